Background: an optimization exercise with open tools, aiming at small area, a short achievable clock period and few clock cycles. Do not read the settings as production practice.
RTL that was checked went through simulation tests only; none was proved equivalent to the original.
Order is by start time. A run may have started before the one above it ended, and the first run may already hold edits.
The series may have gaps, and a smaller design here may also do less where the tests do not look.
Only the layout flow was run in runs 4, 8, 9, 11, 13, 14, 20, 23, 25 and 29; the RTL was not checked for function there.

===== flow/design.v =====
module SW #(parameter WIDTH_SCORE = 8, parameter WIDTH_POS_REF = 7, parameter WIDTH_POS_QUERY = 6)
       (
           input           clk,
           input           reset,
           input           valid,
           input [1:0]     data_ref,
           input [1:0]     data_query,
           output          finish,
           output [WIDTH_SCORE - 1:0]   max,
           output [WIDTH_POS_REF - 1:0]   pos_ref,
           output [WIDTH_POS_QUERY - 1:0]   pos_query
       );
parameter IDLE = 3'd0;
parameter CAL1 = 3'd1;                   
parameter CAL2 = 3'd2;
parameter CAL3 = 3'd3;
parameter OUT = 3'd4;
parameter signed [7:0] gopen = 8'shFE;  
parameter signed [7:0] gextend = 8'shFF; 
parameter signed [7:0] match = 8'sh02;
parameter signed [7:0] mismatch = 8'shFF;
parameter signed [7:0] zero = 8'sh00;
parameter num_q = 7'd47;
parameter num_h0 = 7'd48;
parameter num_r = 7'd63;
parameter num_s = 7'd15;    
parameter num_2s = 7'd31;
integer i;
reg [2:0] state, state_n;
reg [6:0] count, count_n;
reg [1:0] row, row_n;
reg [WIDTH_SCORE-1:0] maxi, maxi_n;
reg [WIDTH_POS_REF-1:0] refi, refi_n;
reg [WIDTH_POS_QUERY-1:0] queryi, queryi_n;
reg [1:0] ref_mem [0:num_r];
reg [1:0] ref_n [0:num_r];
reg [1:0] query [0:num_q];
reg [1:0] query_n [0:num_q];
reg signed [7:0] S [0:num_s];
reg signed [7:0] S_n [0:num_s];
reg [1:0] S_ref [0:num_s];
reg [1:0] S_query [0:num_s];
reg [1:0] S_query_n [0:num_s];
reg signed [WIDTH_SCORE-1:0] I [0:num_s];
reg signed [WIDTH_SCORE-1:0] I_n [0:num_s];
reg signed [WIDTH_SCORE-1:0] I0 [0:num_q];
reg signed [WIDTH_SCORE-1:0] D [0:num_s];
reg signed [WIDTH_SCORE-1:0] D_n [0:num_s];
reg signed [WIDTH_SCORE-1:0] H0 [0:num_h0];
reg signed [WIDTH_SCORE-1:0] H [0:num_2s];
reg signed [WIDTH_SCORE-1:0] H_n [0:num_2s];
reg signed [WIDTH_SCORE-1:0] max_h;
reg [WIDTH_POS_QUERY-1:0] max_i;
assign max = maxi;
assign pos_query = queryi;
assign pos_ref = refi;
assign finish = (state==OUT)? 1'd1 : 1'd0;
always @(*)
begin
    case(state)
        IDLE:
        begin
            state_n = (valid==1)? CAL1 : IDLE;
            count_n = 7'd0;
            row_n = 2'd0;
        end
        CAL1:
        begin
            state_n = (count < num_r-1)? CAL1 : CAL2;     
            count_n = (count < num_r-1)? count+1 : 7'd0;
            row_n = (count < num_r-1)? row : row+1;
        end
        CAL2:
        begin
            state_n = (row < 2'd2 | count < num_r)? CAL2 : CAL3;
            count_n = (count < num_r)? count+1 : 7'd0;
            row_n = (count < num_r)? row : row+1;
        end
        CAL3:
        begin
            state_n = (count < num_s+1)? CAL3 : OUT;   
            count_n = count + 1;
            row_n = row;
        end
        default:
        begin
            state_n = IDLE;
            count_n = 7'd0;
            row_n = 2'd0;
        end
    endcase
end
always @(*)
begin
    case(state)
        IDLE:
        begin
            S_query_n[0] = (valid==1)? data_query :2'd1;
            for(i=1;i<=num_s;i=i+1)
            begin
                S_query_n[i] = S_query[i];
            end
        end
        CAL1:
        begin
            S_query_n[0] = S_query[0];
            for(i=1;i<=num_s;i=i+1)
            begin
                S_query_n[i] = (count==i-1)? data_query : S_query[i];
            end
        end
        CAL2:
        begin
            for(i=0;i<=num_s;i=i+1)
            begin
                S_query_n[i] = (count==i)? query[i+(num_s+1)*row] : S_query[i];
            end
        end
        CAL3:
        begin
            for(i=0;i<=num_s;i=i+1)
            begin
                S_query_n[i] = (count==i)? 2'd1 : S_query[i];
            end
        end
        default:
        begin
            for(i=0;i<=num_s;i=i+1)
            begin
                S_query_n[i] = S_query[i];
            end
        end
    endcase
end
always @(*)
begin
    case(state)
        IDLE:
        begin
            for(i=1;i<=num_s;i=i+1)
            begin
                S_n[i] = S[i];
            end
            if(valid==1)
            begin
                S_n[0] = (data_query==data_ref)? match : mismatch;   
            end
            else
            begin
                S_n[0] = S[0];
            end
        end
        CAL1:
        begin
            S_n[0] = (data_ref==S_query[0])? match : mismatch;
            for(i=1;i<=num_s;i=i+1)
            begin
                S_n[i] = (i-1==count)? ((data_query==S_ref[i-1])? match : mismatch) :
                    (S_ref[i-1]==S_query[i])? match : mismatch;
            end
        end
        CAL2:
        begin
            S_n[0] = (S_query_n[0]==ref_mem[count])? match : mismatch;
            for(i=1;i<=num_s;i=i+1)
            begin
                S_n[i] = (S_query_n[i]==S_ref[i-1])? match : mismatch;
            end
        end
        CAL3:
        begin
            S_n[0] = mismatch;
            for(i=1;i<=num_s;i=i+1)
            begin
                S_n[i] = (S_query_n[i]==S_ref[i-1])? match : mismatch;
            end
        end
        default:
        begin
            for(i=0;i<=num_s;i=i+1)
            begin
                S_n[i] = S[i];
            end
        end
    endcase
end
always @(*)
begin
    for(i=0;i<=num_q;i=i+1)
    begin
        query_n[i] = query[i];
    end
    for(i=0;i<=num_r;i=i+1)
    begin
        ref_n[i] = ref_mem[i];
    end
    if(state==IDLE)
    begin
        ref_n[0] = (valid==1)? data_ref : ref_mem[0];
        query_n[0] = (valid==1)? data_query : query[0];
    end
    else if(state==CAL1)
    begin
        if(count<num_q)
        begin
            query_n[count+1] = data_query;
        end
        ref_n[count+1] = data_ref;
    end
end
always @(*)
begin
    case(state)
        IDLE:
        begin
            for(i=0;i<=num_2s;i=i+1)
            begin
                H_n[i] = H[i];
            end
        end
        CAL1:
        begin
            H_n[0] = (D[0][7] == 0)? {(D[0] > S[0])? D[0] : S[0]} : {(S[0] > zero)? S[0] : zero};    
            for(i=1;i<=num_s;i=i+1)
            begin
                if(I[i]>D[i])
                begin
                    if(H[i+num_s]+S[i]>zero)
                    begin
                        H_n[i] = (I[i]>H[i+num_s]+S[i])? I[i] : H[i+num_s]+S[i];
                    end
                    else
                    begin
                        H_n[i] = (I[i]>zero)? I[i] : zero;
                    end
                end
                else
                begin
                    if(H[i+num_s]+S[i]>zero)
                    begin
                        H_n[i] = (D[i]>H[i+num_s]+S[i])? D[i] : H[i+num_s]+S[i];
                    end
                    else
                    begin
                        H_n[i] = (D[i]>zero)? D[i] : zero;
                    end
                end
            end
            for(i=num_s+1;i<=num_2s;i=i+1)
            begin
                H_n[i] = H[i-num_s-1];
            end
        end
        CAL2, CAL3:
        begin
            if(I[0]>D[0])
            begin
                if(H0[num_h0]+S[0]>zero)
                begin
                    H_n[0] = (I[0]>H0[num_h0]+S[0])? I[0] : H0[num_h0]+S[0];
                end
                else
                begin
                    H_n[0] = (I[0]>zero)? I[0] : zero;
                end
            end
            else
            begin
                if(H0[num_h0]+S[0]>zero)
                begin
                    H_n[0] = (D[0]>H0[num_h0]+S[0])? D[0] : H0[num_h0]+S[0];
                end
                else
                begin
                    H_n[0] = (D[0]>zero)? D[0] : zero;
                end
            end
            for(i=1;i<=num_s;i=i+1)
            begin
                if(I[i]>D[i])
                begin
                    if(H[i+num_s]+S[i]>zero)
                    begin
                        H_n[i] = (I[i]>H[i+num_s]+S[i])? I[i] : H[i+num_s]+S[i];
                    end
                    else
                    begin
                        H_n[i] = (I[i]>zero)? I[i] : zero;
                    end
                end
                else
                begin
                    if(H[i+num_s]+S[i]>zero)
                    begin
                        H_n[i] = (D[i]>H[i+num_s]+S[i])? D[i] : H[i+num_s]+S[i];
                    end
                    else
                    begin
                        H_n[i] = (D[i]>zero)? D[i] : zero;
                    end
                end
            end
            for(i=num_s+1;i<=num_2s;i=i+1)
            begin
                H_n[i] = (i-(num_s+1)==count-1)? 8'd0 : H[i-num_s-1];
            end
        end
        default:
        begin
            for(i=0;i<=num_2s;i=i+1)
            begin
                H_n[i] = H[i];
            end
        end
    endcase
end
always @(*)
begin
    case(state)
        IDLE:
        begin
            for(i=0;i<=num_s;i=i+1)
            begin
                I_n[i] = I[i];
            end
        end
        CAL1:
        begin
            I_n[0] = I[0];
            for(i=1;i<=num_s;i=i+1)
            begin
                I_n[i] = (count>=i-1)? {(H_n[i-1]+gopen > I[i-1]+gextend)? H_n[i-1]+gopen : I[i-1]+gextend} : I[i];
            end
        end
        CAL2, CAL3:
        begin
            I_n[0] = (H0[num_q-1]+gopen > I0[num_q]+gextend)? H0[num_q-1]+gopen : I0[num_q]+gextend;
            for(i=1;i<=num_s;i=i+1)
            begin
                I_n[i] = (H_n[i-1]+gopen > I[i-1]+gextend)? H_n[i-1]+gopen : I[i-1]+gextend;
            end
        end
        default:
        begin
            for(i=0;i<=num_s;i=i+1)
            begin
                I_n[i] = I[i];
            end
        end
    endcase
end
always @(*)
begin
    case(state)
        IDLE:
        begin
            for(i=0;i<=num_s;i=i+1)
            begin
                D_n[i] = D[i];
            end
        end
        CAL1:
        begin
            for(i=0;i<=num_s;i=i+1)
            begin
                D_n[i] = (count>=i-1)? {(H_n[i]+gopen > D[i]+gextend)? H_n[i]+gopen : D[i]+gextend} : D[i];
            end
        end
        CAL2, CAL3:
        begin
            for(i=0;i<=num_s;i=i+1)
            begin
                D_n[i] = (i==count)? gopen :
                    (H_n[i]+gopen > D[i]+gextend)? H_n[i]+gopen : D[i]+gextend;
            end
        end
        default:
        begin
            for(i=0;i<=num_s;i=i+1)
            begin
                D_n[i] = D[i];
            end
        end
    endcase
end
always @(*)
begin
    case(state)
        IDLE:
        begin
            maxi_n = 8'd0;
            queryi_n = 6'd0;
            refi_n = 7'd0;
            max_h = 8'd0;
            max_i = 6'd0;
        end
        CAL1:
        begin
            max_i = num_s;
            max_h = H[num_s];
            for(i=0;i<num_s;i=i+1)
            begin  
                if(H[i] > max_h)
                begin
                    max_h = H[i];
                    max_i = i;
                end
            end
            if(max_h > $signed(maxi))
            begin
                maxi_n = max_h;
                refi_n = count-max_i;
                queryi_n = max_i+1;
            end
            else
            begin
                maxi_n = maxi;
                queryi_n = queryi;
                refi_n = refi;
            end
        end
        CAL2:
        begin
            max_i = num_s;
            max_h = H[num_s];
            for(i=0;i<num_s;i=i+1)
            begin
                if(H[i] > max_h)
                begin
                    max_h = H[i];
                    max_i = i;
                end
            end
            if(max_h > $signed(maxi))
            begin
                maxi_n = max_h;
                refi_n = ((count-max_i+num_r) > num_r+1)? count-max_i-1 : count-max_i+num_r;
                queryi_n = (count > max_i+1)? max_i+1+(1+num_s)*row :  max_i+1+(1+num_s)*(row-1);
            end
            else
            begin
                maxi_n = maxi;
                queryi_n = queryi;
                refi_n = refi;
            end
        end
        CAL3:
        begin                 
            max_i = num_s;
            max_h = H[num_s];
            for(i=0;i<num_s;i=i+1)
            begin
                if(H[i] > max_h)
                begin
                    max_h = H[i];
                    max_i = i;
                end
            end
            if(max_h > $signed(maxi))
            begin
                maxi_n = max_h;
                refi_n = ((count-max_i+num_r) > num_r+1)? count-max_i-1 : count-max_i+num_r;
                queryi_n = (count > max_i+1)? max_i+1+(1+num_s)*row :  max_i+1+(1+num_s)*(row-1);
            end
            else
            begin
                maxi_n = maxi;
                queryi_n = queryi;
                refi_n = refi;
            end
        end
        default:
        begin
            max_h = 8'd0;
            max_i = 6'd0;
            maxi_n = maxi;
            queryi_n = queryi;
            refi_n = refi;
        end
    endcase
end
always@(posedge clk or posedge reset)
begin
    if(reset)
    begin
        state <= IDLE;
        count <= 7'd0;
        row <= 2'd0;
        for(i=0;i<=num_q;i=i+1)
        begin
            query[i] <= 2'd1;       
        end
        for(i=0;i<=num_r;i=i+1)
        begin
            ref_mem[i] <= 2'd0;         
        end
        for(i=0;i<=num_s;i=i+1)
        begin
            S_query[i] <= 2'd1;
        end
        for(i=0;i<=num_s;i=i+1)
        begin
            S_ref[i] <= 2'd0;
        end
        for(i=0;i<=num_s;i=i+1)
        begin
            S[i] <= mismatch;
        end
        for(i=0;i<=num_q;i=i+1)
        begin
            I0[i] <= gopen;
        end
        for(i=0;i<=num_s;i=i+1)
        begin
            I[i] <= gopen;
        end
        for(i=0;i<=num_s;i=i+1)
        begin
            D[i] <= gopen;
        end
        for(i=0;i<=num_2s;i=i+1)
        begin
            H[i] <= zero;
        end
        for(i=0;i<=num_h0;i=i+1)
        begin
            H0[i] <= zero;
        end
        maxi <= 8'd0;
        queryi <= 6'd0;
        refi <= 7'd0;
    end
    else
    begin
        case(state)
            IDLE:
            begin
                S_ref[0] <= (valid==1)? data_ref : 2'd0;  
                for(i=1;i<=num_s;i=i+1)
                begin
                    S_ref[i] <= S_ref[i-1];
                end
                for(i=1;i<=num_h0;i=i+1)
                begin
                    H0[i] <= H0[i-1];
                end
                for(i=0;i<=num_q;i=i+1)
                begin
                    I0[i] <= I0[i];
                end
            end
            CAL1:
            begin
                S_ref[0] <= data_ref;  
                for(i=1;i<=num_s;i=i+1)
                begin
                    S_ref[i] <= S_ref[i-1];
                end
                H0[0] <= (count[6:4] > 3'd0)? H[15] : 8'd0;     
                for(i=1;i<=num_h0;i=i+1)
                begin
                    H0[i] <= H0[i-1];
                end
                I0[0] <= (count>=num_s)? I[num_s] : gopen;
                for(i=1;i<=num_q;i=i+1)
                begin
                    I0[i] <= I0[i-1];
                end
            end
            CAL2:
            begin
                S_ref[0] <= ref_mem[count];  
                for(i=1;i<=num_s;i=i+1)
                begin
                    S_ref[i] <= S_ref[i-1];
                end
                H0[0] <= (count == 7'd16)?  8'd0 : H[15];   
                for(i=1;i<=num_h0;i=i+1)
                begin
                    H0[i] <= H0[i-1];
                end
                I0[0] <= I[num_s];
                for(i=1;i<=num_q;i=i+1)
                begin
                    I0[i] <= I0[i-1];
                end
            end
            CAL3:
            begin
                S_ref[0] <= 2'd0;  
                for(i=1;i<=num_s;i=i+1)
                begin
                    S_ref[i] <= S_ref[i-1];
                end
                H0[0] <= (count == 7'd16)?  8'd0 : H[15];   
                for(i=1;i<=num_h0;i=i+1)
                begin
                    H0[i] <= H0[i-1];
                end
                I0[0] <= I[num_s];
                for(i=1;i<=num_q;i=i+1)
                begin
                    I0[i] <= I0[i-1];
                end
            end
            default:
            begin  
                for(i=1;i<=num_s;i=i+1)
                begin
                    S_ref[i] <= S_ref[i-1];
                end
                for(i=1;i<=num_h0;i=i+1)
                begin
                    H0[i] <= H0[i-1];
                end
                for(i=0;i<=num_q;i=i+1)
                begin
                    I0[i] <= I0[i];
                end
            end
        endcase
        state <= state_n;
        count <= count_n;
        row <= row_n;
        for(i=0;i<=num_q;i=i+1)
        begin
            query[i] <= query_n[i];
        end
        for(i=0;i<=num_r;i=i+1)
        begin
            ref_mem[i] <= ref_n[i];
        end
        for(i=0;i<=num_s;i=i+1)
        begin
            S_query[i] <= S_query_n[i];
        end
        for(i=0;i<=num_s;i=i+1)
        begin
            S[i] <= S_n[i];
        end
        for(i=0;i<=num_s;i=i+1)
        begin
            I[i] <= I_n[i];
        end
        for(i=0;i<=num_s;i=i+1)
        begin
            D[i] <= D_n[i];
        end
        for(i=0;i<=num_2s;i=i+1)
        begin
            H[i] <= H_n[i];
        end
        maxi <= maxi_n;
        queryi <= queryi_n;
        refi <= refi_n;
    end
end
endmodule

===== flow/run.sh =====
#!/bin/bash
# synth_recipe.tcl (not shown) runs the flow's synth.tcl, then flattens the netlist and writes it again
# the make line also repeats each setting of config.mk as NAME=value (left out here)
make -C /OpenROAD-flow-scripts/flow DESIGN_CONFIG=/design/flow/config.mk WORK_HOME=/design/flow/orfs CLKGATE_MAP_FILE= SYNTH_SCRIPT=/design/flow/synth_recipe.tcl finish

===== flow/config.mk =====
export PLATFORM = sky130hd
export DESIGN_NAME = SW
export DESIGN_NICKNAME = SW
export VERILOG_FILES = /design/flow/design.v
export SDC_FILE = /design/flow/constraint.sdc
export NUM_CORES = 4
export LEC_CHECK = 0
export CAP_MARGIN = 20
export CORE_MARGIN = 2
export CORE_UTILIZATION = 40
export SLEW_MARGIN = 20

===== flow/constraint.sdc =====
create_clock -name core_clock -period 33.0 [get_ports {clk}]
set_input_delay 6.6000 -clock core_clock [delete_from_list [all_inputs] [get_ports {clk}]]
set_output_delay 6.6000 -clock core_clock [all_outputs]
set_load 0.01 [all_outputs]

==> results of run 1 <==
## metal layers
metal / track usage / vias up / part of all wire
li1: - / 38000 / -
met1: 0.331 / 40200 / 0.46
met2: 0.365 / 2353 / 0.45
met3: 0.0297 / 541 / 0.055
met4: 0.0765 / 2 / 0.032
met5: 0 / - / 0.000040
## worst paths after layout
kind                                from         to  slack [ns]  cells past startpoint
worst max-delay path            H[15][1]    refi[6]        1.66                    167
worst min-delay path            H0[4][7]   H0[5][7]        0.34                      0
worst max register to register  H[15][1]    refi[6]        1.66                    167
worst min register to register  H0[4][7]   H0[5][7]        0.34                      0
max in group asynchronous          reset   H[15][2]       22.78                      7
min in group asynchronous          reset  I0[19][0]        6.35                      3
## through the flow
step	area, um^2	utilization	setup slack, ns	instances
after global placement	103000	0.419	-0.595	13900
after floorplan	99200	-	1.78	10900
final	111000	0.449	1.66	14300
after CTS	110000	0.446	0.0219	14300
after global routing	111000	0.449	-0.124	14300
after detailed placement	103000	0.419	-0.966	13900
## worst max-delay path: cells and delay by family (launching register included)
| family | cells | cell delay [ns] |
|---|---|---|
| adders and majority gates | 18 | 5.09 |
| xor gates and xnor gates | 1 | 0.13 |
| buffers and inverters | 20 | 2.49 |
| DFF | 1 | 0.39 |
| and+or+nand+nor | 41 | 5.15 |
| AOI/OAI and AO/OA | 80 | 15.69 |
| muxes | 7 | 2.24 |
## cells in the final DEF, fill, tap and decap left out, types with 67 or more instances in the layout
cell type	Yosys	routed
a21oi_1	765	756
a22o_1	129	129
a22oi_1	148	148
and3_1	67	67
buf_4	1	139
clkbuf_16	0	189
dfrtp_1	975	970
dfstp_2	640	640
ha_1	946	942
inv_1	561	560
mux2_2	266	266
mux2i_1	267	249
nand2_1	1816	1814
nand2b_1	151	150
nand3_1	215	212
nand4_1	120	120
nor2_1	871	856
nor2b_1	224	223
nor3_1	190	186
o21a_1	129	128
o21ai_0	657	645
xnor2_1	284	281
xor2_1	188	188
## kinds of logic after synthesis
group / count (synthesis)
buffers and inverters: 977
adder cells (fa/ha/maj): 950
AO/OA/AOI/OAI: 2472
AND/OR/NAND/NOR: 3839
multiplexers: 539
XOR/XNOR: 472
flip-flops: 1615
## cell type report
cell class                 count  area, um^2  area share
multi-input combinational   8275       55000       0.497
sequential                  1615       41200       0.373
clock buffer                 257        5350      0.0483
tap                         3312        4140      0.0375
inverter                     565        2120      0.0192
timing repair buffer         182        1540      0.0139
clock inverter                92        1220      0.0110
antenna                        2        5.00   0.0000453
## timing repair
| item | CTS | global route |
|---|---|---|
| gates resized for setup | 12 | 108 |
| endpoints found under the setup margin | 13 | 21 |
| buffers inserted | 2 | 22 |
| pin swaps | 1 | 20 |
| endpoints found under the hold margin | 0 | 0 |
| cloned | 0 | 4 |
## registers in the layout (all words and copies together) (netlist names), 3 cells and up
name and flops:
D 128, H 248, H0 392, I 128, I0 384, S 16, S_query 32, S_ref 30
count 7, maxi 8, query 96, queryi 6, ref_mem 128, refi 7, state 3
==> run_results.csv, run 1 <==
group,metric,value,unit
drt,drc,0,
logic_synthesis,yosysTopAreaCell,"dfrtp_1",
clocking,path_clk_slew,0.06,ns
logic_synthesis,yosysTopAreaCellShare,0.246,
logic_synthesis,synth_most_common_cell,"nand2_1",
cells_and_area,fin_nets,11800,
timing,holdWs,0.335,ns
drt,viasPerCell,5.67,
timing,slew_viol_final,0,
timing,fin_crit,31.34,ns
drt,num_vias,81000,
floorplan,core,246000,um^2
floorplan,num_rows,182,
worst_setup_path,required,33.75,ns
worst_setup_path,timing.critical_path.fanout_max,29,
clocking,cts_sinks,1615,
worst_setup_path,cp_slowest_cell,"o32a_1",
drt,drt-total-wl,298000,um
clocking,cts_hold_buffers,0,
drt,firstDrtPassIters,8,
placed_design,place_congestion,0.941,
grt,grt_pass1_vias,80300,
timing,final-setup-viol-count,0,
cells_and_area,n_fill_cell,23700,
floorplan,die_area,252000,um^2
logic_synthesis,yosysWarnings,18,
floorplan,fp.dieW,502,um
timing,finalHoldViolations,0,
logic_synthesis,seq_area_frac_synth,0.415,
clocking,numCtsBuffers,186,
cells_and_area,layout-drive-gt1-share,0.141,
cells_and_area,syn2layout_area_growth,11.5,%
worst_setup_path,end_kind,"flop",
drt,first_iter_violations,7242,
clocking,cts_root_buffer,"clkbuf_16",
floorplan,io_pins,29,
logic_synthesis,synth_edf_count,0,
hold_path,min_path_type,"flop to flop",
logic_synthesis,synthCells,10900,
logic_synthesis,avgSynthCellArea,9.13,um^2
clocking,cts_tree,"built",
worst_setup_path,slowest_delay,0.41,ns
logic_synthesis,synth_compound_area_frac,0.157,
logic_synthesis,synth-xor-area-share,0.0417,
run,drv_cap,0,
timing,tns,0,ns
timing,fin_worst_skew,0.0709,ns
run_status,status,"complete, no violations",
worst_setup_path,critPathKind,"flop to flop",
logic_synthesis,synth_mux_area_frac,0.0581,
timing,worst_slew_margin_rel,0.165,
logic_synthesis,ys_types,107,
logic_synthesis,synth-simple-area-share,0.171,
grt,grt_use_total,0.232,
floorplan,dieHeight,502,um
drt,wl_per_cell,20.9,um
logic_synthesis,synth.area.top_cells,"dfrtp_1 (25%), dfstp_2 (17%), ha_1 (12%)",
worst_setup_path,critPathArrivalTime,32.09,ns
grt,grt_pass1_wl,468000,um
grt,antenna_found_initial,6,
logic_synthesis,synthesis.area,99200,um^2
drt,ant_nets,0,
logic_synthesis,synth_seq_cells,1615,
timing,period_share,0.950,
clocking,cts_buffer_depth,3,
clocking,insertion_delay,0.86,ns
grt,grt_max_degree,222,
logic_synthesis,async_flop_share,1.00,
placed_design,dpl.hpwl,214000,um
timing,fmax,0.0319,GHz
worst_setup_path,worstSetupStartpointType,"flop",
placed_design,io_buffers,28,
logic_synthesis,synthFlopType,"dfrtp_1",
floorplan,initial_core_util,0.403,
logic_synthesis,ys_top_cells_by_count,"nand2_1 (1816), dfrtp_1 (975), ha_1 (946)",
logic_synthesis,synth_top_family_by_area,"simple AND/OR/NAND/NOR gates",
logic_synthesis,synth_adder_area_share,0.120,
timing,worst_slew_pin_slew,1.24,ns
grt,grt_overflow_total,0,
clocking,htreeDepth,4,
Testbench counts, summed over its fixed seeds: cycles 40,504.
Power of run 1 is left out: the tool's default activity adds up to more than one toggle a clock period on the data nets, which glitch-free logic cannot reach.
==> inputs of run 2 (changes only) <==
==> flow/design.v (replaced) <==
module SW #(parameter WIDTH_SCORE = 8, parameter WIDTH_POS_REF = 7, parameter WIDTH_POS_QUERY = 6)
       (
           input           clk,
           input           reset,
           input           valid,
           input [1:0]     data_ref,
           input [1:0]     data_query,
           output          finish,
           output [WIDTH_SCORE - 1:0]   max,
           output [WIDTH_POS_REF - 1:0]   pos_ref,
           output [WIDTH_POS_QUERY - 1:0]   pos_query
       );
localparam NQ = 48;
localparam K  = 4;                  
localparam P  = NQ / K;             
localparam D0 = 50 - P;             
localparam DL = D0 + P - 1;         
localparam FIN = DL + 65;           
function integer hw;                
    input integer v;
    integer b;
    begin
        b = 0;
        while ((1 << b) <= v) b = b + 1;
        hw = b;
    end
endfunction
reg [6:0] cnt;                      
reg       run;
reg       fin;
wire      go = valid | run;
always @(posedge clk or posedge reset)
begin
    if (reset) begin
        cnt <= 7'd0;
        run <= 1'b0;
        fin <= 1'b0;
    end
    else begin
        run <= go;
        if (go && cnt != FIN)
            cnt <= cnt + 7'd1;
        fin <= (cnt == FIN - 1);
    end
end
assign finish = fin;
reg [1:0] q_in;
reg [2*D0-1:0] rline;               
always @(posedge clk)
begin
    q_in  <= data_query;
    rline <= {rline[2*D0-3:0], data_ref};
end
reg  [7*NQ-1:0] Hr;                 
reg  [NQ-1:0]   eIr;
reg  [2*NQ-1:0] Qr;
wire [8*NQ-1:0] Xw, Dw;
wire [NQ-1:0]   gew;
reg  [7*P-1:0]  Hdiag;              
reg  [P-1:0]    eDr;                
reg  [2*P-1:0]  Rr;                 
wire [2*P-1:0]  Rin;                
reg  [7*P-1:0]  Mr;                 
reg  [6*P-1:0]  Jr;                 
reg  [6:0] best;
reg  [6:0] best_r;
reg  [5:0] best_q;
genvar p, c;
generate
for (p = 0; p < P; p = p + 1) begin : pe
    wire clr = (cnt == D0 + p - 1);
    wire ld  = (cnt >= p*K + 1) && (cnt <= p*K + K);
    if (p == 0) begin : r0
        assign Rin[1:0] = rline[2*D0-1:2*D0-2];
    end
    else begin : rn
        assign Rin[2*p+:2] = Rr[2*(p-1)+:2];
    end
    always @(posedge clk) begin
        Rr[2*p+:2] <= Rin[2*p+:2];
        eDr[p] <= gew[p*K+K-1];
    end
    if (p > 0) begin : hd
        always @(posedge clk)
            Hdiag[7*p+:7] <= Hr[7*(p*K-1)+:7];
    end
    for (c = 0; c < K; c = c + 1) begin : col
        localparam j = p*K + c;
        localparam W = hw(2*(j+1));
        wire [7:0] hup  = {1'b0, Hr[7*j+:7]};
        wire [7:0] diag;
        wire [7:0] dp;
        if (c == 0) begin : c0
            if (p == 0) begin : p0
                assign diag = 8'd0;
                assign dp   = 8'd0;
            end
            else begin : pn
                wire [7:0] hl = {1'b0, Hr[7*(j-1)+:7]} + eDr[p-1];
                assign diag = {1'b0, Hdiag[7*p+:7]};
                assign dp   = (hl >= 8'd2) ? hl - 8'd2 : 8'd0;
            end
        end
        else begin : cn
            wire [7:0] dprev = Dw[8*(j-1)+:8];
            wire [7:0] xprev = Xw[8*(j-1)+:8];
            assign diag = {1'b0, Hr[7*(j-1)+:7]};
            assign dp   = gew[j-1] ? ((dprev != 8'd0) ? dprev - 8'd1 : 8'd0)
                                   : ((xprev >= 8'd2) ? xprev - 8'd2 : 8'd0);
        end
        wire [7:0] a  = (Rin[2*p+:2] == Qr[2*j+:2]) ? diag + 8'd2
                      : ((diag != 8'd0) ? diag - 8'd1 : 8'd0);
        wire [7:0] t  = hup + eIr[j];
        wire [7:0] ip = (t >= 8'd2) ? t - 8'd2 : 8'd0;
        wire       cia = (ip >= a);
        wire [7:0] x  = cia ? ip : a;
        wire       ge = (dp >= x);
        wire [7:0] h  = ge ? dp : x;
        assign Xw[8*j+:8] = x;
        assign Dw[8*j+:8] = dp;
        assign gew[j] = ge;
        always @(posedge clk) begin
            Hr[7*j+:7] <= clr ? 7'd0 : {{(7-W){1'b0}}, h[W-1:0]};
            eIr[j]     <= clr ? 1'b0 : (cia & (x >= dp));
            if (ld)
                Qr[2*j+:2] <= (c == K-1) ? q_in : Qr[2*(j+1)+:2];
        end
    end
    wire [7*(K+1)-1:0] mv;
    wire [6*(K+1)-1:0] jv;
    if (p == 0) begin : m0
        assign mv[6:0] = 7'd0;
        assign jv[5:0] = 6'd0;
    end
    else begin : mn
        assign mv[6:0] = Mr[7*(p-1)+:7];
        assign jv[5:0] = Jr[6*(p-1)+:6];
    end
    for (c = 0; c < K; c = c + 1) begin : mc
        wire [6:0] hc = Hr[7*(p*K+c)+:7];
        wire       gt = (hc > mv[7*c+:7]);
        assign mv[7*(c+1)+:7] = gt ? hc : mv[7*c+:7];
        assign jv[6*(c+1)+:6] = gt ? (p*K + c + 1) : jv[6*c+:6];
    end
    if (p < P-1) begin : mreg
        localparam WM = hw(2*(p*K+K));
        always @(posedge clk) begin
            Mr[7*p+:7] <= {{(7-WM){1'b0}}, mv[7*K+:WM]};
            Jr[6*p+:6] <= jv[6*K+:6];
        end
    end
    else begin : mlast
        wire en = (cnt >= DL + 1) && (cnt <= DL + 64);
        always @(posedge clk or posedge reset) begin
            if (reset) begin
                best   <= 7'd0;
                best_r <= 7'd0;
                best_q <= 6'd0;
            end
            else if (en && mv[7*K+:7] > best) begin
                best   <= mv[7*K+:7];
                best_q <= jv[6*K+:6];
                best_r <= cnt - DL;
            end
        end
    end
end
endgenerate
assign max       = {1'b0, best};
assign pos_ref   = best_r;
assign pos_query = best_q;
endmodule
==> run 2 against run 1 <==
Non-clock buffer count down 108. Setup slack better by 18 ns. Flip-flop and latch count fell by 865. Highest routed layer unchanged.
==> run_results.csv, run 2 <==
group,metric,value,unit
cells_and_area,stdcell_area,105000,um^2
clocking,cts_root_buffer,"clkbuf_16",
worst_setup_path,timing.critical_path.fanout_max,16,
cells_and_area,fin_nets,14300,
timing,fin_worst_skew,0.0477,ns
cells_and_area,layout-drive-gt1-share,0.0579,
worst_setup_path,critPathKind,"flop to flop",
run_status,status,"complete, no violations",
timing,fin_crit,13.74,ns
floorplan,dieHeight,500,um
cells_and_area,n_fill_cell,25100,
logic_synthesis,synth_edf_count,96,
logic_synthesis,synthesis.area,98600,um^2
drt,drt-total-wl,273000,um
drt,num_vias,91500,
logic_synthesis,yosysTopAreaCell,"ha_1",
logic_synthesis,synthCells,13000,
timing,finalHoldViolations,0,
placed_design,place_congestion,0.922,
logic_synthesis,synth.area.top_cells,"ha_1 (19%), dfxtp_1 (13%), nor2_1 (4.7%)",
cells_and_area,final_common_cell,"ha_1",
cells_and_area,final_cell_mix,"ha_1 (1529), nor2_1 (1245), inv_1 (989), a21oi_1 (921), nand2_1 (919)",
hold_path,min_path_cells,0,
logic_synthesis,synth_compound_area_frac,0.251,
clocking,cts_setup_buffers,0,
timing,period_share,0.416,
timing,worst_slew_margin_rel,0.258,
logic_synthesis,synth-xor-area-share,0.0622,
clocking,numCtsBuffers,100,
timing,tns,0,ns
logic_synthesis,ys_top_cells_by_count,"ha_1 (1529), nor2_1 (1245), inv_1 (989)",
drt,firstDrtPassIters,7,
drt,first_iter_violations,6408,
clocking,cts_hold_buffers,0,
logic_synthesis,synth_top_family_by_area,"compound AO/OA/AOI/OAI gates",
floorplan,num_rows,182,
worst_setup_path,regToRegSetupSlack,19.26,ns
clocking,cts_tree,"built",
floorplan,fp.dieW,500,um
clocking,cts_sinks,750,
grt,grt_pass1_wl,442000,um
clocking,path_clk_slew,0.06,ns
placed_design,dpl.hpwl,218000,um
timing,slew_viol_final,0,
grt,grt_use_total,0.209,
worst_setup_path,r2r_start,"Hr[310]",
cells_and_area,largest_reg_flops,279,
placed_design,io_buffers,27,
worst_setup_path,end_kind,"flop",
grt,grt_pass1_vias,84500,
worst_setup_path,cp_slowest_cell,"a21oi_1",
timing,fmax,0.0728,GHz
clocking,cts_buffer_depth,3,
logic_synthesis,synth-simple-area-share,0.225,
hold_path,hp-start,"rline[34]",
grt,antenna_found_initial,9,
worst_setup_path,slowest_delay,0.70,ns
timing,worst_slew_pin_slew,1.10,ns
logic_synthesis,seq_area_frac_synth,0.164,
timing,final-setup-viol-count,0,
cells_and_area,syn2layout_area_growth,6.62,%
worst_setup_path,rr_endpoint,"Hr[335]",
logic_synthesis,yosysWarnings,1,
floorplan,io_pins,29,
worst_setup_path,required,33.64,ns
logic_synthesis,async_flop_share,0.0387,
clocking,post_cts_resized,0,
hold_path,hold_end,"rline[36]",
logic_synthesis,avgSynthCellArea,7.60,um^2
floorplan,initial_core_util,0.402,
drt,ant_nets,0,
worst_setup_path,worstSetupStartpointType,"flop",
logic_synthesis,yosysTopAreaCellShare,0.194,
timing,grt_setup_unrepaired,"no",
floorplan,core,245000,um^2
floorplan,die_area,250000,um^2
drt,wl_per_cell,17.0,um
logic_synthesis,synth_mux_area_frac,0.0468,
grt,grt_max_degree,34,
worst_setup_path,startpoint,"Hr[310]",
worst_setup_path,critPathArrivalTime,14.37,ns
grt,grt_overflow_total,0,
drt,viasPerCell,5.71,
logic_synthesis,synth_seq_cells,750,
hold_path,min_path_type,"flop to flop",
logic_synthesis,ys_types,148,
placed_design,placed_area,102000,um^2
drt,drc,0,
clocking,insertion_delay,0.76,ns
logic_synthesis,synthFlopType,"dfxtp_1",
logic_synthesis,synth_adder_area_share,0.194,
run,drv_cap,0,
worst_setup_path,worstRegToRegCells,53,
clocking,htreeDepth,3,
logic_synthesis,synth_most_common_cell,"ha_1",
run 2: changes by cell type in the layout (fill, tap and decap cells not counted), moves of 389 or more:
| cell | delta |
|---|---|
| dfstp_2 | -640 |
| inv_1 | +429 |
| nor2_1 | +389 |
| ha_1 | +587 |
| dfrtp_1 | -941 |
| dfxtp_1 | +623 |
| nand2_1 | -895 |
run 2: critical path, delay by kind of cell, from the launching register on:
| family | cells | cell delay (ns) |
|---|---|---|
| AND/OR/NAND/NOR | 14 | 2.84 |
| adder cells (fa/ha/maj) | 6 | 1.74 |
| buffers and inverters | 3 | 0.26 |
| AO/OA/AOI/OAI | 30 | 8.25 |
| flip-flops | 1 | 0.57 |
run 2: cell type report:
type	count	area [um^2]	share of cell area
well taps	3220	4030	0.0383
repair buffers	74	627	0.00596
clock buffers	123	2820	0.0268
diodes	2	5.00	0.0000476
flip-flops and latches	750	16100	0.153
multi-input cells	10800	77100	0.733
inverters	996	3740	0.0356
clock inverters	65	712	0.00677
run 2: kinds of logic (layout without fill, tap and decap cells):
kind of cell             count (synthesis)  after routing
AND/OR/NAND/NOR                       4433           4433
AO/OA/AOI/OAI                         3688           3688
adder cells (fa/ha/maj)               1532           1532
buffers and inverters                 1465           1258
flip-flops                             750            750
XOR/XNOR                               669            669
multiplexers                           437            437
other                                    2             43
run 2: worst max-delay path by stage:
stage | slack, ns | to | cells after the start
detailed placement | 19.52 | Hr[335] | 55
global placement | 19.61 | Hr[335] | 55
floorplan | 21.44 | Hr[306] | 57
global route | 18.26 | Hr[329] | 54
CTS | 19.49 | Hr[335] | 55
finish | 19.26 | Hr[335] | 53
run 2: layer usage:
metal  vias to the layer above  routed length (um)  GRT usage
met4                         2                6260     0.0498
met2                      1907              124000      0.350
met5                         -                  12          0
li1                      46800                   -          -
met1                     42400              131000      0.287
met3                       344               11500     0.0209
run 2: stage by stage:
| step | std cells | hold WS (ns) | worst slack (ns) | util |
|---|---|---|---|---|
| floorplan | 13000 | 0.310 | 21.44 | - |
| global placement | 15800 | 0.310 | 19.61 | 0.413 |
| detailed placement | 15800 | 0.312 | 19.52 | 0.414 |
| CTS | 16000 | 0.325 | 19.49 | 0.428 |
| global route | 16000 | 0.317 | 18.26 | 0.428 |
| finish | 16000 | 0.322 | 19.26 | 0.428 |
Testbench counts for the RTL of run 2, summed over its fixed seeds: cycles 22,264.
Power of run 2 is left out for the same reason.
==> inputs of run 3 (changes only) <==
--- a/flow/design.v
+++ b/flow/design.v
@@ -54,10 +54,11 @@
 reg  [7*NQ-1:0] Hr;                 
 reg  [NQ-1:0]   eIr;
 reg  [2*NQ-1:0] Qr;
-wire [8*NQ-1:0] Xw, Dw;
-wire [NQ-1:0]   gew;
+wire [3*NQ-1:0] Ww;                 
+wire [NQ-1:0]   eDw;                
 reg  [7*P-1:0]  Hdiag;              
 reg  [P-1:0]    eDr;                
+reg  [3*P-1:0]  Wr;                 
 reg  [2*P-1:0]  Rr;                 
 wire [2*P-1:0]  Rin;                
 reg  [7*P-1:0]  Mr;                 
@@ -78,7 +79,8 @@
     end
     always @(posedge clk) begin
         Rr[2*p+:2] <= Rin[2*p+:2];
-        eDr[p] <= gew[p*K+K-1];
+        eDr[p] <= eDw[p*K+K-1];
+        Wr[3*p+:3] <= Ww[3*(p*K+K-1)+:3];
     end
     if (p > 0) begin : hd
         always @(posedge clk)
@@ -87,41 +89,41 @@
     for (c = 0; c < K; c = c + 1) begin : col
         localparam j = p*K + c;
         localparam W = hw(2*(j+1));
-        wire [7:0] hup  = {1'b0, Hr[7*j+:7]};
-        wire [7:0] diag;
-        wire [7:0] dp;
+        wire [6:0] hup = Hr[7*j+:7];
+        wire [6:0] diag;
+        wire [2:0] w;
+        wire       ed;
         if (c == 0) begin : c0
             if (p == 0) begin : p0
-                assign diag = 8'd0;
-                assign dp   = 8'd0;
+                assign diag = 7'd0;
+                assign w    = 3'd2;
+                assign ed   = 1'b0;
             end
             else begin : pn
-                wire [7:0] hl = {1'b0, Hr[7*(j-1)+:7]} + eDr[p-1];
-                assign diag = {1'b0, Hdiag[7*p+:7]};
-                assign dp   = (hl >= 8'd2) ? hl - 8'd2 : 8'd0;
+                assign diag = Hdiag[7*p+:7];
+                assign w    = Wr[3*(p-1)+:3];
+                assign ed   = eDr[p-1];
             end
         end
         else begin : cn
-            wire [7:0] dprev = Dw[8*(j-1)+:8];
-            wire [7:0] xprev = Xw[8*(j-1)+:8];
-            assign diag = {1'b0, Hr[7*(j-1)+:7]};
-            assign dp   = gew[j-1] ? ((dprev != 8'd0) ? dprev - 8'd1 : 8'd0)
-                                   : ((xprev >= 8'd2) ? xprev - 8'd2 : 8'd0);
+            assign diag = Hr[7*(j-1)+:7];
+            assign w    = Ww[3*(j-1)+:3];
+            assign ed   = eDw[j-1];
         end
-        wire [7:0] a  = (Rin[2*p+:2] == Qr[2*j+:2]) ? diag + 8'd2
-                      : ((diag != 8'd0) ? diag - 8'd1 : 8'd0);
-        wire [7:0] t  = hup + eIr[j];
-        wire [7:0] ip = (t >= 8'd2) ? t - 8'd2 : 8'd0;
-        wire       cia = (ip >= a);
-        wire [7:0] x  = cia ? ip : a;
-        wire       ge = (dp >= x);
-        wire [7:0] h  = ge ? dp : x;
-        assign Xw[8*j+:8] = x;
-        assign Dw[8*j+:8] = dp;
-        assign gew[j] = ge;
+        wire [2:0] u   = hup[2:0] - diag[2:0] + 3'd2;
+        wire [2:0] iu  = u + eIr[j];
+        wire [2:0] dw  = w + ed;
+        wire [2:0] s4  = (Rin[2*p+:2] == Qr[2*j+:2]) ? 3'd6 : 3'd3;
+        wire [2:0] x4  = (iu > s4) ? iu : s4;
+        wire [2:0] m4  = (dw > x4) ? dw : x4;
+        wire       z   = (diag == 7'd0);
+        wire [2:0] r4  = (z && m4 == 3'd3) ? 3'd4 : m4;       
+        wire [6:0] h   = diag + {{5{~r4[2]}}, r4[1:0]};      
+        assign Ww[3*j+:3] = r4 - u;
+        assign eDw[j]     = (dw >= r4);
         always @(posedge clk) begin
             Hr[7*j+:7] <= clr ? 7'd0 : {{(7-W){1'b0}}, h[W-1:0]};
-            eIr[j]     <= clr ? 1'b0 : (cia & (x >= dp));
+            eIr[j]     <= clr ? 1'b0 : (iu >= r4);
             if (ld)
                 Qr[2*j+:2] <= (c == K-1) ? q_in : Qr[2*(j+1)+:2];
         end
==> run 3 against run 2 <==
Still clean. First-iteration DRC count is 69% lower. Synthesized area is 33% lower. Critical path depth is 29 higher. Flip-flop and latch count is 33 higher. Critical path type unchanged.
==> run_results.csv, run 3 <==
group,metric,value,unit
run_status,status,"complete, no violations",
floorplan,num_rows,148,
drt,wl_per_cell,14.8,um
clocking,cts_tree,"built",
timing,finalHoldViolations,0,
logic_synthesis,synth_edf_count,96,
grt,antenna_found_initial,2,
floorplan,initial_core_util,0.403,
floorplan,dieHeight,409,um
placed_design,io_buffers,27,
worst_setup_path,end_kind,"flop",
floorplan,io_pins,29,
logic_synthesis,yosysTopAreaCellShare,0.277,
grt,grt_pass1_vias,48600,
cells_and_area,final_common_cell,"ha_1",
cells_and_area,final_util,0.441,
timing,worst_slew_margin_rel,0.178,
cells_and_area,layout-drive-gt1-share,0.0557,
logic_synthesis,synthesis.area,65700,um^2
floorplan,fp.dieW,409,um
cells_and_area,diodes,0,
grt,grt_overflow_total,0,
worst_setup_path,critPathArrivalTime,18.85,ns
timing,fin_crit,18.28,ns
cells_and_area,fin_nets,8757,
clocking,cts_root_buffer,"clkbuf_16",
worst_setup_path,critical-path-top-cell-by-count,"ha_1",
clocking,path_clk_slew,0.06,ns
cells_and_area,syn2layout_area_growth,9.34,%
placed_design,dp_cells,9276,
logic_synthesis,yosysWarnings,1,
worst_setup_path,slowest_delay,0.62,ns
drt,viasPerCell,5.02,
grt,grt_use_met2,0.285,
logic_synthesis,synth.area.top_cells,"ha_1 (28%), dfxtp_1 (20%), xnor2_1 (5.8%)",
cells_and_area,multi_input_area,45200,um^2
timing,fin_worst_skew,0.0444,ns
logic_synthesis,yosysTopAreaCell,"ha_1",
grt,grt_use_total,0.167,
clocking,htreeDepth,3,
cells_and_area,n_fill_cell,15600,
logic_synthesis,avgSynthCellArea,9.21,um^2
logic_synthesis,async_flop_share,0.0370,
clocking,numCtsBuffers,95,
clocking,cts_buffer_depth,3,
worst_setup_path,critPathKind,"flop to flop",
cells_and_area,largest_reg_flops,279,
clocking,post_cts_resized,0,
clocking,cts_hold_buffers,0,
logic_synthesis,ys_top_cells_by_count,"ha_1 (1456), inv_1 (928), dfxtp_1 (658)",
placed_design,dpl.hpwl,112000,um
drt,firstDrtPassIters,5,
grt,grt_pass1_wl,237000,um
logic_synthesis,synth_most_common_cell,"ha_1",
timing,slew_viol_final,0,
drt,num_vias,47500,
timing,worst_slew_pin_slew,1.23,ns
logic_synthesis,synth_seq_cells,783,
timing,final-setup-viol-count,0,
drt,drt-total-wl,140000,um
floorplan,die_area,168000,um^2
drt,first_iter_violations,1959,
logic_synthesis,synthCells,7134,
worst_setup_path,worstSetupStartpointType,"flop",
placed_design,place_congestion,0.842,
timing,period_share,0.554,
cells_and_area,final_cells,9451,
worst_setup_path,timing.critical_path.fanout_max,6,
cells_and_area,final_cell_mix,"ha_1 (1456), inv_1 (928), dfxtp_1 (658), nor2_1 (492), xnor2_1 (438)",
run,drv_cap,0,
logic_synthesis,synthFlopType,"dfxtp_1",
grt,grt_max_degree,34,
timing,tns,0,ns
hold_path,min_path_type,"flop to flop",
grt,gr-usage-met1,0.222,
logic_synthesis,seq_area_frac_synth,0.255,
worst_setup_path,required,33.57,ns
timing,grt_setup_unrepaired,"no",
grt,busiest_layer,"met2",
drt,ant_nets,0,
drt,drc,0,
worst_setup_path,cp_slowest_cell,"o31ai_1",
cells_and_area,regArea,16800,um^2
logic_synthesis,ys_types,87,
floorplan,core,163000,um^2
clocking,cts_setup_buffers,0,
clocking,cts_sinks,783,
clocking,insertion_delay,0.71,ns
grt,gr-usage-met3,0.0208,
timing,fmax,0.0547,GHz
run 3: changes by cell type in the layout (fill, tap and decap cells not counted), sizes merged, moves of 228 or more:
cell | before | now
o21ai | 796 | 235
nor3 | 292 | 64
a21oi | 929 | 386
nor2 | 1250 | 494
nand2 | 920 | 233
nand3 | 420 | 104
run 3: layer usage:
layer	vias up	share of wire
li1	24700	-
met1	22200	0.49
met2	424	0.46
met3	180	0.027
met4	0	0.027
met5	-	0
run 3: final timing paths:
path,start,end,cells past startpoint,slack [ns]
setup / recovery,Hr[57],Hr[81],82,14.72
hold / removal,rline[68],rline[70],0,0.31
setup reg to reg,Hr[57],Hr[81],82,14.72
hold reg to reg,rline[68],rline[70],0,0.31
max in group asynchronous,reset,cnt[5],3,26.35
min in group asynchronous,reset,best_q[2],3,6.27
run 3: critical path: cells and delay by family, from the launching register on:
kind                       cells  cell delay (ns)
xor gates and xnor gates      13             2.76
buffers and inverters          8             0.48
and+or+nand+nor               17             3.10
DFF                            1             0.43
AOI/OAI and AO/OA             19             4.78
muxes                          4             1.06
adders and majority gates     21             5.57
run 3: area by class of cell:
cell class,count,share of cell area
Clock buffer,121,0.0367
Sequential cell,783,0.234
Inverter,929,0.0485
Multi-Input combinational cell,5339,0.629
Tap cell,2175,0.0379
Timing Repair Buffer,51,0.00623
Clock inverter,53,0.00851
run 3: cell families after synthesis:
logic type,share of synthesized area
adders and majority gates,0.306
buffers and inverters,0.0579
and+or+nand+nor,0.123
other,0.0000571
muxes,0.0494
xor gates and xnor gates,0.0825
DFF,0.255
AOI/OAI and AO/OA,0.125
run 3: per-stage QoR:
step	instance area [um^2]	hold WS (ns)	setup slack, ns
after global routing	71900	0.322	13.20
after floorplan	65700	0.310	16.85
after global placement	68600	0.313	15.37
final	71900	0.307	14.72
after CTS	71800	0.304	14.73
after detailed placement	68600	0.313	14.81
Testbench counts for the RTL of run 3, summed over its fixed seeds: cycles 22,264.
Power of run 3 is left out for the same reason.
==> inputs of run 4 (changes only) <==
--- a/flow/design.v
+++ b/flow/design.v
@@ -11,7 +11,7 @@
            output [WIDTH_POS_QUERY - 1:0]   pos_query
        );
 localparam NQ = 48;
-localparam K  = 4;                  
+localparam K  = 6;                  
 localparam P  = NQ / K;             
 localparam D0 = 50 - P;             
 localparam DL = D0 + P - 1;         
@@ -54,11 +54,9 @@
 reg  [7*NQ-1:0] Hr;                 
 reg  [NQ-1:0]   eIr;
 reg  [2*NQ-1:0] Qr;
-wire [3*NQ-1:0] Ww;                 
-wire [NQ-1:0]   eDw;                
+wire [3*NQ-1:0] DWw;                
 reg  [7*P-1:0]  Hdiag;              
-reg  [P-1:0]    eDr;                
-reg  [3*P-1:0]  Wr;                 
+reg  [3*P-1:0]  DWr;                
 reg  [2*P-1:0]  Rr;                 
 wire [2*P-1:0]  Rin;                
 reg  [7*P-1:0]  Mr;                 
@@ -79,8 +77,7 @@
     end
     always @(posedge clk) begin
         Rr[2*p+:2] <= Rin[2*p+:2];
-        eDr[p] <= eDw[p*K+K-1];
-        Wr[3*p+:3] <= Ww[3*(p*K+K-1)+:3];
+        DWr[3*p+:3] <= DWw[3*(p*K+K-1)+:3];
     end
     if (p > 0) begin : hd
         always @(posedge clk)
@@ -91,39 +88,40 @@
         localparam W = hw(2*(j+1));
         wire [6:0] hup = Hr[7*j+:7];
         wire [6:0] diag;
-        wire [2:0] w;
-        wire       ed;
+        wire [2:0] dw;
         if (c == 0) begin : c0
             if (p == 0) begin : p0
                 assign diag = 7'd0;
-                assign w    = 3'd2;
-                assign ed   = 1'b0;
+                assign dw   = 3'd2;
             end
             else begin : pn
                 assign diag = Hdiag[7*p+:7];
-                assign w    = Wr[3*(p-1)+:3];
-                assign ed   = eDr[p-1];
+                assign dw   = DWr[3*(p-1)+:3];
             end
         end
         else begin : cn
             assign diag = Hr[7*(j-1)+:7];
-            assign w    = Ww[3*(j-1)+:3];
-            assign ed   = eDw[j-1];
+            assign dw   = DWw[3*(j-1)+:3];
         end
         wire [2:0] u   = hup[2:0] - diag[2:0] + 3'd2;
         wire [2:0] iu  = u + eIr[j];
-        wire [2:0] dw  = w + ed;
-        wire [2:0] s4  = (Rin[2*p+:2] == Qr[2*j+:2]) ? 3'd6 : 3'd3;
-        wire [2:0] x4  = (iu > s4) ? iu : s4;
-        wire [2:0] m4  = (dw > x4) ? dw : x4;
         wire       z   = (diag == 7'd0);
-        wire [2:0] r4  = (z && m4 == 3'd3) ? 3'd4 : m4;       
-        wire [6:0] h   = diag + {{5{~r4[2]}}, r4[1:0]};      
-        assign Ww[3*j+:3] = r4 - u;
-        assign eDw[j]     = (dw >= r4);
+        wire       mt  = (Rin[2*p+:2] == Qr[2*j+:2]);
+        wire [2:0] e;
+        assign e[2] = mt | iu[2] | z;
+        assign e[1] = mt | (iu[2] ? iu[1] : ~z);
+        assign e[0] = mt ? (&iu) : (iu[2] ? iu[0] : ~z);
+        wire [2:0] ea  = e - u;                  
+        wire [2:0] eb  = 3'd1 - u;               
+        wire [6:0] he  = diag + {{5{~e[2]}}, e[1:0]};     
+        wire [6:0] hd  = diag + {{5{~dw[2]}}, dw[1:0]};   
+        wire       ge  = (dw >= e);
+        wire [2:0] r4  = ge ? dw : e;            
+        wire [6:0] h   = ge ? hd : he;
+        assign DWw[3*j+:3] = ge ? dw + eb : ea;
         always @(posedge clk) begin
             Hr[7*j+:7] <= clr ? 7'd0 : {{(7-W){1'b0}}, h[W-1:0]};
-            eIr[j]     <= clr ? 1'b0 : (iu >= r4);
+            eIr[j]     <= clr ? 1'b0 : (iu == r4);
             if (ld)
                 Qr[2*j+:2] <= (c == K-1) ? q_in : Qr[2*(j+1)+:2];
         end
==> run 4 against run 3 <==
Wire length fell by 7.2%. Synthesized cell count decreased by 6.8%. Clock skew shrank 0.018 ns. Largest cell class unchanged.
==> run_results.csv, run 4 <==
group,metric,value,unit
run_status,status,"complete, no violations",
timing,fin_worst_skew,0.0262,ns
clocking,path_clk_slew,0.06,ns
logic_synthesis,synthesis.area,59400,um^2
drt,first_iter_violations,2076,
cells_and_area,final_cell_mix,"ha_1 (1070), inv_1 (806), nor2_1 (596), dfxtp_1 (563), xnor2_1 (538)",
drt,num_vias,43700,
logic_synthesis,yosysTopAreaCell,"ha_1",
cells_and_area,syn2layout_area_growth,8.86,%
grt,grt_use_total,0.171,
drt,ant_nets,0,
floorplan,fp.dieW,389,um
cells_and_area,fin_nets,7820,
worst_setup_path,required,33.58,ns
cells_and_area,regArea,14900,um^2
cells_and_area,final_common_cell,"ha_1",
clocking,insertion_delay,0.70,ns
worst_setup_path,critical-path-top-cell-by-count,"nor2b_1",
floorplan,io_pins,29,
drt,drc,0,
timing,period_share,0.410,
grt,grt_max_degree,53,
worst_setup_path,timing.critical_path.fanout_max,25,
clocking,cts_sinks,689,
grt,grt_pass1_wl,217000,um
cells_and_area,n_fill_cell,14300,
timing,holdWs,0.322,ns
floorplan,dieHeight,389,um
clocking,cts_buffer_depth,3,
timing,worst_slew_pin_slew,1.15,ns
logic_synthesis,synth_edf_count,96,
logic_synthesis,seq_area_frac_synth,0.251,
placed_design,place_congestion,0.860,
logic_synthesis,ys_top_cells_by_count,"ha_1 (1070), inv_1 (806), nor2_1 (596)",
placed_design,io_buffers,27,
logic_synthesis,synth.area.top_cells,"ha_1 (23%), dfxtp_1 (19%), xnor2_1 (7.9%)",
hold_path,min_path_type,"flop to flop",
worst_setup_path,cp_slowest_cell,"a22oi_1",
clocking,cts_root_buffer,"clkbuf_16",
timing,slew_viol_final,0,
floorplan,die_area,152000,um^2
timing,final-setup-viol-count,0,
logic_synthesis,synthFlopType,"dfxtp_1",
worst_setup_path,regToRegSetupSlack,19.45,ns
logic_synthesis,yosysWarnings,1,
drt,viasPerCell,5.05,
floorplan,num_rows,141,
clocking,htreeDepth,3,
timing,worst_slew_margin_rel,0.231,
clocking,cts_hold_buffers,0,
worst_setup_path,end_kind,"flop",
worst_setup_path,slowest_delay,0.64,ns
grt,grt_pass1_vias,43400,
run,drv_cap,0,
floorplan,core,147000,um^2
logic_synthesis,avgSynthCellArea,8.93,um^2
worst_setup_path,critPathKind,"flop to flop",
logic_synthesis,async_flop_share,0.0421,
clocking,cts_setup_buffers,0,
placed_design,dpl.hpwl,104000,um
cells_and_area,largest_reg_flops,279,
logic_synthesis,ys_types,91,
grt,grt_overflow_total,0,
clocking,post_cts_resized,0,
logic_synthesis,synth_most_common_cell,"ha_1",
cells_and_area,multi_input_area,41000,um^2
grt,antenna_found_initial,3,
logic_synthesis,yosysTopAreaCellShare,0.225,
timing,finalHoldViolations,0,
clocking,cts_tree,"built",
logic_synthesis,synth_seq_cells,689,
timing,grt_setup_unrepaired,"no",
timing,fin_crit,13.55,ns
worst_setup_path,critPathArrivalTime,14.12,ns
timing,tns,0,ns
worst_setup_path,worstSetupStartpointType,"flop",
floorplan,initial_core_util,0.403,
cells_and_area,layout-drive-gt1-share,0.0478,
logic_synthesis,synthCells,6652,
drt,drt-total-wl,130000,um
cells_and_area,diodes,0,
drt,wl_per_cell,15.0,um
timing,fmax,0.0738,GHz
drt,firstDrtPassIters,7,
clocking,numCtsBuffers,81,
==> run 4: cell count changes after synthesis, moves of 62 or more <==
cell      change
a21o_1       -69
dfxtp_1      -94
ha_1        -386
inv_1       -122
nand2_1      +63
nand2b_1    -106
nor2_1      +102
nor2b_1      -62
xnor2_1     +100
xor2_1       +80
==> run 4: final cells by class <==
type	count	share of cell area
inverters	807	0.0469
clock buffers	107	0.0359
flip-flops and latches	689	0.231
well taps	1930	0.0374
multi-input cells	5022	0.634
clock inverters	42	0.00879
repair buffers	47	0.00681
==> run 4: kinds of logic after synthesis <==
logic type                 after synthesis  synth area share
xor gates and xnor gates               837             0.132
buffers and inverters                  941            0.0599
AOI/OAI and AO/OA                     1209             0.127
muxes                                  275            0.0487
DFF                                    689             0.251
adders and majority gates             1173             0.259
and+or+nand+nor                       1527             0.123
other                                    1         0.0000632
==> run 4: routing by layer <==
layer,share of wire,up-vias,global-route usage,routed length [um]
li1,-,22700,-,-
met1,0.49,20300,0.231,63500
met2,0.46,467,0.289,59500
met3,0.033,149,0.0233,4290
met4,0.018,2,0.0379,2280
met5,0.00010,-,0,13
==> run 4: metrics by stage <==
stage	worst slack, ns	cell area, um^2	utilization	instances
after floorplan	20.99	59400	-	6652
after global placement	19.61	61700	0.418	8493
after detailed placement	19.48	61700	0.419	8494
after CTS	19.46	64600	0.438	8643
after global routing	18.02	64600	0.438	8644
final	19.45	64600	0.438	8644
==> run 4: worst paths after layout <==
path | start | endpoint | cells past startpoint
setup / recovery | Hr[295] | best_q[5] | 59
hold / removal | rline[34] | rline[36] | 0
setup reg to reg | Hr[295] | best_q[5] | 59
hold reg to reg | rline[34] | rline[36] | 0
max in group asynchronous | reset | cnt[0] | 3
min in group asynchronous | reset | best_q[3] | 3
==> run 4: worst max-delay path, delay by kind of cell, from the launching register on <==
kind                     cells  cell delay (ns)
buffers and inverters        3             0.40
AO/OA/AOI/OAI               24             5.96
multiplexers                 2             0.76
adder cells (fa/ha/maj)     11             3.46
flip-flops                   1             0.46
AND/OR/NAND/NOR             19             2.42
Power of run 4 is left out for the same reason.
==> inputs of run 5 (changes only) <==
--- a/flow/design.v
+++ b/flow/design.v
@@ -11,7 +11,7 @@
            output [WIDTH_POS_QUERY - 1:0]   pos_query
        );
 localparam NQ = 48;
-localparam K  = 6;                  
+localparam K  = 4;                  
 localparam P  = NQ / K;             
 localparam D0 = 50 - P;             
 localparam DL = D0 + P - 1;         
==> run 5 against run 4 <==
Design area up 1.9%. Setup slack better by 3.4 ns. Utilization up 0.19 points. Critical path type unchanged. Largest cell class unchanged.
==> run_results.csv, run 5 <==
group,metric,value,unit
timing,final-setup-viol-count,0,
cells_and_area,layout-drive-gt1-share,0.0465,
drt,drc,0,
cells_and_area,fin_nets,7767,
cells_and_area,final_common_cell,"ha_1",
cells_and_area,n_fill_cell,14600,
clocking,insertion_delay,0.70,ns
run_status,status,"complete, no violations",
logic_synthesis,synthesis.area,60100,um^2
worst_setup_path,cp_slowest_cell,"a21oi_1",
grt,grt_max_degree,34,
placed_design,io_buffers,27,
cells_and_area,largest_reg_flops,279,
timing,slew_viol_final,0,
placed_design,place_congestion,0.846,
logic_synthesis,synthCells,6580,
floorplan,num_rows,142,
grt,grt_pass1_vias,43900,
floorplan,initial_core_util,0.402,
logic_synthesis,synth.area.top_cells,"ha_1 (22%), dfxtp_1 (22%), xnor2_1 (7.4%)",
logic_synthesis,avgSynthCellArea,9.14,um^2
logic_synthesis,yosysTopAreaCellShare,0.223,
logic_synthesis,synth_most_common_cell,"ha_1",
clocking,cts_tree,"built",
floorplan,fp.dieW,392,um
logic_synthesis,async_flop_share,0.0376,
run,drv_cap,0,
worst_setup_path,slowest_delay,0.73,ns
floorplan,io_pins,29,
grt,grt_use_total,0.173,
worst_setup_path,worstSetupStartpointType,"flop",
worst_setup_path,cp_num_buf_inv,6,
logic_synthesis,ys_top_cells_by_count,"ha_1 (1072), inv_1 (806), dfxtp_1 (647)",
logic_synthesis,synth_seq_cells,772,
timing,period_share,0.309,
floorplan,die_area,153000,um^2
cells_and_area,stdcell_area,65800,um^2
logic_synthesis,ys_types,87,
clocking,cts_root_buffer,"clkbuf_16",
logic_synthesis,synthFlopType,"dfxtp_1",
drt,wl_per_cell,15.2,um
clocking,cts_setup_buffers,0,
cells_and_area,diodes,0,
worst_setup_path,required,33.60,ns
clocking,path_clk_slew,0.06,ns
clocking,cts_sinks,772,
drt,first_iter_violations,1835,
timing,fmax,0.0982,GHz
worst_setup_path,cpLargestDelayFamily,"compound AO/OA/AOI/OAI gates",
timing,tns,0,ns
cells_and_area,syn2layout_area_growth,9.52,%
clocking,post_cts_resized,0,
clocking,cts_buffer_depth,3,
logic_synthesis,yosysTopAreaCell,"ha_1",
worst_setup_path,timing.critical_path.fanout_max,15,
logic_synthesis,yosysWarnings,1,
grt,grt_overflow_total,0,
timing,fin_crit,10.18,ns
grt,grt_pass1_wl,220000,um
worst_setup_path,end_kind,"flop",
logic_synthesis,synth_edf_count,96,
drt,drt-total-wl,132000,um
logic_synthesis,seq_area_frac_synth,0.275,
cells_and_area,final_cell_mix,"ha_1 (1072), inv_1 (806), dfxtp_1 (647), nor2_1 (532), xnor2_1 (511)",
timing,worst_slew_margin_rel,0.263,
grt,antenna_found_initial,1,
worst_setup_path,critical-path-top-cell-by-count,"ha_1",
clocking,cts_hold_buffers,0,
timing,finalHoldViolations,0,
clocking,numCtsBuffers,92,
drt,ant_nets,0,
floorplan,dieHeight,392,um
timing,grt_setup_unrepaired,"no",
worst_setup_path,critPathArrivalTime,10.78,ns
drt,viasPerCell,5.01,
drt,num_vias,43500,
drt,firstDrtPassIters,7,
timing,worst_slew_pin_slew,1.10,ns
hold_path,min_path_type,"flop to flop",
placed_design,placed_area,62600,um^2
worst_setup_path,critPathKind,"flop to flop",
clocking,htreeDepth,3,
timing,fin_worst_skew,0.0423,ns
placed_design,dpl.hpwl,105000,um
floorplan,core,150000,um^2
[run 5: cell types whose count changed in the layout (fill, tap and decap cells not counted), sizes merged, moves of 13 or more]
cell / previous run / this run
a21o: 242 / 222
a21oi: 436 / 405
and2: 22 / 60
and3: 39 / 16
clkbuf: 107 / 133
dfxtp: 564 / 647
mux2i: 188 / 201
nand4: 45 / 26
nor2: 596 / 532
nor2b: 150 / 122
nor3: 67 / 54
o21ai: 266 / 295
xnor2: 545 / 514
[run 5: worst register-to-register path: cells and delay by family (launching register included)]
family	cells	cell delay (ns)
xor gates and xnor gates	6	1.83
adders and majority gates	9	2.47
muxes	2	0.27
DFF	1	0.47
buffers and inverters	6	0.47
AOI/OAI and AO/OA	10	2.72
and+or+nand+nor	11	1.86
[run 5: logic make-up after synthesis]
group,Yosys count,synth area share
other cells,1,0.0000624
xor+xnor,820,0.129
simple gates,1416,0.112
fa+ha+maj,1170,0.255
mux,292,0.0507
flops,772,0.275
compound gates,1171,0.119
buf+inv,938,0.0589
[run 5: final cells by class]
cell class,count,area [um^2],area share
Clock buffer,133,2740,0.0417
Clock inverter,39,470,0.00714
Inverter,807,3030,0.0460
Multi-Input combinational cell,4870,40100,0.609
Sequential cell,772,16600,0.252
Tap cell,2016,2520,0.0383
Timing Repair Buffer,50,443,0.00673
[run 5: path summary, 6_finish.rpt]
| path | end | slack (ns) | start | cells past startpoint |
|---|---|---|---|---|
| max in group asynchronous | best_q[4] | 26.37 | reset | 3 |
| hold / removal | rline[59] | 0.29 | rline[57] | 0 |
| hold reg to reg | rline[59] | 0.29 | rline[57] | 0 |
| min in group asynchronous | best_q[0] | 6.30 | reset | 3 |
| setup reg to reg | Hr[53] | 22.82 | Hr[29] | 44 |
| setup / recovery | Hr[53] | 22.82 | Hr[29] | 44 |
[run 5: per-layer routing]
layer | part of all wire | track usage | vias to the layer above
met5 | 0 | 0 | -
met3 | 0.031 | 0.0237 | 155
li1 | - | - | 22400
met1 | 0.49 | 0.233 | 20500
met2 | 0.46 | 0.293 | 506
met4 | 0.018 | 0.0360 | 0
[run 5: per-stage QoR]
| step | hold slack (ns) | worst slack, ns | cells | util |
|---|---|---|---|---|
| CTS | 0.297 | 22.92 | 8687 | 0.440 |
| floorplan | 0.310 | 24.07 | 6580 | - |
| global route | 0.321 | 21.87 | 8687 | 0.440 |
| global placement | 0.310 | 23.20 | 8515 | 0.419 |
| finish | 0.294 | 22.82 | 8687 | 0.440 |
| detailed placement | 0.312 | 22.99 | 8515 | 0.419 |
Testbench counts for the RTL of run 5, summed over its fixed seeds: cycles 22,264.
Power of run 5 is left out for the same reason.
==> inputs of run 6 (changes only) <==
--- a/flow/design.v
+++ b/flow/design.v
@@ -11,7 +11,7 @@
            output [WIDTH_POS_QUERY - 1:0]   pos_query
        );
 localparam NQ = 48;
-localparam K  = 4;                  
+localparam K  = 2;                  
 localparam P  = NQ / K;             
 localparam D0 = 50 - P;             
 localparam DL = D0 + P - 1;         
@@ -111,7 +111,9 @@
         assign e[2] = mt | iu[2] | z;
         assign e[1] = mt | (iu[2] ? iu[1] : ~z);
         assign e[0] = mt ? (&iu) : (iu[2] ? iu[0] : ~z);
-        wire [2:0] ea  = e - u;                  
+        wire [2:0] ea  = mt     ? ((&iu) ? 3'd1 : 3'd6 - u) :
+                         iu[2]  ? {2'b00, eIr[j]} :
+                         z      ? 3'd4 - u : 3'd3 - u;
         wire [2:0] eb  = 3'd1 - u;               
         wire [6:0] he  = diag + {{5{~e[2]}}, e[1:0]};     
         wire [6:0] hd  = diag + {{5{~dw[2]}}, dw[1:0]};   
==> run 6 against run 5 <==
Worst hold slack improved by 0.029 ns. Synthesized area increased by 18%. Maximum frequency increased by 23%. Clock skew increased by 0.043 ns. First-iteration DRC count increased by 41%. Non-clock buffer count increased by 9. Count of clock-buffer cells in the layout increased by 7. Wire length increased by 21%. Synthesized cell count increased by 18%. Register-to-register slack improved by 2.3 ns. Utilization increased by 0.17 points. Still clean on timing, DRC and antenna. Global-route usage increased by 0.17 points.
==> run_results.csv, run 6 <==
group,metric,value,unit
timing,fmax,0.121,GHz
placed_design,dpl.hpwl,126000,um
drt,wl_per_cell,15.5,um
logic_synthesis,synthFlopType,"dfxtp_1",
drt,first_iter_violations,2582,
clocking,insertion_delay,0.76,ns
worst_setup_path,worstSetupStartpointType,"flop",
worst_setup_path,end_kind,"output pin",
worst_setup_path,cp_num_buf_inv,1,
grt,grt_max_degree,30,
logic_synthesis,synth_edf_count,96,
logic_synthesis,synth_seq_cells,1003,
grt,antenna_found_initial,3,
grt,grt_overflow_total,0,
clocking,numCtsBuffers,114,
worst_setup_path,critPathArrivalTime,1.66,ns
drt,drc,0,
drt,viasPerCell,5.20,
logic_synthesis,ys_top_cells_by_count,"ha_1 (1151), dfxtp_1 (878), inv_1 (812)",
logic_synthesis,yosysWarnings,1,
hold_path,min_path_cells,0,
logic_synthesis,synthCells,7752,
run,drv_cap,0,
logic_synthesis,yosysTopAreaCell,"dfxtp_1",
placed_design,place_congestion,0.862,
drt,drt-total-wl,159000,um
floorplan,num_rows,154,
clocking,cts_setup_buffers,0,
cells_and_area,final_cell_mix,"ha_1 (1151), dfxtp_1 (876), inv_1 (812), nor2_1 (628), xnor2_1 (561)",
timing,fin_crit,8.26,ns
clocking,cts_buffer_depth,3,
timing,final-setup-viol-count,0,
hold_path,min_path_type,"flop to flop",
timing,tns,0,ns
clocking,cts_sinks,1003,
timing,worst_slew_pin_slew,1.14,ns
clocking,post_cts_resized,0,
logic_synthesis,seq_area_frac_synth,0.300,
logic_synthesis,synth_most_common_cell,"ha_1",
clocking,path_clk_slew,0.06,ns
worst_setup_path,required,26.40,ns
timing,worst_slew_margin_rel,0.234,
logic_synthesis,synthesis.area,70700,um^2
timing,finalHoldViolations,0,
hold_path,hp-start,"rline[28]",
grt,grt_use_total,0.174,
worst_setup_path,r2r_start,"Hr[267]",
floorplan,io_pins,29,
worst_setup_path,rr_endpoint,"Hr[279]",
floorplan,initial_core_util,0.402,
placed_design,io_buffers,27,
floorplan,dieHeight,424,um
worst_setup_path,critPathKind,"flop to output pin",
floorplan,fp.dieW,424,um
cells_and_area,final_common_cell,"ha_1",
drt,firstDrtPassIters,6,
clocking,cts_tree,"built",
worst_setup_path,cpLargestDelayFamily,"buffers and inverters",
timing,fin_worst_skew,0.0848,ns
cells_and_area,n_fill_cell,16900,
cells_and_area,fin_nets,9004,
hold_path,hold_end,"rline[30]",
worst_setup_path,timing.critical_path.fanout_max,3,
worst_setup_path,cp_slowest_cell,"clkdlybuf4s50_1",
timing,grt_setup_unrepaired,"no",
logic_synthesis,synth.area.top_cells,"dfxtp_1 (25%), ha_1 (20%), xnor2_1 (7.0%)",
clocking,htreeDepth,3,
floorplan,core,176000,um^2
timing,slew_viol_final,0,
cells_and_area,layout-drive-gt1-share,0.0536,
cells_and_area,largest_reg_flops,279,
logic_synthesis,yosysTopAreaCellShare,0.249,
floorplan,die_area,180000,um^2
run_status,status,"complete, no violations",
worst_setup_path,regToRegSetupSlack,25.15,ns
worst_setup_path,crit_chain,"clkdlybuf4s50_1",
logic_synthesis,avgSynthCellArea,9.12,um^2
grt,grt_pass1_wl,264000,um
logic_synthesis,ys_types,101,
clocking,cts_hold_buffers,0,
logic_synthesis,async_flop_share,0.0289,
drt,num_vias,53200,
timing,period_share,0.250,
grt,grt_pass1_vias,52600,
cells_and_area,syn2layout_area_growth,9.97,%
worst_setup_path,worstRegToRegCells,32,
worst_setup_path,slowest_delay,0.55,ns
drt,ant_nets,0,
clocking,cts_root_buffer,"clkbuf_16",
-- run 6: changes by cell type after synthesis, moves of 57 or more --
cell     before   now
nor2_1      532   628
o21a_1       48   120
ha_1       1072  1151
dfxtp_1     647   878
nand2_1     308   410
xor2_1      267   193
nand3_1      68   125
-- run 6: worst max-delay path by stage --
stage	start	endpoint	slack, ns	depth (start not counted)
after global routing	Hr[267]	Hr[279]	24.57	32
after CTS	best[5]	max[5]	24.67	1
after floorplan	valid	cnt[2]	25.57	4
after global placement	valid	cnt[2]	24.83	5
after detailed placement	valid	cnt[2]	24.83	5
final	best[5]	max[5]	24.74	1
-- run 6: cell families after synthesis --
kind of cell	Yosys count	share of synthesized area
AND/OR/NAND/NOR	1865	0.127
AO/OA/AOI/OAI	1629	0.151
adder cells (fa/ha/maj)	1207	0.219
flip-flops	1003	0.300
buffers and inverters	943	0.0504
XOR/XNOR	799	0.108
multiplexers	305	0.0451
other	1	0.0000530
-- run 6: cell type report --
class / count / area (um^2) / share of cell area
well taps: 2340 / 2930 / 0.0377
repair buffers: 59 / 508 / 0.00653
multi-input cells: 5806 / 46000 / 0.592
diodes: 2 / 5.00 / 0.0000644
inverters: 814 / 3060 / 0.0393
flip-flops and latches: 1003 / 21200 / 0.273
clock inverters: 77 / 916 / 0.0118
clock buffers: 140 / 3110 / 0.0400
-- run 6: per-stage QoR --
stage | utilization | std cells | setup WS [ns] | hold WS [ns] | instance area (um^2)
4_1_cts | 0.442 | 10200 | 24.67 | 0.327 | 77700
3_5_place_dp | 0.419 | 10000 | 24.83 | 0.313 | 73700
3_3_place_gp | 0.419 | 10000 | 24.83 | 0.310 | 73700
2_1_floorplan | - | 7752 | 25.57 | 0.310 | 70700
5_1_grt | 0.442 | 10200 | 24.57 | 0.330 | 77700
6_report | 0.442 | 10200 | 24.74 | 0.323 | 77700
-- run 6: layer usage --
| metal | global-route usage | vias up | routed length [um] |
|---|---|---|---|
| li1 | - | 27200 | - |
| met1 | 0.227 | 25000 | 74900 |
| met2 | 0.303 | 771 | 75400 |
| met3 | 0.0202 | 207 | 4640 |
| met4 | 0.0488 | 0 | 4030 |
| met5 | 0 | - | 0 |
Testbench counts for the RTL of run 6, summed over its fixed seeds: cycles 22,264.
Power of run 6 is left out for the same reason.
==> inputs of run 7 (changes only) <==
==> flow/flow/run.sh (new file) <==
#!/bin/bash
set -euo pipefail
WORK=$(pwd)
rm -rf "$WORK/scripts_abc"
mkdir -p "$WORK/scripts_abc"
cp -r "$FLOW_HOME/scripts/." "$WORK/scripts_abc/"
cp "$WORK/flow/abc.script" "$WORK/scripts_abc/abc_speed.script"
bash "$WORK/standard.sh" SCRIPTS_DIR="$WORK/scripts_abc" ADDER_MAP_FILE= finish > "$WORK/flow_make.log" 2>&1
==> flow/flow/abc.script (new file) <==
strash
&get -n
&fraig -x
&put
scorr
dc2
strash
&get -n
&dch -f
&nf
&put
topo
stime -c
==> flow/standard.sh (new file) <==
#!/bin/bash
# synth_recipe.tcl (not shown) runs the flow's synth.tcl, then flattens the netlist and writes it again
# the make line also repeats each setting of config.mk as NAME=value (left out here)
make -C /OpenROAD-flow-scripts/flow DESIGN_CONFIG=/design/flow/config.mk WORK_HOME=/design/flow/orfs CLKGATE_MAP_FILE= SYNTH_SCRIPT=/design/flow/synth_recipe.tcl "${@:-finish}"
removed: flow/run.sh
==> run 7 against run 6 <==
Clock skew shrank 0.014 ns. Non-clock buffer count is 13 lower. Design area down 16%. Highest routed layer unchanged. Worst hold slack lost 0.035 ns. Utilization is 0.62 points higher.
==> run_results.csv, run 7 <==
group,metric,value,unit
run_status,status,"complete, no violations",
worst_setup_path,cpLargestDelayFamily,"buffers and inverters",
floorplan,fp.dieW,387,um
timing,worst_slew_margin_rel,0.265,
cells_and_area,fin_nets,7247,
clocking,cts_root_buffer,"clkbuf_16",
worst_setup_path,regToRegSetupSlack,26.81,ns
grt,grt_overflow_total,0,
cells_and_area,final_cells,9252,
timing,slew_viol_final,0,
timing,fin_worst_skew,0.0710,ns
grt,grt_use_total,0.189,
timing,grt_setup_unrepaired,"no",
floorplan,dieHeight,387,um
drt,wl_per_cell,15.8,um
clocking,post_cts_resized,0,
grt,grt_pass1_wl,238000,um
floorplan,core,145000,um^2
clocking,numCtsBuffers,108,
timing,fin_crit,8.45,ns
clocking,insertion_delay,0.76,ns
drt,first_iter_violations,3122,
timing,worst_slew_pin_slew,1.09,ns
worst_setup_path,crit_chain,"clkdlybuf4s50_1",
logic_synthesis,synth.area.top_cells,"dfxtp_1 (30%), xnor2_1 (12%), nor2_1 (5.0%)",
clocking,htreeDepth,3,
timing,fmax,0.118,GHz
clocking,cts_buffer_depth,3,
placed_design,preCtsSetupSlack,24.92,ns
grt,grt_max_degree,30,
clocking,cts_sinks,1003,
timing,tns,0,ns
floorplan,num_rows,140,
placed_design,place_congestion,0.873,
cells_and_area,final_util,0.448,
placed_design,dp_cells,9045,
timing,final-setup-viol-count,0,
run,drv_cap,0,
logic_synthesis,avgSynthCellArea,8.26,um^2
cells_and_area,multi_input_area,36100,um^2
timing,fin_ws,24.55,ns
cells_and_area,final_cell_mix,"dfxtp_1 (876), nor2_1 (785), xnor2_1 (775), nand2_1 (668), a21oi_1 (565)",
timing,period_share,0.256,
grt,grt_pass1_vias,46200,
worst_setup_path,slowest_delay,0.71,ns
clocking,path_clk_slew,0.06,ns
drt,num_vias,49900,
placed_design,dpl.hpwl,111000,um
clocking,cts_setup_buffers,0,
drt,drc,0,
logic_synthesis,synth_most_common_cell,"dfxtp_1",
floorplan,die_area,149000,um^2
drt,firstDrtPassIters,5,
floorplan,io_pins,29,
hold_path,hp-start,"rline[42]",
placed_design,io_buffers,27,
cells_and_area,largest_reg_flops,279,
logic_synthesis,async_flop_share,0.0289,
grt,antenna_found_initial,0,
worst_setup_path,worstRegToRegCells,17,
cells_and_area,final_common_cell,"dfxtp_1",
clocking,cts_tree,"built",
logic_synthesis,synth_seq_cells,1003,
worst_setup_path,r2r_start,"Hr[84]",
hold_path,min_path_type,"flop to flop",
worst_setup_path,critPathArrivalTime,1.85,ns
logic_synthesis,synth_edf_count,96,
logic_synthesis,yosysWarnings,1,
logic_synthesis,yosysTopAreaCellShare,0.300,
logic_synthesis,synthCells,7090,
logic_synthesis,synthFlopType,"dfxtp_1",
cells_and_area,layout-drive-gt1-share,0.0288,
drt,ant_nets,0,
hold_path,hold_end,"rline[44]",
logic_synthesis,yosysTopAreaCell,"dfxtp_1",
worst_setup_path,critPathKind,"flop to output pin",
worst_setup_path,cp_num_buf_inv,1,
cells_and_area,n_fill_cell,14200,
drt,viasPerCell,5.39,
worst_setup_path,worstSetupStartpointType,"flop",
hold_path,min_path_cells,0,
timing,finalHoldViolations,0,
logic_synthesis,ys_types,75,
worst_setup_path,cp_slowest_cell,"clkdlybuf4s50_1",
worst_setup_path,timing.critical_path.fanout_max,4,
clocking,cts_hold_buffers,0,
cells_and_area,syn2layout_area_growth,11.3,%
logic_synthesis,synthesis.area,58500,um^2
worst_setup_path,rr_endpoint,"Hr[95]",
drt,drt-total-wl,146000,um
floorplan,initial_core_util,0.403,
cells_and_area,regArea,21200,um^2
worst_setup_path,required,26.40,ns
worst_setup_path,end_kind,"output pin",
logic_synthesis,ys_top_cells_by_count,"dfxtp_1 (878), nor2_1 (786), xnor2_1 (775)",
logic_synthesis,seq_area_frac_synth,0.362,
worst_setup_path,path_depth,1,
==> run 7: final cells by class <==
cell class / count / share of cell area
diodes: 2 / 0.0000768
clock buffers: 132 / 0.0447
clock inverters: 71 / 0.0134
inverters: 341 / 0.0196
multi-input cells: 5740 / 0.554
flip-flops and latches: 1003 / 0.325
well taps: 1917 / 0.0368
repair buffers: 46 / 0.00630
==> run 7: cells by family (layout without fill, tap and decap cells) <==
logic type,Yosys count,after routing,share of synthesized area
buffers and inverters,347,590,0.0223
and+or+nand+nor,2379,2379,0.189
adders and majority gates,95,95,0.0162
muxes,283,283,0.0496
DFF,1003,1003,0.362
xor gates and xnor gates,1107,1107,0.166
AOI/OAI and AO/OA,1875,1875,0.195
other,1,3,0.0000641
==> run 7: layer usage <==
metal / global-route usage / up-vias / wire [um]
met5: 0 / - / 0
met3: 0.0242 / 176 / 6130
met2: 0.311 / 986 / 66500
li1: - / 25400 / -
met1: 0.259 / 23300 / 70800
met4: 0.0477 / 0 / 3040
==> run 7: metrics by stage <==
step | area, um^2 | hold WS [ns]
floorplan | 58500 | 0.310
global placement | 61300 | 0.311
detailed placement | 61300 | 0.312
CTS | 65100 | 0.296
global route | 65100 | 0.297
finish | 65100 | 0.288
==> run 7: worst max-delay path by stage <==
| stage | endpoint | from | slack (ns) |
|---|---|---|---|
| 6_report | max[1] | best[1] | 24.55 |
| 3_3_place_gp | cnt[6] | valid | 24.91 |
| 2_1_floorplan | cnt[6] | valid | 25.52 |
| 3_5_place_dp | cnt[6] | valid | 24.92 |
| 5_1_grt | max[1] | best[1] | 24.44 |
| 4_1_cts | max[1] | best[1] | 24.44 |
Power of run 7 is left out for the same reason.
==> inputs of run 8 (changes only) <==
--- a/flow/design.v
+++ b/flow/design.v
@@ -11,7 +11,7 @@
            output [WIDTH_POS_QUERY - 1:0]   pos_query
        );
 localparam NQ = 48;
-localparam K  = 2;                  
+localparam K  = 3;                  
 localparam P  = NQ / K;             
 localparam D0 = 50 - P;             
 localparam DL = D0 + P - 1;         
@@ -64,6 +64,9 @@
 reg  [6:0] best;
 reg  [6:0] best_r;
 reg  [5:0] best_q;
+reg  [6:0] o_max;
+reg  [6:0] o_r;
+reg  [5:0] o_q;
 genvar p, c;
 generate
 for (p = 0; p < P; p = p + 1) begin : pe
@@ -152,23 +155,34 @@
         end
     end
     else begin : mlast
-        wire en = (cnt >= DL + 1) && (cnt <= DL + 64);
+        wire       en  = (cnt >= DL + 1) && (cnt <= DL + 64);
+        wire       upd = en && (mv[7*K+:7] > best);
+        wire [6:0] nb  = upd ? mv[7*K+:7] : best;
+        wire [5:0] nq  = upd ? jv[6*K+:6] : best_q;
+        wire [6:0] nr  = upd ? cnt - DL   : best_r;
         always @(posedge clk or posedge reset) begin
             if (reset) begin
                 best   <= 7'd0;
                 best_r <= 7'd0;
                 best_q <= 6'd0;
             end
-            else if (en && mv[7*K+:7] > best) begin
-                best   <= mv[7*K+:7];
-                best_q <= jv[6*K+:6];
-                best_r <= cnt - DL;
+            else begin
+                best   <= nb;
+                best_q <= nq;
+                best_r <= nr;
+            end
+        end
+        always @(posedge clk) begin
+            if (cnt == FIN - 1) begin
+                o_max <= nb;
+                o_q   <= nq;
+                o_r   <= nr;
             end
         end
     end
 end
 endgenerate
-assign max       = {1'b0, best};
-assign pos_ref   = best_r;
-assign pos_query = best_q;
+assign max       = {1'b0, o_max};
+assign pos_ref   = o_r;
+assign pos_query = o_q;
 endmodule
==> run 8 against run 7 <==
Die area decreased by 4.2%. Maximum frequency increased by 2.9%. Synthesized area decreased by 4.3%. Design area decreased by 3.9%. Via count decreased by 0.12%. Sequential share of layout area decreased by 2.8 points. Clock skew decreased by 0.011 ns. Critical path type unchanged. Critical endpoint is now finish. Largest cell class unchanged.
==> run_results.csv, run 8 <==
group,metric,value,unit
placed_design,place_congestion,0.881,
drt,wl_per_cell,16.1,um
drt,ant_nets,0,
worst_setup_path,worstRegToRegCells,20,
grt,grt_pass1_wl,238000,um
floorplan,dieHeight,378,um
cells_and_area,layout-drive-gt1-share,0.0277,
worst_setup_path,worstSetupStartpointType,"flop",
logic_synthesis,seq_area_frac_synth,0.332,
timing,worst_slew_margin_rel,0.141,
grt,grt_pass1_vias,46900,
clocking,path_clk_slew,0.06,ns
grt,grt_use_total,0.199,
clocking,cts_setup_buffers,0,
floorplan,io_pins,29,
cells_and_area,final_common_cell,"nor2_1",
logic_synthesis,ys_top_cells_by_count,"nor2_1 (786), xnor2_1 (752), dfxtp_1 (718)",
cells_and_area,largest_reg_flops,279,
cells_and_area,n_fill_cell,13800,
worst_setup_path,path_depth,1,
grt,busiest_layer,"met2",
clocking,cts_buffer_depth,3,
grt,grt_use_met2,0.348,
run,drv_cap,0,
logic_synthesis,synth_seq_cells,863,
grt,grt_overflow_total,0,
worst_setup_path,required,26.40,ns
timing,fin_ws,24.79,ns
clocking,htreeDepth,3,
floorplan,num_rows,137,
clocking,cts_tree,"built",
logic_synthesis,yosysTopAreaCellShare,0.257,
timing,final-setup-viol-count,0,
timing,fin_worst_skew,0.0596,ns
run_status,status,"complete, no violations",
timing,grt_setup_unrepaired,"no",
logic_synthesis,async_flop_share,0.0336,
timing,tns,0,ns
floorplan,core,139000,um^2
logic_synthesis,ys_types,75,
placed_design,dpl.hpwl,110000,um
worst_setup_path,critPathArrivalTime,1.61,ns
drt,num_vias,49800,
logic_synthesis,yosysTopAreaCell,"dfxtp_1",
worst_setup_path,cpLargestDelayFamily,"buffers and inverters",
floorplan,initial_core_util,0.403,
placed_design,io_buffers,27,
worst_setup_path,cp_num_buf_inv,1,
timing,period_share,0.249,
floorplan,fp.dieW,378,um
clocking,cts_sinks,863,
clocking,insertion_delay,0.74,ns
logic_synthesis,synthesis.area,56000,um^2
drt,drt-total-wl,146000,um
logic_synthesis,synthFlopType,"dfxtp_1",
logic_synthesis,synthCells,6943,
logic_synthesis,avgSynthCellArea,8.07,um^2
logic_synthesis,synth.area.top_cells,"dfxtp_1 (26%), xnor2_1 (12%), edfxtp_1 (6.2%)",
cells_and_area,final_cell_mix,"nor2_1 (786), xnor2_1 (752), dfxtp_1 (718), nand2_1 (682), a21oi_1 (626)",
drt,first_iter_violations,3553,
worst_setup_path,critPathKind,"flop to output pin",
timing,fin_crit,8.21,ns
worst_setup_path,end_kind,"output pin",
timing,slew_viol_final,0,
logic_synthesis,synth_most_common_cell,"nor2_1",
placed_design,preCtsSetupSlack,24.75,ns
clocking,numCtsBuffers,101,
clocking,cts_root_buffer,"clkbuf_16",
logic_synthesis,synth_edf_count,116,
cells_and_area,syn2layout_area_growth,11.7,%
timing,finalHoldViolations,0,
clocking,post_cts_resized,0,
grt,gr-usage-met1,0.254,
logic_synthesis,yosysWarnings,1,
grt,antenna_found_initial,6,
grt,grt_max_degree,30,
grt,gr-usage-met3,0.0251,
drt,drc,0,
worst_setup_path,timing.critical_path.fanout_max,1,
timing,fmax,0.122,GHz
worst_setup_path,crit_chain,"clkdlybuf4s50_1",
hold_path,min_path_type,"flop to flop",
worst_setup_path,cp_slowest_cell,"clkdlybuf4s50_1",
drt,viasPerCell,5.50,
cells_and_area,fin_nets,7097,
timing,worst_slew_pin_slew,1.28,ns
worst_setup_path,slowest_delay,0.54,ns
floorplan,die_area,143000,um^2
hold_path,min_path_cells,0,
drt,firstDrtPassIters,7,
clocking,cts_hold_buffers,0,
cells_and_area,diodes,0,
[run 8: cell count changes in the layout (fill, tap and decap cells not counted), sizes merged, moves of 27 or more]
cell | before | now
a21oi | 565 | 626
clkinv | 380 | 293
dfxtp | 878 | 718
mux2i | 228 | 201
o21ai | 515 | 589
o22ai | 163 | 133
[run 8: worst paths after layout]
path	start	to	slack, ns
max	fin	finish	24.79
min	rline[47]	rline[49]	0.32
max reg2reg	Hr[273]	Hr[292]	25.51
min reg2reg	rline[47]	rline[49]	0.32
max in group asynchronous	reset	fin	25.92
min in group asynchronous	reset	best_q[0]	6.45
[run 8: metal layers]
metal | routed length [um] | part of all wire
met3 | 5950 | 0.041
met1 | 66700 | 0.46
met5 | 0 | 0
met2 | 69800 | 0.48
met4 | 3570 | 0.024
[run 8: final cells by class]
type,instances,area [um^2],area share
Tap cell,1876,2350,0.0375
Inverter,269,1010,0.0161
Clock buffer,135,2920,0.0467
Multi-Input combinational cell,5810,36500,0.583
Sequential cell,863,18600,0.297
Clock inverter,56,861,0.0138
Timing Repair Buffer,45,403,0.00644
[run 8: per-stage QoR]
| stage | util | hold slack, ns | area, um^2 | instances |
|---|---|---|---|---|
| 2_1_floorplan | - | 0.310 | 56000 | 6943 |
| 3_3_place_gp | 0.422 | 0.310 | 58800 | 8861 |
| 3_5_place_dp | 0.422 | 0.312 | 58800 | 8861 |
| 4_1_cts | 0.449 | 0.311 | 62600 | 9052 |
| 5_1_grt | 0.450 | 0.330 | 62600 | 9054 |
| 6_report | 0.450 | 0.317 | 62600 | 9054 |
[run 8: cell families (layout without fill, tap and decap cells)]
family / count (synthesis) / after routing / synth area share
flip-flops: 863 / 863 / 0.332
buffers and inverters: 270 / 505 / 0.0182
XOR/XNOR: 1068 / 1068 / 0.168
adder cells (fa/ha/maj): 105 / 105 / 0.0188
other: 1 / 1 / 0.0000669
AND/OR/NAND/NOR: 2373 / 2373 / 0.197
AO/OA/AOI/OAI: 2003 / 2003 / 0.218
multiplexers: 260 / 260 / 0.0478
Power of run 8 is left out for the same reason.
==> inputs of run 9 (changes only) <==
--- a/flow/design.v
+++ b/flow/design.v
@@ -11,7 +11,7 @@
            output [WIDTH_POS_QUERY - 1:0]   pos_query
        );
 localparam NQ = 48;
-localparam K  = 3;                  
+localparam K  = 4;                  
 localparam P  = NQ / K;             
 localparam D0 = 50 - P;             
 localparam DL = D0 + P - 1;         
@@ -64,9 +64,6 @@
 reg  [6:0] best;
 reg  [6:0] best_r;
 reg  [5:0] best_q;
-reg  [6:0] o_max;
-reg  [6:0] o_r;
-reg  [5:0] o_q;
 genvar p, c;
 generate
 for (p = 0; p < P; p = p + 1) begin : pe
@@ -155,34 +152,23 @@
         end
     end
     else begin : mlast
-        wire       en  = (cnt >= DL + 1) && (cnt <= DL + 64);
-        wire       upd = en && (mv[7*K+:7] > best);
-        wire [6:0] nb  = upd ? mv[7*K+:7] : best;
-        wire [5:0] nq  = upd ? jv[6*K+:6] : best_q;
-        wire [6:0] nr  = upd ? cnt - DL   : best_r;
+        wire en = (cnt >= DL + 1) && (cnt <= DL + 64);
         always @(posedge clk or posedge reset) begin
             if (reset) begin
                 best   <= 7'd0;
                 best_r <= 7'd0;
                 best_q <= 6'd0;
             end
-            else begin
-                best   <= nb;
-                best_q <= nq;
-                best_r <= nr;
-            end
-        end
-        always @(posedge clk) begin
-            if (cnt == FIN - 1) begin
-                o_max <= nb;
-                o_q   <= nq;
-                o_r   <= nr;
+            else if (en && mv[7*K+:7] > best) begin
+                best   <= mv[7*K+:7];
+                best_q <= jv[6*K+:6];
+                best_r <= cnt - DL;
             end
         end
     end
 end
 endgenerate
-assign max       = {1'b0, o_max};
-assign pos_ref   = o_r;
-assign pos_query = o_q;
+assign max       = {1'b0, best};
+assign pos_ref   = best_r;
+assign pos_query = best_q;
 endmodule
==> run 9 against run 8 <==
Wire length shrank 4.7%. Setup slack lost 1.4 ns. Highest routed layer unchanged. Critical path type is now flop to flop. Die area shrank 3.9%. Maximum frequency shrank 15%. Synthesized cell count shrank 1.9%. Flip-flop and latch count shrank 91. Design area shrank 4.6%. Critical endpoint is now best_q[4].
==> run_results.csv, run 9 <==
group,metric,value,unit
cells_and_area,layout-drive-gt1-share,0.0271,
clocking,insertion_delay,0.68,ns
timing,fmax,0.104,GHz
clocking,cts_buffer_depth,3,
logic_synthesis,synthCells,6813,
floorplan,dieHeight,371,um
logic_synthesis,async_flop_share,0.0376,
timing,worst_slew_pin_slew,1.17,ns
cells_and_area,final_common_cell,"nor2_1",
worst_setup_path,regToRegSetupSlack,23.34,ns
timing,worst_slew_margin_rel,0.210,
clocking,cts_hold_buffers,0,
timing,finalHoldViolations,0,
cells_and_area,final_cell_mix,"nor2_1 (785), xnor2_1 (741), dfxtp_1 (647), a21oi_1 (633), nand2_1 (627)",
drt,viasPerCell,5.49,
floorplan,core,133000,um^2
logic_synthesis,yosysWarnings,1,
clocking,cts_sinks,772,
floorplan,io_pins,29,
placed_design,placed_area,56500,um^2
clocking,numCtsBuffers,89,
clocking,htreeDepth,3,
grt,grt_pass1_wl,228000,um
drt,firstDrtPassIters,6,
logic_synthesis,avgSynthCellArea,7.90,um^2
drt,wl_per_cell,15.8,um
drt,drt-total-wl,139000,um
grt,grt_max_degree,30,
clocking,path_clk_slew,0.06,ns
placed_design,dpl.hpwl,106000,um
timing,slew_viol_final,0,
clocking,cts_root_buffer,"clkbuf_16",
grt,grt_use_total,0.197,
worst_setup_path,worstSetupStartpointType,"flop",
run,drv_cap,0,
timing,grt_setup_unrepaired,"no",
worst_setup_path,end_kind,"flop",
drt,first_iter_violations,3380,
worst_setup_path,critPathArrivalTime,10.21,ns
logic_synthesis,synthesis.area,53800,um^2
clocking,cts_setup_buffers,0,
placed_design,io_buffers,27,
timing,period_share,0.293,
worst_setup_path,cpLargestDelayFamily,"compound AO/OA/AOI/OAI gates",
logic_synthesis,synth_edf_count,96,
timing,tns,0,ns
run_status,status,"complete, no violations",
cells_and_area,syn2layout_area_growth,10.9,%
timing,fin_worst_skew,0.0253,ns
worst_setup_path,critPathKind,"flop to flop",
worst_setup_path,cp_num_buf_inv,2,
hold_path,min_path_type,"flop to flop",
logic_synthesis,ys_types,75,
drt,num_vias,48300,
logic_synthesis,synth_most_common_cell,"nor2_1",
logic_synthesis,seq_area_frac_synth,0.308,
timing,fin_crit,9.66,ns
worst_setup_path,required,33.55,ns
timing,final-setup-viol-count,0,
logic_synthesis,synth.area.top_cells,"dfxtp_1 (24%), xnor2_1 (12%), a21oi_1 (5.9%)",
drt,ant_nets,0,
grt,antenna_found_initial,3,
grt,grt_pass1_vias,45000,
worst_setup_path,cp_slowest_cell,"a2111oi_0",
clocking,cts_tree,"built",
floorplan,num_rows,134,
clocking,post_cts_resized,0,
logic_synthesis,synth_seq_cells,772,
floorplan,fp.dieW,371,um
worst_setup_path,timing.critical_path.fanout_max,15,
floorplan,initial_core_util,0.403,
grt,grt_overflow_total,0,
logic_synthesis,synthFlopType,"dfxtp_1",
cells_and_area,fin_nets,6955,
drt,drc,0,
cells_and_area,stdcell_area,59700,um^2
logic_synthesis,yosysTopAreaCell,"dfxtp_1",
placed_design,place_congestion,0.885,
logic_synthesis,ys_top_cells_by_count,"nor2_1 (786), xnor2_1 (741), dfxtp_1 (647)",
cells_and_area,largest_reg_flops,279,
logic_synthesis,yosysTopAreaCellShare,0.241,
floorplan,die_area,137000,um^2
worst_setup_path,slowest_delay,0.73,ns
## run 9: changes by cell type after synthesis, sizes merged, moves of 23 or more
cell,previous run,this run
clkinv,269,307
dfxtp,718,647
mux2i,201,226
nand2,682,627
nor3,153,191
nor4,25,48
xor2,310,345
## run 9: per-stage QoR
stage / hold WS (ns) / setup WS (ns) / utilization / cells
after floorplan: 0.310 / 23.95 / - / 6813
after global placement: 0.311 / 22.90 / 0.423 / 8625
after detailed placement: 0.312 / 22.84 / 0.423 / 8625
after CTS: 0.322 / 22.82 / 0.447 / 8790
after global routing: 0.328 / 22.39 / 0.447 / 8790
final: 0.319 / 23.34 / 0.447 / 8791
## run 9: final timing paths
path                       startpoint        end  cells past startpoint
min in group asynchronous       reset    best[3]                      2
max reg2reg                   Hr[308]  best_q[4]                     25
min reg2reg                 rline[63]  rline[65]                      0
min                         rline[63]  rline[65]                      0
max in group asynchronous       reset     cnt[6]                      2
max                           Hr[308]  best_q[4]                     25
## run 9: kinds of logic (layout without fill, tap and decap cells)
kind of cell,after synthesis,after routing,share of synthesized area
buf+inv,312,521,0.0218
compound gates,1973,1973,0.221
simple gates,2269,2269,0.194
mux,297,297,0.0569
xor+xnor,1094,1094,0.180
flops,772,772,0.308
other cells,1,2,0.0000697
fa+ha+maj,95,95,0.0177
## run 9: layout make-up
class,count,area [um^2]
Antenna cell,1,2.50
Clock buffer,116,2500
Clock inverter,49,643
Fill cell,13300,73800
Inverter,307,1150
Multi-Input combinational cell,5729,36200
Sequential cell,772,16600
Tap cell,1768,2210
Timing Repair Buffer,49,435
## run 9: per-layer routing
layer / vias to the layer above / global-route usage / wire length [um]
li1: 24600 / - / -
met1: 22500 / 0.263 / 65400
met2: 1001 / 0.332 / 64500
met3: 176 / 0.0256 / 5980
met4: 0 / 0.0533 / 3240
met5: - / 0 / 0
Power of run 9 is left out for the same reason.
==> inputs of run 10 (changes only) <==
--- a/flow/design.v
+++ b/flow/design.v
@@ -11,7 +11,7 @@
            output [WIDTH_POS_QUERY - 1:0]   pos_query
        );
 localparam NQ = 48;
-localparam K  = 4;                  
+localparam K  = 3;                  
 localparam P  = NQ / K;             
 localparam D0 = 50 - P;             
 localparam DL = D0 + P - 1;         
==> run 10 against run 9 <==
Utilization increased by 0.051 points. Worst hold slack improved by 0.0027 ns. Setup slack improved by 1.3 ns. Wire length decreased by 1.9%. Non-clock buffer count decreased by 3. Flip-flop and latch count increased by 71. Global-route usage decreased by 0.88 points. Maximum frequency increased by 16%. First-iteration DRC count decreased by 1.8%. Final cell count about the same. Design area increased by 1.6%. Critical path depth decreased by 24.
==> run_results.csv, run 10 <==
group,metric,value,unit
run_status,status,"complete, no violations",
hold_path,min_path_type,"flop to flop",
grt,grt_pass1_vias,44200,
grt,grt_max_degree,30,
grt,grt_use_total,0.188,
cells_and_area,fin_nets,6943,
logic_synthesis,synth_seq_cells,843,
logic_synthesis,synthCells,6795,
clocking,post_cts_resized,0,
logic_synthesis,async_flop_share,0.0344,
placed_design,dpl.hpwl,103000,um
grt,grt_pass1_wl,223000,um
worst_setup_path,cp_num_buf_inv,1,
timing,worst_slew_margin_rel,0.205,
grt,gr-usage-met1,0.250,
worst_setup_path,end_kind,"output pin",
cells_and_area,regArea,18000,um^2
grt,grt_overflow_total,0,
grt,busiest_layer,"met2",
drt,drc,0,
worst_setup_path,critPathArrivalTime,1.72,ns
clocking,cts_buffer_depth,3,
logic_synthesis,synthesis.area,54600,um^2
drt,wl_per_cell,15.5,um
timing,fmax,0.120,GHz
timing,fin_ws,24.68,ns
drt,firstDrtPassIters,5,
clocking,cts_sinks,843,
floorplan,core,135000,um^2
timing,final-setup-viol-count,0,
placed_design,place_congestion,0.902,
floorplan,dieHeight,374,um
placed_design,preCtsSetupSlack,24.71,ns
drt,ant_nets,0,
grt,grt_use_met2,0.319,
floorplan,fp.dieW,374,um
cells_and_area,n_fill_cell,13300,
timing,fin_crit,8.32,ns
timing,fin_worst_skew,0.0304,ns
cells_and_area,syn2layout_area_growth,11.0,%
worst_setup_path,crit_chain,"clkdlybuf4s50_1",
cells_and_area,layout-drive-gt1-share,0.0255,
clocking,path_clk_slew,0.06,ns
clocking,cts_setup_buffers,0,
clocking,numCtsBuffers,94,
clocking,cts_hold_buffers,0,
worst_setup_path,timing.critical_path.fanout_max,2,
logic_synthesis,ys_top_cells_by_count,"nor2_1 (815), xnor2_1 (772), dfxtp_1 (718)",
worst_setup_path,slowest_delay,0.71,ns
cells_and_area,diodes,0,
placed_design,io_buffers,27,
timing,holdWs,0.321,ns
logic_synthesis,yosysTopAreaCellShare,0.263,
logic_synthesis,synth.area.top_cells,"dfxtp_1 (26%), xnor2_1 (12%), xor2_1 (5.6%)",
grt,antenna_found_initial,2,
floorplan,io_pins,29,
cells_and_area,final_cell_mix,"nor2_1 (814), xnor2_1 (772), dfxtp_1 (718), nand2_1 (669), a21oi_1 (607)",
drt,first_iter_violations,3318,
logic_synthesis,synth_most_common_cell,"nor2_1",
worst_setup_path,worstSetupStartpointType,"flop",
drt,viasPerCell,5.43,
floorplan,initial_core_util,0.403,
floorplan,die_area,140000,um^2
logic_synthesis,synthFlopType,"dfxtp_1",
timing,worst_slew_pin_slew,1.18,ns
logic_synthesis,ys_types,73,
logic_synthesis,yosysTopAreaCell,"dfxtp_1",
cells_and_area,largest_reg_flops,279,
logic_synthesis,seq_area_frac_synth,0.329,
timing,finalHoldViolations,0,
grt,gr-usage-met3,0.0249,
worst_setup_path,critPathKind,"flop to output pin",
timing,period_share,0.252,
floorplan,num_rows,135,
worst_setup_path,cp_slowest_cell,"clkdlybuf4s50_1",
logic_synthesis,synth_edf_count,96,
clocking,cts_root_buffer,"clkbuf_16",
clocking,insertion_delay,0.70,ns
timing,grt_setup_unrepaired,"no",
timing,tns,0,ns
clocking,htreeDepth,3,
drt,drt-total-wl,136000,um
run,drv_cap,0,
drt,num_vias,47800,
logic_synthesis,avgSynthCellArea,8.04,um^2
worst_setup_path,required,26.40,ns
logic_synthesis,yosysWarnings,1,
clocking,cts_tree,"built",
cells_and_area,final_common_cell,"nor2_1",
timing,slew_viol_final,0,
cells_and_area,multi_input_area,35700,um^2
worst_setup_path,cpLargestDelayFamily,"buffers and inverters",
[run 10: changes by cell type after synthesis, moves of 30 or more]
cell / change
maj3_1: +30
a21oi_1: -30
nand2_1: +42
clkinv_1: -46
xnor2_1: +31
o21ai_0: -36
dfxtp_1: +71
[run 10: area by class of cell]
type,instances,share of cell area
clock buffers,124,0.0447
clock inverters,52,0.0108
inverters,261,0.0162
multi-input cells,5690,0.588
flip-flops and latches,843,0.297
well taps,1781,0.0367
repair buffers,46,0.00691
[run 10: path summary, 6_finish.rpt]
path,cells past startpoint,slack (ns),to,startpoint
min in group asynchronous,3,6.31,best_r[3],reset
min,0,0.32,rline[25],rline[23]
max,1,24.68,pos_ref[2],best_r[2]
min reg2reg,0,0.32,rline[25],rline[23]
max in group asynchronous,3,26.31,best_r[2],reset
max reg2reg,22,25.16,best_r[6],Hr[316]
[run 10: kinds of logic (layout without fill, tap and decap cells)]
family,after synthesis,after routing,synth area share
fa+ha+maj,125,125,0.0229
compound gates,1844,1844,0.202
flops,843,843,0.329
simple gates,2319,2319,0.195
mux,278,278,0.0525
buf+inv,262,483,0.0181
xor+xnor,1123,1123,0.180
other cells,1,1,0.0000687
[run 10: per-stage QoR]
step                      cells  instance area (um^2)   util
after floorplan            6795                 54600      -
after global placement     8620                 57300  0.423
after detailed placement   8620                 57300  0.423
after CTS                  8796                 60600  0.448
after global routing       8797                 60600  0.448
final                      8797                 60600  0.448
[run 10: per-layer routing]
metal	wire, um	share of wire
met3	5460	0.040
met1	64300	0.47
met2	63500	0.47
met4	3170	0.023
met5	0	0
Testbench counts for the RTL of run 10, summed over its fixed seeds: cycles 22,264.
Power of run 10 is left out for the same reason.
==> inputs of run 11 (changes only) <==
--- a/flow/design.v
+++ b/flow/design.v
@@ -13,7 +13,7 @@
 localparam NQ = 48;
 localparam K  = 3;                  
 localparam P  = NQ / K;             
-localparam D0 = 50 - P;             
+localparam D0 = 49 - P;             
 localparam DL = D0 + P - 1;         
 localparam FIN = DL + 65;           
 function integer hw;                
@@ -44,18 +44,18 @@
     end
 end
 assign finish = fin;
-reg [1:0] q_in;
 reg [2*D0-1:0] rline;               
 always @(posedge clk)
 begin
-    q_in  <= data_query;
     rline <= {rline[2*D0-3:0], data_ref};
 end
 reg  [7*NQ-1:0] Hr;                 
 reg  [NQ-1:0]   eIr;
 reg  [2*NQ-1:0] Qr;
 wire [3*NQ-1:0] DWw;                
-reg  [7*P-1:0]  Hdiag;              
+reg  [3*P-1:0]  Hd3;                
+reg  [P-1:0]    Hdz;                
+wire [3*NQ-1:0] Uw;                 
 reg  [3*P-1:0]  DWr;                
 reg  [2*P-1:0]  Rr;                 
 wire [2*P-1:0]  Rin;                
@@ -68,7 +68,7 @@
 generate
 for (p = 0; p < P; p = p + 1) begin : pe
     wire clr = (cnt == D0 + p - 1);
-    wire ld  = (cnt >= p*K + 1) && (cnt <= p*K + K);
+    wire ld  = (cnt >= p*K) && (cnt <= p*K + K - 1);
     if (p == 0) begin : r0
         assign Rin[1:0] = rline[2*D0-1:2*D0-2];
     end
@@ -80,14 +80,18 @@
         DWr[3*p+:3] <= DWw[3*(p*K+K-1)+:3];
     end
     if (p > 0) begin : hd
-        always @(posedge clk)
-            Hdiag[7*p+:7] <= Hr[7*(p*K-1)+:7];
+        always @(posedge clk) begin
+            Hd3[3*p+:3] <= Hr[7*(p*K-1)+:3];
+            Hdz[p]      <= (Hr[7*(p*K-1)+:7] == 7'd0);
+        end
     end
     for (c = 0; c < K; c = c + 1) begin : col
         localparam j = p*K + c;
         localparam W = hw(2*(j+1));
         wire [6:0] hup = Hr[7*j+:7];
-        wire [6:0] diag;
+        wire [6:0] diag;                     
+        wire [2:0] diag3;
+        wire       z;
         wire [2:0] dw;
         if (c == 0) begin : c0
             if (p == 0) begin : p0
@@ -95,7 +99,7 @@
                 assign dw   = 3'd2;
             end
             else begin : pn
-                assign diag = Hdiag[7*p+:7];
+                assign diag = 7'd0;
                 assign dw   = DWr[3*(p-1)+:3];
             end
         end
@@ -103,9 +107,17 @@
             assign diag = Hr[7*(j-1)+:7];
             assign dw   = DWw[3*(j-1)+:3];
         end
-        wire [2:0] u   = hup[2:0] - diag[2:0] + 3'd2;
+        if (c == 0 && p > 0) begin : dz
+            assign diag3 = Hd3[3*p+:3];
+            assign z     = Hdz[p];
+        end
+        else begin : dzn
+            assign diag3 = diag[2:0];
+            assign z     = (diag == 7'd0);
+        end
+        wire [2:0] u   = hup[2:0] - diag3 + 3'd2;
+        assign Uw[3*j+:3] = u;
         wire [2:0] iu  = u + eIr[j];
-        wire       z   = (diag == 7'd0);
         wire       mt  = (Rin[2*p+:2] == Qr[2*j+:2]);
         wire [2:0] e;
         assign e[2] = mt | iu[2] | z;
@@ -115,17 +127,24 @@
                          iu[2]  ? {2'b00, eIr[j]} :
                          z      ? 3'd4 - u : 3'd3 - u;
         wire [2:0] eb  = 3'd1 - u;               
-        wire [6:0] he  = diag + {{5{~e[2]}}, e[1:0]};     
-        wire [6:0] hd  = diag + {{5{~dw[2]}}, dw[1:0]};   
         wire       ge  = (dw >= e);
         wire [2:0] r4  = ge ? dw : e;            
-        wire [6:0] h   = ge ? hd : he;
+        wire [6:0] h;
+        if (c == 0 && p > 0) begin : hu
+            wire [3:0] dv = {1'b0, r4} - {1'b0, u} - 4'd2;    
+            assign h = hup + {{3{dv[3]}}, dv};
+        end
+        else begin : hg
+            wire [6:0] he = diag + {{5{~e[2]}}, e[1:0]};     
+            wire [6:0] hd = diag + {{5{~dw[2]}}, dw[1:0]};   
+            assign h = ge ? hd : he;
+        end
         assign DWw[3*j+:3] = ge ? dw + eb : ea;
         always @(posedge clk) begin
             Hr[7*j+:7] <= clr ? 7'd0 : {{(7-W){1'b0}}, h[W-1:0]};
             eIr[j]     <= clr ? 1'b0 : (iu == r4);
             if (ld)
-                Qr[2*j+:2] <= (c == K-1) ? q_in : Qr[2*(j+1)+:2];
+                Qr[2*j+:2] <= (c == K-1) ? data_query : Qr[2*(j+1)+:2];
         end
     end
     wire [7*(K+1)-1:0] mv;
@@ -138,12 +157,22 @@
         assign mv[6:0] = Mr[7*(p-1)+:7];
         assign jv[5:0] = Jr[6*(p-1)+:6];
     end
-    for (c = 0; c < K; c = c + 1) begin : mc
-        wire [6:0] hc = Hr[7*(p*K+c)+:7];
-        wire       gt = (hc > mv[7*c+:7]);
-        assign mv[7*(c+1)+:7] = gt ? hc : mv[7*c+:7];
-        assign jv[6*(c+1)+:6] = gt ? (p*K + c + 1) : jv[6*c+:6];
-    end
+    wire [6*K-1:0] rel;                  
+    wire [6*K-1:0] lm;                   
+    wire [2*K-1:0] li;                   
+    assign rel[5:0] = 6'd0;
+    assign lm[5:0]  = 6'd0;
+    assign li[1:0]  = 2'd0;
+    for (c = 1; c < K; c = c + 1) begin : mc
+        assign rel[6*c+:6] = rel[6*(c-1)+:6] + {3'd0, Uw[3*(p*K+c)+:3]} - 6'd2;
+        wire gt = ($signed(rel[6*c+:6]) > $signed(lm[6*(c-1)+:6]));
+        assign lm[6*c+:6] = gt ? rel[6*c+:6] : lm[6*(c-1)+:6];
+        assign li[2*c+:2] = gt ? c : li[2*(c-1)+:2];
+    end
+    wire [6:0] cand = Hr[7*(p*K)+:7] + lm[6*(K-1)+:6];
+    wire       cgt  = (cand > mv[6:0]);
+    assign mv[7*K+:7] = cgt ? cand : mv[6:0];
+    assign jv[6*K+:6] = cgt ? (p*K + 1 + li[2*(K-1)+:2]) : jv[5:0];
     if (p < P-1) begin : mreg
         localparam WM = hw(2*(p*K+K));
         always @(posedge clk) begin
==> run 11 against run 10 <==
Still clean. Utilization shrank 0.10 points. Maximum frequency down 2.6%. Worst hold slack lost 0.0021 ns. Count of clock-buffer cells in the layout increased by 1. Die area rose by 3.1%. Highest routed layer is now met5.
==> run_results.csv, run 11 <==
group,metric,value,unit
floorplan,fp.dieW,379,um
logic_synthesis,synth-simple-area-share,0.203,
floorplan,io_pins,29,
timing,fmax,0.117,GHz
drt,first_iter_violations,3049,
cells_and_area,final_common_cell,"xnor2_1",
worst_setup_path,cp_slowest_cell,"clkdlybuf4s50_1",
clocking,cts_sinks,810,
logic_synthesis,synth_mux_area_frac,0.0474,
logic_synthesis,synthFlopType,"dfxtp_1",
clocking,cts_setup_buffers,0,
timing,holdWs,0.319,ns
logic_synthesis,yosysTopAreaCell,"dfxtp_1",
worst_setup_path,end_kind,"output pin",
floorplan,initial_core_util,0.403,
logic_synthesis,avgSynthCellArea,8.06,um^2
timing,finalHoldViolations,0,
logic_synthesis,synth_edf_count,96,
timing,slew_viol_final,0,
placed_design,place_congestion,0.916,
clocking,htreeDepth,3,
hold_path,min_path_type,"flop to flop",
logic_synthesis,synth_seq_cells,810,
timing,fin_worst_skew,0.0422,ns
timing,final-setup-viol-count,0,
clocking,cts_root_buffer,"clkbuf_16",
logic_synthesis,async_flop_share,0.0358,
grt,grt_overflow_total,0,
clocking,cts_tree,"built",
run,drv_cap,0,
worst_setup_path,startpoint,"fin",
run_status,status,"complete, no violations",
logic_synthesis,synthCells,6994,
grt,grt_pass1_wl,229000,um
worst_setup_path,slowest_delay,0.62,ns
clocking,post_cts_resized,0,
logic_synthesis,yosysTopAreaCellShare,0.243,
logic_synthesis,ys_top_cells_by_count,"xnor2_1 (953), nor2_1 (818), nand2_1 (708)",
worst_setup_path,timing.critical_path.fanout_max,1,
worst_setup_path,r2r_start,"pe[15].col[0].hup[0]",
cells_and_area,n_fill_cell,13800,
drt,drc,0,
worst_setup_path,cpLargestDelayFamily,"buffers and inverters",
floorplan,die_area,144000,um^2
logic_synthesis,synth_most_common_cell,"xnor2_1",
floorplan,core,140000,um^2
worst_setup_path,required,26.40,ns
timing,period_share,0.259,
cells_and_area,regArea,17300,um^2
timing,tns,0,ns
cells_and_area,layout-drive-gt1-share,0.0269,
logic_synthesis,synth_compound_area_frac,0.181,
logic_synthesis,yosysWarnings,1,
clocking,cts_hold_buffers,0,
grt,grt_pass1_vias,45300,
logic_synthesis,synth-xor-area-share,0.216,
clocking,numCtsBuffers,92,
worst_setup_path,cp_num_buf_inv,1,
clocking,insertion_delay,0.71,ns
cells_and_area,final_cell_mix,"xnor2_1 (952), nor2_1 (817), nand2_1 (708), dfxtp_1 (685), o21ai_0 (570)",
logic_synthesis,seq_area_frac_synth,0.307,
worst_setup_path,worstSetupStartpointType,"flop",
clocking,path_clk_slew,0.06,ns
grt,antenna_found_initial,3,
logic_synthesis,synth.area.top_cells,"dfxtp_1 (24%), xnor2_1 (15%), xor2_1 (6.1%)",
drt,ant_nets,0,
placed_design,io_buffers,27,
cells_and_area,diodes,0,
timing,worst_slew_margin_rel,0.278,
cells_and_area,syn2layout_area_growth,10.8,%
drt,num_vias,48700,
hold_path,hp-start,"rline[21]",
floorplan,dieHeight,379,um
drt,drt-total-wl,141000,um
cells_and_area,multi_input_area,38300,um^2
cells_and_area,fin_nets,7150,
cells_and_area,largest_reg_flops,218,
logic_synthesis,synthesis.area,56300,um^2
worst_setup_path,crit_chain,"clkdlybuf4s50_1",
timing,grt_setup_unrepaired,"no",
worst_setup_path,critPathKind,"flop to output pin",
drt,firstDrtPassIters,6,
placed_design,dpl.hpwl,107000,um
logic_synthesis,ys_types,74,
logic_synthesis,synth_adder_area_share,0.0307,
grt,grt_use_total,0.191,
grt,grt_max_degree,23,
clocking,cts_buffer_depth,3,
drt,viasPerCell,5.35,
drt,wl_per_cell,15.5,um
logic_synthesis,synth_top_family_by_area,"XOR/XNOR gates",
worst_setup_path,critPathArrivalTime,1.95,ns
floorplan,num_rows,137,
timing,fin_crit,8.55,ns
timing,worst_slew_pin_slew,1.07,ns
==> run 11: cells by family after synthesis <==
| group | count (synthesis) |
|---|---|
| other | 1 |
| DFF | 810 |
| buffers and inverters | 213 |
| and+or+nand+nor | 2481 |
| muxes | 257 |
| adders and majority gates | 173 |
| AOI/OAI and AO/OA | 1696 |
| xor gates and xnor gates | 1363 |
==> run 11: through the flow <==
| stage | cell area, um^2 | setup slack [ns] | cells | utilization |
|---|---|---|---|---|
| 2_1_floorplan | 56300 | 25.10 | 6996 | - |
| 3_3_place_gp | 59100 | 24.71 | 8921 | 0.423 |
| 3_5_place_dp | 59200 | 24.71 | 8922 | 0.424 |
| 4_1_cts | 62300 | 24.41 | 9096 | 0.446 |
| 5_1_grt | 62400 | 24.40 | 9099 | 0.447 |
| 6_report | 62400 | 24.45 | 9099 | 0.447 |
==> run 11: worst paths after layout <==
path / to / slack [ns] / cells after the start
worst min-delay path: rline[23] / 0.32 / 0
worst max-delay path: finish / 24.45 / 1
worst max register to register: best_q[3] / 25.15 / 20
worst min register to register: rline[23] / 0.32 / 0
min in group asynchronous: best_r[3] / 6.22 / 2
max in group asynchronous: cnt[6] / 26.32 / 3
==> run 11: area by class of cell <==
type                    count  share of cell area
well taps                1876              0.0376
clock buffers             125              0.0425
clock inverters            49             0.00854
inverters                 212              0.0128
flip-flops and latches    810               0.278
repair buffers             54             0.00762
multi-input cells        5973               0.613
==> run 11: per-layer routing <==
layer | GRT usage | part of all wire | up-vias
met3 | 0.0229 | 0.037 | 188
met5 | 0 | 0.000092 | -
met1 | 0.259 | 0.48 | 22800
met4 | 0.0463 | 0.020 | 2
li1 | - | - | 24800
met2 | 0.322 | 0.46 | 919
Power of run 11 is left out for the same reason.
==> inputs of run 12 (changes only) <==
==> flow/design.v: back to that of run 10 <==
--- a/flow/config.mk
+++ b/flow/config.mk
@@ -8,4 +8,6 @@
 export CAP_MARGIN = 20
 export CORE_MARGIN = 2
 export CORE_UTILIZATION = 40
+export CTS_CLUSTER_DIAMETER = 100
+export CTS_CLUSTER_SIZE = 30
 export SLEW_MARGIN = 20
==> run 12 against run 11 <==
Synthesized cell count fell by 2.8%. Die area decreased by 3.0%. Sequential share of layout area rose by 2.8 points. Via count down 3.1%. Clock skew rose by 0.0021 ns. Utilization fell by 1.3 points. Wire length fell by 4.5%. Critical path type unchanged.
==> run_results.csv, run 12 <==
group,metric,value,unit
grt,grt_use_total,0.185,
timing,final-setup-viol-count,0,
worst_setup_path,slowest_delay,0.73,ns
logic_synthesis,async_flop_share,0.0344,
clocking,cts_sinks,843,
clocking,cts_root_buffer,"clkbuf_16",
drt,ant_nets,0,
logic_synthesis,synthCells,6795,
timing,worst_slew_margin_rel,0.157,
logic_synthesis,synth_mux_area_frac,0.0525,
clocking,insertion_delay,0.66,ns
hold_path,hold_end,"rline[14]",
timing,tns,0,ns
timing,period_share,0.253,
logic_synthesis,synth-xor-area-share,0.180,
logic_synthesis,synth-simple-area-share,0.195,
logic_synthesis,yosysTopAreaCellShare,0.263,
worst_setup_path,cp_num_buf_inv,1,
worst_setup_path,worstSetupStartpointType,"flop",
timing,holdWs,0.316,ns
clocking,cts_hold_buffers,0,
worst_setup_path,worstRegToRegCells,22,
floorplan,num_rows,135,
grt,grt_pass1_wl,221000,um
worst_setup_path,timing.critical_path.fanout_max,2,
logic_synthesis,ys_types,73,
clocking,post_cts_resized,0,
logic_synthesis,ys_top_cells_by_count,"nor2_1 (815), xnor2_1 (772), dfxtp_1 (718)",
timing,worst_slew_pin_slew,1.25,ns
worst_setup_path,r2r_start,"Hr[316]",
placed_design,io_buffers,27,
worst_setup_path,crit_chain,"clkdlybuf4s50_1",
drt,drt-total-wl,134000,um
grt,grt_max_degree,32,
placed_design,dpl.hpwl,103000,um
logic_synthesis,synth_edf_count,96,
logic_synthesis,synth_compound_area_frac,0.202,
worst_setup_path,cpLargestDelayFamily,"buffers and inverters",
worst_setup_path,end_kind,"output pin",
floorplan,io_pins,29,
grt,antenna_found_initial,3,
drt,num_vias,47200,
worst_setup_path,critPathArrivalTime,1.74,ns
hold_path,min_path_cells,0,
drt,wl_per_cell,15.4,um
worst_setup_path,regToRegSetupSlack,25.13,ns
clocking,htreeDepth,2,
logic_synthesis,synth_top_family_by_area,"compound AO/OA/AOI/OAI gates",
drt,first_iter_violations,3498,
grt,grt_overflow_total,0,
worst_setup_path,critPathKind,"flop to output pin",
clocking,path_clk_slew,0.10,ns
floorplan,dieHeight,374,um
logic_synthesis,synthFlopType,"dfxtp_1",
logic_synthesis,yosysWarnings,1,
cells_and_area,syn2layout_area_growth,7.62,%
timing,fin_crit,8.34,ns
worst_setup_path,required,26.40,ns
placed_design,place_congestion,0.902,
timing,grt_setup_unrepaired,"no",
cells_and_area,layout-drive-gt1-share,0.0136,
floorplan,fp.dieW,374,um
run,drv_cap,0,
drt,firstDrtPassIters,6,
hold_path,min_path_type,"flop to flop",
logic_synthesis,synth.area.top_cells,"dfxtp_1 (26%), xnor2_1 (12%), xor2_1 (5.6%)",
logic_synthesis,yosysTopAreaCell,"dfxtp_1",
cells_and_area,final_cell_mix,"nor2_1 (813), xnor2_1 (772), dfxtp_1 (718), nand2_1 (669), a21oi_1 (607)",
timing,finalHoldViolations,0,
logic_synthesis,synth_most_common_cell,"nor2_1",
cells_and_area,fin_nets,6891,
clocking,cts_setup_buffers,0,
worst_setup_path,cp_slowest_cell,"clkdlybuf4s50_1",
hold_path,hp-start,"rline[12]",
logic_synthesis,avgSynthCellArea,8.04,um^2
run_status,status,"complete, no violations",
floorplan,die_area,140000,um^2
grt,grt_pass1_vias,43400,
logic_synthesis,seq_area_frac_synth,0.329,
clocking,cts_tree,"built",
logic_synthesis,synthesis.area,54600,um^2
logic_synthesis,synth_adder_area_share,0.0229,
cells_and_area,final_common_cell,"nor2_1",
floorplan,initial_core_util,0.403,
timing,fin_worst_skew,0.0443,ns
cells_and_area,diodes,0,
timing,fmax,0.120,GHz
cells_and_area,largest_reg_flops,279,
clocking,numCtsBuffers,43,
clocking,cts_buffer_depth,3,
worst_setup_path,rr_endpoint,"best_r[6]",
drt,drc,0,
logic_synthesis,synth_seq_cells,843,
floorplan,core,135000,um^2
timing,slew_viol_final,0,
drt,viasPerCell,5.43,
-- run 12: per-stage QoR --
stage,util,cells,worst slack (ns),cell area (um^2)
floorplan,-,6795,25.16,54600
global placement,0.423,8620,24.67,57300
detailed placement,0.423,8620,24.71,57300
CTS,0.434,8697,24.62,58800
global route,0.434,8697,24.49,58800
finish,0.434,8697,24.66,58800
-- run 12: worst max path at each step --
stage,endpoint,cells after the start,slack [ns],startpoint
4_1_cts,pos_ref[2],1,24.62,best_r[2]
5_1_grt,Hr[293],22,24.49,Hr[273]
3_3_place_gp,cnt[6],6,24.67,valid
6_report,pos_ref[2],1,24.66,best_r[2]
2_1_floorplan,best[5],21,25.16,Hr[316]
3_5_place_dp,cnt[6],6,24.71,valid
-- run 12: layout make-up --
class	instances	area, um^2
inverters	261	980
flip-flops and latches	843	18000
repair buffers	45	405
multi-input cells	5690	35700
clock buffers	50	1110
well taps	1781	2230
fillers	13500	76700
clock inverters	27	398
-- run 12: cell families (layout without fill, tap and decap cells) --
| group | Yosys count | in the layout |
|---|---|---|
| adders and majority gates | 125 | 125 |
| DFF | 843 | 843 |
| and+or+nand+nor | 2319 | 2319 |
| xor gates and xnor gates | 1123 | 1123 |
| other | 1 | 1 |
| buffers and inverters | 262 | 383 |
| muxes | 278 | 278 |
| AOI/OAI and AO/OA | 1844 | 1844 |
-- run 12: per-layer routing --
layer	GRT usage	vias up	share of wire
li1	-	24200	-
met2	0.317	784	0.47
met5	0	-	0.00015
met3	0.0160	156	0.032
met4	0.0461	2	0.022
met1	0.249	22100	0.48
Testbench counts for the RTL of run 12, summed over its fixed seeds: cycles 22,264.
Power of run 12 is left out for the same reason.
==> inputs of run 13 (changes only) <==
--- a/flow/design.v
+++ b/flow/design.v
@@ -13,7 +13,7 @@
 localparam NQ = 48;
 localparam K  = 3;                  
 localparam P  = NQ / K;             
-localparam D0 = 50 - P;             
+localparam D0 = 49 - P;             
 localparam DL = D0 + P - 1;         
 localparam FIN = DL + 65;           
 function integer hw;                
@@ -44,11 +44,9 @@
     end
 end
 assign finish = fin;
-reg [1:0] q_in;
 reg [2*D0-1:0] rline;               
 always @(posedge clk)
 begin
-    q_in  <= data_query;
     rline <= {rline[2*D0-3:0], data_ref};
 end
 reg  [7*NQ-1:0] Hr;                 
@@ -68,7 +66,7 @@
 generate
 for (p = 0; p < P; p = p + 1) begin : pe
     wire clr = (cnt == D0 + p - 1);
-    wire ld  = (cnt >= p*K + 1) && (cnt <= p*K + K);
+    wire ld  = (cnt >= p*K) && (cnt <= p*K + K - 1);
     if (p == 0) begin : r0
         assign Rin[1:0] = rline[2*D0-1:2*D0-2];
     end
@@ -125,7 +123,7 @@
             Hr[7*j+:7] <= clr ? 7'd0 : {{(7-W){1'b0}}, h[W-1:0]};
             eIr[j]     <= clr ? 1'b0 : (iu == r4);
             if (ld)
-                Qr[2*j+:2] <= (c == K-1) ? q_in : Qr[2*(j+1)+:2];
+                Qr[2*j+:2] <= (c == K-1) ? data_query : Qr[2*(j+1)+:2];
         end
     end
     wire [7*(K+1)-1:0] mv;
==> flow/flow/abc.script (replaced) <==
strash
&get -n
&fraig -x
&put
scorr
dc2
strash
&get -n
&dch -f
&nf -R 100
&put
topo
stime -c
--- a/flow/config.mk
+++ b/flow/config.mk
@@ -8,6 +8,4 @@
 export CAP_MARGIN = 20
 export CORE_MARGIN = 2
 export CORE_UTILIZATION = 40
-export CTS_CLUSTER_DIAMETER = 100
-export CTS_CLUSTER_SIZE = 30
 export SLEW_MARGIN = 20
==> run 13 against run 12 <==
Worst hold slack lost 0.0050 ns. Final cell count grew 0.90%. Wire length shrank 0.66%. Synthesized cell count shrank 0.29%. Register-to-register slack lost 0.08 ns. Die area shrank 2.7%. Count of clock-buffer cells in the layout grew 78. Clock skew is essentially flat. Via count shrank 0.39%. Flip-flop and latch count shrank 4.
==> run_results.csv, run 13 <==
group,metric,value,unit
run_status,status,"complete, no violations",
placed_design,dpl.hpwl,100000,um
clocking,cts_setup_buffers,0,
timing,fmax,0.117,GHz
floorplan,initial_core_util,0.404,
clocking,cts_tree,"built",
floorplan,die_area,136000,um^2
worst_setup_path,rr_endpoint,"Hr[166]",
logic_synthesis,yosysTopAreaCell,"dfxtp_1",
drt,first_iter_violations,3340,
cells_and_area,regArea,17900,um^2
grt,grt_overflow_total,0,
timing,final-setup-viol-count,0,
clocking,cts_buffer_depth,3,
worst_setup_path,critPathArrivalTime,1.95,ns
placed_design,place_congestion,0.877,
drt,wl_per_cell,15.2,um
drt,num_vias,47000,
clocking,path_clk_slew,0.07,ns
drt,firstDrtPassIters,6,
worst_setup_path,worstSetupStartpointType,"flop",
clocking,post_cts_resized,0,
logic_synthesis,synth_most_common_cell,"nor2_1",
grt,grt_pass1_vias,43500,
clocking,numCtsBuffers,98,
hold_path,min_path_cells,0,
logic_synthesis,synthCells,6775,
timing,worst_slew_margin_rel,0.301,
logic_synthesis,avgSynthCellArea,7.84,um^2
worst_setup_path,slowest_delay,0.87,ns
cells_and_area,syn2layout_area_growth,11.7,%
logic_synthesis,async_flop_share,0.0346,
placed_design,io_buffers,27,
worst_setup_path,timing.critical_path.fanout_max,2,
grt,grt_max_degree,30,
floorplan,io_pins,29,
timing,worst_slew_pin_slew,1.04,ns
timing,slew_viol_final,0,
timing,fin_worst_skew,0.0447,ns
cells_and_area,final_cell_mix,"nor2_1 (898), nand2_1 (742), dfxtp_1 (714), xnor2_1 (706), a21oi_1 (607)",
logic_synthesis,synth.area.top_cells,"dfxtp_1 (27%), xnor2_1 (12%), xor2_1 (6.6%)",
grt,antenna_found_initial,3,
cells_and_area,largest_reg_flops,279,
logic_synthesis,synth_seq_cells,839,
floorplan,num_rows,133,
clocking,htreeDepth,3,
drt,ant_nets,0,
grt,grt_use_total,0.192,
drt,drt-total-wl,133000,um
logic_synthesis,seq_area_frac_synth,0.337,
clocking,cts_root_buffer,"clkbuf_16",
cells_and_area,multi_input_area,34300,um^2
floorplan,fp.dieW,368,um
worst_setup_path,cpLargestDelayFamily,"buffers and inverters",
worst_setup_path,cp_num_buf_inv,1,
worst_setup_path,crit_chain,"clkdlybuf4s50_1",
cells_and_area,fin_nets,6942,
floorplan,core,132000,um^2
logic_synthesis,ys_top_cells_by_count,"nor2_1 (900), nand2_1 (742), dfxtp_1 (714)",
cells_and_area,layout-drive-gt1-share,0.0306,
run,drv_cap,0,
timing,tns,0,ns
hold_path,min_path_type,"flop to flop",
logic_synthesis,ys_types,73,
drt,drc,0,
worst_setup_path,worstRegToRegCells,27,
logic_synthesis,synth_edf_count,96,
timing,finalHoldViolations,0,
logic_synthesis,yosysTopAreaCellShare,0.269,
worst_setup_path,regToRegSetupSlack,25.05,ns
clocking,cts_sinks,839,
drt,viasPerCell,5.36,
floorplan,dieHeight,368,um
logic_synthesis,synthesis.area,53100,um^2
hold_path,hp-start,"rline[51]",
logic_synthesis,synthFlopType,"dfxtp_1",
hold_path,hold_end,"rline[53]",
timing,fin_crit,8.55,ns
cells_and_area,n_fill_cell,13000,
grt,grt_pass1_wl,220000,um
worst_setup_path,required,26.40,ns
worst_setup_path,end_kind,"output pin",
timing,period_share,0.259,
worst_setup_path,r2r_start,"Hr[147]",
cells_and_area,final_common_cell,"nor2_1",
worst_setup_path,critPathKind,"flop to output pin",
timing,grt_setup_unrepaired,"no",
clocking,insertion_delay,0.72,ns
worst_setup_path,cp_slowest_cell,"clkdlybuf4s50_1",
logic_synthesis,yosysWarnings,1,
clocking,cts_hold_buffers,0,
[run 13: changes by cell type in the layout (fill, tap and decap cells not counted), sizes merged, moves of 15 or more]
cell | previous run | this run
mux2i | 210 | 108
nor2 | 815 | 900
clkbuf | 50 | 129
nand2 | 669 | 742
xnor2 | 772 | 706
xor2 | 351 | 399
o21ai | 564 | 605
clkinv | 266 | 304
mux2 | 68 | 35
o22ai | 115 | 146
maj3 | 125 | 104
a211oi | 51 | 35
buf | 18 | 33
[run 13: worst max-delay path by stage]
stage	startpoint	to	slack, ns	depth (start not counted)
2_1_floorplan	valid	cnt[4]	25.58	4
3_3_place_gp	valid	cnt[6]	24.90	6
3_5_place_dp	Hr[316]	best_r[2]	24.83	29
4_1_cts	best_r[1]	pos_ref[1]	24.42	1
5_1_grt	Hr[294]	Hr[314]	24.12	32
6_report	best_r[1]	pos_ref[1]	24.45	1
[run 13: layer usage]
metal  part of all wire  vias to the layer above  track usage
li1                   -                    24200            -
met1               0.49                    21800        0.265
met2               0.45                      853        0.313
met3              0.041                      163       0.0288
met4              0.019                        2       0.0435
met5           0.000097                        -            0
[run 13: through the flow]
stage | hold WS [ns] | cells | utilization | instance area (um^2) | setup WS [ns]
detailed placement | 0.312 | 8589 | 0.424 | 55900 | 24.83
finish | 0.311 | 8775 | 0.451 | 59400 | 24.45
global route | 0.323 | 8774 | 0.451 | 59400 | 24.12
CTS | 0.319 | 8773 | 0.451 | 59400 | 24.42
floorplan | 0.310 | 6775 | - | 53100 | 25.58
global placement | 0.311 | 8589 | 0.424 | 55900 | 24.90
[run 13: layout make-up]
type	instances	area share
Tap cell	1755	0.0370
Inverter	273	0.0173
Sequential cell	839	0.301
Clock inverter	56	0.0116
Multi-Input combinational cell	5662	0.577
Antenna cell	1	0.0000421
Timing Repair Buffer	61	0.00881
Clock buffer	128	0.0470
[run 13: cells by family after synthesis]
logic type	count (synthesis)	share of synthesized area
DFF	839	0.337
muxes	143	0.0278
adders and majority gates	104	0.0196
buffers and inverters	274	0.0194
other	1	0.0000706
AOI/OAI and AO/OA	1874	0.208
xor gates and xnor gates	1105	0.182
and+or+nand+nor	2435	0.206
Power of run 13 is left out for the same reason.
==> inputs of run 14 (changes only) <==
--- a/flow/config.mk
+++ b/flow/config.mk
@@ -8,4 +8,6 @@
 export CAP_MARGIN = 20
 export CORE_MARGIN = 2
 export CORE_UTILIZATION = 40
+export CTS_CLUSTER_DIAMETER = 80
+export CTS_CLUSTER_SIZE = 24
 export SLEW_MARGIN = 20
==> run 14 against run 13 <==
Synthesized area stayed put. Non-clock buffer count stayed put. Via count decreased by 0.99%. Design area down 2.6%. Clock skew is 0.0020 ns lower. Final cell count shrank 0.96%. Critical endpoint unchanged. Largest cell class unchanged.
==> run_results.csv, run 14 <==
group,metric,value,unit
run_status,status,"complete, no violations",
worst_setup_path,cp_slowest_cell,"clkdlybuf4s50_1",
logic_synthesis,yosysWarnings,1,
worst_setup_path,timing.critical_path.fanout_max,2,
worst_setup_path,required,26.40,ns
logic_synthesis,yosysTopAreaCellShare,0.269,
floorplan,io_pins,29,
grt,grt_pass1_vias,43000,
cells_and_area,n_fill_cell,13100,
cells_and_area,multi_input_area,34300,um^2
worst_setup_path,slowest_delay,0.88,ns
cells_and_area,regArea,17900,um^2
clocking,cts_tree,"built",
logic_synthesis,synth-xor-area-share,0.182,
drt,drc,0,
cells_and_area,final_util,0.439,
worst_setup_path,critPathKind,"flop to output pin",
hold_path,min_path_type,"flop to flop",
logic_synthesis,synth_most_common_cell,"nor2_1",
timing,period_share,0.259,
logic_synthesis,avgSynthCellArea,7.84,um^2
drt,firstDrtPassIters,6,
timing,final-setup-viol-count,0,
timing,fin_worst_skew,0.0427,ns
logic_synthesis,async_flop_share,0.0346,
worst_setup_path,cpLargestDelayFamily,"buffers and inverters",
logic_synthesis,synth.area.top_cells,"dfxtp_1 (27%), xnor2_1 (12%), xor2_1 (6.6%)",
floorplan,fp.dieW,368,um
clocking,numCtsBuffers,55,
clocking,cts_buffer_depth,3,
logic_synthesis,seq_area_frac_synth,0.337,
timing,slew_viol_final,0,
worst_setup_path,critPathArrivalTime,1.95,ns
clocking,path_clk_slew,0.09,ns
timing,holdWs,0.323,ns
worst_setup_path,worstSetupStartpointType,"flop",
logic_synthesis,synthCells,6775,
logic_synthesis,synth_edf_count,96,
logic_synthesis,synth-simple-area-share,0.206,
drt,first_iter_violations,3141,
drt,ant_nets,0,
floorplan,dieHeight,368,um
grt,grt_use_total,0.189,
cells_and_area,diodes,0,
clocking,insertion_delay,0.70,ns
cells_and_area,final_cell_mix,"nor2_1 (898), nand2_1 (742), dfxtp_1 (714), xnor2_1 (706), a21oi_1 (607)",
grt,grt_overflow_total,0,
clocking,cts_sinks,839,
logic_synthesis,synth_top_family_by_area,"compound AO/OA/AOI/OAI gates",
logic_synthesis,synth_adder_area_share,0.0196,
clocking,cts_root_buffer,"clkbuf_16",
logic_synthesis,synth_mux_area_frac,0.0278,
timing,tns,0,ns
logic_synthesis,synthesis.area,53100,um^2
clocking,htreeDepth,2,
logic_synthesis,ys_top_cells_by_count,"nor2_1 (900), nand2_1 (742), dfxtp_1 (714)",
floorplan,num_rows,133,
logic_synthesis,synthFlopType,"dfxtp_1",
grt,antenna_found_initial,3,
timing,worst_slew_margin_rel,0.282,
logic_synthesis,ys_types,73,
timing,grt_setup_unrepaired,"no",
placed_design,io_buffers,27,
logic_synthesis,synth_compound_area_frac,0.208,
drt,drt-total-wl,132000,um
grt,grt_pass1_wl,217000,um
timing,fmax,0.117,GHz
run,drv_cap,0,
floorplan,die_area,136000,um^2
drt,viasPerCell,5.36,
clocking,cts_hold_buffers,0,
drt,wl_per_cell,15.2,um
cells_and_area,final_common_cell,"nor2_1",
cells_and_area,largest_reg_flops,279,
cells_and_area,layout-drive-gt1-share,0.0199,
floorplan,core,132000,um^2
worst_setup_path,cp_num_buf_inv,1,
clocking,post_cts_resized,0,
drt,num_vias,46500,
timing,finalHoldViolations,0,
floorplan,initial_core_util,0.404,
logic_synthesis,yosysTopAreaCell,"dfxtp_1",
timing,fin_crit,8.55,ns
worst_setup_path,end_kind,"output pin",
placed_design,place_congestion,0.877,
logic_synthesis,synth_seq_cells,839,
clocking,cts_setup_buffers,0,
grt,grt_max_degree,30,
cells_and_area,fin_nets,6899,
timing,worst_slew_pin_slew,1.07,ns
worst_setup_path,crit_chain,"clkdlybuf4s50_1",
placed_design,dpl.hpwl,100000,um
cells_and_area,syn2layout_area_growth,8.78,%
-- run 14: cells by family after synthesis --
| group | count (synthesis) |
|---|---|
| muxes | 143 |
| buffers and inverters | 274 |
| AOI/OAI and AO/OA | 1874 |
| adders and majority gates | 104 |
| other | 1 |
| DFF | 839 |
| and+or+nand+nor | 2435 |
| xor gates and xnor gates | 1105 |
-- run 14: final timing paths --
check	start	to	slack, ns	cells past startpoint
max	best_r[1]	pos_ref[1]	24.45	1
min	rline[1]	rline[3]	0.32	0
max reg2reg	Hr[147]	Hr[166]	25.04	27
min reg2reg	rline[1]	rline[3]	0.32	0
max in group asynchronous	reset	fin	26.27	2
min in group asynchronous	reset	best[3]	6.31	2
-- run 14: routing by layer --
metal	wire, um	global-route usage	vias to the layer above
met5	0	0	-
met4	3150	0.0507	0
met3	5780	0.0256	160
met2	58900	0.308	771
met1	64300	0.261	21600
li1	-	-	24000
-- run 14: cell type report --
type,count,area share
inverters,273,0.0177
clock inverters,38,0.00818
well taps,1755,0.0380
flip-flops and latches,839,0.310
clock buffers,63,0.0249
repair buffers,61,0.00905
multi-input cells,5662,0.593
-- run 14: stage by stage --
stage               cells  worst slack (ns)  cell area [um^2]
floorplan            6775             25.58             53100
detailed placement   8589             24.83             55900
finish               8691             24.45             57800
global route         8691             24.13             57800
global placement     8589             24.90             55900
CTS                  8690             24.43             57800
Power of run 14 is left out for the same reason.
==> inputs of run 15 (changes only) <==
--- a/flow/design.v
+++ b/flow/design.v
@@ -62,6 +62,9 @@
 reg  [6:0] best;
 reg  [6:0] best_r;
 reg  [5:0] best_q;
+reg  [6:0] o_max;
+reg  [6:0] o_r;
+reg  [5:0] o_q;
 genvar p, c;
 generate
 for (p = 0; p < P; p = p + 1) begin : pe
@@ -150,23 +153,32 @@
         end
     end
     else begin : mlast
-        wire en = (cnt >= DL + 1) && (cnt <= DL + 64);
+        wire       en  = (cnt >= DL + 1) && (cnt <= DL + 64);
+        wire       upd = en && (mv[7*K+:7] > best);
+        wire [6:0] nb  = upd ? mv[7*K+:7] : best;
+        wire [5:0] nq  = upd ? jv[6*K+:6] : best_q;
+        wire [6:0] nr  = upd ? cnt - DL   : best_r;
         always @(posedge clk or posedge reset) begin
             if (reset) begin
                 best   <= 7'd0;
                 best_r <= 7'd0;
                 best_q <= 6'd0;
             end
-            else if (en && mv[7*K+:7] > best) begin
-                best   <= mv[7*K+:7];
-                best_q <= jv[6*K+:6];
-                best_r <= cnt - DL;
+            else begin
+                best   <= nb;
+                best_q <= nq;
+                best_r <= nr;
             end
+        end
+        always @(posedge clk) begin
+            o_max <= nb;
+            o_q   <= nq;
+            o_r   <= nr;
         end
     end
 end
 endgenerate
-assign max       = {1'b0, best};
-assign pos_ref   = best_r;
-assign pos_query = best_q;
+assign max       = {1'b0, o_max};
+assign pos_ref   = o_r;
+assign pos_query = o_q;
 endmodule
--- a/flow/config.mk
+++ b/flow/config.mk
@@ -8,6 +8,6 @@
 export CAP_MARGIN = 20
 export CORE_MARGIN = 2
 export CORE_UTILIZATION = 40
-export CTS_CLUSTER_DIAMETER = 80
-export CTS_CLUSTER_SIZE = 24
+export CTS_CLUSTER_DIAMETER = 100
+export CTS_CLUSTER_SIZE = 30
 export SLEW_MARGIN = 20
==> run 15 against run 14 <==
Critical path depth increased by 27. Non-clock buffer count decreased by 11. Final cell count decreased by 0.25%. Setup slack improved by 0.29 ns.
==> run_results.csv, run 15 <==
group,metric,value,unit
drt,ant_nets,0,
worst_setup_path,worstSetupStartpointType,"flop",
worst_setup_path,startpoint,"Hr[105]",
worst_setup_path,r2r_start,"Hr[105]",
grt,grt_overflow_total,0,
clocking,cts_sinks,859,
floorplan,die_area,137000,um^2
timing,grt_setup_unrepaired,"no",
clocking,numCtsBuffers,40,
clocking,cts_tree,"built",
drt,wl_per_cell,15.2,um
logic_synthesis,ys_types,72,
grt,grt_use_met2,0.318,
floorplan,initial_core_util,0.402,
clocking,post_cts_resized,0,
worst_setup_path,cp_num_buf_inv,0,
logic_synthesis,yosysTopAreaCellShare,0.275,
floorplan,core,133000,um^2
grt,grt_use_total,0.187,
cells_and_area,fin_nets,6874,
timing,fin_crit,8.26,ns
timing,finalHoldViolations,0,
worst_setup_path,critPathArrivalTime,8.85,ns
clocking,htreeDepth,2,
drt,num_vias,46700,
logic_synthesis,synthFlopType,"dfxtp_1",
floorplan,io_pins,29,
timing,slew_viol_final,0,
cells_and_area,syn2layout_area_growth,7.55,%
floorplan,fp.dieW,370,um
clocking,cts_hold_buffers,0,
cells_and_area,n_fill_cell,13300,
clocking,path_clk_slew,0.12,ns
logic_synthesis,avgSynthCellArea,7.89,um^2
grt,gr-usage-met3,0.0147,
cells_and_area,largest_reg_flops,279,
worst_setup_path,cp_slowest_cell,"o21ai_0",
timing,tns,0,ns
logic_synthesis,synth_seq_cells,859,
run_status,status,"complete, no violations",
grt,grt_pass1_vias,42900,
clocking,cts_setup_buffers,0,
logic_synthesis,seq_area_frac_synth,0.342,
placed_design,place_congestion,0.855,
cells_and_area,multi_input_area,34100,um^2
worst_setup_path,required,33.58,ns
grt,gr-usage-met1,0.259,
worst_setup_path,slowest_delay,0.70,ns
cells_and_area,final_cell_mix,"nor2_1 (843), nand2_1 (742), dfxtp_1 (734), xnor2_1 (693), o21ai_0 (688)",
grt,busiest_layer,"met2",
logic_synthesis,yosysTopAreaCell,"dfxtp_1",
logic_synthesis,synth.area.top_cells,"dfxtp_1 (27%), xnor2_1 (11%), xor2_1 (6.5%)",
clocking,insertion_delay,0.67,ns
cells_and_area,regArea,18300,um^2
logic_synthesis,synth_edf_count,96,
grt,grt_max_degree,36,
logic_synthesis,async_flop_share,0.0338,
floorplan,dieHeight,370,um
timing,final-setup-viol-count,0,
clocking,cts_buffer_depth,3,
worst_setup_path,critical-path-top-cell-by-count,"o21ai_0",
logic_synthesis,synth_most_common_cell,"nor2_1",
drt,first_iter_violations,3406,
placed_design,dpl.hpwl,100000,um
logic_synthesis,synthesis.area,53400,um^2
floorplan,num_rows,134,
grt,grt_pass1_wl,217000,um
run,drv_cap,0,
clocking,cts_root_buffer,"clkbuf_16",
placed_design,preCtsSetupSlack,24.64,ns
logic_synthesis,yosysWarnings,1,
timing,fin_worst_skew,0.0454,ns
cells_and_area,final_common_cell,"nor2_1",
worst_setup_path,end_kind,"flop",
logic_synthesis,synthCells,6776,
worst_setup_path,critPathKind,"flop to flop",
timing,fmax,0.121,GHz
grt,antenna_found_initial,4,
cells_and_area,layout-drive-gt1-share,0.0129,
hold_path,hp-start,"rline[57]",
timing,worst_slew_pin_slew,1.15,ns
drt,viasPerCell,5.38,
logic_synthesis,ys_top_cells_by_count,"nor2_1 (843), nand2_1 (742), dfxtp_1 (734)",
drt,drt-total-wl,132000,um
drt,drc,0,
worst_setup_path,timing.critical_path.fanout_max,12,
timing,fin_ws,24.74,ns
timing,worst_slew_margin_rel,0.230,
hold_path,min_path_type,"flop to flop",
worst_setup_path,cpLargestDelayFamily,"compound AO/OA/AOI/OAI gates",
drt,firstDrtPassIters,7,
timing,period_share,0.250,
placed_design,io_buffers,27,
run 15: metal layers:
metal | wire [um] | vias to the layer above
li1 | - | 23900
met1 | 64300 | 21900
met2 | 61800 | 732
met3 | 4030 | 103
met4 | 1810 | 0
met5 | 0 | -
run 15: worst paths after layout:
check,end,slack (ns),depth (start not counted)
worst min register to register,rline[59],0.31,0
max in group asynchronous,cnt[2],26.33,3
worst max-delay path,Hr[124],24.74,28
worst max register to register,Hr[124],24.74,28
worst min-delay path,rline[59],0.31,0
min in group asynchronous,best_q[4],6.34,3
run 15: cell type report:
cell class                      instances  share of cell area
Sequential cell                       859               0.318
Antenna cell                            3            0.000131
Clock buffer                           54              0.0187
Multi-Input combinational cell       5640               0.594
Inverter                              276              0.0180
Timing Repair Buffer                   50             0.00764
Clock inverter                         19             0.00464
Tap cell                             1768              0.0385
run 15: through the flow:
step | utilization | cells | hold WS (ns) | instance area, um^2
floorplan | - | 6776 | 0.310 | 53400
global placement | 0.422 | 8590 | 0.311 | 56100
detailed placement | 0.422 | 8591 | 0.312 | 56100
CTS | 0.432 | 8664 | 0.313 | 57400
global route | 0.432 | 8666 | 0.307 | 57500
finish | 0.432 | 8669 | 0.309 | 57500
run 15: worst reg2reg max path: cells and delay by family, from the launching register on:
family,cells,cell delay [ns]
flip-flops,1,0.60
adder cells (fa/ha/maj),5,2.03
AO/OA/AOI/OAI,11,2.87
XOR/XNOR,2,0.91
multiplexers,2,0.77
AND/OR/NAND/NOR,8,0.99
run 15: cells by family (layout without fill, tap and decap cells):
logic type,Yosys count,count (layout),synth area share
xor+xnor,1091,1091,0.179
mux,159,159,0.0306
compound gates,1956,1956,0.212
simple gates,2325,2325,0.196
buf+inv,277,399,0.0195
other cells,1,4,0.0000702
flops,859,859,0.342
fa+ha+maj,108,108,0.0202
Testbench counts for the RTL of run 15, summed over its fixed seeds: cycles 22,072.
Power of run 15 is left out for the same reason.
==> inputs of run 16 (changes only) <==
--- a/flow/config.mk
+++ b/flow/config.mk
@@ -7,7 +7,7 @@
 export LEC_CHECK = 0
 export CAP_MARGIN = 20
 export CORE_MARGIN = 2
-export CORE_UTILIZATION = 40
-export CTS_CLUSTER_DIAMETER = 100
-export CTS_CLUSTER_SIZE = 30
+export CORE_UTILIZATION = 60
+export CTS_CLUSTER_DIAMETER = 80
+export CTS_CLUSTER_SIZE = 24
 export SLEW_MARGIN = 20
==> run 16 against run 15 <==
Highest routed layer unchanged. Synthesized cell count unchanged. Final cell count fell by 6.8%. Still clean. Die area is 33% lower. Critical endpoint unchanged. Clock skew decreased by 0.0049 ns. Sequential share of layout area increased by 0.24 points. Worst hold slack improved by 0.014 ns. Non-clock buffer count is the same. Count of clock-buffer cells in the layout rose by 10. Global-route usage up 8.4 points.
==> run_results.csv, run 16 <==
group,metric,value,unit
cells_and_area,n_fill_cell,7864,
drt,first_iter_violations,3737,
floorplan,core,88400,um^2
worst_setup_path,critical-path-top-cell-by-count,"o21ai_0",
drt,num_vias,46900,
timing,fin_crit,8.25,ns
logic_synthesis,yosysTopAreaCellShare,0.275,
clocking,post_cts_resized,0,
floorplan,die_area,91500,um^2
logic_synthesis,async_flop_share,0.0338,
drt,viasPerCell,5.81,
run_status,status,"complete, no violations",
timing,slew_viol_final,0,
clocking,numCtsBuffers,51,
logic_synthesis,seq_area_frac_synth,0.342,
logic_synthesis,ys_top_cells_by_count,"nor2_1 (843), nand2_1 (742), dfxtp_1 (734)",
logic_synthesis,synthFlopType,"dfxtp_1",
worst_setup_path,critPathKind,"flop to flop",
clocking,cts_root_buffer,"clkbuf_16",
floorplan,io_pins,29,
cells_and_area,fin_nets,6885,
worst_setup_path,required,33.52,ns
floorplan,dieHeight,302,um
grt,antenna_found_initial,1,
placed_design,dpl.hpwl,97300,um
cells_and_area,final_cell_mix,"nor2_1 (843), nand2_1 (742), dfxtp_1 (734), xnor2_1 (693), o21ai_0 (689)",
timing,grt_setup_unrepaired,"no",
floorplan,num_rows,109,
grt,grt_pass1_vias,42400,
logic_synthesis,synth_edf_count,96,
grt,grt_use_total,0.272,
timing,final-setup-viol-count,0,
worst_setup_path,critPathArrivalTime,8.77,ns
worst_setup_path,slowest_delay,0.67,ns
clocking,cts_hold_buffers,0,
cells_and_area,layout-drive-gt1-share,0.0155,
clocking,htreeDepth,2,
clocking,cts_setup_buffers,0,
logic_synthesis,synthCells,6776,
cells_and_area,syn2layout_area_growth,6.75,%
drt,ant_nets,0,
placed_design,place_congestion,0.904,
logic_synthesis,ys_types,72,
logic_synthesis,yosysWarnings,1,
clocking,insertion_delay,0.65,ns
floorplan,initial_core_util,0.605,
logic_synthesis,synth_seq_cells,859,
worst_setup_path,timing.critical_path.fanout_max,12,
placed_design,io_buffers,27,
logic_synthesis,synth_most_common_cell,"nor2_1",
cells_and_area,final_common_cell,"nor2_1",
grt,gr-usage-met3,0.0209,
logic_synthesis,synth.area.top_cells,"dfxtp_1 (27%), xnor2_1 (11%), xor2_1 (6.5%)",
logic_synthesis,yosysTopAreaCell,"dfxtp_1",
timing,tns,0,ns
grt,grt_pass1_wl,210000,um
clocking,cts_sinks,859,
grt,grt_use_met2,0.453,
grt,grt_overflow_total,0,
timing,fin_worst_skew,0.0406,ns
logic_synthesis,synthesis.area,53400,um^2
drt,drt-total-wl,128000,um
timing,worst_slew_pin_slew,1.16,ns
cells_and_area,largest_reg_flops,279,
grt,busiest_layer,"met2",
clocking,path_clk_slew,0.09,ns
worst_setup_path,cp_slowest_cell,"o21ai_0",
timing,worst_slew_margin_rel,0.226,
drt,firstDrtPassIters,7,
floorplan,fp.dieW,302,um
worst_setup_path,end_kind,"flop",
timing,finalHoldViolations,0,
run,drv_cap,0,
cells_and_area,diodes,0,
drt,drc,0,
logic_synthesis,avgSynthCellArea,7.89,um^2
worst_setup_path,worstSetupStartpointType,"flop",
timing,period_share,0.250,
grt,gr-usage-met1,0.383,
drt,wl_per_cell,15.8,um
clocking,cts_buffer_depth,3,
clocking,cts_tree,"built",
grt,grt_max_degree,36,
hold_path,min_path_type,"flop to flop",
timing,fmax,0.121,GHz
[run 16: area by class of cell]
| type | count | area [um^2] | share of cell area |
|---|---|---|---|
| Multi-Input combinational cell | 5640 | 34100 | 0.598 |
| Sequential cell | 859 | 18300 | 0.321 |
| Tap cell | 1165 | 1460 | 0.0256 |
| Clock buffer | 64 | 1360 | 0.0238 |
| Inverter | 276 | 1040 | 0.0182 |
| Timing Repair Buffer | 50 | 443 | 0.00776 |
| Clock inverter | 28 | 340 | 0.00597 |
[run 16: worst paths after layout]
check | startpoint | to | slack [ns] | cells past startpoint
max | Hr[105] | Hr[124] | 24.75 | 28
min | rline[43] | rline[45] | 0.32 | 0
max reg2reg | Hr[105] | Hr[124] | 24.75 | 28
min reg2reg | rline[43] | rline[45] | 0.32 | 0
max in group asynchronous | reset | best_r[1] | 26.32 | 3
min in group asynchronous | reset | best[1] | 6.36 | 3
[run 16: cell families (layout without fill, tap and decap cells)]
| kind of cell | Yosys count | in the layout | synth area share |
|---|---|---|---|
| other cells | 1 | 1 | 0.0000702 |
| xor+xnor | 1091 | 1091 | 0.179 |
| buf+inv | 277 | 418 | 0.0195 |
| simple gates | 2325 | 2325 | 0.196 |
| flops | 859 | 859 | 0.342 |
| compound gates | 1956 | 1956 | 0.212 |
| mux | 159 | 159 | 0.0306 |
| fa+ha+maj | 108 | 108 | 0.0202 |
[run 16: critical path, delay by kind of cell (launching register included)]
family | cells | cell delay [ns]
AO/OA/AOI/OAI | 11 | 2.85
adder cells (fa/ha/maj) | 5 | 2.06
AND/OR/NAND/NOR | 8 | 1.04
XOR/XNOR | 2 | 0.86
multiplexers | 2 | 0.77
flip-flops | 1 | 0.57
[run 16: per-stage QoR]
stage               worst slack [ns]   util  instances  cell area (um^2)  hold WS [ns]
floorplan                      25.41      -       6776             53400         0.310
finish                         24.75  0.646       8082             57000         0.323
detailed placement             24.83  0.626       7990             55400         0.312
global placement               24.87  0.626       7990             55400         0.310
CTS                            24.79  0.646       8082             57000         0.323
global route                   23.91  0.646       8082             57000         0.328
[run 16: routing by layer]
layer | part of all wire | wire length [um] | vias up
li1 | - | - | 24000
met4 | 0.020 | 2620 | 0
met3 | 0.043 | 5460 | 160
met1 | 0.48 | 61500 | 21700
met2 | 0.46 | 58400 | 1082
met5 | 0 | 0 | -
Power of run 16 is left out for the same reason.
==> inputs of run 17 (changes only) <==
==> flow/flow/abc.script (replaced) <==
strash
&get -n
&fraig -x
&put
scorr
dc2
strash
&get -n
&dch -f
&nf -R 20
&put
topo
stime -c
--- a/flow/config.mk
+++ b/flow/config.mk
@@ -7,7 +7,7 @@
 export LEC_CHECK = 0
 export CAP_MARGIN = 20
 export CORE_MARGIN = 2
-export CORE_UTILIZATION = 60
+export CORE_UTILIZATION = 40
 export CTS_CLUSTER_DIAMETER = 80
 export CTS_CLUSTER_SIZE = 24
 export SLEW_MARGIN = 20
==> run 17 against run 16 <==
Global-route usage shrank 8.3 points. Register-to-register slack gained 0.25 ns. Setup slack gained 0.049 ns. Flip-flop and latch count is the same. Highest routed layer unchanged. Critical path depth shrank 27. Maximum frequency grew 0.60%. Wire length grew 5.1%. Count of clock-buffer cells in the layout grew 8. Worst hold slack is essentially flat. Critical path type is now flop to output pin. Final cell count grew 7.9%. Synthesized cell count is essentially flat. Design area grew 3.5%.
==> run_results.csv, run 17 <==
group,metric,value,unit
drt,viasPerCell,5.38,
floorplan,die_area,138000,um^2
timing,grt_setup_unrepaired,"no",
floorplan,fp.dieW,372,um
timing,fin_crit,8.20,ns
logic_synthesis,async_flop_share,0.0338,
placed_design,preCtsSetupSlack,24.81,ns
run,drv_cap,0,
worst_setup_path,worstSetupStartpointType,"flop",
logic_synthesis,synthesis.area,54200,um^2
grt,grt_use_met2,0.315,
drt,drt-total-wl,135000,um
logic_synthesis,synth_edf_count,96,
cells_and_area,largest_reg_flops,279,
floorplan,num_rows,135,
logic_synthesis,yosysTopAreaCellShare,0.271,
cells_and_area,final_common_cell,"nor2_1",
clocking,cts_setup_buffers,0,
worst_setup_path,timing.critical_path.fanout_max,1,
timing,worst_slew_pin_slew,1.14,ns
grt,grt_pass1_wl,219000,um
logic_synthesis,yosysTopAreaCell,"dfxtp_1",
logic_synthesis,synth.area.top_cells,"dfxtp_1 (27%), xnor2_1 (12%), xor2_1 (5.7%)",
clocking,htreeDepth,2,
drt,first_iter_violations,3296,
worst_setup_path,crit_chain,"clkdlybuf4s50_1",
clocking,post_cts_resized,0,
worst_setup_path,critPathArrivalTime,1.60,ns
placed_design,dpl.hpwl,103000,um
logic_synthesis,ys_top_cells_by_count,"nor2_1 (817), xnor2_1 (752), dfxtp_1 (734)",
run_status,status,"complete, no violations",
floorplan,core,135000,um^2
drt,ant_nets,0,
worst_setup_path,end_kind,"output pin",
drt,wl_per_cell,15.4,um
clocking,cts_buffer_depth,3,
grt,gr-usage-met1,0.253,
drt,drc,0,
timing,fin_worst_skew,0.0558,ns
clocking,insertion_delay,0.72,ns
logic_synthesis,synth_most_common_cell,"nor2_1",
logic_synthesis,ys_types,73,
cells_and_area,syn2layout_area_growth,9.03,%
cells_and_area,final_cells,8719,
timing,final-setup-viol-count,0,
clocking,cts_root_buffer,"clkbuf_16",
placed_design,io_buffers,27,
cells_and_area,fin_nets,6893,
clocking,path_clk_slew,0.09,ns
floorplan,dieHeight,372,um
grt,antenna_found_initial,5,
logic_synthesis,synth_seq_cells,859,
grt,gr-usage-met3,0.0238,
logic_synthesis,avgSynthCellArea,8.00,um^2
grt,grt_pass1_vias,43400,
floorplan,initial_core_util,0.401,
drt,num_vias,46900,
clocking,cts_hold_buffers,0,
grt,busiest_layer,"met2",
clocking,cts_tree,"built",
timing,slew_viol_final,0,
clocking,cts_sinks,859,
grt,grt_use_total,0.188,
drt,firstDrtPassIters,6,
logic_synthesis,yosysWarnings,1,
timing,fin_ws,24.80,ns
timing,tns,0,ns
cells_and_area,n_fill_cell,13400,
clocking,numCtsBuffers,60,
timing,finalHoldViolations,0,
hold_path,min_path_type,"flop to flop",
worst_setup_path,required,26.40,ns
floorplan,io_pins,29,
worst_setup_path,cp_num_buf_inv,1,
logic_synthesis,seq_area_frac_synth,0.338,
cells_and_area,layout-drive-gt1-share,0.0195,
worst_setup_path,slowest_delay,0.55,ns
grt,grt_overflow_total,0,
logic_synthesis,synthFlopType,"dfxtp_1",
logic_synthesis,synthCells,6770,
cells_and_area,final_cell_mix,"nor2_1 (816), xnor2_1 (752), dfxtp_1 (734), nand2_1 (682), a21oi_1 (620)",
timing,holdWs,0.323,ns
timing,fmax,0.122,GHz
placed_design,dp_cells,8605,
worst_setup_path,critPathKind,"flop to output pin",
placed_design,place_congestion,0.879,
worst_setup_path,cpLargestDelayFamily,"buffers and inverters",
grt,grt_max_degree,30,
timing,worst_slew_margin_rel,0.234,
timing,period_share,0.248,
worst_setup_path,cp_slowest_cell,"clkdlybuf4s50_1",
==> run 17: changes by cell type after synthesis, moves of 16 or more <==
cell / before / now
o21ai_0: 689 / 597
nand2_1: 742 / 682
xnor2_1: 693 / 752
mux2i_1: 125 / 181
a21oi_1: 668 / 620
xor2_1: 397 / 355
nor2_1: 843 / 817
mux2_1: 34 / 57
nand2b_1: 101 / 124
and2_0: 136 / 115
o22ai_1: 134 / 151
a22oi_1: 89 / 73
==> run 17: cells by family after synthesis <==
kind of cell	share of synthesized area
AND/OR/NAND/NOR	0.192
adder cells (fa/ha/maj)	0.0198
flip-flops	0.338
buffers and inverters	0.0203
multiplexers	0.0453
AO/OA/AOI/OAI	0.205
XOR/XNOR	0.179
other	0.0000692
==> run 17: per-layer routing <==
layer / vias up / share of wire
met5: - / 0
met3: 160 / 0.044
li1: 24100 / -
met4: 0 / 0.023
met2: 812 / 0.46
met1: 21800 / 0.47
==> run 17: area by class of cell <==
| type | instances | area [um^2] | share of cell area |
|---|---|---|---|
| Inverter | 291 | 1090 | 0.0185 |
| Clock inverter | 41 | 598 | 0.0101 |
| Sequential cell | 859 | 18300 | 0.310 |
| Tap cell | 1781 | 2230 | 0.0377 |
| Timing Repair Buffer | 55 | 480 | 0.00813 |
| Clock buffer | 72 | 1550 | 0.0262 |
| Multi-Input combinational cell | 5619 | 34800 | 0.589 |
| Antenna cell | 1 | 2.50 | 0.0000424 |
==> run 17: final timing paths <==
| path | to | cells past startpoint | slack, ns | start |
|---|---|---|---|---|
| setup reg to reg | Hr[124] | 24 | 25.00 | Hr[106] |
| setup / recovery | max[3] | 1 | 24.80 | o_max[3] |
| min in group asynchronous | best_r[4] | 3 | 6.26 | reset |
| hold / removal | rline[59] | 0 | 0.32 | rline[57] |
| max in group asynchronous | best[5] | 3 | 26.43 | reset |
| hold reg to reg | rline[59] | 0 | 0.32 | rline[57] |
==> run 17: through the flow <==
stage               utilization  cell area [um^2]
finish                    0.438             59100
global route              0.438             59100
CTS                       0.437             59000
detailed placement        0.422             56900
global placement          0.422             56900
floorplan                     -             54200
Power of run 17 is left out for the same reason.
==> inputs of run 18 (changes only) <==
==> flow/flow/abc.script (replaced) <==
strash
&get -n
&fraig -x
&put
scorr
dc2
strash
&get -n
&dch -f
&nf
&put
topo
stime -c
==> run 18 against run 17 <==
Still clean on timing, DRC and antenna. Critical path type unchanged. Synthesized cell count increased by 2.6%. Design area increased by 2.8%. Sequential share of layout area decreased by 0.84 points. Count of clock-buffer cells in the layout decreased by 2.
==> run_results.csv, run 18 <==
group,metric,value,unit
clocking,cts_setup_buffers,0,
hold_path,min_path_cells,0,
worst_setup_path,end_kind,"output pin",
timing,period_share,0.248,
clocking,cts_hold_buffers,0,
worst_setup_path,critPathArrivalTime,1.57,ns
timing,worst_slew_margin_rel,0.217,
clocking,post_cts_resized,0,
cells_and_area,syn2layout_area_growth,8.43,%
grt,antenna_found_initial,1,
logic_synthesis,async_flop_share,0.0338,
drt,firstDrtPassIters,5,
logic_synthesis,ys_top_cells_by_count,"nor2_1 (757), xnor2_1 (747), dfxtp_1 (734)",
worst_setup_path,worstSetupStartpointType,"flop",
worst_setup_path,critPathKind,"flop to output pin",
timing,worst_slew_pin_slew,1.16,ns
logic_synthesis,yosysTopAreaCell,"dfxtp_1",
worst_setup_path,cpLargestDelayFamily,"buffers and inverters",
logic_synthesis,synth.area.top_cells,"dfxtp_1 (26%), xnor2_1 (12%), a21oi_1 (5.2%)",
logic_synthesis,synthesis.area,56000,um^2
grt,grt_max_degree,26,
clocking,cts_tree,"built",
worst_setup_path,timing.critical_path.fanout_max,1,
logic_synthesis,ys_types,77,
floorplan,core,139000,um^2
worst_setup_path,rr_endpoint,"Hr[124]",
clocking,numCtsBuffers,52,
cells_and_area,fin_nets,7068,
timing,tns,0,ns
clocking,insertion_delay,0.69,ns
floorplan,io_pins,29,
drt,viasPerCell,5.46,
clocking,cts_root_buffer,"clkbuf_16",
placed_design,place_congestion,0.881,
placed_design,placed_area,58900,um^2
worst_setup_path,worstRegToRegCells,20,
placed_design,io_buffers,27,
cells_and_area,final_cell_mix,"nor2_1 (757), xnor2_1 (747), dfxtp_1 (734), nand2_1 (691), a21oi_1 (587)",
floorplan,fp.dieW,378,um
timing,fin_worst_skew,0.0479,ns
drt,drt-total-wl,139000,um
logic_synthesis,seq_area_frac_synth,0.327,
hold_path,hold_end,"rline[9]",
logic_synthesis,synth_seq_cells,859,
worst_setup_path,regToRegSetupSlack,25.45,ns
clocking,path_clk_slew,0.10,ns
drt,num_vias,49100,
drt,wl_per_cell,15.5,um
timing,finalHoldViolations,0,
clocking,htreeDepth,2,
floorplan,die_area,143000,um^2
logic_synthesis,yosysTopAreaCellShare,0.262,
clocking,cts_buffer_depth,3,
timing,holdWs,0.317,ns
worst_setup_path,slowest_delay,0.53,ns
worst_setup_path,cp_num_buf_inv,1,
timing,grt_setup_unrepaired,"no",
logic_synthesis,avgSynthCellArea,8.06,um^2
cells_and_area,stdcell_area,60700,um^2
timing,final-setup-viol-count,0,
hold_path,min_path_type,"flop to flop",
floorplan,dieHeight,378,um
hold_path,hp-start,"rline[7]",
worst_setup_path,r2r_start,"Hr[106]",
worst_setup_path,path_depth,1,
worst_setup_path,crit_chain,"clkdlybuf4s50_1",
placed_design,dpl.hpwl,106000,um
cells_and_area,layout-drive-gt1-share,0.0175,
logic_synthesis,synth_most_common_cell,"nor2_1",
logic_synthesis,yosysWarnings,1,
cells_and_area,final_common_cell,"nor2_1",
drt,ant_nets,0,
timing,fmax,0.122,GHz
grt,grt_overflow_total,0,
logic_synthesis,synth_edf_count,96,
floorplan,num_rows,137,
worst_setup_path,required,26.40,ns
drt,drc,0,
logic_synthesis,synthFlopType,"dfxtp_1",
floorplan,initial_core_util,0.402,
grt,grt_pass1_vias,45400,
logic_synthesis,synthCells,6945,
worst_setup_path,cp_slowest_cell,"clkdlybuf4s50_1",
grt,grt_pass1_wl,228000,um
drt,first_iter_violations,3112,
grt,grt_use_total,0.188,
timing,fin_crit,8.17,ns
run,drv_cap,0,
clocking,cts_sinks,859,
timing,slew_viol_final,0,
run_status,status,"complete, no violations",
cells_and_area,largest_reg_flops,279,
run 18: changes by cell type in the layout (fill, tap and decap cells not counted), sizes merged, moves of 13 or more:
cell | previous run | this run
o21a | 33 | 71
a211oi | 33 | 46
o21ai | 597 | 572
nor3 | 156 | 183
nor2 | 817 | 757
xor2 | 355 | 324
o22ai | 151 | 131
and2 | 115 | 97
and3 | 27 | 43
a21o | 36 | 50
or2 | 44 | 81
nand3 | 67 | 92
a21oi | 620 | 587
mux2i | 181 | 194
run 18: metal layers:
metal | global-route usage | vias to the layer above | part of all wire
met5 | 0 | - | 0
met4 | 0.0407 | 0 | 0.017
met3 | 0.0181 | 148 | 0.037
met2 | 0.321 | 834 | 0.47
met1 | 0.256 | 23000 | 0.48
li1 | - | 25100 | -
run 18: layout make-up:
cell class	instances	area, um^2
Clock inverter	26	353
Fill cell	14000	78500
Clock buffer	70	1430
Timing Repair Buffer	63	558
Antenna cell	1	2.50
Tap cell	1876	2350
Sequential cell	859	18300
Multi-Input combinational cell	5776	36600
Inverter	309	1160
run 18: stage by stage:
stage               worst slack (ns)  instances   util
finish                         24.83       8980  0.436
CTS                            24.78       8977  0.436
global route                   24.76       8979  0.436
floorplan                      25.41       6945      -
global placement               24.73       8880  0.423
detailed placement             24.78       8881  0.423
run 18: worst max path at each step:
stage	slack, ns	start	endpoint
finish	24.83	fin	finish
global route	24.76	fin	finish
CTS	24.78	fin	finish
detailed placement	24.78	valid	cnt[6]
global placement	24.73	valid	cnt[6]
floorplan	25.41	valid	cnt[5]
run 18: logic make-up (layout without fill, tap and decap cells):
logic type | Yosys count | count (layout) | share of synthesized area
and+or+nand+nor | 2342 | 2342 | 0.194
buffers and inverters | 310 | 468 | 0.0208
other | 1 | 2 | 0.0000670
muxes | 260 | 260 | 0.0480
AOI/OAI and AO/OA | 1986 | 1986 | 0.219
adders and majority gates | 104 | 104 | 0.0186
DFF | 859 | 859 | 0.327
xor gates and xnor gates | 1083 | 1083 | 0.172
Power of run 18 is left out for the same reason.
==> inputs of run 19 (changes only) <==
--- a/flow/design.v
+++ b/flow/design.v
@@ -49,11 +49,15 @@
 begin
     rline <= {rline[2*D0-3:0], data_ref};
 end
-reg  [7*NQ-1:0] Hr;                 
+reg  [7*P-1:0]  Ar;                 
+reg  [3*NQ-1:0] Dr;                 
 reg  [NQ-1:0]   eIr;
 reg  [2*NQ-1:0] Qr;
 wire [3*NQ-1:0] DWw;                
-reg  [7*P-1:0]  Hdiag;              
+wire [3*NQ-1:0] Uw;                 
+wire [3*NQ-1:0] R4w;                
+reg  [3*P-1:0]  Hd3;                
+reg  [P-1:0]    Hdz;                
 reg  [3*P-1:0]  DWr;                
 reg  [2*P-1:0]  Rr;                 
 wire [2*P-1:0]  Rin;                
@@ -70,43 +74,49 @@
 for (p = 0; p < P; p = p + 1) begin : pe
     wire clr = (cnt == D0 + p - 1);
     wire ld  = (cnt >= p*K) && (cnt <= p*K + K - 1);
+    localparam WA = hw(2*(p*K+1));
+    wire [6:0] a0 = Ar[7*p+:7];         
     if (p == 0) begin : r0
         assign Rin[1:0] = rline[2*D0-1:2*D0-2];
     end
     else begin : rn
         assign Rin[2*p+:2] = Rr[2*(p-1)+:2];
     end
+    wire [6*K-1:0] sd;
+    assign sd[5:0] = {3'd0, a0[2:0]};
+    for (c = 1; c < K; c = c + 1) begin : sums
+        assign sd[6*c+:6] = sd[6*(c-1)+:6] + {3'd0, Dr[3*(p*K+c)+:3]};
+    end
     always @(posedge clk) begin
-        Rr[2*p+:2] <= Rin[2*p+:2];
+        Rr[2*p+:2]  <= Rin[2*p+:2];
         DWr[3*p+:3] <= DWw[3*(p*K+K-1)+:3];
-    end
-    if (p > 0) begin : hd
-        always @(posedge clk)
-            Hdiag[7*p+:7] <= Hr[7*(p*K-1)+:7];
+        Hd3[3*p+:3] <= sd[6*(K-1)+:3] - 2*(K-1);
+        Hdz[p]      <= (a0[6:3] == 4'd0) && (sd[6*(K-1)+:6] == 2*(K-1));
     end
     for (c = 0; c < K; c = c + 1) begin : col
         localparam j = p*K + c;
-        localparam W = hw(2*(j+1));
-        wire [6:0] hup = Hr[7*j+:7];
-        wire [6:0] diag;
+        wire [2:0] u;
+        wire       z;                    
         wire [2:0] dw;
         if (c == 0) begin : c0
             if (p == 0) begin : p0
-                assign diag = 7'd0;
-                assign dw   = 3'd2;
+                assign u  = a0[2:0] + 3'd2;
+                assign z  = 1'b1;
+                assign dw = 3'd2;
             end
             else begin : pn
-                assign diag = Hdiag[7*p+:7];
-                assign dw   = DWr[3*(p-1)+:3];
+                assign u  = a0[2:0] - Hd3[3*(p-1)+:3] + 3'd2;
+                assign z  = Hdz[p-1];
+                assign dw = DWr[3*(p-1)+:3];
             end
         end
         else begin : cn
-            assign diag = Hr[7*(j-1)+:7];
-            assign dw   = DWw[3*(j-1)+:3];
-        end
-        wire [2:0] u   = hup[2:0] - diag[2:0] + 3'd2;
+            assign u  = Dr[3*j+:3];
+            assign z  = (a0[6:3] == 4'd0) && (sd[6*(c-1)+:6] == 2*(c-1));
+            assign dw = DWw[3*(j-1)+:3];
+        end
+        assign Uw[3*j+:3] = u;
         wire [2:0] iu  = u + eIr[j];
-        wire       z   = (diag == 7'd0);
         wire       mt  = (Rin[2*p+:2] == Qr[2*j+:2]);
         wire [2:0] e;
         assign e[2] = mt | iu[2] | z;
@@ -116,14 +126,21 @@
                          iu[2]  ? {2'b00, eIr[j]} :
                          z      ? 3'd4 - u : 3'd3 - u;
         wire [2:0] eb  = 3'd1 - u;               
-        wire [6:0] he  = diag + {{5{~e[2]}}, e[1:0]};     
-        wire [6:0] hd  = diag + {{5{~dw[2]}}, dw[1:0]};   
         wire       ge  = (dw >= e);
         wire [2:0] r4  = ge ? dw : e;            
-        wire [6:0] h   = ge ? hd : he;
+        assign R4w[3*j+:3] = r4;
         assign DWw[3*j+:3] = ge ? dw + eb : ea;
+        if (c == 0) begin : ha
+            wire [3:0] dv = {1'b0, r4} - {1'b0, u} - 4'd2;
+            wire [6:0] h  = a0 + {{3{dv[3]}}, dv};
+            always @(posedge clk)
+                Ar[7*p+:7] <= clr ? 7'd0 : {{(7-WA){1'b0}}, h[WA-1:0]};
+        end
+        else begin : hd
+            always @(posedge clk)
+                Dr[3*j+:3] <= clr ? 3'd2 : r4 - R4w[3*(j-1)+:3] + Uw[3*(j-1)+:3];
+        end
         always @(posedge clk) begin
-            Hr[7*j+:7] <= clr ? 7'd0 : {{(7-W){1'b0}}, h[W-1:0]};
             eIr[j]     <= clr ? 1'b0 : (iu == r4);
             if (ld)
                 Qr[2*j+:2] <= (c == K-1) ? data_query : Qr[2*(j+1)+:2];
@@ -139,12 +156,22 @@
         assign mv[6:0] = Mr[7*(p-1)+:7];
         assign jv[5:0] = Jr[6*(p-1)+:6];
     end
-    for (c = 0; c < K; c = c + 1) begin : mc
-        wire [6:0] hc = Hr[7*(p*K+c)+:7];
-        wire       gt = (hc > mv[7*c+:7]);
-        assign mv[7*(c+1)+:7] = gt ? hc : mv[7*c+:7];
-        assign jv[6*(c+1)+:6] = gt ? (p*K + c + 1) : jv[6*c+:6];
-    end
+    wire [6*K-1:0] rel;                  
+    wire [6*K-1:0] lm;                   
+    wire [2*K-1:0] li;                   
+    assign rel[5:0] = 6'd0;
+    assign lm[5:0]  = 6'd0;
+    assign li[1:0]  = 2'd0;
+    for (c = 1; c < K; c = c + 1) begin : mc
+        assign rel[6*c+:6] = rel[6*(c-1)+:6] + {3'd0, Dr[3*(p*K+c)+:3]} - 6'd2;
+        wire gt = ($signed(rel[6*c+:6]) > $signed(lm[6*(c-1)+:6]));
+        assign lm[6*c+:6] = gt ? rel[6*c+:6] : lm[6*(c-1)+:6];
+        assign li[2*c+:2] = gt ? c : li[2*(c-1)+:2];
+    end
+    wire [6:0] cand = a0 + lm[6*(K-1)+:6];
+    wire       cgt  = (cand > mv[6:0]);
+    assign mv[7*K+:7] = cgt ? cand : mv[6:0];
+    assign jv[6*K+:6] = cgt ? (p*K + 1 + li[2*(K-1)+:2]) : jv[5:0];
     if (p < P-1) begin : mreg
         localparam WM = hw(2*(p*K+K));
         always @(posedge clk) begin
==> flow/flow/abc.script (replaced) <==
strash
&get -n
&fraig -x
&put
scorr
dc2
strash
&get -n
&dch -f
&nf -R 20
&put
topo
stime -c
==> run 19 against run 18 <==
Design area fell by 6.3%. Setup slack got worse by 0.0036 ns. Final cell count fell by 6.9%. Critical path type unchanged. Largest cell class unchanged.
==> run_results.csv, run 19 <==
group,metric,value,unit
timing,fmax,0.122,GHz
logic_synthesis,synth.area.top_cells,"dfxtp_1 (24%), xnor2_1 (17%), xor2_1 (7.4%)",
clocking,cts_root_buffer,"clkbuf_16",
worst_setup_path,cpLargestDelayFamily,"buffers and inverters",
placed_design,dpl.hpwl,92600,um
grt,grt_max_degree,33,
timing,finalHoldViolations,0,
timing,fin_crit,8.17,ns
worst_setup_path,cp_slowest_cell,"clkdlybuf4s50_1",
clocking,cts_buffer_depth,3,
clocking,post_cts_resized,0,
timing,grt_setup_unrepaired,"no",
grt,grt_overflow_total,0,
cells_and_area,regArea,16000,um^2
worst_setup_path,required,26.40,ns
logic_synthesis,synthFlopType,"dfxtp_1",
clocking,cts_tree,"built",
clocking,cts_setup_buffers,0,
timing,worst_slew_margin_rel,0.233,
logic_synthesis,synth_seq_cells,742,
clocking,cts_hold_buffers,0,
drt,firstDrtPassIters,6,
worst_setup_path,crit_chain,"clkdlybuf4s50_1",
grt,antenna_found_initial,1,
placed_design,place_congestion,0.880,
run_status,status,"complete, no violations",
timing,worst_slew_pin_slew,1.15,ns
cells_and_area,syn2layout_area_growth,9.41,%
floorplan,core,129000,um^2
cells_and_area,diodes,0,
floorplan,fp.dieW,364,um
worst_setup_path,timing.critical_path.fanout_max,1,
hold_path,min_path_type,"flop to flop",
logic_synthesis,avgSynthCellArea,8.05,um^2
floorplan,initial_core_util,0.402,
drt,num_vias,43600,
worst_setup_path,startpoint,"o_max[5]",
cells_and_area,multi_input_area,35200,um^2
logic_synthesis,synth_edf_count,96,
timing,slew_viol_final,0,
timing,tns,0,ns
worst_setup_path,critPathArrivalTime,1.57,ns
drt,drt-total-wl,123000,um
grt,grt_use_total,0.181,
worst_setup_path,cp_num_buf_inv,1,
logic_synthesis,yosysTopAreaCellShare,0.238,
logic_synthesis,synthCells,6452,
grt,grt_pass1_wl,203000,um
hold_path,hp-start,"rline[41]",
logic_synthesis,ys_top_cells_by_count,"xnor2_1 (982), nand2_1 (770), nor2_1 (717)",
logic_synthesis,seq_area_frac_synth,0.307,
floorplan,dieHeight,364,um
drt,ant_nets,0,
logic_synthesis,yosysTopAreaCell,"dfxtp_1",
timing,fin_worst_skew,0.0763,ns
floorplan,num_rows,132,
clocking,htreeDepth,2,
logic_synthesis,ys_types,69,
grt,grt_pass1_vias,40600,
worst_setup_path,end_kind,"output pin",
clocking,path_clk_slew,0.09,ns
timing,period_share,0.248,
cells_and_area,n_fill_cell,12800,
timing,final-setup-viol-count,0,
cells_and_area,layout-drive-gt1-share,0.0214,
worst_setup_path,critPathKind,"flop to output pin",
floorplan,io_pins,29,
worst_setup_path,r2r_start,"Ar[36]",
worst_setup_path,slowest_delay,0.53,ns
clocking,insertion_delay,0.72,ns
drt,viasPerCell,5.22,
floorplan,die_area,133000,um^2
logic_synthesis,synth_most_common_cell,"xnor2_1",
drt,drc,0,
clocking,cts_sinks,742,
drt,first_iter_violations,2739,
worst_setup_path,worstSetupStartpointType,"flop",
logic_synthesis,yosysWarnings,1,
cells_and_area,final_common_cell,"xnor2_1",
placed_design,io_buffers,27,
logic_synthesis,async_flop_share,0.0391,
clocking,numCtsBuffers,56,
cells_and_area,final_cell_mix,"xnor2_1 (982), nand2_1 (770), nor2_1 (717), dfxtp_1 (617), o21ai_0 (502)",
cells_and_area,fin_nets,6581,
logic_synthesis,synthesis.area,52000,um^2
drt,wl_per_cell,14.7,um
run,drv_cap,0,
[run 19: cell count changes after synthesis, moves of 79 or more]
cell and delta:
xor2_1 +113, clkinv_1 -94, xnor2_1 +235, dfxtp_1 -117
a21oi_1 -112, nand2_1 +79, maj3_1 +147
[run 19: layout make-up]
class,count,area share
Clock buffer,65,0.0262
Clock inverter,40,0.0113
Inverter,215,0.0142
Multi-Input combinational cell,5496,0.620
Sequential cell,742,0.281
Tap cell,1742,0.0383
Timing Repair Buffer,63,0.00946
[run 19: per-layer routing]
layer	GRT usage	routed length, um
met1	0.246	59700
met4	0.0330	1860
met5	0	0
met2	0.307	56800
met3	0.0230	4470
[run 19: metrics by stage]
stage	util	hold WS, ns	instances	setup WS, ns	cell area, um^2
2_1_floorplan	-	0.310	6454	25.62	52000
3_3_place_gp	0.423	0.312	8257	24.88	54700
3_5_place_dp	0.424	0.312	8257	24.93	54700
4_1_cts	0.440	0.326	8362	24.75	56800
5_1_grt	0.440	0.329	8363	24.49	56900
6_report	0.440	0.328	8363	24.83	56900
[run 19: worst paths after layout]
| check | endpoint | slack, ns | depth (start not counted) |
|---|---|---|---|
| worst max-delay path | max[5] | 24.83 | 1 |
| worst min-delay path | rline[43] | 0.33 | 0 |
| worst max register to register | Dr[53] | 25.32 | 22 |
| worst min register to register | rline[43] | 0.33 | 0 |
| max in group asynchronous | best_r[2] | 26.36 | 2 |
| min in group asynchronous | best_q[0] | 6.25 | 2 |
[run 19: cell families (layout without fill, tap and decap cells)]
logic type               count (synthesis)  after routing  share of synthesized area
AND/OR/NAND/NOR                       2221           2221                      0.193
AO/OA/AOI/OAI                         1438           1438                      0.163
XOR/XNOR                              1424           1424                      0.241
flip-flops                             742            742                      0.307
adder cells (fa/ha/maj)                251            251                     0.0483
buffers and inverters                  216            383                     0.0157
multiplexers                           159            159                     0.0316
other                                    1              3                  0.0000722
Testbench counts for the RTL of run 19, summed over its fixed seeds: cycles 22,072.
Power of run 19 is left out for the same reason.
==> inputs of run 20 (changes only) <==
--- a/flow/design.v
+++ b/flow/design.v
@@ -11,7 +11,7 @@
            output [WIDTH_POS_QUERY - 1:0]   pos_query
        );
 localparam NQ = 48;
-localparam K  = 3;                  
+localparam K  = 4;                  
 localparam P  = NQ / K;             
 localparam D0 = 49 - P;             
 localparam DL = D0 + P - 1;         
==> run 20 against run 19 <==
Register-to-register slack got worse by 1.2 ns. Non-clock buffer count fell by 6. Die area fell by 2.4%. Design area fell by 2.8%. Via count fell by 0.41%. Highest routed layer unchanged. First-iteration DRC count rose by 1.2%. Synthesized cell count fell by 0.91%.
==> run_results.csv, run 20 <==
group,metric,value,unit
logic_synthesis,synthesis.area,50700,um^2
logic_synthesis,synth_edf_count,96,
floorplan,initial_core_util,0.403,
logic_synthesis,ys_types,68,
clocking,cts_sinks,663,
clocking,cts_hold_buffers,0,
placed_design,io_buffers,27,
clocking,post_cts_resized,0,
placed_design,placed_area,53300,um^2
grt,antenna_found_initial,1,
grt,grt_pass1_vias,40500,
logic_synthesis,synth_seq_cells,663,
placed_design,place_congestion,0.878,
timing,grt_setup_unrepaired,"no",
floorplan,io_pins,29,
drt,drt-total-wl,123000,um
timing,finalHoldViolations,0,
cells_and_area,stdcell_area,55200,um^2
logic_synthesis,seq_area_frac_synth,0.283,
logic_synthesis,synth_most_common_cell,"xnor2_1",
floorplan,num_rows,130,
worst_setup_path,cp_slowest_cell,"dfxtp_1",
logic_synthesis,async_flop_share,0.0437,
drt,drc,0,
drt,met2_length,56500,um
cells_and_area,final_cells,8195,
cells_and_area,final_cell_mix,"xnor2_1 (994), nand2_1 (743), nor2_1 (672), dfxtp_1 (538), o21ai_0 (496)",
clocking,cts_root_buffer,"clkbuf_16",
logic_synthesis,avgSynthCellArea,7.93,um^2
floorplan,core,126000,um^2
floorplan,die_area,130000,um^2
drt,first_iter_violations,2771,
logic_synthesis,yosysTopAreaCellShare,0.212,
timing,tns,0,ns
timing,fin_crit,8.86,ns
clocking,cts_buffer_depth,3,
hold_path,min_path_type,"flop to flop",
drt,num_vias,43400,
drt,viasPerCell,5.30,
worst_setup_path,worstSetupStartpointType,"flop",
worst_setup_path,worstRegToRegCells,25,
worst_setup_path,end_kind,"flop",
worst_setup_path,critPathArrivalTime,9.41,ns
cells_and_area,syn2layout_area_growth,8.92,%
cells_and_area,n_fill_cell,12600,
drt,firstDrtPassIters,5,
drt,wl_met1,59200,um
placed_design,dp_cells,8099,
placed_design,dpl.hpwl,93400,um
cells_and_area,largest_reg_flops,108,
floorplan,dieHeight,360,um
run_status,status,"complete, no violations",
worst_setup_path,timing.critical_path.fanout_max,23,
drt,wl_met3,4690,um
logic_synthesis,yosysWarnings,1,
drt,ant_nets,0,
grt,grt_pass1_wl,203000,um
timing,final-setup-viol-count,0,
cells_and_area,multi_input_area,35300,um^2
worst_setup_path,critPathKind,"flop to flop",
clocking,htreeDepth,2,
drt,wl_per_cell,15.0,um
grt,grt_use_total,0.183,
worst_setup_path,slowest_delay,0.82,ns
drt,routed.top_layer,"met4",
logic_synthesis,synthCells,6393,
clocking,numCtsBuffers,51,
timing,fin_worst_skew,0.0435,ns
cells_and_area,final_common_cell,"xnor2_1",
clocking,path_clk_slew,0.09,ns
clocking,cts_tree,"built",
grt,grt_max_degree,30,
timing,period_share,0.268,
logic_synthesis,ys_top_cells_by_count,"xnor2_1 (994), nand2_1 (743), nor2_1 (674)",
logic_synthesis,synthFlopType,"dfxtp_1",
hold_path,min_path_cells,0,
floorplan,fp.dieW,360,um
timing,worst_slew_pin_slew,1.13,ns
cells_and_area,layout-drive-gt1-share,0.0194,
timing,worst_slew_margin_rel,0.249,
timing,fmax,0.113,GHz
worst_setup_path,required,33.55,ns
logic_synthesis,yosysTopAreaCell,"dfxtp_1",
timing,holdWs,0.317,ns
cells_and_area,regArea,14400,um^2
timing,slew_viol_final,0,
run,drv_cap,0,
logic_synthesis,synth.area.top_cells,"dfxtp_1 (21%), xnor2_1 (17%), xor2_1 (7.3%)",
clocking,insertion_delay,0.70,ns
cells_and_area,fin_nets,6509,
worst_setup_path,critical-path-top-cell-by-count,"o21ai_0",
grt,grt_overflow_total,0,
clocking,cts_setup_buffers,0,
==> run 20: area by class of cell <==
class / count / share of cell area
Inverter: 282 / 0.0192
Clock buffer: 55 / 0.0236
Antenna cell: 1 / 0.0000453
Timing Repair Buffer: 57 / 0.00904
Sequential cell: 663 / 0.260
Clock inverter: 40 / 0.0116
Tap cell: 1650 / 0.0374
Multi-Input combinational cell: 5447 / 0.639
==> run 20: path summary, 6_finish.rpt <==
check / start / endpoint / slack, ns
worst max-delay path: Dr[136] / best_q[1] / 24.14
worst min register to register: rline[58] / rline[60] / 0.32
max in group asynchronous: reset / best_q[0] / 26.27
worst min-delay path: rline[58] / rline[60] / 0.32
worst max register to register: Dr[136] / best_q[1] / 24.14
min in group asynchronous: reset / best_r[2] / 6.29
==> run 20: cells by family after synthesis <==
| kind of cell | after synthesis | share of synthesized area |
|---|---|---|
| compound gates | 1457 | 0.170 |
| xor+xnor | 1421 | 0.247 |
| flops | 663 | 0.283 |
| mux | 198 | 0.0402 |
| other cells | 1 | 0.0000739 |
| buf+inv | 283 | 0.0210 |
| fa+ha+maj | 252 | 0.0497 |
| simple gates | 2118 | 0.188 |
==> run 20: through the flow <==
| step | utilization | setup WS, ns |
|---|---|---|
| 6_report | 0.439 | 24.14 |
| 5_1_grt | 0.439 | 23.47 |
| 4_1_cts | 0.439 | 24.27 |
| 3_5_place_dp | 0.424 | 24.31 |
| 3_3_place_gp | 0.424 | 23.99 |
| 2_1_floorplan | - | 25.13 |
==> run 20: worst max-delay path, delay by kind of cell, from the launching register on <==
kind	cells	cell delay [ns]
AND/OR/NAND/NOR	3	0.68
adder cells (fa/ha/maj)	2	0.71
flip-flops	1	0.82
buffers and inverters	1	0.28
AO/OA/AOI/OAI	12	4.08
XOR/XNOR	4	1.30
multiplexers	3	0.87
==> run 20: routing by layer <==
metal	up-vias	GRT usage
li1	22400	-
met1	20200	0.250
met2	714	0.309
met3	126	0.0183
met4	0	0.0433
met5	-	0
Power of run 20 is left out for the same reason.
==> inputs of run 21 (changes only) <==
--- a/flow/design.v
+++ b/flow/design.v
@@ -11,7 +11,7 @@
            output [WIDTH_POS_QUERY - 1:0]   pos_query
        );
 localparam NQ = 48;
-localparam K  = 4;                  
+localparam K  = 3;                  
 localparam P  = NQ / K;             
 localparam D0 = 49 - P;             
 localparam DL = D0 + P - 1;         
--- a/flow/config.mk
+++ b/flow/config.mk
@@ -8,6 +8,7 @@
 export CAP_MARGIN = 20
 export CORE_MARGIN = 2
 export CORE_UTILIZATION = 40
-export CTS_CLUSTER_DIAMETER = 80
-export CTS_CLUSTER_SIZE = 24
+export CTS_BUF_LIST = sky130_fd_sc_hd__clkbuf_8
+export CTS_CLUSTER_DIAMETER = 60
+export CTS_CLUSTER_SIZE = 16
 export SLEW_MARGIN = 20
==> run 21 against run 20 <==
Still clean on timing, DRC and antenna. Utilization rose by 0.21 points. Sequential share of layout area increased by 2.0 points. Global-route usage is 0.087 points lower. Critical endpoint is now finish. Largest cell class unchanged.
==> run_results.csv, run 21 <==
group,metric,value,unit
clocking,cts_sinks,742,
clocking,cts_hold_buffers,0,
cells_and_area,final_common_cell,"xnor2_1",
logic_synthesis,ys_types,69,
worst_setup_path,r2r_start,"Ar[36]",
grt,grt_overflow_total,0,
drt,ant_nets,0,
worst_setup_path,worstSetupStartpointType,"flop",
timing,tns,0,ns
logic_synthesis,synth_edf_count,96,
grt,grt_pass1_wl,205000,um
timing,period_share,0.250,
drt,first_iter_violations,2744,
logic_synthesis,synth.area.top_cells,"dfxtp_1 (24%), xnor2_1 (17%), xor2_1 (7.4%)",
grt,grt_pass1_vias,40900,
cells_and_area,final_util,0.442,
logic_synthesis,avgSynthCellArea,8.05,um^2
floorplan,die_area,133000,um^2
hold_path,hold_end,"rline[38]",
logic_synthesis,synthesis.area,52000,um^2
floorplan,num_rows,132,
drt,firstDrtPassIters,7,
logic_synthesis,synthCells,6452,
logic_synthesis,yosysTopAreaCell,"dfxtp_1",
floorplan,dieHeight,364,um
placed_design,io_buffers,27,
timing,fmax,0.121,GHz
timing,finalHoldViolations,0,
timing,worst_slew_pin_slew,1.10,ns
clocking,numCtsBuffers,94,
clocking,insertion_delay,0.84,ns
grt,grt_use_total,0.182,
logic_synthesis,yosysWarnings,1,
drt,viasPerCell,5.21,
clocking,cts_buffer_depth,3,
floorplan,initial_core_util,0.402,
logic_synthesis,yosysTopAreaCellShare,0.238,
worst_setup_path,cpLargestDelayFamily,"buffers and inverters",
drt,wl_per_cell,14.7,um
worst_setup_path,critPathKind,"flop to output pin",
cells_and_area,stdcell_area,57000,um^2
hold_path,min_path_type,"flop to flop",
logic_synthesis,ys_top_cells_by_count,"xnor2_1 (982), nand2_1 (770), nor2_1 (717)",
worst_setup_path,worstRegToRegCells,22,
grt,grt_max_degree,33,
cells_and_area,layout-drive-gt1-share,0.0314,
cells_and_area,fin_nets,6619,
worst_setup_path,end_kind,"output pin",
timing,slew_viol_final,0,
timing,final-setup-viol-count,0,
clocking,post_cts_resized,0,
clocking,htreeDepth,3,
timing,grt_setup_unrepaired,"no",
run_status,status,"complete, no violations",
logic_synthesis,seq_area_frac_synth,0.307,
timing,fin_worst_skew,0.0834,ns
worst_setup_path,rr_endpoint,"Dr[53]",
worst_setup_path,timing.critical_path.fanout_max,1,
logic_synthesis,synthFlopType,"dfxtp_1",
timing,worst_slew_margin_rel,0.261,
worst_setup_path,slowest_delay,0.52,ns
timing,fin_crit,8.26,ns
floorplan,fp.dieW,364,um
placed_design,placed_area,54700,um^2
clocking,cts_tree,"built",
logic_synthesis,async_flop_share,0.0391,
hold_path,hp-start,"rline[36]",
drt,drc,0,
worst_setup_path,required,26.40,ns
cells_and_area,final_cell_mix,"xnor2_1 (982), nand2_1 (770), nor2_1 (717), dfxtp_1 (617), o21ai_0 (502)",
worst_setup_path,cp_slowest_cell,"clkdlybuf4s50_1",
run,drv_cap,0,
floorplan,io_pins,29,
grt,antenna_found_initial,2,
worst_setup_path,regToRegSetupSlack,25.33,ns
clocking,path_clk_slew,0.10,ns
drt,drt-total-wl,124000,um
drt,num_vias,43900,
worst_setup_path,cp_num_buf_inv,1,
hold_path,min_path_cells,0,
logic_synthesis,synth_seq_cells,742,
placed_design,dpl.hpwl,92600,um
logic_synthesis,synth_most_common_cell,"xnor2_1",
clocking,cts_setup_buffers,0,
clocking,cts_root_buffer,"clkbuf_8",
worst_setup_path,critPathArrivalTime,1.66,ns
cells_and_area,syn2layout_area_growth,9.73,%
floorplan,core,129000,um^2
worst_setup_path,crit_chain,"clkdlybuf4s50_1",
placed_design,place_congestion,0.880,
## run 21: worst register-to-register path, cell delays in order (launching register included)
cell and delay, ns:
dfxtp_1 0.56, xnor2_1 0.26, nor2_1 0.09, xnor2_1 0.77
xnor2_1 0.30, or2_0 0.34, nor2_1 0.15, o22ai_1 0.09
o21ai_0 0.65, mux2i_1 0.44, nor2b_1 0.10, maj3_1 0.35
o21ai_0 0.69, mux2i_1 0.30, nor2b_1 0.22, maj3_1 0.38
maj3_1 0.49, mux2_1 0.43, xor2_1 0.19, nand2_1 0.13
maj3_1 0.43, o21ai_0 0.17, a21oi_1 0.06
## run 21: logic make-up after synthesis
family / share of synthesized area
buf+inv: 0.0157
compound gates: 0.163
flops: 0.307
fa+ha+maj: 0.0483
mux: 0.0316
other cells: 0.0000722
simple gates: 0.193
xor+xnor: 0.241
## run 21: per-layer routing
metal | global-route usage | wire (um) | up-vias
met5 | 0 | 0 | -
met3 | 0.0250 | 4490 | 142
met4 | 0.0387 | 2260 | 0
met1 | 0.247 | 59900 | 20400
li1 | - | - | 22700
met2 | 0.308 | 57000 | 709
## run 21: metrics by stage
stage,instances,hold WS (ns),setup WS [ns]
floorplan,6454,0.310,25.62
global placement,8257,0.312,24.88
detailed placement,8257,0.312,24.93
CTS,8434,0.328,24.65
global route,8436,0.338,24.50
finish,8436,0.323,24.74
## run 21: worst max path at each step
stage               startpoint      to  slack (ns)  cells past startpoint
finish                     fin  finish       24.74                      1
global route            Ar[36]  Dr[53]       24.50                     22
CTS                        fin  finish       24.65                      1
detailed placement       valid  cnt[6]       24.93                      7
global placement         valid  cnt[6]       24.88                      7
floorplan                valid  cnt[6]       25.62                      6
## run 21: cell type report
cell class                      count  area (um^2)
Fill cell                       12900        72100
Inverter                          215          807
Multi-Input combinational cell   5496        35200
Clock buffer                       98         1350
Antenna cell                        1         2.50
Sequential cell                   742        16000
Timing Repair Buffer               63          538
Clock inverter                     79          947
Tap cell                         1742         2180
Testbench counts for the RTL of run 21, summed over its fixed seeds: cycles 22,072.
Power of run 21 is left out for the same reason.
==> inputs of run 22 (changes only) <==
==> flow/config.mk (replaced) <==
export PLATFORM = sky130hd
export DESIGN_NAME = SW
export DESIGN_NICKNAME = SW
export VERILOG_FILES = /design/flow/design.v
export SDC_FILE = /design/flow/constraint.sdc
export NUM_CORES = 4
export LEC_CHECK = 0
export CAP_MARGIN = 20
export CORE_MARGIN = 2
export CORE_UTILIZATION = 55
export CTS_CLUSTER_DIAMETER = 80
export CTS_CLUSTER_SIZE = 24
export SLEW_MARGIN = 20
==> run 22 against run 21 <==
Still clean on timing, DRC and antenna. First-iteration DRC count increased by 8.5%. Critical path depth is the same. Synthesized area did not move. Register-to-register slack got worse by 0.05 ns. Highest routed layer is now met5.
==> run_results.csv, run 22 <==
group,metric,value,unit
worst_setup_path,worstRegToRegCells,21,
grt,grt_use_met2,0.403,
hold_path,hp-start,"rline[58]",
logic_synthesis,synth_most_common_cell,"xnor2_1",
worst_setup_path,cpLargestDelayFamily,"buffers and inverters",
grt,gr-usage-met3,0.0342,
worst_setup_path,cp_slowest_cell,"clkdlybuf4s50_1",
clocking,cts_buffer_depth,3,
drt,num_vias,43600,
hold_path,min_path_type,"flop to flop",
drt,wl_per_cell,15.7,um
worst_setup_path,timing.critical_path.fanout_max,1,
worst_setup_path,r2r_start,"Ar[49]",
worst_setup_path,regToRegSetupSlack,25.28,ns
drt,firstDrtPassIters,5,
hold_path,hold_end,"rline[60]",
timing,tns,0,ns
timing,fmax,0.123,GHz
worst_setup_path,rr_endpoint,"Dr[71]",
logic_synthesis,yosysTopAreaCell,"dfxtp_1",
floorplan,die_area,97000,um^2
logic_synthesis,async_flop_share,0.0391,
drt,viasPerCell,5.54,
timing,slew_viol_final,0,
clocking,insertion_delay,0.68,ns
logic_synthesis,synth_edf_count,96,
cells_and_area,final_common_cell,"xnor2_1",
timing,worst_slew_pin_slew,1.05,ns
cells_and_area,n_fill_cell,8679,
floorplan,num_rows,112,
logic_synthesis,synth_seq_cells,742,
clocking,cts_sinks,742,
clocking,cts_hold_buffers,0,
logic_synthesis,yosysTopAreaCellShare,0.238,
clocking,cts_setup_buffers,0,
timing,fin_crit,8.10,ns
floorplan,fp.dieW,311,um
clocking,cts_tree,"built",
logic_synthesis,synthFlopType,"dfxtp_1",
clocking,htreeDepth,2,
grt,grt_overflow_total,0,
timing,finalHoldViolations,0,
drt,ant_nets,0,
timing,grt_setup_unrepaired,"no",
run_status,status,"complete, no violations",
grt,antenna_found_initial,2,
grt,busiest_layer,"met2",
drt,drc,0,
logic_synthesis,yosysWarnings,1,
worst_setup_path,cp_num_buf_inv,1,
grt,gr-usage-met1,0.338,
cells_and_area,final_cell_mix,"xnor2_1 (981), nand2_1 (770), nor2_1 (717), dfxtp_1 (617), o21ai_0 (502)",
clocking,post_cts_resized,0,
clocking,numCtsBuffers,51,
drt,drt-total-wl,123000,um
worst_setup_path,critPathArrivalTime,1.50,ns
drt,first_iter_violations,2976,
logic_synthesis,synthesis.area,52000,um^2
cells_and_area,regArea,16000,um^2
floorplan,io_pins,29,
timing,worst_slew_margin_rel,0.291,
worst_setup_path,startpoint,"o_r[6]",
worst_setup_path,crit_chain,"clkdlybuf4s50_1",
clocking,path_clk_slew,0.09,ns
worst_setup_path,end_kind,"output pin",
timing,final-setup-viol-count,0,
grt,grt_pass1_wl,202000,um
placed_design,io_buffers,27,
placed_design,dpl.hpwl,93200,um
logic_synthesis,ys_top_cells_by_count,"xnor2_1 (982), nand2_1 (770), nor2_1 (717)",
grt,grt_max_degree,33,
timing,period_share,0.245,
placed_design,preCtsSetupSlack,24.78,ns
cells_and_area,layout-drive-gt1-share,0.0203,
logic_synthesis,synthCells,6452,
clocking,cts_root_buffer,"clkbuf_16",
floorplan,core,93500,um^2
worst_setup_path,required,26.40,ns
logic_synthesis,seq_area_frac_synth,0.307,
placed_design,place_congestion,0.908,
timing,fin_ws,24.90,ns
cells_and_area,multi_input_area,35300,um^2
run,drv_cap,0,
cells_and_area,fin_nets,6576,
floorplan,dieHeight,311,um
logic_synthesis,synth.area.top_cells,"dfxtp_1 (24%), xnor2_1 (17%), xor2_1 (7.4%)",
timing,fin_worst_skew,0.0368,ns
floorplan,initial_core_util,0.556,
grt,grt_use_total,0.247,
hold_path,min_path_cells,0,
worst_setup_path,slowest_delay,0.53,ns
worst_setup_path,critPathKind,"flop to output pin",
worst_setup_path,worstSetupStartpointType,"flop",
logic_synthesis,avgSynthCellArea,8.05,um^2
logic_synthesis,ys_types,69,
cells_and_area,syn2layout_area_growth,7.71,%
grt,grt_pass1_vias,40100,
run 22: changes by cell type in the layout (fill, tap and decap cells not counted), moves of 9 or more:
cell / before / now
inv_8: 17 / 8
inv_1: 11 / 0
clkbuf_8: 98 / 0
clkbuf_16: 0 / 53
inv_6: 14 / 5
clkinv_8: 20 / 5
run 22: cell type report:
cell class                 instances  area share
antenna                            2   0.0000894
clock buffer                      60      0.0242
clock inverter                    35     0.00870
inverter                         215      0.0144
multi-input combinational       5496       0.630
sequential                       742       0.285
tap                             1254      0.0280
timing repair buffer              63     0.00957
run 22: per-layer routing:
metal,wire length (um),share of wire,up-vias
met3,4810,0.039,172
met5,13,0.00011,-
met1,59200,0.48,20200
li1,-,-,22600
met2,55500,0.45,663
met4,3630,0.029,2
run 22: kinds of logic (layout without fill, tap and decap cells):
kind of cell / Yosys count / count (layout) / share of synthesized area
compound gates: 1438 / 1438 / 0.163
fa+ha+maj: 251 / 251 / 0.0483
simple gates: 2221 / 2221 / 0.193
flops: 742 / 742 / 0.307
other cells: 1 / 5 / 0.0000722
mux: 159 / 159 / 0.0316
buf+inv: 216 / 373 / 0.0157
xor+xnor: 1424 / 1424 / 0.241
run 22: per-stage QoR:
stage           util  instance area [um^2]  cells  hold slack [ns]
2_1_floorplan      -                 52000   6454            0.310
3_3_place_gp   0.579                 54100   7770            0.310
3_5_place_dp   0.579                 54100   7770            0.312
4_1_cts        0.598                 55900   7865            0.329
5_1_grt        0.599                 56000   7866            0.336
6_report       0.599                 56000   7867            0.323
run 22: worst max-delay path by stage:
stage,slack (ns),endpoint,cells after the start
after floorplan,25.62,cnt[6],6
after global placement,24.77,Qr[29],1
after detailed placement,24.78,Qr[29],1
after CTS,24.84,finish,1
after global routing,24.49,Dr[71],21
final,24.90,pos_ref[6],1
Power of run 22 is left out for the same reason.
==> inputs of run 23 (changes only) <==
--- a/flow/design.v
+++ b/flow/design.v
@@ -55,7 +55,7 @@
 reg  [2*NQ-1:0] Qr;
 wire [3*NQ-1:0] DWw;                
 wire [3*NQ-1:0] Uw;                 
-wire [3*NQ-1:0] R4w;                
+wire [NQ-1:0]   GEw;                
 reg  [3*P-1:0]  Hd3;                
 reg  [P-1:0]    Hdz;                
 reg  [3*P-1:0]  DWr;                
@@ -128,7 +128,7 @@
         wire [2:0] eb  = 3'd1 - u;               
         wire       ge  = (dw >= e);
         wire [2:0] r4  = ge ? dw : e;            
-        assign R4w[3*j+:3] = r4;
+        assign GEw[j] = ge;
         assign DWw[3*j+:3] = ge ? dw + eb : ea;
         if (c == 0) begin : ha
             wire [3:0] dv = {1'b0, r4} - {1'b0, u} - 4'd2;
@@ -137,8 +137,9 @@
                 Ar[7*p+:7] <= clr ? 7'd0 : {{(7-WA){1'b0}}, h[WA-1:0]};
         end
         else begin : hd
+            wire eD = GEw[j-1];
             always @(posedge clk)
-                Dr[3*j+:3] <= clr ? 3'd2 : r4 - R4w[3*(j-1)+:3] + Uw[3*(j-1)+:3];
+                Dr[3*j+:3] <= clr ? 3'd2 : (ge ? {2'b00, eD} : e - dw + eD);
         end
         always @(posedge clk) begin
             eIr[j]     <= clr ? 1'b0 : (iu == r4);
==> run 23 against run 22 <==
Still clean. Non-clock buffer count shrank 10. Design area shrank 0.67%. Synthesized area shrank 0.39%.
==> run_results.csv, run 23 <==
group,metric,value,unit
logic_synthesis,seq_area_frac_synth,0.308,
timing,holdWs,0.329,ns
grt,busiest_layer,"met2",
clocking,insertion_delay,0.65,ns
timing,finalHoldViolations,0,
clocking,cts_setup_buffers,0,
timing,worst_slew_margin_rel,0.279,
floorplan,io_pins,29,
cells_and_area,n_fill_cell,8700,
hold_path,min_path_type,"flop to flop",
worst_setup_path,required,26.40,ns
placed_design,io_buffers,27,
grt,grt_max_degree,30,
timing,fin_crit,8.12,ns
run,drv_cap,0,
floorplan,fp.dieW,311,um
timing,period_share,0.246,
logic_synthesis,yosysTopAreaCellShare,0.239,
logic_synthesis,yosysTopAreaCell,"dfxtp_1",
placed_design,dpl.hpwl,91400,um
cells_and_area,stdcell_area,55600,um^2
timing,final-setup-viol-count,0,
run_status,status,"complete, no violations",
drt,firstDrtPassIters,6,
logic_synthesis,synth.area.top_cells,"dfxtp_1 (24%), xnor2_1 (16%), xor2_1 (7.5%)",
grt,gr-usage-met3,0.0183,
worst_setup_path,startpoint,"o_r[3]",
grt,grt_pass1_wl,200000,um
logic_synthesis,avgSynthCellArea,8.03,um^2
drt,wl_per_cell,15.4,um
cells_and_area,layout-drive-gt1-share,0.0177,
timing,slew_viol_final,0,
logic_synthesis,async_flop_share,0.0391,
grt,grt_use_met2,0.426,
grt,antenna_found_initial,3,
floorplan,initial_core_util,0.555,
worst_setup_path,r2r_start,"Ar[85]",
worst_setup_path,crit_chain,"clkdlybuf4s50_1",
timing,tns,0,ns
logic_synthesis,ys_types,68,
logic_synthesis,synthesis.area,51800,um^2
placed_design,place_congestion,0.877,
floorplan,core,93300,um^2
worst_setup_path,worstSetupStartpointType,"flop",
worst_setup_path,critPathKind,"flop to output pin",
floorplan,num_rows,112,
drt,ant_nets,0,
cells_and_area,syn2layout_area_growth,7.41,%
clocking,htreeDepth,2,
grt,grt_overflow_total,0,
floorplan,die_area,96600,um^2
logic_synthesis,yosysWarnings,1,
clocking,cts_root_buffer,"clkbuf_16",
timing,grt_setup_unrepaired,"no",
worst_setup_path,end_kind,"output pin",
logic_synthesis,synthCells,6449,
drt,num_vias,43100,
clocking,post_cts_resized,0,
drt,viasPerCell,5.48,
clocking,numCtsBuffers,50,
worst_setup_path,cp_slowest_cell,"clkdlybuf4s50_1",
logic_synthesis,synth_edf_count,96,
cells_and_area,fin_nets,6562,
timing,worst_slew_pin_slew,1.08,ns
logic_synthesis,synth_most_common_cell,"xnor2_1",
clocking,path_clk_slew,0.09,ns
cells_and_area,final_cell_mix,"xnor2_1 (923), nor2_1 (768), nand2_1 (689), dfxtp_1 (617), o21ai_0 (495)",
placed_design,placed_area,53800,um^2
timing,fin_worst_skew,0.0232,ns
worst_setup_path,timing.critical_path.fanout_max,1,
worst_setup_path,critPathArrivalTime,1.52,ns
clocking,cts_tree,"built",
clocking,cts_buffer_depth,3,
drt,first_iter_violations,2664,
grt,gr-usage-met1,0.330,
worst_setup_path,cpLargestDelayFamily,"buffers and inverters",
cells_and_area,final_common_cell,"xnor2_1",
grt,grt_pass1_vias,39800,
worst_setup_path,slowest_delay,0.54,ns
worst_setup_path,cp_num_buf_inv,1,
hold_path,hp-start,"rline[15]",
logic_synthesis,ys_top_cells_by_count,"xnor2_1 (923), nor2_1 (768), nand2_1 (689)",
grt,grt_use_total,0.243,
timing,fmax,0.123,GHz
logic_synthesis,synthFlopType,"dfxtp_1",
floorplan,dieHeight,311,um
clocking,cts_sinks,742,
drt,drt-total-wl,121000,um
drt,drc,0,
clocking,cts_hold_buffers,0,
logic_synthesis,synth_seq_cells,742,
==> run 23: changes by cell type in the layout (fill, tap and decap cells not counted), moves of 11 or more <==
| cell | change |
|---|---|
| nor2_1 | +51 |
| a22oi_1 | -17 |
| nand2b_1 | +22 |
| mux2i_1 | +26 |
| maj3_1 | -26 |
| xnor2_1 | -58 |
| and3_1 | +11 |
| nand2_1 | -81 |
| clkinv_1 | +29 |
| or2_0 | +12 |
==> run 23: cell type report <==
class	count	area (um^2)	share of cell area
multi-input combinational	5464	34900	0.628
sequential	742	16000	0.287
tap	1254	1570	0.0282
clock buffer	59	1320	0.0237
inverter	244	916	0.0165
timing repair buffer	53	465	0.00837
clock inverter	33	445	0.00801
antenna	1	2.50	0.0000450
==> run 23: cell families (layout without fill, tap and decap cells) <==
kind of cell / Yosys count / in the layout / synth area share
and+or+nand+nor: 2241 / 2241 / 0.197
adders and majority gates: 225 / 225 / 0.0435
xor gates and xnor gates: 1369 / 1369 / 0.232
other: 1 / 4 / 0.0000724
AOI/OAI and AO/OA: 1435 / 1435 / 0.163
buffers and inverters: 245 / 389 / 0.0178
muxes: 191 / 191 / 0.0380
DFF: 742 / 742 / 0.308
==> run 23: metrics by stage <==
stage | instances | util | worst slack (ns)
after floorplan | 6451 | - | 25.52
after global placement | 7757 | 0.577 | 24.78
after detailed placement | 7757 | 0.577 | 24.79
after CTS | 7849 | 0.596 | 24.83
after global routing | 7849 | 0.596 | 24.82
final | 7850 | 0.596 | 24.88
==> run 23: routing by layer <==
metal | up-vias | wire length (um) | part of all wire
met4 | 0 | 1940 | 0.016
met3 | 107 | 3200 | 0.027
li1 | 22500 | - | -
met5 | - | 0 | 0
met2 | 507 | 57500 | 0.48
met1 | 19900 | 58000 | 0.48
==> run 23: final timing paths <==
kind / to / slack, ns / depth (start not counted)
worst min register to register: rline[17] / 0.33 / 0
worst max register to register: eIr[38] / 25.68 / 21
min in group asynchronous: fin / 6.36 / 3
max in group asynchronous: best_r[1] / 26.27 / 3
worst min-delay path: rline[17] / 0.33 / 0
worst max-delay path: pos_ref[3] / 24.88 / 1
Power of run 23 is left out for the same reason.
==> inputs of run 24 (changes only) <==
--- a/flow/design.v
+++ b/flow/design.v
@@ -55,7 +55,7 @@
 reg  [2*NQ-1:0] Qr;
 wire [3*NQ-1:0] DWw;                
 wire [3*NQ-1:0] Uw;                 
-wire [NQ-1:0]   GEw;                
+wire [3*NQ-1:0] R4w;                
 reg  [3*P-1:0]  Hd3;                
 reg  [P-1:0]    Hdz;                
 reg  [3*P-1:0]  DWr;                
@@ -128,7 +128,7 @@
         wire [2:0] eb  = 3'd1 - u;               
         wire       ge  = (dw >= e);
         wire [2:0] r4  = ge ? dw : e;            
-        assign GEw[j] = ge;
+        assign R4w[3*j+:3] = r4;
         assign DWw[3*j+:3] = ge ? dw + eb : ea;
         if (c == 0) begin : ha
             wire [3:0] dv = {1'b0, r4} - {1'b0, u} - 4'd2;
@@ -137,9 +137,8 @@
                 Ar[7*p+:7] <= clr ? 7'd0 : {{(7-WA){1'b0}}, h[WA-1:0]};
         end
         else begin : hd
-            wire eD = GEw[j-1];
             always @(posedge clk)
-                Dr[3*j+:3] <= clr ? 3'd2 : (ge ? {2'b00, eD} : e - dw + eD);
+                Dr[3*j+:3] <= clr ? 3'd2 : r4 - R4w[3*(j-1)+:3] + Uw[3*(j-1)+:3];
         end
         always @(posedge clk) begin
             eIr[j]     <= clr ? 1'b0 : (iu == r4);
--- a/flow/config.mk
+++ b/flow/config.mk
@@ -7,7 +7,7 @@
 export LEC_CHECK = 0
 export CAP_MARGIN = 20
 export CORE_MARGIN = 2
-export CORE_UTILIZATION = 55
+export CORE_UTILIZATION = 80
 export CTS_CLUSTER_DIAMETER = 80
 export CTS_CLUSTER_SIZE = 24
 export SLEW_MARGIN = 20
==> run 24 against run 23 <==
Final cell count decreased by 5.3%. Setup slack got worse by 0.027 ns. Utilization increased by 26 points. Via count increased by 7.6%.
==> run_results.csv, run 24 <==
group,metric,value,unit
clocking,cts_sinks,742,
worst_setup_path,timing.critical_path.fanout_max,11,
cells_and_area,fin_nets,6553,
worst_setup_path,cp_num_buf_inv,0,
worst_setup_path,critPathKind,"flop to flop",
hold_path,hp-start,"rline[12]",
grt,antenna_found_initial,2,
grt,grt_use_total,0.364,
timing,grt_setup_unrepaired,"no",
hold_path,min_path_cells,0,
cells_and_area,final_common_cell,"xnor2_1",
worst_setup_path,cpLargestDelayFamily,"compound AO/OA/AOI/OAI gates",
clocking,post_cts_resized,0,
drt,viasPerCell,6.23,
logic_synthesis,synthFlopType,"dfxtp_1",
logic_synthesis,avgSynthCellArea,8.05,um^2
timing,worst_slew_pin_slew,1.15,ns
logic_synthesis,ys_top_cells_by_count,"xnor2_1 (982), nand2_1 (770), nor2_1 (717)",
logic_synthesis,synthesis.area,52000,um^2
clocking,htreeDepth,2,
run_status,status,"complete, no violations",
placed_design,place_congestion,0.930,
worst_setup_path,startpoint,"Ar[49]",
clocking,cts_buffer_depth,3,
floorplan,dieHeight,259,um
worst_setup_path,required,33.46,ns
worst_setup_path,regToRegSetupSlack,24.86,ns
floorplan,num_rows,93,
logic_synthesis,async_flop_share,0.0391,
clocking,path_clk_slew,0.09,ns
drt,first_iter_violations,4160,
cells_and_area,final_cell_mix,"xnor2_1 (982), nand2_1 (770), nor2_1 (717), dfxtp_1 (617), o21ai_0 (502)",
placed_design,io_buffers,27,
logic_synthesis,synth_edf_count,96,
worst_setup_path,worstSetupStartpointType,"flop",
timing,worst_slew_margin_rel,0.230,
drt,num_vias,46300,
hold_path,hold_end,"rline[14]",
grt,grt_pass1_wl,207000,um
clocking,cts_setup_buffers,0,
drt,drt-total-wl,127000,um
logic_synthesis,synthCells,6452,
drt,drc,0,
cells_and_area,layout-drive-gt1-share,0.0143,
timing,fin_crit,8.14,ns
floorplan,fp.dieW,259,um
worst_setup_path,slowest_delay,0.83,ns
worst_setup_path,end_kind,"flop",
worst_setup_path,critical-path-top-cell-by-count,"o21ai_0",
logic_synthesis,ys_types,69,
floorplan,initial_core_util,0.808,
clocking,numCtsBuffers,43,
drt,ant_nets,0,
cells_and_area,syn2layout_area_growth,5.63,%
logic_synthesis,yosysTopAreaCellShare,0.238,
worst_setup_path,r2r_start,"Ar[49]",
grt,grt_overflow_total,0,
floorplan,die_area,67000,um^2
worst_setup_path,crit_chain,"xor2_1 -> nand2_1 -> nor2_1 -> xor2_1 -> o21ai_0 -> nor2_1 -> o22ai_1 -> o21ai_0 -> mux2i_1 -> or3_1 -> maj3_1 -> maj3_1 -> o21ai_0 -> o22ai_1 -> o21ai_0 -> mux2_1 -> xor2_1 -> nand2_1 -> maj3_1 -> nor2_1 -> a211oi_1",
drt,wl_per_cell,17.1,um
logic_synthesis,yosysWarnings,1,
clocking,insertion_delay,0.65,ns
cells_and_area,regArea,16000,um^2
placed_design,dpl.hpwl,92600,um
worst_setup_path,cp_slowest_cell,"o21ai_0",
floorplan,io_pins,29,
grt,grt_pass1_vias,43200,
cells_and_area,multi_input_area,35200,um^2
run,drv_cap,0,
timing,fin_worst_skew,0.0305,ns
worst_setup_path,critPathArrivalTime,8.60,ns
timing,final-setup-viol-count,0,
grt,grt_max_degree,33,
worst_setup_path,rr_endpoint,"Dr[71]",
cells_and_area,n_fill_cell,3944,
clocking,cts_root_buffer,"clkbuf_16",
timing,fmax,0.123,GHz
hold_path,min_path_type,"flop to flop",
timing,period_share,0.247,
logic_synthesis,synth_seq_cells,742,
drt,firstDrtPassIters,7,
worst_setup_path,worstRegToRegCells,21,
timing,slew_viol_final,0,
timing,finalHoldViolations,0,
logic_synthesis,synth_most_common_cell,"xnor2_1",
clocking,cts_tree,"built",
timing,tns,0,ns
logic_synthesis,yosysTopAreaCell,"dfxtp_1",
logic_synthesis,seq_area_frac_synth,0.307,
logic_synthesis,synth.area.top_cells,"dfxtp_1 (24%), xnor2_1 (17%), xor2_1 (7.4%)",
floorplan,core,64300,um^2
clocking,cts_hold_buffers,0,
run 24: cell types whose count changed after synthesis, sizes merged, moves of 12 or more:
cell	change
nand2	+81
maj3	+26
or2	-12
a22oi	+17
mux2i	-26
nand2b	-22
clkinv	-29
xnor2	+59
nor2	-51
run 24: layout make-up:
class	count	area share
clock buffers	59	0.0211
inverters	215	0.0147
clock inverters	21	0.00431
well taps	855	0.0195
repair buffers	48	0.00770
flip-flops and latches	742	0.291
diodes	1	0.0000456
multi-input cells	5496	0.642
run 24: stage by stage:
step,instance area (um^2),cells,worst slack (ns),hold WS (ns),util
final,54900,7437,24.86,0.326,0.853
after global routing,54900,7436,24.38,0.323,0.853
after CTS,54900,7435,24.88,0.323,0.852
after detailed placement,53500,7355,24.75,0.312,0.831
after global placement,53500,7355,24.80,0.310,0.831
after floorplan,52000,6454,25.62,0.310,-
run 24: kinds of logic after synthesis:
kind of cell / after synthesis / synth area share
AO/OA/AOI/OAI: 1438 / 0.163
multiplexers: 159 / 0.0316
adder cells (fa/ha/maj): 251 / 0.0483
buffers and inverters: 216 / 0.0157
AND/OR/NAND/NOR: 2221 / 0.193
XOR/XNOR: 1424 / 0.241
flip-flops: 742 / 0.307
other: 1 / 0.0000722
run 24: how the worst max path moves through the flow:
stage                 end  slack [ns]  cells after the start
6_report           Dr[71]       24.86                     21
5_1_grt            Dr[71]       24.38                     21
4_1_cts        pos_ref[2]       24.88                      1
3_5_place_dp       Qr[70]       24.75                      1
3_3_place_gp       Qr[70]       24.80                      1
2_1_floorplan      cnt[6]       25.62                      6
run 24: layer usage:
layer  global-route usage  wire length [um]
met2                0.641             61900
met3               0.0406              8010
met1                0.459             52800
met5                    0                 0
met4                0.133              4270
Testbench counts for the RTL of run 24, summed over its fixed seeds: cycles 22,072.
Power of run 24 is left out for the same reason.
==> inputs of run 25 (changes only) <==
--- a/flow/design.v
+++ b/flow/design.v
@@ -55,7 +55,7 @@
 reg  [2*NQ-1:0] Qr;
 wire [3*NQ-1:0] DWw;                
 wire [3*NQ-1:0] Uw;                 
-wire [3*NQ-1:0] R4w;                
+wire [NQ-1:0]   GEw;                
 reg  [3*P-1:0]  Hd3;                
 reg  [P-1:0]    Hdz;                
 reg  [3*P-1:0]  DWr;                
@@ -128,7 +128,7 @@
         wire [2:0] eb  = 3'd1 - u;               
         wire       ge  = (dw >= e);
         wire [2:0] r4  = ge ? dw : e;            
-        assign R4w[3*j+:3] = r4;
+        assign GEw[j] = ge;
         assign DWw[3*j+:3] = ge ? dw + eb : ea;
         if (c == 0) begin : ha
             wire [3:0] dv = {1'b0, r4} - {1'b0, u} - 4'd2;
@@ -137,8 +137,9 @@
                 Ar[7*p+:7] <= clr ? 7'd0 : {{(7-WA){1'b0}}, h[WA-1:0]};
         end
         else begin : hd
+            wire eD = GEw[j-1];
             always @(posedge clk)
-                Dr[3*j+:3] <= clr ? 3'd2 : r4 - R4w[3*(j-1)+:3] + Uw[3*(j-1)+:3];
+                Dr[3*j+:3] <= clr ? 3'd2 : (ge ? {2'b00, eD} : e - dw + eD);
         end
         always @(posedge clk) begin
             eIr[j]     <= clr ? 1'b0 : (iu == r4);
--- a/flow/config.mk
+++ b/flow/config.mk
@@ -7,7 +7,7 @@
 export LEC_CHECK = 0
 export CAP_MARGIN = 20
 export CORE_MARGIN = 2
-export CORE_UTILIZATION = 80
+export CORE_UTILIZATION = 70
 export CTS_CLUSTER_DIAMETER = 80
 export CTS_CLUSTER_SIZE = 24
 export SLEW_MARGIN = 20
==> run 25 against run 24 <==
Worst hold slack better by 0.0059 ns. Still clean. Global-route usage fell by 6.2 points. Sequential share of layout area shrank 0.091 points. Synthesized area is 0.39% lower. Non-clock buffer count down 6. Clock skew fell by 0.0032 ns. Critical path type is now flop to output pin. First-iteration DRC count down 32%. Highest routed layer unchanged. Design area grew 0.31%. Count of clock-buffer cells in the layout unchanged. Die area up 14%. Maximum frequency decreased by 0.11%.
==> run_results.csv, run 25 <==
group,metric,value,unit
logic_synthesis,synth.area.top_cells,"dfxtp_1 (24%), xnor2_1 (16%), xor2_1 (7.5%)",
worst_setup_path,end_kind,"output pin",
cells_and_area,final_cell_mix,"xnor2_1 (923), nor2_1 (768), nand2_1 (689), dfxtp_1 (617), o21ai_0 (495)",
clocking,path_clk_slew,0.09,ns
drt,firstDrtPassIters,16,
floorplan,die_area,76100,um^2
logic_synthesis,yosysTopAreaCellShare,0.239,
logic_synthesis,async_flop_share,0.0391,
hold_path,hold_end,"rline[63]",
placed_design,place_congestion,0.941,
timing,worst_slew_margin_rel,0.149,
worst_setup_path,worstRegToRegCells,20,
floorplan,dieHeight,276,um
clocking,cts_buffer_depth,3,
grt,antenna_found_initial,2,
placed_design,io_buffers,27,
logic_synthesis,synthesis.area,51800,um^2
logic_synthesis,yosysWarnings,1,
logic_synthesis,seq_area_frac_synth,0.308,
floorplan,initial_core_util,0.708,
cells_and_area,multi_input_area,34900,um^2
timing,tns,0,ns
run,drv_cap,0,
cells_and_area,n_fill_cell,5725,
floorplan,fp.dieW,276,um
drt,first_iter_violations,2813,
clocking,cts_tree,"built",
timing,finalHoldViolations,0,
worst_setup_path,slowest_delay,0.54,ns
worst_setup_path,r2r_start,"Ar[99]",
clocking,cts_hold_buffers,0,
drt,num_vias,44300,
logic_synthesis,avgSynthCellArea,8.03,um^2
clocking,post_cts_resized,0,
worst_setup_path,worstSetupStartpointType,"flop",
worst_setup_path,regToRegSetupSlack,25.71,ns
worst_setup_path,cpLargestDelayFamily,"buffers and inverters",
worst_setup_path,critPathKind,"flop to output pin",
hold_path,min_path_type,"flop to flop",
floorplan,num_rows,99,
drt,drt-total-wl,119000,um
worst_setup_path,cp_slowest_cell,"clkdlybuf4s50_1",
clocking,htreeDepth,2,
drt,wl_per_cell,15.7,um
logic_synthesis,synth_most_common_cell,"xnor2_1",
placed_design,dpl.hpwl,88600,um
cells_and_area,layout-drive-gt1-share,0.0157,
floorplan,core,73100,um^2
worst_setup_path,cp_num_buf_inv,1,
logic_synthesis,synth_edf_count,96,
timing,fin_worst_skew,0.0273,ns
timing,period_share,0.247,
logic_synthesis,ys_types,68,
clocking,numCtsBuffers,48,
clocking,insertion_delay,0.63,ns
worst_setup_path,required,26.40,ns
drt,drc,0,
drt,viasPerCell,5.87,
placed_design,placed_area,53400,um^2
drt,ant_nets,0,
timing,holdWs,0.332,ns
grt,grt_pass1_wl,195000,um
logic_synthesis,synthCells,6449,
hold_path,min_path_cells,0,
run_status,status,"complete, no violations",
worst_setup_path,timing.critical_path.fanout_max,1,
cells_and_area,stdcell_area,55100,um^2
logic_synthesis,yosysTopAreaCell,"dfxtp_1",
clocking,cts_root_buffer,"clkbuf_16",
logic_synthesis,synth_seq_cells,742,
timing,fmax,0.123,GHz
logic_synthesis,ys_top_cells_by_count,"xnor2_1 (923), nor2_1 (768), nand2_1 (689)",
clocking,cts_setup_buffers,0,
grt,grt_overflow_total,0,
timing,slew_viol_final,0,
cells_and_area,regArea,16000,um^2
clocking,cts_sinks,742,
worst_setup_path,rr_endpoint,"eIr[44]",
worst_setup_path,critPathArrivalTime,1.55,ns
timing,grt_setup_unrepaired,"no",
cells_and_area,final_util,0.754,
cells_and_area,fin_nets,6549,
timing,fin_crit,8.15,ns
floorplan,io_pins,29,
hold_path,hp-start,"rline[61]",
worst_setup_path,crit_chain,"clkdlybuf4s50_1",
grt,grt_use_total,0.302,
timing,worst_slew_pin_slew,1.27,ns
grt,grt_pass1_vias,40500,
cells_and_area,syn2layout_area_growth,6.39,%
timing,final-setup-viol-count,0,
cells_and_area,final_common_cell,"xnor2_1",
logic_synthesis,synthFlopType,"dfxtp_1",
grt,grt_max_degree,30,
-- run 25: changes by cell type in the layout (fill, tap and decap cells not counted), sizes merged, moves of 11 or more --
| cell | previous run | this run |
|---|---|---|
| nand2b | 127 | 149 |
| or2 | 72 | 84 |
| xnor2 | 982 | 923 |
| mux2i | 120 | 146 |
| nor2 | 717 | 768 |
| a22oi | 41 | 24 |
| and3 | 25 | 36 |
| clkinv | 221 | 258 |
| maj3 | 251 | 225 |
| nand2 | 770 | 689 |
-- run 25: routing by layer --
metal | up-vias | wire length (um) | GRT usage
met2 | 912 | 56200 | 0.520
li1 | 22500 | - | -
met4 | 0 | 2970 | 0.0880
met5 | - | 0 | 0
met3 | 185 | 5030 | 0.0302
met1 | 20700 | 54500 | 0.402
-- run 25: through the flow --
stage | worst slack [ns] | std cells
after global placement | 24.78 | 7451
after floorplan | 25.52 | 6451
after detailed placement | 24.73 | 7451
after global routing | 24.80 | 7540
after CTS | 24.82 | 7540
final | 24.85 | 7541
-- run 25: logic make-up after synthesis --
kind of cell             share of synthesized area
AO/OA/AOI/OAI                                0.163
AND/OR/NAND/NOR                              0.197
multiplexers                                0.0380
flip-flops                                   0.308
buffers and inverters                       0.0178
XOR/XNOR                                     0.232
other                                    0.0000724
adder cells (fa/ha/maj)                     0.0435
-- run 25: worst max path at each step --
stage,startpoint,to,depth (start not counted)
floorplan,valid,cnt[6],7
global placement,valid,cnt[6],8
detailed placement,valid,cnt[6],8
CTS,fin,finish,1
global route,fin,finish,1
finish,fin,finish,1
-- run 25: layout make-up --
type | count | area share
Timing Repair Buffer | 42 | 0.00695
Clock buffer | 59 | 0.0231
Tap cell | 959 | 0.0218
Inverter | 244 | 0.0166
Antenna cell | 1 | 0.0000454
Multi-Input combinational cell | 5464 | 0.634
Clock inverter | 30 | 0.00723
Sequential cell | 742 | 0.290
Power of run 25 is left out for the same reason.
==> inputs of run 26 (changes only) <==
--- a/flow/design.v
+++ b/flow/design.v
@@ -55,7 +55,7 @@
 reg  [2*NQ-1:0] Qr;
 wire [3*NQ-1:0] DWw;                
 wire [3*NQ-1:0] Uw;                 
-wire [NQ-1:0]   GEw;                
+wire [3*NQ-1:0] R4w;                
 reg  [3*P-1:0]  Hd3;                
 reg  [P-1:0]    Hdz;                
 reg  [3*P-1:0]  DWr;                
@@ -128,7 +128,7 @@
         wire [2:0] eb  = 3'd1 - u;               
         wire       ge  = (dw >= e);
         wire [2:0] r4  = ge ? dw : e;            
-        assign GEw[j] = ge;
+        assign R4w[3*j+:3] = r4;
         assign DWw[3*j+:3] = ge ? dw + eb : ea;
         if (c == 0) begin : ha
             wire [3:0] dv = {1'b0, r4} - {1'b0, u} - 4'd2;
@@ -137,9 +137,8 @@
                 Ar[7*p+:7] <= clr ? 7'd0 : {{(7-WA){1'b0}}, h[WA-1:0]};
         end
         else begin : hd
-            wire eD = GEw[j-1];
             always @(posedge clk)
-                Dr[3*j+:3] <= clr ? 3'd2 : (ge ? {2'b00, eD} : e - dw + eD);
+                Dr[3*j+:3] <= clr ? 3'd2 : r4 - R4w[3*(j-1)+:3] + Uw[3*(j-1)+:3];
         end
         always @(posedge clk) begin
             eIr[j]     <= clr ? 1'b0 : (iu == r4);
==> run 26 against run 25 <==
Clock skew is 0.0086 ns higher. Die area increased by 0.39%. Still clean on timing, DRC and antenna. Utilization barely moved. Design area increased by 0.18%. First-iteration DRC count up 6.2%. Maximum frequency is 0.64% higher. Global-route usage shrank 0.11 points.
==> run_results.csv, run 26 <==
group,metric,value,unit
worst_setup_path,r2r_start,"Ar[49]",
timing,worst_slew_margin_rel,0.231,
run,drv_cap,0,
timing,fin_ws,24.90,ns
cells_and_area,multi_input_area,35200,um^2
placed_design,dpl.hpwl,89000,um
clocking,post_cts_resized,0,
drt,viasPerCell,5.90,
logic_synthesis,seq_area_frac_synth,0.307,
floorplan,fp.dieW,276,um
run_status,status,"complete, no violations",
clocking,cts_buffer_depth,3,
logic_synthesis,ys_types,69,
hold_path,min_path_type,"flop to flop",
floorplan,num_rows,99,
placed_design,io_buffers,27,
logic_synthesis,synthesis.area,52000,um^2
worst_setup_path,cpLargestDelayFamily,"buffers and inverters",
grt,busiest_layer,"met2",
worst_setup_path,worstSetupStartpointType,"flop",
drt,ant_nets,0,
clocking,insertion_delay,0.63,ns
grt,grt_pass1_vias,41000,
worst_setup_path,cp_num_buf_inv,1,
drt,drc,0,
grt,gr-usage-met3,0.0305,
logic_synthesis,synth_edf_count,96,
floorplan,initial_core_util,0.710,
logic_synthesis,yosysWarnings,1,
worst_setup_path,critPathKind,"flop to output pin",
worst_setup_path,regToRegSetupSlack,25.22,ns
clocking,numCtsBuffers,44,
cells_and_area,layout-drive-gt1-share,0.0147,
logic_synthesis,synth_most_common_cell,"xnor2_1",
hold_path,hp-start,"rline[48]",
worst_setup_path,slowest_delay,0.53,ns
floorplan,die_area,76400,um^2
worst_setup_path,end_kind,"output pin",
timing,fin_worst_skew,0.0359,ns
grt,antenna_found_initial,1,
logic_synthesis,synthFlopType,"dfxtp_1",
logic_synthesis,ys_top_cells_by_count,"xnor2_1 (982), nand2_1 (770), nor2_1 (717)",
hold_path,min_path_cells,0,
cells_and_area,diodes,0,
logic_synthesis,async_flop_share,0.0391,
drt,drt-total-wl,119000,um
timing,grt_setup_unrepaired,"no",
cells_and_area,fin_nets,6556,
timing,final-setup-viol-count,0,
clocking,cts_hold_buffers,0,
logic_synthesis,avgSynthCellArea,8.05,um^2
cells_and_area,syn2layout_area_growth,6.15,%
cells_and_area,final_common_cell,"xnor2_1",
floorplan,io_pins,29,
worst_setup_path,critPathArrivalTime,1.50,ns
worst_setup_path,cp_slowest_cell,"clkdlybuf4s50_1",
grt,grt_overflow_total,0,
drt,first_iter_violations,2987,
drt,num_vias,44500,
timing,tns,0,ns
logic_synthesis,synth_seq_cells,742,
clocking,cts_tree,"built",
grt,grt_use_met2,0.515,
worst_setup_path,rr_endpoint,"Dr[71]",
grt,grt_use_total,0.301,
cells_and_area,final_cell_mix,"xnor2_1 (982), nand2_1 (770), nor2_1 (717), dfxtp_1 (617), o21ai_0 (502)",
drt,firstDrtPassIters,6,
grt,gr-usage-met1,0.401,
worst_setup_path,required,26.40,ns
timing,finalHoldViolations,0,
placed_design,preCtsSetupSlack,24.87,ns
hold_path,hold_end,"rline[50]",
timing,period_share,0.245,
logic_synthesis,synthCells,6452,
placed_design,place_congestion,0.930,
logic_synthesis,yosysTopAreaCellShare,0.238,
floorplan,core,73200,um^2
clocking,cts_setup_buffers,0,
clocking,cts_sinks,742,
grt,grt_max_degree,33,
logic_synthesis,synth.area.top_cells,"dfxtp_1 (24%), xnor2_1 (17%), xor2_1 (7.4%)",
worst_setup_path,worstRegToRegCells,21,
worst_setup_path,timing.critical_path.fanout_max,1,
clocking,path_clk_slew,0.09,ns
timing,worst_slew_pin_slew,1.15,ns
timing,fmax,0.123,GHz
cells_and_area,regArea,16000,um^2
grt,grt_pass1_wl,197000,um
worst_setup_path,crit_chain,"clkdlybuf4s50_1",
clocking,cts_root_buffer,"clkbuf_16",
clocking,htreeDepth,2,
timing,slew_viol_final,0,
cells_and_area,n_fill_cell,5669,
timing,fin_crit,8.10,ns
drt,wl_per_cell,15.7,um
logic_synthesis,yosysTopAreaCell,"dfxtp_1",
floorplan,dieHeight,276,um
## run 26: final cells by class
cell class | count | share of cell area
Multi-Input combinational cell | 5496 | 0.639
Sequential cell | 742 | 0.289
Clock buffer | 63 | 0.0224
Tap cell | 959 | 0.0218
Inverter | 215 | 0.0146
Timing Repair Buffer | 50 | 0.00798
Clock inverter | 19 | 0.00513
## run 26: layer usage
layer | part of all wire | routed length, um
met2 | 0.47 | 55900
met3 | 0.045 | 5400
met5 | 0 | 0
met1 | 0.46 | 54200
met4 | 0.028 | 3350
## run 26: worst max-delay path by stage
stage	from	end	slack (ns)	cells after the start
final	fin	finish	24.90	1
after global routing	Ar[49]	Dr[71]	24.61	21
after CTS	fin	finish	24.86	1
after detailed placement	valid	cnt[6]	24.87	7
after global placement	valid	cnt[6]	24.87	7
after floorplan	valid	cnt[6]	25.62	6
## run 26: cell families after synthesis
kind of cell | share of synthesized area
multiplexers | 0.0316
adder cells (fa/ha/maj) | 0.0483
buffers and inverters | 0.0157
XOR/XNOR | 0.241
other | 0.0000722
AO/OA/AOI/OAI | 0.163
flip-flops | 0.307
AND/OR/NAND/NOR | 0.193
## run 26: per-stage QoR
stage	hold WS [ns]	cells	cell area [um^2]	util
CTS	0.321	7543	55100	0.753
finish	0.320	7544	55200	0.754
global placement	0.311	7461	53600	0.732
detailed placement	0.312	7461	53600	0.732
floorplan	0.310	6454	52000	-
global route	0.330	7544	55200	0.754
Testbench counts for the RTL of run 26, summed over its fixed seeds: cycles 22,072.
Power of run 26 is left out for the same reason.
==> inputs of run 27 (changes only) <==
--- a/flow/config.mk
+++ b/flow/config.mk
@@ -9,5 +9,5 @@
 export CORE_MARGIN = 2
 export CORE_UTILIZATION = 70
 export CTS_CLUSTER_DIAMETER = 80
-export CTS_CLUSTER_SIZE = 24
+export CTS_CLUSTER_SIZE = 30
 export SLEW_MARGIN = 20
==> run 27 against run 26 <==
Flip-flop and latch count did not move. Still clean on timing, DRC and antenna. Count of clock-buffer cells in the layout fell by 13. Maximum frequency barely moved. Setup slack improved by 0.0019 ns.
==> run_results.csv, run 27 <==
group,metric,value,unit
run_status,status,"complete, no violations",
placed_design,io_buffers,27,
run,drv_cap,0,
timing,fin_worst_skew,0.0237,ns
logic_synthesis,synth_most_common_cell,"xnor2_1",
floorplan,num_rows,99,
logic_synthesis,synth_seq_cells,742,
timing,worst_slew_margin_rel,0.232,
clocking,cts_tree,"built",
grt,grt_pass1_vias,41100,
grt,grt_pass1_wl,198000,um
floorplan,core,73200,um^2
drt,wl_per_cell,15.7,um
worst_setup_path,path_depth,1,
floorplan,io_pins,29,
drt,num_vias,44400,
drt,first_iter_violations,3205,
timing,grt_setup_unrepaired,"no",
cells_and_area,final_common_cell,"xnor2_1",
clocking,cts_setup_buffers,0,
timing,finalHoldViolations,0,
timing,fin_crit,8.10,ns
logic_synthesis,yosysTopAreaCellShare,0.238,
logic_synthesis,synth_edf_count,96,
drt,ant_nets,0,
logic_synthesis,yosysWarnings,1,
drt,drt-total-wl,118000,um
worst_setup_path,timing.critical_path.fanout_max,1,
drt,drc,0,
worst_setup_path,end_kind,"output pin",
clocking,insertion_delay,0.64,ns
floorplan,fp.dieW,276,um
worst_setup_path,required,26.40,ns
floorplan,initial_core_util,0.710,
logic_synthesis,avgSynthCellArea,8.05,um^2
clocking,post_cts_resized,0,
cells_and_area,syn2layout_area_growth,6.51,%
logic_synthesis,ys_types,69,
logic_synthesis,synthFlopType,"dfxtp_1",
timing,final-setup-viol-count,0,
worst_setup_path,cp_slowest_cell,"clkdlybuf4s50_1",
hold_path,min_path_cells,0,
drt,viasPerCell,5.88,
cells_and_area,fin_nets,6556,
timing,fmax,0.123,GHz
placed_design,dpl.hpwl,89000,um
worst_setup_path,cpLargestDelayFamily,"buffers and inverters",
worst_setup_path,critPathKind,"flop to output pin",
clocking,htreeDepth,2,
logic_synthesis,seq_area_frac_synth,0.307,
worst_setup_path,worstRegToRegCells,21,
worst_setup_path,slowest_delay,0.53,ns
floorplan,dieHeight,276,um
logic_synthesis,async_flop_share,0.0391,
grt,grt_max_degree,33,
timing,worst_slew_pin_slew,1.14,ns
grt,antenna_found_initial,1,
cells_and_area,final_util,0.756,
grt,grt_use_total,0.301,
floorplan,die_area,76400,um^2
timing,period_share,0.245,
grt,grt_overflow_total,0,
clocking,cts_hold_buffers,0,
worst_setup_path,crit_chain,"clkdlybuf4s50_1",
cells_and_area,final_cell_mix,"xnor2_1 (982), nand2_1 (770), nor2_1 (717), dfxtp_1 (617), o21ai_0 (502)",
logic_synthesis,synthesis.area,52000,um^2
logic_synthesis,ys_top_cells_by_count,"xnor2_1 (982), nand2_1 (770), nor2_1 (717)",
clocking,cts_buffer_depth,3,
placed_design,place_congestion,0.930,
logic_synthesis,yosysTopAreaCell,"dfxtp_1",
worst_setup_path,cp_num_buf_inv,1,
worst_setup_path,critPathArrivalTime,1.50,ns
drt,firstDrtPassIters,6,
cells_and_area,layout-drive-gt1-share,0.0161,
hold_path,min_path_type,"flop to flop",
timing,tns,0,ns
worst_setup_path,worstSetupStartpointType,"flop",
logic_synthesis,synthCells,6452,
clocking,cts_root_buffer,"clkbuf_16",
clocking,numCtsBuffers,44,
timing,slew_viol_final,0,
clocking,path_clk_slew,0.11,ns
logic_synthesis,synth.area.top_cells,"dfxtp_1 (24%), xnor2_1 (17%), xor2_1 (7.4%)",
clocking,cts_sinks,742,
run 27: cell counts after synthesis:
No cell type changed its count.
run 27: path summary, 6_finish.rpt:
| path | slack (ns) | endpoint | start |
|---|---|---|---|
| max | 24.90 | finish | fin |
| min | 0.32 | rline[44] | rline[42] |
| max reg2reg | 25.23 | Dr[71] | Ar[49] |
| min reg2reg | 0.32 | rline[44] | rline[42] |
| max in group asynchronous | 26.30 | best_r[5] | reset |
| min in group asynchronous | 6.36 | best_r[6] | reset |
run 27: layer usage:
| layer | track usage | wire length (um) | up-vias |
|---|---|---|---|
| li1 | - | - | 22500 |
| met1 | 0.403 | 54100 | 20700 |
| met2 | 0.517 | 56000 | 1006 |
| met3 | 0.0294 | 5260 | 186 |
| met4 | 0.0870 | 3130 | 0 |
| met5 | 0 | 0 | - |
run 27: logic make-up after synthesis:
kind of cell,after synthesis,share of synthesized area
mux,159,0.0316
other cells,1,0.0000722
fa+ha+maj,251,0.0483
xor+xnor,1424,0.241
compound gates,1438,0.163
flops,742,0.307
buf+inv,216,0.0157
simple gates,2221,0.193
run 27: through the flow:
stage | instances | worst slack, ns | cell area, um^2 | hold WS [ns]
after floorplan | 6454 | 25.62 | 52000 | 0.310
after global placement | 7461 | 24.87 | 53600 | 0.311
after detailed placement | 7461 | 24.87 | 53600 | 0.312
final | 7545 | 24.90 | 55400 | 0.315
after global routing | 7544 | 24.56 | 55300 | 0.322
after CTS | 7543 | 24.86 | 55300 | 0.319
run 27: final cells by class:
class	count	area, um^2
Multi-Input combinational cell	5496	35200
Fill cell	5636	17900
Sequential cell	742	16000
Tap cell	959	1200
Clock buffer	50	1150
Inverter	215	807
Clock inverter	32	552
Timing Repair Buffer	50	440
Antenna cell	1	2.50
Power of run 27 is left out for the same reason.
==> inputs of run 28 (changes only) <==
==> flow/flow/abc.script (replaced) <==
strash
&get -n
&fraig -x
&put
scorr
dc2
strash
&get -n
&dch -f
&nf -R 40
&put
topo
stime -c
--- a/flow/config.mk
+++ b/flow/config.mk
@@ -9,5 +9,5 @@
 export CORE_MARGIN = 2
 export CORE_UTILIZATION = 70
 export CTS_CLUSTER_DIAMETER = 80
-export CTS_CLUSTER_SIZE = 30
+export CTS_CLUSTER_SIZE = 24
 export SLEW_MARGIN = 20
==> run 28 against run 27 <==
Count of clock-buffer cells in the layout is 8 higher. Global-route usage is 0.86 points higher. Synthesized area is 0.89% lower. Utilization is 0.63 points lower. Worst hold slack better by 0.015 ns. Still clean on timing, DRC and antenna. Maximum frequency is 0.27% higher. First-iteration DRC count is 9.5% lower. Register-to-register slack worse by 0.15 ns.
==> run_results.csv, run 28 <==
group,metric,value,unit
run_status,status,"complete, no violations",
drt,viasPerCell,5.94,
worst_setup_path,crit_chain,"clkdlybuf4s50_1",
cells_and_area,layout-drive-gt1-share,0.0153,
timing,period_share,0.245,
drt,drt-total-wl,121000,um
timing,worst_slew_margin_rel,0.187,
clocking,numCtsBuffers,46,
worst_setup_path,endpoint,"pos_ref[1]",
cells_and_area,final_common_cell,"xnor2_1",
drt,wl_per_cell,16.0,um
timing,worst_slew_pin_slew,1.22,ns
grt,grt_use_total,0.310,
clocking,cts_root_buffer,"clkbuf_16",
placed_design,dpl.hpwl,90500,um
grt,antenna_found_initial,2,
logic_synthesis,ys_top_cells_by_count,"xnor2_1 (981), nand2_1 (766), nor2_1 (749)",
worst_setup_path,regToRegSetupSlack,25.08,ns
worst_setup_path,rr_endpoint,"Dr[134]",
logic_synthesis,seq_area_frac_synth,0.310,
clocking,cts_tree,"built",
grt,grt_overflow_total,0,
logic_synthesis,synthCells,6451,
worst_setup_path,startpoint,"o_r[1]",
worst_setup_path,cpLargestDelayFamily,"buffers and inverters",
drt,first_iter_violations,2901,
logic_synthesis,yosysWarnings,1,
drt,firstDrtPassIters,5,
cells_and_area,final_cell_mix,"xnor2_1 (980), nand2_1 (766), nor2_1 (749), dfxtp_1 (617), a21oi_1 (549)",
drt,drc,0,
drt,ant_nets,0,
logic_synthesis,synth_edf_count,96,
clocking,htreeDepth,2,
clocking,cts_setup_buffers,0,
worst_setup_path,end_kind,"output pin",
placed_design,io_buffers,27,
clocking,post_cts_resized,0,
placed_design,place_congestion,0.905,
run,drv_cap,0,
logic_synthesis,synth_seq_cells,742,
timing,fin_crit,8.08,ns
worst_setup_path,worstSetupStartpointType,"flop",
logic_synthesis,synthFlopType,"dfxtp_1",
worst_setup_path,cp_num_buf_inv,1,
cells_and_area,n_fill_cell,5726,
floorplan,core,73000,um^2
floorplan,num_rows,99,
logic_synthesis,synth.area.top_cells,"dfxtp_1 (24%), xnor2_1 (17%), xor2_1 (7.3%)",
worst_setup_path,timing.critical_path.fanout_max,1,
logic_synthesis,yosysTopAreaCellShare,0.240,
hold_path,min_path_type,"flop to flop",
worst_setup_path,worstRegToRegCells,24,
cells_and_area,syn2layout_area_growth,6.20,%
timing,grt_setup_unrepaired,"no",
logic_synthesis,synthesis.area,51500,um^2
floorplan,initial_core_util,0.706,
clocking,cts_buffer_depth,3,
logic_synthesis,async_flop_share,0.0391,
worst_setup_path,r2r_start,"Ar[99]",
worst_setup_path,path_depth,1,
timing,final-setup-viol-count,0,
timing,fin_worst_skew,0.0261,ns
timing,finalHoldViolations,0,
drt,num_vias,44800,
timing,fmax,0.124,GHz
grt,grt_pass1_wl,198000,um
clocking,cts_sinks,742,
worst_setup_path,cp_slowest_cell,"clkdlybuf4s50_1",
grt,grt_max_degree,34,
floorplan,die_area,75800,um^2
timing,tns,0,ns
logic_synthesis,synth_most_common_cell,"xnor2_1",
logic_synthesis,avgSynthCellArea,7.98,um^2
logic_synthesis,ys_types,70,
clocking,insertion_delay,0.62,ns
clocking,path_clk_slew,0.09,ns
floorplan,dieHeight,275,um
worst_setup_path,slowest_delay,0.54,ns
worst_setup_path,required,26.40,ns
cells_and_area,fin_nets,6554,
worst_setup_path,critPathArrivalTime,1.48,ns
clocking,cts_hold_buffers,0,
floorplan,io_pins,29,
logic_synthesis,yosysTopAreaCell,"dfxtp_1",
grt,grt_pass1_vias,41500,
floorplan,fp.dieW,275,um
timing,slew_viol_final,0,
worst_setup_path,critPathKind,"flop to output pin",
run 28: per-layer routing:
layer,vias to the layer above,share of wire,routed length (um),global-route usage
met5,-,0,0,0
met4,0,0.023,2820,0.0819
met3,169,0.043,5180,0.0271
met2,1031,0.48,58100,0.543
met1,21100,0.45,54700,0.410
li1,22600,-,-,-
run 28: metrics by stage:
step	util	area, um^2	hold slack [ns]	std cells	worst slack [ns]
4_1_cts	0.749	54700	0.333	7540	24.88
5_1_grt	0.750	54700	0.330	7542	24.52
3_5_place_dp	0.728	53100	0.313	7457	24.75
3_3_place_gp	0.728	53100	0.311	7457	24.79
6_report	0.750	54700	0.331	7542	24.92
2_1_floorplan	-	51500	0.310	6453	25.62
run 28: area by class of cell:
type                       count  area (um^2)  share of cell area
sequential                   742        16000               0.292
antenna                        1         2.50           0.0000457
clock buffer                  58         1250              0.0228
multi-input combinational   5532        34900               0.638
tap                          959         1200              0.0219
timing repair buffer          47          418             0.00764
inverter                     178          669              0.0122
clock inverter                25          294             0.00538
run 28: cells by family (layout without fill, tap and decap cells):
logic type | after synthesis | count (layout) | synth area share
and+or+nand+nor | 2245 | 2245 | 0.196
AOI/OAI and AO/OA | 1522 | 1522 | 0.171
xor gates and xnor gates | 1415 | 1415 | 0.241
DFF | 742 | 742 | 0.310
adders and majority gates | 244 | 244 | 0.0474
buffers and inverters | 179 | 308 | 0.0131
muxes | 103 | 103 | 0.0206
other | 1 | 4 | 0.0000728
run 28: worst reg2reg max path, stage by stage, from the launching register on:
cell and delay, ns:
dfxtp_1 0.58, xnor2_1 0.23, xnor2_1 0.72, nor2_1 0.25, nand2_1 0.17, xnor2_1 0.13
a22oi_1 0.21, nor2_1 0.07, or3_1 0.32, maj3_1 0.37, maj3_1 0.49, a31oi_1 0.44
nand2_1 0.11, maj3_1 0.37, maj3_1 0.48, a31oi_1 0.44, a22oi_1 0.16, o21ai_0 0.78
nor2_1 0.08, a21oi_1 0.38, xor2_1 0.22, nand2_1 0.15, maj3_1 0.43, o21ai_0 0.18
a21oi_1 0.05
run 28: how the worst min path moves through the flow:
stage,start,end,slack [ns],depth (start not counted)
after floorplan,rline[8],rline[10],0.31,0
after global placement,rline[52],rline[54],0.31,0
after detailed placement,rline[37],rline[39],0.31,0
after CTS,rline[49],rline[51],0.33,0
after global routing,rline[49],rline[51],0.33,0
final,rline[62],rline[64],0.33,0
Power of run 28 is left out for the same reason.
==> inputs of run 29 (changes only) <==
--- a/flow/design.v
+++ b/flow/design.v
@@ -15,7 +15,7 @@
 localparam P  = NQ / K;             
 localparam D0 = 49 - P;             
 localparam DL = D0 + P - 1;         
-localparam FIN = DL + 65;           
+localparam FIN = DL + 66;           
 function integer hw;                
     input integer v;
     integer b;
@@ -61,8 +61,9 @@
 reg  [3*P-1:0]  DWr;                
 reg  [2*P-1:0]  Rr;                 
 wire [2*P-1:0]  Rin;                
-reg  [7*P-1:0]  Mr;                 
-reg  [6*P-1:0]  Jr;                 
+reg  [P-1:0]    vr;                 
+wire [7*P-1:0]  Lv;                 
+wire [2*P-1:0]  Lc;                 
 reg  [6:0] best;
 reg  [6:0] best_r;
 reg  [5:0] best_q;
@@ -146,16 +147,6 @@
                 Qr[2*j+:2] <= (c == K-1) ? data_query : Qr[2*(j+1)+:2];
         end
     end
-    wire [7*(K+1)-1:0] mv;
-    wire [6*(K+1)-1:0] jv;
-    if (p == 0) begin : m0
-        assign mv[6:0] = 7'd0;
-        assign jv[5:0] = 6'd0;
-    end
-    else begin : mn
-        assign mv[6:0] = Mr[7*(p-1)+:7];
-        assign jv[5:0] = Jr[6*(p-1)+:6];
-    end
     wire [6*K-1:0] rel;                  
     wire [6*K-1:0] lm;                   
     wire [2*K-1:0] li;                   
@@ -169,40 +160,70 @@
         assign li[2*c+:2] = gt ? c : li[2*(c-1)+:2];
     end
     wire [6:0] cand = a0 + lm[6*(K-1)+:6];
-    wire       cgt  = (cand > mv[6:0]);
-    assign mv[7*K+:7] = cgt ? cand : mv[6:0];
-    assign jv[6*K+:6] = cgt ? (p*K + 1 + li[2*(K-1)+:2]) : jv[5:0];
-    if (p < P-1) begin : mreg
-        localparam WM = hw(2*(p*K+K));
-        always @(posedge clk) begin
-            Mr[7*p+:7] <= {{(7-WM){1'b0}}, mv[7*K+:WM]};
-            Jr[6*p+:6] <= jv[6*K+:6];
-        end
-    end
-    else begin : mlast
-        wire       en  = (cnt >= DL + 1) && (cnt <= DL + 64);
-        wire       upd = en && (mv[7*K+:7] > best);
-        wire [6:0] nb  = upd ? mv[7*K+:7] : best;
-        wire [5:0] nq  = upd ? jv[6*K+:6] : best_q;
-        wire [6:0] nr  = upd ? cnt - DL   : best_r;
-        always @(posedge clk or posedge reset) begin
-            if (reset) begin
-                best   <= 7'd0;
-                best_r <= 7'd0;
-                best_q <= 6'd0;
-            end
-            else begin
-                best   <= nb;
-                best_q <= nq;
-                best_r <= nr;
-            end
-        end
-        always @(posedge clk) begin
-            o_max <= nb;
-            o_q   <= nq;
-            o_r   <= nr;
-        end
-    end
+    assign Lv[7*p+:7] = vr[p] ? cand : 7'd0;
+    assign Lc[2*p+:2] = li[2*(K-1)+:2];
+    if (p == 0) begin : v0
+        always @(posedge clk or posedge reset)
+            if (reset) vr[0] <= 1'b0;
+            else       vr[0] <= (cnt >= D0) && (cnt <= D0 + 63);
+    end
+    else begin : vn
+        always @(posedge clk or posedge reset)
+            if (reset) vr[p] <= 1'b0;
+            else       vr[p] <= vr[p-1];
+    end
+end
+localparam NG = P / 4;
+reg  [7*NG-1:0] Gv;
+reg  [2*NG-1:0] Gp;                 
+reg  [2*NG-1:0] Gc;                 
+for (p = 0; p < NG; p = p + 1) begin : grp
+    wire [6:0] v0 = Lv[7*(4*p)+:7],   v1 = Lv[7*(4*p+1)+:7];
+    wire [6:0] v2 = Lv[7*(4*p+2)+:7], v3 = Lv[7*(4*p+3)+:7];
+    wire       s01 = (v1 > v0);
+    wire       s23 = (v3 > v2);
+    wire [6:0] a01 = s01 ? v1 : v0;
+    wire [6:0] a23 = s23 ? v3 : v2;
+    wire [1:0] c01 = s01 ? Lc[2*(4*p+1)+:2] : Lc[2*(4*p)+:2];
+    wire [1:0] c23 = s23 ? Lc[2*(4*p+3)+:2] : Lc[2*(4*p+2)+:2];
+    wire       s   = (a23 > a01);
+    always @(posedge clk) begin
+        Gv[7*p+:7] <= s ? a23 : a01;
+        Gp[2*p+:2] <= s ? {1'b1, s23} : {1'b0, s01};
+        Gc[2*p+:2] <= s ? c23 : c01;
+    end
+end
+wire [6:0] w0 = Gv[6:0],   w1 = Gv[13:7];
+wire [6:0] w2 = Gv[20:14], w3 = Gv[27:21];
+wire       t01 = (w1 > w0);
+wire       t23 = (w3 > w2);
+wire [6:0] b01 = t01 ? w1 : w0;
+wire [6:0] b23 = t23 ? w3 : w2;
+wire       t   = (b23 > b01);
+wire [6:0] bv  = t ? b23 : b01;
+wire [1:0] bg  = t ? {1'b1, t23} : {1'b0, t01};
+wire [3:0] bp  = {bg, Gp[2*bg+:2]};              
+wire [1:0] bc  = Gc[2*bg+:2];                    
+wire       upd = (bv > best);
+wire [6:0] nb  = upd ? bv : best;
+wire [5:0] nq  = upd ? bp * K + bc + 6'd1 : best_q;
+wire [6:0] nr  = upd ? cnt - D0 - 7'd1 - bp : best_r;    
+always @(posedge clk or posedge reset) begin
+    if (reset) begin
+        best   <= 7'd0;
+        best_r <= 7'd0;
+        best_q <= 6'd0;
+    end
+    else begin
+        best   <= nb;
+        best_q <= nq;
+        best_r <= nr;
+    end
+end
+always @(posedge clk) begin
+    o_max <= nb;
+    o_q   <= nq;
+    o_r   <= nr;
 end
 endgenerate
 assign max       = {1'b0, o_max};
==> flow/flow/abc.script (replaced) <==
strash
&get -n
&fraig -x
&put
scorr
dc2
strash
&get -n
&dch -f
&nf -R 20
&put
topo
stime -c
==> run 29 against run 28 <==
Synthesized cell count is 0.20% higher. Sequential share of layout area shrank 3.3 points. Utilization rose by 0.32 points. Wire length grew 2.8%. Design area fell by 1.1%. Global-route usage rose by 1.6 points. Via count grew 2.1%. Still clean.
==> run_results.csv, run 29 <==
group,metric,value,unit
placed_design,io_buffers,27,
worst_setup_path,slowest_delay,0.65,ns
clocking,cts_tree,"built",
clocking,path_clk_slew,0.09,ns
worst_setup_path,required,26.40,ns
logic_synthesis,synth.area.top_cells,"dfxtp_1 (20%), xnor2_1 (16%), xor2_1 (7.3%)",
drt,drc,0,
logic_synthesis,synthFlopType,"dfxtp_1",
timing,worst_slew_pin_slew,1.26,ns
timing,worst_slew_margin_rel,0.151,
logic_synthesis,seq_area_frac_synth,0.275,
grt,antenna_found_initial,2,
worst_setup_path,cpLargestDelayFamily,"buffers and inverters",
clocking,post_cts_resized,0,
logic_synthesis,synth_most_common_cell,"xnor2_1",
logic_synthesis,ys_types,72,
clocking,numCtsBuffers,42,
clocking,htreeDepth,2,
cells_and_area,diodes,0,
drt,viasPerCell,6.07,
worst_setup_path,cp_slowest_cell,"clkdlybuf4s50_1",
grt,grt_max_degree,46,
cells_and_area,final_common_cell,"xnor2_1",
floorplan,initial_core_util,0.710,
clocking,cts_setup_buffers,0,
clocking,cts_root_buffer,"clkbuf_16",
timing,finalHoldViolations,0,
drt,drt-total-wl,124000,um
logic_synthesis,async_flop_share,0.0702,
clocking,insertion_delay,0.63,ns
grt,grt_use_total,0.326,
hold_path,min_path_cells,0,
logic_synthesis,synth_edf_count,96,
floorplan,core,71900,um^2
logic_synthesis,yosysTopAreaCell,"dfxtp_1",
clocking,cts_hold_buffers,0,
timing,fin_worst_skew,0.0341,ns
placed_design,dpl.hpwl,93700,um
drt,num_vias,45800,
worst_setup_path,worstRegToRegCells,24,
drt,first_iter_violations,3555,
worst_setup_path,end_kind,"output pin",
cells_and_area,syn2layout_area_growth,6.11,%
timing,grt_setup_unrepaired,"no",
timing,holdWs,0.321,ns
worst_setup_path,crit_chain,"clkdlybuf4s50_1",
logic_synthesis,yosysWarnings,1,
grt,grt_pass1_wl,206000,um
worst_setup_path,timing.critical_path.fanout_max,1,
grt,grt_pass1_vias,42400,
worst_setup_path,startpoint,"fin",
logic_synthesis,avgSynthCellArea,7.89,um^2
worst_setup_path,worstSetupStartpointType,"flop",
logic_synthesis,yosysTopAreaCellShare,0.196,
cells_and_area,final_util,0.753,
cells_and_area,fin_nets,6569,
timing,fin_crit,8.21,ns
drt,firstDrtPassIters,6,
run,drv_cap,0,
floorplan,die_area,75000,um^2
drt,wl_per_cell,16.5,um
cells_and_area,final_cell_mix,"xnor2_1 (922), nor2_1 (755), nand2_1 (723), dfxtp_1 (500), o21ai_0 (479)",
floorplan,dieHeight,274,um
timing,slew_viol_final,0,
worst_setup_path,critPathArrivalTime,1.61,ns
worst_setup_path,r2r_start,"Ar[50]",
grt,grt_overflow_total,0,
timing,tns,0,ns
floorplan,fp.dieW,274,um
placed_design,place_congestion,0.919,
cells_and_area,layout-drive-gt1-share,0.0161,
worst_setup_path,critPathKind,"flop to output pin",
clocking,cts_buffer_depth,3,
clocking,cts_sinks,641,
timing,period_share,0.249,
logic_synthesis,ys_top_cells_by_count,"xnor2_1 (922), nor2_1 (755), nand2_1 (723)",
hold_path,hp-start,"rline[13]",
floorplan,num_rows,98,
run_status,status,"complete, no violations",
worst_setup_path,path_depth,1,
drt,ant_nets,0,
hold_path,min_path_type,"flop to flop",
floorplan,io_pins,29,
timing,final-setup-viol-count,0,
timing,fmax,0.122,GHz
logic_synthesis,synthesis.area,51000,um^2
logic_synthesis,synth_seq_cells,641,
logic_synthesis,synthCells,6464,
worst_setup_path,cp_num_buf_inv,1,
[run 29: cells by family after synthesis]
| logic type | count (synthesis) | synth area share |
|---|---|---|
| multiplexers | 202 | 0.0405 |
| other | 1 | 0.0000735 |
| AO/OA/AOI/OAI | 1509 | 0.178 |
| AND/OR/NAND/NOR | 2307 | 0.207 |
| XOR/XNOR | 1359 | 0.237 |
| buffers and inverters | 209 | 0.0155 |
| flip-flops | 641 | 0.275 |
| adder cells (fa/ha/maj) | 236 | 0.0463 |
[run 29: cell type report]
class                      count  area, um^2
inverter                     208         781
sequential                   641       14000
fill                        5705       17800
timing repair buffer          54         470
multi-input combinational   5615       36200
clock inverter                28         329
tap                          950        1190
clock buffer                  48        1070
[run 29: metal layers]
layer / vias to the layer above / track usage / part of all wire
met5: - / 0 / 0
met4: 0 / 0.0875 / 0.023
met3: 196 / 0.0341 / 0.057
met2: 1195 / 0.552 / 0.47
met1: 21500 / 0.442 / 0.45
li1: 22800 / - / -
[run 29: worst paths after layout]
path | slack [ns] | to
worst max-delay path | 24.79 | finish
worst min-delay path | 0.32 | rline[15]
worst max register to register | 25.12 | Dr[71]
worst min register to register | 0.32 | rline[15]
max in group asynchronous | 26.00 | vr[11]
min in group asynchronous | 6.49 | vr[4]
[run 29: through the flow]
stage	setup slack [ns]	std cells	area (um^2)
2_1_floorplan	25.25	6465	51000
3_3_place_gp	24.53	7466	52700
3_5_place_dp	24.48	7467	52700
4_1_cts	24.78	7543	54100
5_1_grt	24.29	7544	54100
6_report	24.79	7544	54100
Power of run 29 is left out for the same reason.

## static timing again, ports no longer ideal
The flow's constraints put no driver on any port. The routed layouts listed below were extracted and timed again, unchanged, in two steps. Step 1 (the two cells are an assumption about what drives the block):
set clk [get_ports {clk}]
set_driving_cell -lib_cell sky130_fd_sc_hd__clkbuf_16 $clk
set_driving_cell -lib_cell sky130_fd_sc_hd__buf_2 [delete_from_list [all_inputs] $clk]
Step 2 also shifts input and output timing later by t, the mid clock arrival at the registers, as if the neighbouring blocks saw the same clock. Slacks: no drivers / after step 1 / after step 2; pairs: no drivers / after step 1.
run | t (ns) | slack for setup (ns) | hold WS [ns]
run 1 | 0.918 | 1.658 / 1.658 / 1.658 | 0.335 / 0.335 / 0.335
run 2 | 0.821 | 19.262 / 19.262 / 19.262 | 0.322 / 0.322 / 0.322
run 3 | 0.762 | 14.721 / 14.721 / 14.721 | 0.307 / 0.307 / 0.307
run 4 | 0.758 | 19.454 / 19.454 / 19.454 | 0.322 / 0.322 / 0.322
run 5 | 0.754 | 22.819 / 22.819 / 22.819 | 0.294 / 0.294 / 0.294
run 6 | 0.799 | 24.744 / 24.666 / 24.800 | 0.323 / 0.323 / 0.323
run 7 | 0.794 | 24.550 / 24.473 / 24.922 | 0.288 / 0.288 / 0.288
run 8 | 0.787 | 24.788 / 24.714 / 24.716 | 0.317 / 0.317 / 0.317
run 9 | 0.734 | 23.345 / 23.345 / 23.345 | 0.319 / 0.319 / 0.319
run 10 | 0.762 | 24.676 / 24.602 / 24.719 | 0.321 / 0.321 / 0.321
run 11 | 0.758 | 24.453 / 24.381 / 24.643 | 0.319 / 0.319 / 0.319
run 12 | 0.712 | 24.658 / 24.586 / 24.737 | 0.316 / 0.316 / 0.316
run 13 | 0.768 | 24.451 / 24.380 / 24.933 | 0.311 / 0.311 / 0.311
run 14 | 0.746 | 24.450 / 24.379 / 24.933 | 0.323 / 0.323 / 0.323
run 15 | 0.728 | 24.739 / 24.739 / 24.657 | 0.309 / 0.309 / 0.309
run 16 | 0.703 | 24.754 / 24.754 / 24.754 | 0.323 / 0.323 / 0.323
run 17 | 0.768 | 24.803 / 24.730 / 24.780 | 0.323 / 0.323 / 0.323
run 18 | 0.744 | 24.831 / 24.754 / 24.771 | 0.317 / 0.317 / 0.317
run 19 | 0.754 | 24.828 / 24.757 / 24.948 | 0.328 / 0.328 / 0.328
run 20 | 0.754 | 24.140 / 24.140 / 24.140 | 0.317 / 0.317 / 0.317
run 21 | 0.869 | 24.739 / 24.670 / 24.923 | 0.323 / 0.323 / 0.323
run 22 | 0.728 | 24.901 / 24.831 / 24.818 | 0.323 / 0.323 / 0.323
run 23 | 0.712 | 24.884 / 24.810 / 24.748 | 0.329 / 0.329 / 0.329
run 24 | 0.700 | 24.857 / 24.835 / 24.783 | 0.326 / 0.326 / 0.326
run 25 | 0.687 | 24.847 / 24.781 / 24.668 | 0.332 / 0.332 / 0.332
run 26 | 0.687 | 24.899 / 24.830 / 24.866 | 0.320 / 0.320 / 0.320
run 27 | 0.692 | 24.901 / 24.834 / 24.851 | 0.315 / 0.315 / 0.315
run 28 | 0.682 | 24.923 / 24.853 / 24.715 | 0.331 / 0.331 / 0.331
run 29 | 0.683 | 24.787 / 24.720 / 24.480 | 0.321 / 0.321 / 0.321
After both steps setup and hold are still met in every run listed. The setup slack of run 29, which loses most, moves by -0.067 ns with the drivers and by -0.307 ns with both steps.
